Context: an optimization exercise on an open-source flow, tuned for a short achievable clock period and few clock cycles. The choices shown serve that exercise and are no tape-out recipe. Where RTL was checked, it was by simulation tests only, not by an equivalence proof against the original. Runs are listed by start time; runs that overlapped did not see each other's results, and the first one shown may already differ from the original design. Not every run is shown, and edits may drop behaviour that the tests do not exercise. Only the layout flow was run in runs 2 and 3; the RTL was not checked for function there.

--- config.mk ---
export PLATFORM = sky130hd
export DESIGN_NAME = CPUTop
export DESIGN_NICKNAME = CPUTop
export VERILOG_FILES = /design/flow/design.v
export SDC_FILE = /design/flow/constraint.sdc
export NUM_CORES = 4
export LEC_CHECK = 0
export CAP_MARGIN = 20
export CORE_MARGIN = 2
export CORE_UTILIZATION = 40
export SLEW_MARGIN = 20
--- constraint.sdc ---
create_clock -name core_clock -period 17.5 [get_ports {clock}]
set_input_delay 3.5000 -clock core_clock [delete_from_list [all_inputs] [get_ports {clock}]]
set_output_delay 3.5000 -clock core_clock [all_outputs]
set_load 0.01 [all_outputs]
--- design.v ---
module ControlUnit(
  input  [5:0] io_opcode,
  output       io_output0,
  output       io_output1,
  output       io_output2,
  output       io_output3,
  output       io_output4,
  output       io_output5
);
  assign io_output0 = io_opcode[0];
  assign io_output1 = io_opcode[1];
  assign io_output2 = io_opcode[2];
  assign io_output3 = io_opcode[3];
  assign io_output4 = io_opcode[4];
  assign io_output5 = io_opcode[5];
endmodule
module ALU(
  input  [5:0]  io_sel,
  input  [31:0] io_oper1,
  input  [31:0] io_oper2,
  output reg        io_comparisonResult,
  output reg [31:0] io_result
);
  wire [63:0] product = io_oper1 * io_oper2;
  always @(*) begin
    io_result = 32'h0;
    io_comparisonResult = 1'b0;
    case (io_sel)
      6'b010000: io_result = io_oper1 + io_oper2;           
      6'b010001: io_result = io_oper1 + io_oper2;           
      6'b010010: io_result = io_oper1 - io_oper2;           
      6'b100000: io_result = product[31:0];                 
      6'b000100: io_comparisonResult = 1'b1;                
      6'b000101: io_comparisonResult = io_oper1 == io_oper2;  
      6'b000110: io_comparisonResult = io_oper1 < io_oper2;   
      6'b001000: io_result = io_oper2;                      
      6'b001001: io_result = io_oper1;                      
      6'b001010: io_result = io_oper1;                      
      default: ;
    endcase
  end
endmodule
module RegisterFile(
  input         clock,
  input  [4:0]  io_aSel,
  input  [4:0]  io_bSel,
  input  [31:0] io_writeData,
  input  [4:0]  io_writeSel,
  input         io_writeEnable,
  output [31:0] io_a,
  output [31:0] io_b
);
  reg [31:0] regs [0:31];
  always @(posedge clock) begin
    if (io_writeEnable) begin
      regs[io_writeSel] <= io_writeData;
    end
  end
  assign io_a = regs[io_aSel];
  assign io_b = regs[io_bSel];
endmodule
module ProgramCounter(
  input         clock,
  input         reset,
  input         io_stop,
  input         io_jump,
  input         io_run,
  input  [15:0] io_programCounterJump,
  output [15:0] io_programCounter
);
  reg  [15:0] countReg;
  wire [15:0] adderOutput = countReg + 16'h1;
  wire        stopped = io_stop | ~io_run;
  assign io_programCounter = countReg;
  always @(posedge clock) begin
    if (reset) begin
      countReg <= 16'h0;
    end else if (!stopped) begin
      if (io_jump) begin
        countReg <= io_programCounterJump;
      end else begin
        countReg <= adderOutput;
      end
    end
  end
endmodule
module CPUTop(
  input         clock,
  input         reset,
  input         run,
  output        done,
  output [15:0] imem_addr,
  input  [31:0] imem_rdata,
  output [15:0] dmem_addr,
  input  [31:0] dmem_rdata,
  output        dmem_we,
  output [31:0] dmem_wdata
);
  wire [15:0] pc;
  wire [31:0] instruction = imem_rdata;
  wire [5:0]  opcode = instruction[31:26];
  wire [15:0] data = instruction[15:0];
  wire cu0, cu1, cu2, cu3, cu4, cu5;
  wire [31:0] regA, regB, aluResult;
  wire        cmp;
  wire isSD  = opcode == 6'b001001;
  wire isLD  = opcode == 6'b001010;
  wire isEND = opcode == 6'b111111;
  wire isImm = (opcode == 6'b010000) | (opcode == 6'b001000);
  ControlUnit controlUnit(
    .io_opcode(opcode),
    .io_output0(cu0), .io_output1(cu1), .io_output2(cu2),
    .io_output3(cu3), .io_output4(cu4), .io_output5(cu5)
  );
  wire swapSel = cu2 | isSD;
  wire [4:0] aSel = swapSel ? instruction[25:21] : instruction[20:16];
  wire [4:0] bSel = swapSel ? instruction[20:16] : instruction[15:11];
  wire active = run & ~reset;
  wire regWE = active & (isLD | ((cu5 | cu4 | cu3) & ~isSD & ~isEND));
  wire [31:0] regWD = (isSD | isLD) ? dmem_rdata : aluResult;
  RegisterFile registerFile(
    .clock(clock),
    .io_aSel(aSel), .io_bSel(bSel),
    .io_writeData(regWD), .io_writeSel(instruction[25:21]),
    .io_writeEnable(regWE),
    .io_a(regA), .io_b(regB)
  );
  ALU alu(
    .io_sel(opcode),
    .io_oper1(regA),
    .io_oper2(isImm ? {16'h0, data} : regB),
    .io_comparisonResult(cmp),
    .io_result(aluResult)
  );
  ProgramCounter programCounter(
    .clock(clock), .reset(reset),
    .io_stop(isEND),
    .io_jump(cu2 & cmp),
    .io_run(run),
    .io_programCounterJump(data),
    .io_programCounter(pc)
  );
  assign imem_addr  = pc;
  assign dmem_addr  = isLD ? regA[15:0] : regB[15:0];
  assign dmem_we    = active & isSD;
  assign dmem_wdata = aluResult;
  assign done       = ~run | isEND;
endmodule
--- run.sh ---
#!/bin/bash
# synth_recipe.tcl (not shown) runs the flow's synth.tcl, then flattens the netlist and writes it again
# the make line also repeats each setting of config.mk as NAME=value (left out here)
make -C /OpenROAD-flow-scripts/flow DESIGN_CONFIG=/design/flow/config.mk WORK_HOME=/design/flow/orfs CLKGATE_MAP_FILE= SYNTH_SCRIPT=/design/flow/synth_recipe.tcl finish
==> impl_metrics.tcl, run 1 <==
set metrics [dict create \
    finalCoreUtilization 0.498 \
    drt_first_pass_iters 6 \
    synth_seq_cells 1040 \
    fmax_mhz 58.0 \
    overflow 0 \
    hold_start "programCounter.countReg[0]" \
    postRouteAntennaNets 0 \
    required_ns 14.00 \
    drt_iter0_markers 10608 \
    maxCapViolCount 0 \
    outcome "timing/DRC/antenna clean" \
    multiInputGateArea_um2 37400 \
    wire_per_inst_um 31.9 \
    synth_area_per_cell_um2 9.95 \
    hold_ws_ns 0.517 \
    start_util 0.402 \
    cts_tree "yes" \
    cp_slowest_cell "fa_1" \
    period_share 0.985 \
    hold_viol_final 0 \
    ys.flop_type "edfxtp_1" \
    synth.distinct_cells 103 \
    routed_wl_um 334000 \
    via_per_inst 6.27 \
    fillCellCount 16010 \
    yosysWarnings 3 \
    max_slew_margin 0.165 \
    grtUsageTotal 0.356 \
    die_y_um 427 \
    clock_skew_ns 0.0410 \
    regArea_um2 31100 \
    grt_pass1_vias 62920 \
    numPortBuffers 132 \
    synth_edf_count 1024 \
    layout-drive-gt1-share 0.198 \
    dp_slack_ns -1.24 \
    numClockSinks 1040 \
    crit_fanout 15 \
    cp_common_cell "fa_1" \
    grt_pass1_wl_um 463000 \
    area_delta_synth_final_pct 24.0 \
    root_buffer "clkbuf_16" \
    syn-num-nets 7864 \
    hold_path_class "reg -> reg" \
    gp_congestion 0.994 \
    cts-htree-levels 3 \
    syn_area_um2 71600 \
    setup-tns-final_ns 0 \
    dpl.hpwl_um 234000 \
    numCtsBuffers 109 \
    crit_start "imem_rdata[30]" \
    die_area_um2 182000 \
    criticalPathCategory "in -> out" \
    clk_pin_slew_worst_paths_ns 0.06 \
    antenna_found_initial 14 \
    rows 155 \
    grt_start_max_net_pins 58 \
    fin_crit_ns 17.23 \
    drv_slew 0 \
    arrival_ns 13.73 \
    start_kind "input port" \
    core_area_um2 178000 \
    rr_startpoint "registerFile.regs[17][7]" \
    ctsHoldBuffers 0 \
    yosysSeqAreaShare 0.434 \
    netlist_instances 7199 \
    dieWidth_um 427 \
    clockBufferDepth 3 \
    endpoint_kind "output pin" \
    setup_viol 0 \
    clock_latency_ns 0.76 \
    final_nets 8709 \
    finalWorstSetupSlack_ns 0.267 \
    num_vias 65794 \
    synthArstFlopShare 0 \
    drc 0 \
    critPathMaxStageDelay_ns 0.52 \
    boundaryPins 133 \
    tightest_slew_ns 1.25 \
]
-- per-layer routing --
layer	global-route usage	vias to the layer above	wire length (um)	part of all wire
li1	-	27230	-	-
met1	0.454	32423	122000	0.37
met2	0.545	5005	146000	0.44
met3	0.0811	1124	40000	0.12
met4	0.228	12	26000	0.078
met5	0	-	80	0.00024
-- synthesized netlist by cell type (all sizes together) (60+ instances only) --
| cell type | instances | area [um^2] |
|---|---|---|
| nor2 | 490 | 1840 |
| nand3 | 376 | 1880 |
| buf | 328 | 2000 |
| a21oi | 188 | 978 |
| edfxtp | 1024 | 30700 |
| and3 | 237 | 1480 |
| a311oi | 108 | 946 |
| ha | 188 | 2350 |
| a211oi | 202 | 1550 |
| fa | 410 | 8210 |
| nand2 | 1605 | 6030 |
| a31oi | 157 | 988 |
| o21ai | 114 | 582 |
| clkbuf | 179 | 672 |
| xnor2 | 60 | 526 |
| inv | 518 | 1940 |
| mux2i | 201 | 2030 |
-- path summary, 6_finish.rpt --
| kind | endpoint | slack [ns] | cells after the start |
|---|---|---|---|
| worst max-delay path | dmem_wdata[30] | 0.27 | 45 |
| worst min-delay path | programCounter.countReg[0] | 0.52 | 2 |
| worst max register to register | registerFile.regs[3][30] | 7.60 | 38 |
| worst min register to register | programCounter.countReg[0] | 0.52 | 2 |
-- cell families (layout without fill, tap and decap cells) --
family,Yosys count,count (layout),share of synthesized area
DFF,1040,1040,0.434
other,0,3,0
adders and majority gates,598,598,0.147
and+or+nand+nor,2974,2977,0.181
xor gates and xnor gates,82,82,0.0110
buffers and inverters,1039,1965,0.0651
muxes,245,247,0.0378
AOI/OAI and AO/OA,1221,1221,0.124
-- cells in the final DEF (no fill, tap or decap), types with 38 or more instances in the layout --
cell type,n
nor2_4,41
clkbuf_16,118
nor3_1,43
ha_1,183
o21ai_0,102
buf_12,127
a211oi_1,184
mux2i_1,192
a311oi_1,101
and2_1,38
fa_1,405
inv_1,506
xnor2_1,56
and3_1,233
nand4_1,52
edfxtp_1,1024
a31oi_1,143
clkdlybuf4s50_1,115
a21oi_1,166
nor2_1,414
buf_6,42
nand2_1,1597
nand3_1,375
buf_4,902
-- area by class of cell --
type | count | share of cell area
antenna | 3 | 0.0000845
clock buffer | 138 | 0.0327
clock inverter | 59 | 0.00647
inverter | 532 | 0.0228
multi-input combinational | 5125 | 0.421
sequential | 1040 | 0.350
tap | 2355 | 0.0332
timing repair buffer | 1236 | 0.134
-- flip-flops by register name, summed over array words and instances, names as in the netlist --
| register | count |
|---|---|
| registerFile.regs | 1024 |
| programCounter.countReg | 16 |
-- what timing repair did --
item / CTS / global route
pin swaps: 24 / 75
setup buffers: 29 / 46
resized for setup: 110 / 214
gates cloned: 8 / 8
endpoints found under the setup margin: 11 / 10
-- worst max-delay path: cells and delay by family --
kind | cells | cell delay, ns
AND/OR/NAND/NOR | 8 | 1.80
adder cells (fa/ha/maj) | 9 | 3.93
multiplexers | 1 | 0.34
AO/OA/AOI/OAI | 8 | 1.52
buffers and inverters | 19 | 2.58
-- per-stage QoR --
step	area, um^2	std cells
6_report	88800	10488
3_3_place_gp	82900	10193
3_5_place_dp	82900	10195
5_1_grt	88800	10485
2_1_floorplan	71600	7199
4_1_cts	87300	10429
Testbench counts, summed over its fixed seeds: cycles 201,258.
Power of run 1 is not shown: default switching activity piles up to over one toggle a cycle in this logic, so the estimate is an artifact.
==> run 2: changes to the inputs <==
==> design.v (replaced) <==
module CPUTop(
  input         clock,
  input         reset,
  input         run,
  output        done,
  output [15:0] imem_addr,
  input  [31:0] imem_rdata,
  output [15:0] dmem_addr,
  input  [31:0] dmem_rdata,
  output        dmem_we,
  output [31:0] dmem_wdata
);
  localparam [5:0] OP_JR=6'b000100, OP_JEQ=6'b000101, OP_JLT=6'b000110,
                   OP_LI=6'b001000, OP_SD=6'b001001, OP_LD=6'b001010, OP_ADDI=6'b010000,
                   OP_ADD=6'b010001, OP_SUB=6'b010010, OP_MULT=6'b100000, OP_END=6'b111111;
  reg        e1_end, e1_wen, e1_jr, e1_jeq, e1_jlt, e1_as, e1_sub, e1_mul, e1_li, e1_ld;
  reg [4:0]  e1_a;
  reg [15:0] e1_imm;
  reg [31:0] e1_ra, e1_rb, e1_op2;    
  reg        e2_wen, e2_jr, e2_jeq, e2_jlt, e2_as, e2_sub, e2_mul, e2_li, e2_ld;
  reg        e2_chb, e2_chc;          
  reg [4:0]  e2_a;
  reg [15:0] e2_imm;
  reg [31:0] e2_ra, e2_rb, e2_op2;
  reg        m_sd, m_s2, m_cha, m_chd;
  reg [15:0] m_addr;
  reg [31:0] m_data;
  reg [31:0] mul_x, mul_y;
  reg [15:0] npc, npc1, t1p1, t2p1;
  wire taken1 = e1_jr | (e1_jeq & (e1_ra == e1_rb)) | (e1_jlt & (e1_ra < e1_rb));
  wire taken2 = e2_jr | (e2_jeq & (e2_ra == e2_rb)) | (e2_jlt & (e2_ra < e2_rb));
  assign imem_addr = taken1 ? e1_imm : taken2 ? e2_imm : npc;
  wire [15:0] q    = taken1 ? t1p1   : taken2 ? t2p1   : npc1;
  wire [31:0] sum1 = e1_rb + e1_op2 + {31'h0, e1_sub};
  wire [31:0] b2   = e2_chb ? sum1 : e2_rb;
  wire [31:0] c2   = e2_chc ? (sum1 ^ {32{e2_sub}}) : e2_op2;
  wire [31:0] sum2 = b2 + c2 + {31'h0, e2_sub};
  wire [31:0] prod = mul_x * mul_y;
  reg [31:0] res1, res2;
  always @(*) begin
    res1 = 32'h0;
    if (e1_as)  res1 = sum1;
    if (e1_mul) res1 = prod;
    if (e1_li)  res1 = {16'h0, e1_imm};
    if (e1_ld)  res1 = dmem_rdata;
    res2 = 32'h0;
    if (e2_as)  res2 = sum2;
    if (e2_mul) res2 = prod;
    if (e2_li)  res2 = {16'h0, e2_imm};
    if (e2_ld)  res2 = dmem_rdata;
  end
  assign dmem_addr  = m_cha ? sum1[15:0] : m_addr;
  assign dmem_wdata = m_chd ? sum1 : m_data;
  assign dmem_we    = m_sd & ~(m_s2 & taken1) & run & ~reset;
  assign done       = e1_end;
  wire act = run & ~reset;
  wire adv = act & ~e1_end;
  wire w1  = act & e1_wen;
  wire w2n = e2_wen & ~taken1;
  wire w2  = act & w2n;
  reg [31:0] regs [0:31];
  integer i;
  always @(posedge clock) begin
    for (i = 0; i < 32; i = i + 1) begin
      if (w2 && e2_a == i[4:0]) regs[i] <= res2;
      else if (w1 && e1_a == i[4:0]) regs[i] <= res1;
    end
  end
  function [31:0] rd(input [4:0] f);
    if (w2n && e2_a == f) rd = res2;
    else if (e1_wen && e1_a == f) rd = res1;
    else rd = regs[f];
  endfunction
  reg [63:0] cv;
  reg [9:0]  ct [0:63];
  reg [31:0] cd [0:63];
  wire [15:0] p = imem_addr;
  always @(posedge clock) begin
    if (reset) cv <= 64'h0;
    else if (adv) cv[p[5:0]] <= 1'b1;
  end
  always @(posedge clock) begin
    if (adv) begin
      ct[p[5:0]] <= p[15:6];
      cd[p[5:0]] <= imem_rdata;
    end
  end
  wire [31:0] i1 = imem_rdata;
  wire [31:0] i2 = cd[q[5:0]];
  wire hit = cv[q[5:0]] & (ct[q[5:0]] == q[15:6]);
  wire [5:0] o1 = i1[31:26], o2 = i2[31:26];
  wire [4:0] a1 = i1[25:21], b1f = i1[20:16], c1 = i1[15:11];
  wire [4:0] a2 = i2[25:21], b2f = i2[20:16], c2f = i2[15:11];
  wire i1_sd = o1 == OP_SD, i1_ld = o1 == OP_LD, i1_end = o1 == OP_END, i1_jr = o1 == OP_JR;
  wire i1_mul = o1 == OP_MULT, i1_sub = o1 == OP_SUB;
  wire i1_as = (o1 == OP_ADD) | (o1 == OP_ADDI) | i1_sub;
  wire i1_imm = (o1 == OP_ADDI) | (o1 == OP_LI);
  wire i1_wen = i1_ld | ((o1[5] | o1[4] | o1[3]) & ~i1_sd & ~i1_end);
  wire i2_sd = o2 == OP_SD, i2_ld = o2 == OP_LD, i2_end = o2 == OP_END;
  wire i2_mul = o2 == OP_MULT, i2_sub = o2 == OP_SUB;
  wire i2_as = (o2 == OP_ADD) | (o2 == OP_ADDI) | i2_sub;
  wire i2_imm = (o2 == OP_ADDI) | (o2 == OP_LI);
  wire i2_wen = i2_ld | ((o2[5] | o2[4] | o2[3]) & ~i2_sd & ~i2_end);
  wire i2_br  = (o2 == OP_JEQ) | (o2 == OP_JLT);
  wire i2_rr  = (o2 == OP_ADD) | i2_sub | i2_mul;       
  wire u2_a = i2_br | i2_sd;
  wire u2_b = i2_br | i2_sd | i2_ld | i2_rr | (o2 == OP_ADDI);
  wire u2_c = i2_rr;
  wire d_a = i1_wen & (a1 == a2)  & u2_a;
  wire d_b = i1_wen & (a1 == b2f) & u2_b;
  wire d_c = i1_wen & (a1 == c2f) & u2_c;
  wire ok_a = ~d_a | (i1_as & i2_sd);
  wire ok_b = ~d_b | (i1_as & ~i2_br & ~i2_mul);
  wire ok_c = ~d_c | (i1_as & ~i2_mul);
  wire pair = hit & ~i1_jr & ~i1_end & ~i2_end & ~((i1_sd | i1_ld) & (i2_sd | i2_ld)) &
              ~(i1_mul & i2_mul) & ok_a & ok_b & ok_c;
  wire [31:0] va1 = rd(a1), vb1 = rd(b1f), vc1 = rd(c1);
  wire [31:0] va2 = rd(a2), vb2 = rd(b2f), vc2 = rd(c2f);
  wire [31:0] op2_1 = (i1_imm ? {16'h0, i1[15:0]} : vc1) ^ {32{i1_sub}};
  wire [31:0] op2_2 = (i2_imm ? {16'h0, i2[15:0]} : vc2) ^ {32{i2_sub}};
  always @(posedge clock) begin
    if (reset) begin
      e1_end <= 1'b0; e1_wen <= 1'b0; e1_jr <= 1'b0; e1_jeq <= 1'b0; e1_jlt <= 1'b0;
      e2_wen <= 1'b0; e2_jr <= 1'b0; e2_jeq <= 1'b0; e2_jlt <= 1'b0;
      m_sd <= 1'b0;
      npc <= 16'h0;
      npc1 <= 16'h1;
    end else if (adv) begin
      e1_end <= i1_end;
      e1_wen <= i1_wen;
      e1_jr  <= i1_jr;
      e1_jeq <= o1 == OP_JEQ;
      e1_jlt <= o1 == OP_JLT;
      e2_wen <= pair & i2_wen;
      e2_jr  <= pair & (o2 == OP_JR);
      e2_jeq <= pair & (o2 == OP_JEQ);
      e2_jlt <= pair & (o2 == OP_JLT);
      m_sd   <= i1_sd | (pair & i2_sd);
      npc    <= p + (pair ? 16'h2 : 16'h1);
      npc1   <= p + (pair ? 16'h3 : 16'h2);
    end
  end
  always @(posedge clock) begin
    if (adv) begin
      e1_as  <= i1_as;
      e1_sub <= i1_sub;
      e1_mul <= i1_mul;
      e1_li  <= o1 == OP_LI;
      e1_ld  <= i1_ld;
      e1_a   <= a1;
      e1_imm <= i1[15:0];
      e1_ra  <= va1;
      e1_rb  <= vb1;
      e1_op2 <= op2_1;
      t1p1   <= i1[15:0] + 16'h1;
      e2_as  <= i2_as;
      e2_sub <= i2_sub;
      e2_mul <= i2_mul;
      e2_li  <= o2 == OP_LI;
      e2_ld  <= i2_ld;
      e2_chb <= d_b;
      e2_chc <= d_c;
      e2_a   <= a2;
      e2_imm <= i2[15:0];
      e2_ra  <= va2;
      e2_rb  <= vb2;
      e2_op2 <= op2_2;
      t2p1   <= i2[15:0] + 16'h1;
      m_s2   <= ~(i1_sd | i1_ld);
      m_cha  <= ~(i1_sd | i1_ld) & d_b;
      m_chd  <= ~(i1_sd | i1_ld) & d_a;
      m_addr <= (i1_sd | i1_ld) ? vb1[15:0] : vb2[15:0];
      m_data <= (i1_sd | i1_ld) ? va1 : va2;
      mul_x  <= i1_mul ? vb1 : vb2;
      mul_y  <= i1_mul ? vc1 : vc2;
    end
  end
endmodule
==> flow/run.sh (new file) <==
#!/bin/bash
# The standard layout, with the resizer asked to leave 10 ns of setup slack
# at the design's 17.5 ns clock (the SDC is unchanged).
set -euo pipefail
bash standard.sh SETUP_SLACK_MARGIN=10 finish > standard.log 2>&1
==> standard.sh (new file) <==
#!/bin/bash
# synth_recipe.tcl (not shown) runs the flow's synth.tcl, then flattens the netlist and writes it again
# the make line also repeats each setting of config.mk as NAME=value (left out here)
make -C /OpenROAD-flow-scripts/flow DESIGN_CONFIG=/design/flow/config.mk WORK_HOME=/design/flow/orfs CLKGATE_MAP_FILE= SYNTH_SCRIPT=/design/flow/synth_recipe.tcl "${@:-finish}"
--- a/config.mk
+++ b/config.mk
@@ -7,2 +7,3 @@
 export LEC_CHECK = 0
+export ABC_CLOCK_PERIOD_IN_PS = 6000
 export CAP_MARGIN = 20
@@ -10,2 +11,3 @@
 export CORE_UTILIZATION = 40
+export SETUP_SLACK_MARGIN = 5
 export SLEW_MARGIN = 20
removed: run.sh
==> impl_metrics.tcl, run 2 <==
set metrics [dict create \
    grt_pass1_wl_um 2740000 \
    numCtsBuffers 461 \
    dpl.hpwl_um 1080000 \
    boundaryPins 133 \
    haltStage "global routing" \
    numPortBuffers 132 \
    yosysSeqAreaShare 0.532 \
    synth.most_common_cell "edfxtp_1" \
    netlist_top_cells_count "4105 x edfxtp_1, 2647 x nand2_1, 1593 x nor2_1, 1516 x a21oi_1, 1250 x clkbuf_1" \
    start_util 0.402 \
    yosys.area.top_type "edfxtp_1" \
    synth_area_per_cell_um2 10.8 \
    grt_start_max_net_pins 83 \
    die_y_um 771 \
    grtUsageTotal 0.703 \
    outcome "aborted with a tool error" \
    numClockSinks 4211 \
    root_buffer "clkbuf_16" \
    yosysTopAreaCellShare 0.523 \
    yosysWarnings 2 \
    synth_seq_cells 4211 \
    synth.distinct_cells 126 \
    synthArstFlopShare 0 \
    syn-num-nets 22564 \
    cts-htree-levels 5 \
    error_message "[ERROR GRT-0116] Global routing finished with congestion. Check the congestion regions in the DRC Viewer." \
    netlist_instances 21827 \
    grt_pass1_vias 249586 \
    synth.area.top_cells "edfxtp_1 52%, nand2_1 4.2%, a22oi_1 3.6%" \
    overflow 9 \
    synth_edf_count 4105 \
    dieWidth_um 771 \
    gp_congestion 1.22 \
    clockBufferDepth 4 \
    syn_area_um2 236000 \
    rows 281 \
    ys.flop_type "edfxtp_1" \
]
-- run 2: cell count changes after synthesis, sizes merged, moves of 429 or more --
cell / change
nand2: +1047
nor2: +1112
a221oi: +763
a22oi: +1088
a22o: +786
o21ai: +429
a21oi: +1330
edfxtp: +3081
clkbuf: +1072
-- run 2: worst max-delay path by stage --
| stage | end | slack (ns) | cells past startpoint |
|---|---|---|---|
| global placement | mul_x[23] | 4.88 | 24 |
| detailed placement | m_data[9] | 5.61 | 29 |
| CTS | dmem_wdata[30] | 8.52 | 22 |
| floorplan | cd[57][0] | 9.63 | 7 |
-- run 2: logic make-up after synthesis --
family	share of synthesized area
flip-flops	0.532
AND/OR/NAND/NOR	0.136
multiplexers	0.0195
XOR/XNOR	0.0133
adder cells (fa/ha/maj)	0.0488
buffers and inverters	0.0498
AO/OA/AOI/OAI	0.200
-- run 2: per-stage QoR --
stage	worst slack, ns	hold WS (ns)	cells	utilization	instance area, um^2
3_3_place_gp	4.88	0.448	28853	0.427	250000
2_1_floorplan	9.63	0.419	21827	-	236000
4_1_cts	8.52	0.456	31492	0.517	303000
3_5_place_dp	5.61	0.447	28868	0.428	251000
-- run 2: per-layer routing --
metal,GRT overflow,GRT usage
met1,0,0.728
met2,1,0.805
met3,4,0.609
met4,3,0.623
met5,1,0.476
-- run 2: timing repair --
action / in CTS
pin swaps: 637
setup buffers: 1454
hold buffers: 0
setup endpoints to repair: 2062
cloned: 314
resized for setup: 3716
==> run 3: changes to the inputs <==
--- a/design.v
+++ b/design.v
@@ -1 +1,810 @@
+module mul32lo(
+  input  [31:0] a,
+  input  [31:0] b,
+  output [31:0] p
+);
+  wire s1_0 = b[0] ^ 1'b0;
+  wire s2_0 = (b[1] & ~b[0] & ~1'b0) | (~b[1] & b[0] & 1'b0);
+  wire ng_0 = b[1];
+  wire pp0_0 = ((s1_0 & a[0]) | (s2_0 & 1'b0)) ^ ng_0;
+  wire pp0_1 = ((s1_0 & a[1]) | (s2_0 & a[0])) ^ ng_0;
+  wire pp0_2 = ((s1_0 & a[2]) | (s2_0 & a[1])) ^ ng_0;
+  wire pp0_3 = ((s1_0 & a[3]) | (s2_0 & a[2])) ^ ng_0;
+  wire pp0_4 = ((s1_0 & a[4]) | (s2_0 & a[3])) ^ ng_0;
+  wire pp0_5 = ((s1_0 & a[5]) | (s2_0 & a[4])) ^ ng_0;
+  wire pp0_6 = ((s1_0 & a[6]) | (s2_0 & a[5])) ^ ng_0;
+  wire pp0_7 = ((s1_0 & a[7]) | (s2_0 & a[6])) ^ ng_0;
+  wire pp0_8 = ((s1_0 & a[8]) | (s2_0 & a[7])) ^ ng_0;
+  wire pp0_9 = ((s1_0 & a[9]) | (s2_0 & a[8])) ^ ng_0;
+  wire pp0_10 = ((s1_0 & a[10]) | (s2_0 & a[9])) ^ ng_0;
+  wire pp0_11 = ((s1_0 & a[11]) | (s2_0 & a[10])) ^ ng_0;
+  wire pp0_12 = ((s1_0 & a[12]) | (s2_0 & a[11])) ^ ng_0;
+  wire pp0_13 = ((s1_0 & a[13]) | (s2_0 & a[12])) ^ ng_0;
+  wire pp0_14 = ((s1_0 & a[14]) | (s2_0 & a[13])) ^ ng_0;
+  wire pp0_15 = ((s1_0 & a[15]) | (s2_0 & a[14])) ^ ng_0;
+  wire pp0_16 = ((s1_0 & a[16]) | (s2_0 & a[15])) ^ ng_0;
+  wire pp0_17 = ((s1_0 & a[17]) | (s2_0 & a[16])) ^ ng_0;
+  wire pp0_18 = ((s1_0 & a[18]) | (s2_0 & a[17])) ^ ng_0;
+  wire pp0_19 = ((s1_0 & a[19]) | (s2_0 & a[18])) ^ ng_0;
+  wire pp0_20 = ((s1_0 & a[20]) | (s2_0 & a[19])) ^ ng_0;
+  wire pp0_21 = ((s1_0 & a[21]) | (s2_0 & a[20])) ^ ng_0;
+  wire pp0_22 = ((s1_0 & a[22]) | (s2_0 & a[21])) ^ ng_0;
+  wire pp0_23 = ((s1_0 & a[23]) | (s2_0 & a[22])) ^ ng_0;
+  wire pp0_24 = ((s1_0 & a[24]) | (s2_0 & a[23])) ^ ng_0;
+  wire pp0_25 = ((s1_0 & a[25]) | (s2_0 & a[24])) ^ ng_0;
+  wire pp0_26 = ((s1_0 & a[26]) | (s2_0 & a[25])) ^ ng_0;
+  wire pp0_27 = ((s1_0 & a[27]) | (s2_0 & a[26])) ^ ng_0;
+  wire pp0_28 = ((s1_0 & a[28]) | (s2_0 & a[27])) ^ ng_0;
+  wire pp0_29 = ((s1_0 & a[29]) | (s2_0 & a[28])) ^ ng_0;
+  wire pp0_30 = ((s1_0 & a[30]) | (s2_0 & a[29])) ^ ng_0;
+  wire pp0_31 = ((s1_0 & a[31]) | (s2_0 & a[30])) ^ ng_0;
+  wire s1_1 = b[2] ^ b[1];
+  wire s2_1 = (b[3] & ~b[2] & ~b[1]) | (~b[3] & b[2] & b[1]);
+  wire ng_1 = b[3];
+  wire pp1_0 = ((s1_1 & a[0]) | (s2_1 & 1'b0)) ^ ng_1;
+  wire pp1_1 = ((s1_1 & a[1]) | (s2_1 & a[0])) ^ ng_1;
+  wire pp1_2 = ((s1_1 & a[2]) | (s2_1 & a[1])) ^ ng_1;
+  wire pp1_3 = ((s1_1 & a[3]) | (s2_1 & a[2])) ^ ng_1;
+  wire pp1_4 = ((s1_1 & a[4]) | (s2_1 & a[3])) ^ ng_1;
+  wire pp1_5 = ((s1_1 & a[5]) | (s2_1 & a[4])) ^ ng_1;
+  wire pp1_6 = ((s1_1 & a[6]) | (s2_1 & a[5])) ^ ng_1;
+  wire pp1_7 = ((s1_1 & a[7]) | (s2_1 & a[6])) ^ ng_1;
+  wire pp1_8 = ((s1_1 & a[8]) | (s2_1 & a[7])) ^ ng_1;
+  wire pp1_9 = ((s1_1 & a[9]) | (s2_1 & a[8])) ^ ng_1;
+  wire pp1_10 = ((s1_1 & a[10]) | (s2_1 & a[9])) ^ ng_1;
+  wire pp1_11 = ((s1_1 & a[11]) | (s2_1 & a[10])) ^ ng_1;
+  wire pp1_12 = ((s1_1 & a[12]) | (s2_1 & a[11])) ^ ng_1;
+  wire pp1_13 = ((s1_1 & a[13]) | (s2_1 & a[12])) ^ ng_1;
+  wire pp1_14 = ((s1_1 & a[14]) | (s2_1 & a[13])) ^ ng_1;
+  wire pp1_15 = ((s1_1 & a[15]) | (s2_1 & a[14])) ^ ng_1;
+  wire pp1_16 = ((s1_1 & a[16]) | (s2_1 & a[15])) ^ ng_1;
+  wire pp1_17 = ((s1_1 & a[17]) | (s2_1 & a[16])) ^ ng_1;
+  wire pp1_18 = ((s1_1 & a[18]) | (s2_1 & a[17])) ^ ng_1;
+  wire pp1_19 = ((s1_1 & a[19]) | (s2_1 & a[18])) ^ ng_1;
+  wire pp1_20 = ((s1_1 & a[20]) | (s2_1 & a[19])) ^ ng_1;
+  wire pp1_21 = ((s1_1 & a[21]) | (s2_1 & a[20])) ^ ng_1;
+  wire pp1_22 = ((s1_1 & a[22]) | (s2_1 & a[21])) ^ ng_1;
+  wire pp1_23 = ((s1_1 & a[23]) | (s2_1 & a[22])) ^ ng_1;
+  wire pp1_24 = ((s1_1 & a[24]) | (s2_1 & a[23])) ^ ng_1;
+  wire pp1_25 = ((s1_1 & a[25]) | (s2_1 & a[24])) ^ ng_1;
+  wire pp1_26 = ((s1_1 & a[26]) | (s2_1 & a[25])) ^ ng_1;
+  wire pp1_27 = ((s1_1 & a[27]) | (s2_1 & a[26])) ^ ng_1;
+  wire pp1_28 = ((s1_1 & a[28]) | (s2_1 & a[27])) ^ ng_1;
+  wire pp1_29 = ((s1_1 & a[29]) | (s2_1 & a[28])) ^ ng_1;
+  wire s1_2 = b[4] ^ b[3];
+  wire s2_2 = (b[5] & ~b[4] & ~b[3]) | (~b[5] & b[4] & b[3]);
+  wire ng_2 = b[5];
+  wire pp2_0 = ((s1_2 & a[0]) | (s2_2 & 1'b0)) ^ ng_2;
+  wire pp2_1 = ((s1_2 & a[1]) | (s2_2 & a[0])) ^ ng_2;
+  wire pp2_2 = ((s1_2 & a[2]) | (s2_2 & a[1])) ^ ng_2;
+  wire pp2_3 = ((s1_2 & a[3]) | (s2_2 & a[2])) ^ ng_2;
+  wire pp2_4 = ((s1_2 & a[4]) | (s2_2 & a[3])) ^ ng_2;
+  wire pp2_5 = ((s1_2 & a[5]) | (s2_2 & a[4])) ^ ng_2;
+  wire pp2_6 = ((s1_2 & a[6]) | (s2_2 & a[5])) ^ ng_2;
+  wire pp2_7 = ((s1_2 & a[7]) | (s2_2 & a[6])) ^ ng_2;
+  wire pp2_8 = ((s1_2 & a[8]) | (s2_2 & a[7])) ^ ng_2;
+  wire pp2_9 = ((s1_2 & a[9]) | (s2_2 & a[8])) ^ ng_2;
+  wire pp2_10 = ((s1_2 & a[10]) | (s2_2 & a[9])) ^ ng_2;
+  wire pp2_11 = ((s1_2 & a[11]) | (s2_2 & a[10])) ^ ng_2;
+  wire pp2_12 = ((s1_2 & a[12]) | (s2_2 & a[11])) ^ ng_2;
+  wire pp2_13 = ((s1_2 & a[13]) | (s2_2 & a[12])) ^ ng_2;
+  wire pp2_14 = ((s1_2 & a[14]) | (s2_2 & a[13])) ^ ng_2;
+  wire pp2_15 = ((s1_2 & a[15]) | (s2_2 & a[14])) ^ ng_2;
+  wire pp2_16 = ((s1_2 & a[16]) | (s2_2 & a[15])) ^ ng_2;
+  wire pp2_17 = ((s1_2 & a[17]) | (s2_2 & a[16])) ^ ng_2;
+  wire pp2_18 = ((s1_2 & a[18]) | (s2_2 & a[17])) ^ ng_2;
+  wire pp2_19 = ((s1_2 & a[19]) | (s2_2 & a[18])) ^ ng_2;
+  wire pp2_20 = ((s1_2 & a[20]) | (s2_2 & a[19])) ^ ng_2;
+  wire pp2_21 = ((s1_2 & a[21]) | (s2_2 & a[20])) ^ ng_2;
+  wire pp2_22 = ((s1_2 & a[22]) | (s2_2 & a[21])) ^ ng_2;
+  wire pp2_23 = ((s1_2 & a[23]) | (s2_2 & a[22])) ^ ng_2;
+  wire pp2_24 = ((s1_2 & a[24]) | (s2_2 & a[23])) ^ ng_2;
+  wire pp2_25 = ((s1_2 & a[25]) | (s2_2 & a[24])) ^ ng_2;
+  wire pp2_26 = ((s1_2 & a[26]) | (s2_2 & a[25])) ^ ng_2;
+  wire pp2_27 = ((s1_2 & a[27]) | (s2_2 & a[26])) ^ ng_2;
+  wire s1_3 = b[6] ^ b[5];
+  wire s2_3 = (b[7] & ~b[6] & ~b[5]) | (~b[7] & b[6] & b[5]);
+  wire ng_3 = b[7];
+  wire pp3_0 = ((s1_3 & a[0]) | (s2_3 & 1'b0)) ^ ng_3;
+  wire pp3_1 = ((s1_3 & a[1]) | (s2_3 & a[0])) ^ ng_3;
+  wire pp3_2 = ((s1_3 & a[2]) | (s2_3 & a[1])) ^ ng_3;
+  wire pp3_3 = ((s1_3 & a[3]) | (s2_3 & a[2])) ^ ng_3;
+  wire pp3_4 = ((s1_3 & a[4]) | (s2_3 & a[3])) ^ ng_3;
+  wire pp3_5 = ((s1_3 & a[5]) | (s2_3 & a[4])) ^ ng_3;
+  wire pp3_6 = ((s1_3 & a[6]) | (s2_3 & a[5])) ^ ng_3;
+  wire pp3_7 = ((s1_3 & a[7]) | (s2_3 & a[6])) ^ ng_3;
+  wire pp3_8 = ((s1_3 & a[8]) | (s2_3 & a[7])) ^ ng_3;
+  wire pp3_9 = ((s1_3 & a[9]) | (s2_3 & a[8])) ^ ng_3;
+  wire pp3_10 = ((s1_3 & a[10]) | (s2_3 & a[9])) ^ ng_3;
+  wire pp3_11 = ((s1_3 & a[11]) | (s2_3 & a[10])) ^ ng_3;
+  wire pp3_12 = ((s1_3 & a[12]) | (s2_3 & a[11])) ^ ng_3;
+  wire pp3_13 = ((s1_3 & a[13]) | (s2_3 & a[12])) ^ ng_3;
+  wire pp3_14 = ((s1_3 & a[14]) | (s2_3 & a[13])) ^ ng_3;
+  wire pp3_15 = ((s1_3 & a[15]) | (s2_3 & a[14])) ^ ng_3;
+  wire pp3_16 = ((s1_3 & a[16]) | (s2_3 & a[15])) ^ ng_3;
+  wire pp3_17 = ((s1_3 & a[17]) | (s2_3 & a[16])) ^ ng_3;
+  wire pp3_18 = ((s1_3 & a[18]) | (s2_3 & a[17])) ^ ng_3;
+  wire pp3_19 = ((s1_3 & a[19]) | (s2_3 & a[18])) ^ ng_3;
+  wire pp3_20 = ((s1_3 & a[20]) | (s2_3 & a[19])) ^ ng_3;
+  wire pp3_21 = ((s1_3 & a[21]) | (s2_3 & a[20])) ^ ng_3;
+  wire pp3_22 = ((s1_3 & a[22]) | (s2_3 & a[21])) ^ ng_3;
+  wire pp3_23 = ((s1_3 & a[23]) | (s2_3 & a[22])) ^ ng_3;
+  wire pp3_24 = ((s1_3 & a[24]) | (s2_3 & a[23])) ^ ng_3;
+  wire pp3_25 = ((s1_3 & a[25]) | (s2_3 & a[24])) ^ ng_3;
+  wire s1_4 = b[8] ^ b[7];
+  wire s2_4 = (b[9] & ~b[8] & ~b[7]) | (~b[9] & b[8] & b[7]);
+  wire ng_4 = b[9];
+  wire pp4_0 = ((s1_4 & a[0]) | (s2_4 & 1'b0)) ^ ng_4;
+  wire pp4_1 = ((s1_4 & a[1]) | (s2_4 & a[0])) ^ ng_4;
+  wire pp4_2 = ((s1_4 & a[2]) | (s2_4 & a[1])) ^ ng_4;
+  wire pp4_3 = ((s1_4 & a[3]) | (s2_4 & a[2])) ^ ng_4;
+  wire pp4_4 = ((s1_4 & a[4]) | (s2_4 & a[3])) ^ ng_4;
+  wire pp4_5 = ((s1_4 & a[5]) | (s2_4 & a[4])) ^ ng_4;
+  wire pp4_6 = ((s1_4 & a[6]) | (s2_4 & a[5])) ^ ng_4;
+  wire pp4_7 = ((s1_4 & a[7]) | (s2_4 & a[6])) ^ ng_4;
+  wire pp4_8 = ((s1_4 & a[8]) | (s2_4 & a[7])) ^ ng_4;
+  wire pp4_9 = ((s1_4 & a[9]) | (s2_4 & a[8])) ^ ng_4;
+  wire pp4_10 = ((s1_4 & a[10]) | (s2_4 & a[9])) ^ ng_4;
+  wire pp4_11 = ((s1_4 & a[11]) | (s2_4 & a[10])) ^ ng_4;
+  wire pp4_12 = ((s1_4 & a[12]) | (s2_4 & a[11])) ^ ng_4;
+  wire pp4_13 = ((s1_4 & a[13]) | (s2_4 & a[12])) ^ ng_4;
+  wire pp4_14 = ((s1_4 & a[14]) | (s2_4 & a[13])) ^ ng_4;
+  wire pp4_15 = ((s1_4 & a[15]) | (s2_4 & a[14])) ^ ng_4;
+  wire pp4_16 = ((s1_4 & a[16]) | (s2_4 & a[15])) ^ ng_4;
+  wire pp4_17 = ((s1_4 & a[17]) | (s2_4 & a[16])) ^ ng_4;
+  wire pp4_18 = ((s1_4 & a[18]) | (s2_4 & a[17])) ^ ng_4;
+  wire pp4_19 = ((s1_4 & a[19]) | (s2_4 & a[18])) ^ ng_4;
+  wire pp4_20 = ((s1_4 & a[20]) | (s2_4 & a[19])) ^ ng_4;
+  wire pp4_21 = ((s1_4 & a[21]) | (s2_4 & a[20])) ^ ng_4;
+  wire pp4_22 = ((s1_4 & a[22]) | (s2_4 & a[21])) ^ ng_4;
+  wire pp4_23 = ((s1_4 & a[23]) | (s2_4 & a[22])) ^ ng_4;
+  wire s1_5 = b[10] ^ b[9];
+  wire s2_5 = (b[11] & ~b[10] & ~b[9]) | (~b[11] & b[10] & b[9]);
+  wire ng_5 = b[11];
+  wire pp5_0 = ((s1_5 & a[0]) | (s2_5 & 1'b0)) ^ ng_5;
+  wire pp5_1 = ((s1_5 & a[1]) | (s2_5 & a[0])) ^ ng_5;
+  wire pp5_2 = ((s1_5 & a[2]) | (s2_5 & a[1])) ^ ng_5;
+  wire pp5_3 = ((s1_5 & a[3]) | (s2_5 & a[2])) ^ ng_5;
+  wire pp5_4 = ((s1_5 & a[4]) | (s2_5 & a[3])) ^ ng_5;
+  wire pp5_5 = ((s1_5 & a[5]) | (s2_5 & a[4])) ^ ng_5;
+  wire pp5_6 = ((s1_5 & a[6]) | (s2_5 & a[5])) ^ ng_5;
+  wire pp5_7 = ((s1_5 & a[7]) | (s2_5 & a[6])) ^ ng_5;
+  wire pp5_8 = ((s1_5 & a[8]) | (s2_5 & a[7])) ^ ng_5;
+  wire pp5_9 = ((s1_5 & a[9]) | (s2_5 & a[8])) ^ ng_5;
+  wire pp5_10 = ((s1_5 & a[10]) | (s2_5 & a[9])) ^ ng_5;
+  wire pp5_11 = ((s1_5 & a[11]) | (s2_5 & a[10])) ^ ng_5;
+  wire pp5_12 = ((s1_5 & a[12]) | (s2_5 & a[11])) ^ ng_5;
+  wire pp5_13 = ((s1_5 & a[13]) | (s2_5 & a[12])) ^ ng_5;
+  wire pp5_14 = ((s1_5 & a[14]) | (s2_5 & a[13])) ^ ng_5;
+  wire pp5_15 = ((s1_5 & a[15]) | (s2_5 & a[14])) ^ ng_5;
+  wire pp5_16 = ((s1_5 & a[16]) | (s2_5 & a[15])) ^ ng_5;
+  wire pp5_17 = ((s1_5 & a[17]) | (s2_5 & a[16])) ^ ng_5;
+  wire pp5_18 = ((s1_5 & a[18]) | (s2_5 & a[17])) ^ ng_5;
+  wire pp5_19 = ((s1_5 & a[19]) | (s2_5 & a[18])) ^ ng_5;
+  wire pp5_20 = ((s1_5 & a[20]) | (s2_5 & a[19])) ^ ng_5;
+  wire pp5_21 = ((s1_5 & a[21]) | (s2_5 & a[20])) ^ ng_5;
+  wire s1_6 = b[12] ^ b[11];
+  wire s2_6 = (b[13] & ~b[12] & ~b[11]) | (~b[13] & b[12] & b[11]);
+  wire ng_6 = b[13];
+  wire pp6_0 = ((s1_6 & a[0]) | (s2_6 & 1'b0)) ^ ng_6;
+  wire pp6_1 = ((s1_6 & a[1]) | (s2_6 & a[0])) ^ ng_6;
+  wire pp6_2 = ((s1_6 & a[2]) | (s2_6 & a[1])) ^ ng_6;
+  wire pp6_3 = ((s1_6 & a[3]) | (s2_6 & a[2])) ^ ng_6;
+  wire pp6_4 = ((s1_6 & a[4]) | (s2_6 & a[3])) ^ ng_6;
+  wire pp6_5 = ((s1_6 & a[5]) | (s2_6 & a[4])) ^ ng_6;
+  wire pp6_6 = ((s1_6 & a[6]) | (s2_6 & a[5])) ^ ng_6;
+  wire pp6_7 = ((s1_6 & a[7]) | (s2_6 & a[6])) ^ ng_6;
+  wire pp6_8 = ((s1_6 & a[8]) | (s2_6 & a[7])) ^ ng_6;
+  wire pp6_9 = ((s1_6 & a[9]) | (s2_6 & a[8])) ^ ng_6;
+  wire pp6_10 = ((s1_6 & a[10]) | (s2_6 & a[9])) ^ ng_6;
+  wire pp6_11 = ((s1_6 & a[11]) | (s2_6 & a[10])) ^ ng_6;
+  wire pp6_12 = ((s1_6 & a[12]) | (s2_6 & a[11])) ^ ng_6;
+  wire pp6_13 = ((s1_6 & a[13]) | (s2_6 & a[12])) ^ ng_6;
+  wire pp6_14 = ((s1_6 & a[14]) | (s2_6 & a[13])) ^ ng_6;
+  wire pp6_15 = ((s1_6 & a[15]) | (s2_6 & a[14])) ^ ng_6;
+  wire pp6_16 = ((s1_6 & a[16]) | (s2_6 & a[15])) ^ ng_6;
+  wire pp6_17 = ((s1_6 & a[17]) | (s2_6 & a[16])) ^ ng_6;
+  wire pp6_18 = ((s1_6 & a[18]) | (s2_6 & a[17])) ^ ng_6;
+  wire pp6_19 = ((s1_6 & a[19]) | (s2_6 & a[18])) ^ ng_6;
+  wire s1_7 = b[14] ^ b[13];
+  wire s2_7 = (b[15] & ~b[14] & ~b[13]) | (~b[15] & b[14] & b[13]);
+  wire ng_7 = b[15];
+  wire pp7_0 = ((s1_7 & a[0]) | (s2_7 & 1'b0)) ^ ng_7;
+  wire pp7_1 = ((s1_7 & a[1]) | (s2_7 & a[0])) ^ ng_7;
+  wire pp7_2 = ((s1_7 & a[2]) | (s2_7 & a[1])) ^ ng_7;
+  wire pp7_3 = ((s1_7 & a[3]) | (s2_7 & a[2])) ^ ng_7;
+  wire pp7_4 = ((s1_7 & a[4]) | (s2_7 & a[3])) ^ ng_7;
+  wire pp7_5 = ((s1_7 & a[5]) | (s2_7 & a[4])) ^ ng_7;
+  wire pp7_6 = ((s1_7 & a[6]) | (s2_7 & a[5])) ^ ng_7;
+  wire pp7_7 = ((s1_7 & a[7]) | (s2_7 & a[6])) ^ ng_7;
+  wire pp7_8 = ((s1_7 & a[8]) | (s2_7 & a[7])) ^ ng_7;
+  wire pp7_9 = ((s1_7 & a[9]) | (s2_7 & a[8])) ^ ng_7;
+  wire pp7_10 = ((s1_7 & a[10]) | (s2_7 & a[9])) ^ ng_7;
+  wire pp7_11 = ((s1_7 & a[11]) | (s2_7 & a[10])) ^ ng_7;
+  wire pp7_12 = ((s1_7 & a[12]) | (s2_7 & a[11])) ^ ng_7;
+  wire pp7_13 = ((s1_7 & a[13]) | (s2_7 & a[12])) ^ ng_7;
+  wire pp7_14 = ((s1_7 & a[14]) | (s2_7 & a[13])) ^ ng_7;
+  wire pp7_15 = ((s1_7 & a[15]) | (s2_7 & a[14])) ^ ng_7;
+  wire pp7_16 = ((s1_7 & a[16]) | (s2_7 & a[15])) ^ ng_7;
+  wire pp7_17 = ((s1_7 & a[17]) | (s2_7 & a[16])) ^ ng_7;
+  wire s1_8 = b[16] ^ b[15];
+  wire s2_8 = (b[17] & ~b[16] & ~b[15]) | (~b[17] & b[16] & b[15]);
+  wire ng_8 = b[17];
+  wire pp8_0 = ((s1_8 & a[0]) | (s2_8 & 1'b0)) ^ ng_8;
+  wire pp8_1 = ((s1_8 & a[1]) | (s2_8 & a[0])) ^ ng_8;
+  wire pp8_2 = ((s1_8 & a[2]) | (s2_8 & a[1])) ^ ng_8;
+  wire pp8_3 = ((s1_8 & a[3]) | (s2_8 & a[2])) ^ ng_8;
+  wire pp8_4 = ((s1_8 & a[4]) | (s2_8 & a[3])) ^ ng_8;
+  wire pp8_5 = ((s1_8 & a[5]) | (s2_8 & a[4])) ^ ng_8;
+  wire pp8_6 = ((s1_8 & a[6]) | (s2_8 & a[5])) ^ ng_8;
+  wire pp8_7 = ((s1_8 & a[7]) | (s2_8 & a[6])) ^ ng_8;
+  wire pp8_8 = ((s1_8 & a[8]) | (s2_8 & a[7])) ^ ng_8;
+  wire pp8_9 = ((s1_8 & a[9]) | (s2_8 & a[8])) ^ ng_8;
+  wire pp8_10 = ((s1_8 & a[10]) | (s2_8 & a[9])) ^ ng_8;
+  wire pp8_11 = ((s1_8 & a[11]) | (s2_8 & a[10])) ^ ng_8;
+  wire pp8_12 = ((s1_8 & a[12]) | (s2_8 & a[11])) ^ ng_8;
+  wire pp8_13 = ((s1_8 & a[13]) | (s2_8 & a[12])) ^ ng_8;
+  wire pp8_14 = ((s1_8 & a[14]) | (s2_8 & a[13])) ^ ng_8;
+  wire pp8_15 = ((s1_8 & a[15]) | (s2_8 & a[14])) ^ ng_8;
+  wire s1_9 = b[18] ^ b[17];
+  wire s2_9 = (b[19] & ~b[18] & ~b[17]) | (~b[19] & b[18] & b[17]);
+  wire ng_9 = b[19];
+  wire pp9_0 = ((s1_9 & a[0]) | (s2_9 & 1'b0)) ^ ng_9;
+  wire pp9_1 = ((s1_9 & a[1]) | (s2_9 & a[0])) ^ ng_9;
+  wire pp9_2 = ((s1_9 & a[2]) | (s2_9 & a[1])) ^ ng_9;
+  wire pp9_3 = ((s1_9 & a[3]) | (s2_9 & a[2])) ^ ng_9;
+  wire pp9_4 = ((s1_9 & a[4]) | (s2_9 & a[3])) ^ ng_9;
+  wire pp9_5 = ((s1_9 & a[5]) | (s2_9 & a[4])) ^ ng_9;
+  wire pp9_6 = ((s1_9 & a[6]) | (s2_9 & a[5])) ^ ng_9;
+  wire pp9_7 = ((s1_9 & a[7]) | (s2_9 & a[6])) ^ ng_9;
+  wire pp9_8 = ((s1_9 & a[8]) | (s2_9 & a[7])) ^ ng_9;
+  wire pp9_9 = ((s1_9 & a[9]) | (s2_9 & a[8])) ^ ng_9;
+  wire pp9_10 = ((s1_9 & a[10]) | (s2_9 & a[9])) ^ ng_9;
+  wire pp9_11 = ((s1_9 & a[11]) | (s2_9 & a[10])) ^ ng_9;
+  wire pp9_12 = ((s1_9 & a[12]) | (s2_9 & a[11])) ^ ng_9;
+  wire pp9_13 = ((s1_9 & a[13]) | (s2_9 & a[12])) ^ ng_9;
+  wire s1_10 = b[20] ^ b[19];
+  wire s2_10 = (b[21] & ~b[20] & ~b[19]) | (~b[21] & b[20] & b[19]);
+  wire ng_10 = b[21];
+  wire pp10_0 = ((s1_10 & a[0]) | (s2_10 & 1'b0)) ^ ng_10;
+  wire pp10_1 = ((s1_10 & a[1]) | (s2_10 & a[0])) ^ ng_10;
+  wire pp10_2 = ((s1_10 & a[2]) | (s2_10 & a[1])) ^ ng_10;
+  wire pp10_3 = ((s1_10 & a[3]) | (s2_10 & a[2])) ^ ng_10;
+  wire pp10_4 = ((s1_10 & a[4]) | (s2_10 & a[3])) ^ ng_10;
+  wire pp10_5 = ((s1_10 & a[5]) | (s2_10 & a[4])) ^ ng_10;
+  wire pp10_6 = ((s1_10 & a[6]) | (s2_10 & a[5])) ^ ng_10;
+  wire pp10_7 = ((s1_10 & a[7]) | (s2_10 & a[6])) ^ ng_10;
+  wire pp10_8 = ((s1_10 & a[8]) | (s2_10 & a[7])) ^ ng_10;
+  wire pp10_9 = ((s1_10 & a[9]) | (s2_10 & a[8])) ^ ng_10;
+  wire pp10_10 = ((s1_10 & a[10]) | (s2_10 & a[9])) ^ ng_10;
+  wire pp10_11 = ((s1_10 & a[11]) | (s2_10 & a[10])) ^ ng_10;
+  wire s1_11 = b[22] ^ b[21];
+  wire s2_11 = (b[23] & ~b[22] & ~b[21]) | (~b[23] & b[22] & b[21]);
+  wire ng_11 = b[23];
+  wire pp11_0 = ((s1_11 & a[0]) | (s2_11 & 1'b0)) ^ ng_11;
+  wire pp11_1 = ((s1_11 & a[1]) | (s2_11 & a[0])) ^ ng_11;
+  wire pp11_2 = ((s1_11 & a[2]) | (s2_11 & a[1])) ^ ng_11;
+  wire pp11_3 = ((s1_11 & a[3]) | (s2_11 & a[2])) ^ ng_11;
+  wire pp11_4 = ((s1_11 & a[4]) | (s2_11 & a[3])) ^ ng_11;
+  wire pp11_5 = ((s1_11 & a[5]) | (s2_11 & a[4])) ^ ng_11;
+  wire pp11_6 = ((s1_11 & a[6]) | (s2_11 & a[5])) ^ ng_11;
+  wire pp11_7 = ((s1_11 & a[7]) | (s2_11 & a[6])) ^ ng_11;
+  wire pp11_8 = ((s1_11 & a[8]) | (s2_11 & a[7])) ^ ng_11;
+  wire pp11_9 = ((s1_11 & a[9]) | (s2_11 & a[8])) ^ ng_11;
+  wire s1_12 = b[24] ^ b[23];
+  wire s2_12 = (b[25] & ~b[24] & ~b[23]) | (~b[25] & b[24] & b[23]);
+  wire ng_12 = b[25];
+  wire pp12_0 = ((s1_12 & a[0]) | (s2_12 & 1'b0)) ^ ng_12;
+  wire pp12_1 = ((s1_12 & a[1]) | (s2_12 & a[0])) ^ ng_12;
+  wire pp12_2 = ((s1_12 & a[2]) | (s2_12 & a[1])) ^ ng_12;
+  wire pp12_3 = ((s1_12 & a[3]) | (s2_12 & a[2])) ^ ng_12;
+  wire pp12_4 = ((s1_12 & a[4]) | (s2_12 & a[3])) ^ ng_12;
+  wire pp12_5 = ((s1_12 & a[5]) | (s2_12 & a[4])) ^ ng_12;
+  wire pp12_6 = ((s1_12 & a[6]) | (s2_12 & a[5])) ^ ng_12;
+  wire pp12_7 = ((s1_12 & a[7]) | (s2_12 & a[6])) ^ ng_12;
+  wire s1_13 = b[26] ^ b[25];
+  wire s2_13 = (b[27] & ~b[26] & ~b[25]) | (~b[27] & b[26] & b[25]);
+  wire ng_13 = b[27];
+  wire pp13_0 = ((s1_13 & a[0]) | (s2_13 & 1'b0)) ^ ng_13;
+  wire pp13_1 = ((s1_13 & a[1]) | (s2_13 & a[0])) ^ ng_13;
+  wire pp13_2 = ((s1_13 & a[2]) | (s2_13 & a[1])) ^ ng_13;
+  wire pp13_3 = ((s1_13 & a[3]) | (s2_13 & a[2])) ^ ng_13;
+  wire pp13_4 = ((s1_13 & a[4]) | (s2_13 & a[3])) ^ ng_13;
+  wire pp13_5 = ((s1_13 & a[5]) | (s2_13 & a[4])) ^ ng_13;
+  wire s1_14 = b[28] ^ b[27];
+  wire s2_14 = (b[29] & ~b[28] & ~b[27]) | (~b[29] & b[28] & b[27]);
+  wire ng_14 = b[29];
+  wire pp14_0 = ((s1_14 & a[0]) | (s2_14 & 1'b0)) ^ ng_14;
+  wire pp14_1 = ((s1_14 & a[1]) | (s2_14 & a[0])) ^ ng_14;
+  wire pp14_2 = ((s1_14 & a[2]) | (s2_14 & a[1])) ^ ng_14;
+  wire pp14_3 = ((s1_14 & a[3]) | (s2_14 & a[2])) ^ ng_14;
+  wire s1_15 = b[30] ^ b[29];
+  wire s2_15 = (b[31] & ~b[30] & ~b[29]) | (~b[31] & b[30] & b[29]);
+  wire ng_15 = b[31];
+  wire pp15_0 = ((s1_15 & a[0]) | (s2_15 & 1'b0)) ^ ng_15;
+  wire pp15_1 = ((s1_15 & a[1]) | (s2_15 & a[0])) ^ ng_15;
+  wire hs1 = pp0_24 ^ pp1_22;
+  wire hc2 = pp0_24 & pp1_22;
+  wire hs3 = pp0_25 ^ pp1_23;
+  wire hc4 = pp0_25 & pp1_23;
+  wire fs5 = pp0_26 ^ pp1_24 ^ pp2_22;
+  wire fc6 = (pp0_26 & pp1_24) | (pp0_26 & pp2_22) | (pp1_24 & pp2_22);
+  wire hs7 = pp3_20 ^ pp4_18;
+  wire hc8 = pp3_20 & pp4_18;
+  wire fs9 = pp0_27 ^ pp1_25 ^ pp2_23;
+  wire fc10 = (pp0_27 & pp1_25) | (pp0_27 & pp2_23) | (pp1_25 & pp2_23);
+  wire hs11 = pp3_21 ^ pp4_19;
+  wire hc12 = pp3_21 & pp4_19;
+  wire fs13 = pp0_28 ^ pp1_26 ^ pp2_24;
+  wire fc14 = (pp0_28 & pp1_26) | (pp0_28 & pp2_24) | (pp1_26 & pp2_24);
+  wire fs15 = pp3_22 ^ pp4_20 ^ pp5_18;
+  wire fc16 = (pp3_22 & pp4_20) | (pp3_22 & pp5_18) | (pp4_20 & pp5_18);
+  wire hs17 = pp6_16 ^ pp7_14;
+  wire hc18 = pp6_16 & pp7_14;
+  wire fs19 = pp0_29 ^ pp1_27 ^ pp2_25;
+  wire fc20 = (pp0_29 & pp1_27) | (pp0_29 & pp2_25) | (pp1_27 & pp2_25);
+  wire fs21 = pp3_23 ^ pp4_21 ^ pp5_19;
+  wire fc22 = (pp3_23 & pp4_21) | (pp3_23 & pp5_19) | (pp4_21 & pp5_19);
+  wire hs23 = pp6_17 ^ pp7_15;
+  wire hc24 = pp6_17 & pp7_15;
+  wire fs25 = pp0_30 ^ pp1_28 ^ pp2_26;
+  wire fc26 = (pp0_30 & pp1_28) | (pp0_30 & pp2_26) | (pp1_28 & pp2_26);
+  wire fs27 = pp3_24 ^ pp4_22 ^ pp5_20;
+  wire fc28 = (pp3_24 & pp4_22) | (pp3_24 & pp5_20) | (pp4_22 & pp5_20);
+  wire fs29 = pp6_18 ^ pp7_16 ^ pp8_14;
+  wire fc30 = (pp6_18 & pp7_16) | (pp6_18 & pp8_14) | (pp7_16 & pp8_14);
+  wire hs31 = pp9_12 ^ pp10_10;
+  wire hc32 = pp9_12 & pp10_10;
+  wire fs33 = pp0_31 ^ pp1_29 ^ pp2_27;
+  wire fc34 = (pp0_31 & pp1_29) | (pp0_31 & pp2_27) | (pp1_29 & pp2_27);
+  wire fs35 = pp3_25 ^ pp4_23 ^ pp5_21;
+  wire fc36 = (pp3_25 & pp4_23) | (pp3_25 & pp5_21) | (pp4_23 & pp5_21);
+  wire fs37 = pp6_19 ^ pp7_17 ^ pp8_15;
+  wire fc38 = (pp6_19 & pp7_17) | (pp6_19 & pp8_15) | (pp7_17 & pp8_15);
+  wire hs39 = pp9_13 ^ pp10_11;
+  wire hc40 = pp9_13 & pp10_11;
+  wire hs41 = pp0_16 ^ pp1_14;
+  wire hc42 = pp0_16 & pp1_14;
+  wire hs43 = pp0_17 ^ pp1_15;
+  wire hc44 = pp0_17 & pp1_15;
+  wire fs45 = pp0_18 ^ pp1_16 ^ pp2_14;
+  wire fc46 = (pp0_18 & pp1_16) | (pp0_18 & pp2_14) | (pp1_16 & pp2_14);
+  wire hs47 = pp3_12 ^ pp4_10;
+  wire hc48 = pp3_12 & pp4_10;
+  wire fs49 = pp0_19 ^ pp1_17 ^ pp2_15;
+  wire fc50 = (pp0_19 & pp1_17) | (pp0_19 & pp2_15) | (pp1_17 & pp2_15);
+  wire hs51 = pp3_13 ^ pp4_11;
+  wire hc52 = pp3_13 & pp4_11;
+  wire fs53 = pp0_20 ^ pp1_18 ^ pp2_16;
+  wire fc54 = (pp0_20 & pp1_18) | (pp0_20 & pp2_16) | (pp1_18 & pp2_16);
+  wire fs55 = pp3_14 ^ pp4_12 ^ pp5_10;
+  wire fc56 = (pp3_14 & pp4_12) | (pp3_14 & pp5_10) | (pp4_12 & pp5_10);
+  wire hs57 = pp6_8 ^ pp7_6;
+  wire hc58 = pp6_8 & pp7_6;
+  wire fs59 = pp0_21 ^ pp1_19 ^ pp2_17;
+  wire fc60 = (pp0_21 & pp1_19) | (pp0_21 & pp2_17) | (pp1_19 & pp2_17);
+  wire fs61 = pp3_15 ^ pp4_13 ^ pp5_11;
+  wire fc62 = (pp3_15 & pp4_13) | (pp3_15 & pp5_11) | (pp4_13 & pp5_11);
+  wire hs63 = pp6_9 ^ pp7_7;
+  wire hc64 = pp6_9 & pp7_7;
+  wire fs65 = pp0_22 ^ pp1_20 ^ pp2_18;
+  wire fc66 = (pp0_22 & pp1_20) | (pp0_22 & pp2_18) | (pp1_20 & pp2_18);
+  wire fs67 = pp3_16 ^ pp4_14 ^ pp5_12;
+  wire fc68 = (pp3_16 & pp4_14) | (pp3_16 & pp5_12) | (pp4_14 & pp5_12);
+  wire fs69 = pp6_10 ^ pp7_8 ^ pp8_6;
+  wire fc70 = (pp6_10 & pp7_8) | (pp6_10 & pp8_6) | (pp7_8 & pp8_6);
+  wire hs71 = pp9_4 ^ pp10_2;
+  wire hc72 = pp9_4 & pp10_2;
+  wire fs73 = pp0_23 ^ pp1_21 ^ pp2_19;
+  wire fc74 = (pp0_23 & pp1_21) | (pp0_23 & pp2_19) | (pp1_21 & pp2_19);
+  wire fs75 = pp3_17 ^ pp4_15 ^ pp5_13;
+  wire fc76 = (pp3_17 & pp4_15) | (pp3_17 & pp5_13) | (pp4_15 & pp5_13);
+  wire fs77 = pp6_11 ^ pp7_9 ^ pp8_7;
+  wire fc78 = (pp6_11 & pp7_9) | (pp6_11 & pp8_7) | (pp7_9 & pp8_7);
+  wire hs79 = pp9_5 ^ pp10_3;
+  wire hc80 = pp9_5 & pp10_3;
+  wire fs81 = hs1 ^ pp2_20 ^ pp3_18;
+  wire fc82 = (hs1 & pp2_20) | (hs1 & pp3_18) | (pp2_20 & pp3_18);
+  wire fs83 = pp4_16 ^ pp5_14 ^ pp6_12;
+  wire fc84 = (pp4_16 & pp5_14) | (pp4_16 & pp6_12) | (pp5_14 & pp6_12);
+  wire fs85 = pp7_10 ^ pp8_8 ^ pp9_6;
+  wire fc86 = (pp7_10 & pp8_8) | (pp7_10 & pp9_6) | (pp8_8 & pp9_6);
+  wire fs87 = pp10_4 ^ pp11_2 ^ pp12_0;
+  wire fc88 = (pp10_4 & pp11_2) | (pp10_4 & pp12_0) | (pp11_2 & pp12_0);
+  wire fs89 = hs3 ^ pp2_21 ^ pp3_19;
+  wire fc90 = (hs3 & pp2_21) | (hs3 & pp3_19) | (pp2_21 & pp3_19);
+  wire fs91 = pp4_17 ^ pp5_15 ^ pp6_13;
+  wire fc92 = (pp4_17 & pp5_15) | (pp4_17 & pp6_13) | (pp5_15 & pp6_13);
+  wire fs93 = pp7_11 ^ pp8_9 ^ pp9_7;
+  wire fc94 = (pp7_11 & pp8_9) | (pp7_11 & pp9_7) | (pp8_9 & pp9_7);
+  wire fs95 = pp10_5 ^ pp11_3 ^ pp12_1;
+  wire fc96 = (pp10_5 & pp11_3) | (pp10_5 & pp12_1) | (pp11_3 & pp12_1);
+  wire fs97 = fs5 ^ hs7 ^ pp5_16;
+  wire fc98 = (fs5 & hs7) | (fs5 & pp5_16) | (hs7 & pp5_16);
+  wire fs99 = pp6_14 ^ pp7_12 ^ pp8_10;
+  wire fc100 = (pp6_14 & pp7_12) | (pp6_14 & pp8_10) | (pp7_12 & pp8_10);
+  wire fs101 = pp9_8 ^ pp10_6 ^ pp11_4;
+  wire fc102 = (pp9_8 & pp10_6) | (pp9_8 & pp11_4) | (pp10_6 & pp11_4);
+  wire fs103 = pp12_2 ^ pp13_0 ^ ng_13;
+  wire fc104 = (pp12_2 & pp13_0) | (pp12_2 & ng_13) | (pp13_0 & ng_13);
+  wire fs105 = fs9 ^ hs11 ^ pp5_17;
+  wire fc106 = (fs9 & hs11) | (fs9 & pp5_17) | (hs11 & pp5_17);
+  wire fs107 = pp6_15 ^ pp7_13 ^ pp8_11;
+  wire fc108 = (pp6_15 & pp7_13) | (pp6_15 & pp8_11) | (pp7_13 & pp8_11);
+  wire fs109 = pp9_9 ^ pp10_7 ^ pp11_5;
+  wire fc110 = (pp9_9 & pp10_7) | (pp9_9 & pp11_5) | (pp10_7 & pp11_5);
+  wire fs111 = pp12_3 ^ pp13_1 ^ fc6;
+  wire fc112 = (pp12_3 & pp13_1) | (pp12_3 & fc6) | (pp13_1 & fc6);
+  wire fs113 = fs13 ^ fs15 ^ hs17;
+  wire fc114 = (fs13 & fs15) | (fs13 & hs17) | (fs15 & hs17);
+  wire fs115 = pp8_12 ^ pp9_10 ^ pp10_8;
+  wire fc116 = (pp8_12 & pp9_10) | (pp8_12 & pp10_8) | (pp9_10 & pp10_8);
+  wire fs117 = pp11_6 ^ pp12_4 ^ pp13_2;
+  wire fc118 = (pp11_6 & pp12_4) | (pp11_6 & pp13_2) | (pp12_4 & pp13_2);
+  wire fs119 = pp14_0 ^ ng_14 ^ fc10;
+  wire fc120 = (pp14_0 & ng_14) | (pp14_0 & fc10) | (ng_14 & fc10);
+  wire fs121 = fs19 ^ fs21 ^ hs23;
+  wire fc122 = (fs19 & fs21) | (fs19 & hs23) | (fs21 & hs23);
+  wire fs123 = pp8_13 ^ pp9_11 ^ pp10_9;
+  wire fc124 = (pp8_13 & pp9_11) | (pp8_13 & pp10_9) | (pp9_11 & pp10_9);
+  wire fs125 = pp11_7 ^ pp12_5 ^ pp13_3;
+  wire fc126 = (pp11_7 & pp12_5) | (pp11_7 & pp13_3) | (pp12_5 & pp13_3);
+  wire fs127 = pp14_1 ^ fc14 ^ fc16;
+  wire fc128 = (pp14_1 & fc14) | (pp14_1 & fc16) | (fc14 & fc16);
+  wire fs129 = fs25 ^ fs27 ^ fs29;
+  wire fc130 = (fs25 & fs27) | (fs25 & fs29) | (fs27 & fs29);
+  wire fs131 = hs31 ^ pp11_8 ^ pp12_6;
+  wire fc132 = (hs31 & pp11_8) | (hs31 & pp12_6) | (pp11_8 & pp12_6);
+  wire fs133 = pp13_4 ^ pp14_2 ^ pp15_0;
+  wire fc134 = (pp13_4 & pp14_2) | (pp13_4 & pp15_0) | (pp14_2 & pp15_0);
+  wire fs135 = ng_15 ^ fc20 ^ fc22;
+  wire fc136 = (ng_15 & fc20) | (ng_15 & fc22) | (fc20 & fc22);
+  wire fs137 = fs33 ^ fs35 ^ fs37;
+  wire fc138 = (fs33 & fs35) | (fs33 & fs37) | (fs35 & fs37);
+  wire fs139 = hs39 ^ pp11_9 ^ pp12_7;
+  wire fc140 = (hs39 & pp11_9) | (hs39 & pp12_7) | (pp11_9 & pp12_7);
+  wire fs141 = pp13_5 ^ pp14_3 ^ pp15_1;
+  wire fc142 = (pp13_5 & pp14_3) | (pp13_5 & pp15_1) | (pp14_3 & pp15_1);
+  wire fs143 = fc26 ^ fc28 ^ fc30;
+  wire fc144 = (fc26 & fc28) | (fc26 & fc30) | (fc28 & fc30);
+  wire hs145 = pp0_10 ^ pp1_8;
+  wire hc146 = pp0_10 & pp1_8;
+  wire hs147 = pp0_11 ^ pp1_9;
+  wire hc148 = pp0_11 & pp1_9;
+  wire fs149 = pp0_12 ^ pp1_10 ^ pp2_8;
+  wire fc150 = (pp0_12 & pp1_10) | (pp0_12 & pp2_8) | (pp1_10 & pp2_8);
+  wire hs151 = pp3_6 ^ pp4_4;
+  wire hc152 = pp3_6 & pp4_4;
+  wire fs153 = pp0_13 ^ pp1_11 ^ pp2_9;
+  wire fc154 = (pp0_13 & pp1_11) | (pp0_13 & pp2_9) | (pp1_11 & pp2_9);
+  wire hs155 = pp3_7 ^ pp4_5;
+  wire hc156 = pp3_7 & pp4_5;
+  wire fs157 = pp0_14 ^ pp1_12 ^ pp2_10;
+  wire fc158 = (pp0_14 & pp1_12) | (pp0_14 & pp2_10) | (pp1_12 & pp2_10);
+  wire fs159 = pp3_8 ^ pp4_6 ^ pp5_4;
+  wire fc160 = (pp3_8 & pp4_6) | (pp3_8 & pp5_4) | (pp4_6 & pp5_4);
+  wire hs161 = pp6_2 ^ pp7_0;
+  wire hc162 = pp6_2 & pp7_0;
+  wire fs163 = pp0_15 ^ pp1_13 ^ pp2_11;
+  wire fc164 = (pp0_15 & pp1_13) | (pp0_15 & pp2_11) | (pp1_13 & pp2_11);
+  wire fs165 = pp3_9 ^ pp4_7 ^ pp5_5;
+  wire fc166 = (pp3_9 & pp4_7) | (pp3_9 & pp5_5) | (pp4_7 & pp5_5);
+  wire hs167 = pp6_3 ^ pp7_1;
+  wire hc168 = pp6_3 & pp7_1;
+  wire fs169 = hs41 ^ pp2_12 ^ pp3_10;
+  wire fc170 = (hs41 & pp2_12) | (hs41 & pp3_10) | (pp2_12 & pp3_10);
+  wire fs171 = pp4_8 ^ pp5_6 ^ pp6_4;
+  wire fc172 = (pp4_8 & pp5_6) | (pp4_8 & pp6_4) | (pp5_6 & pp6_4);
+  wire fs173 = pp7_2 ^ pp8_0 ^ ng_8;
+  wire fc174 = (pp7_2 & pp8_0) | (pp7_2 & ng_8) | (pp8_0 & ng_8);
+  wire fs175 = hs43 ^ pp2_13 ^ pp3_11;
+  wire fc176 = (hs43 & pp2_13) | (hs43 & pp3_11) | (pp2_13 & pp3_11);
+  wire fs177 = pp4_9 ^ pp5_7 ^ pp6_5;
+  wire fc178 = (pp4_9 & pp5_7) | (pp4_9 & pp6_5) | (pp5_7 & pp6_5);
+  wire fs179 = pp7_3 ^ pp8_1 ^ hc42;
+  wire fc180 = (pp7_3 & pp8_1) | (pp7_3 & hc42) | (pp8_1 & hc42);
+  wire fs181 = fs45 ^ hs47 ^ pp5_8;
+  wire fc182 = (fs45 & hs47) | (fs45 & pp5_8) | (hs47 & pp5_8);
+  wire fs183 = pp6_6 ^ pp7_4 ^ pp8_2;
+  wire fc184 = (pp6_6 & pp7_4) | (pp6_6 & pp8_2) | (pp7_4 & pp8_2);
+  wire fs185 = pp9_0 ^ ng_9 ^ hc44;
+  wire fc186 = (pp9_0 & ng_9) | (pp9_0 & hc44) | (ng_9 & hc44);
+  wire fs187 = fs49 ^ hs51 ^ pp5_9;
+  wire fc188 = (fs49 & hs51) | (fs49 & pp5_9) | (hs51 & pp5_9);
+  wire fs189 = pp6_7 ^ pp7_5 ^ pp8_3;
+  wire fc190 = (pp6_7 & pp7_5) | (pp6_7 & pp8_3) | (pp7_5 & pp8_3);
+  wire fs191 = pp9_1 ^ fc46 ^ hc48;
+  wire fc192 = (pp9_1 & fc46) | (pp9_1 & hc48) | (fc46 & hc48);
+  wire fs193 = fs53 ^ fs55 ^ hs57;
+  wire fc194 = (fs53 & fs55) | (fs53 & hs57) | (fs55 & hs57);
+  wire fs195 = pp8_4 ^ pp9_2 ^ pp10_0;
+  wire fc196 = (pp8_4 & pp9_2) | (pp8_4 & pp10_0) | (pp9_2 & pp10_0);
+  wire fs197 = ng_10 ^ fc50 ^ hc52;
+  wire fc198 = (ng_10 & fc50) | (ng_10 & hc52) | (fc50 & hc52);
+  wire fs199 = fs59 ^ fs61 ^ hs63;
+  wire fc200 = (fs59 & fs61) | (fs59 & hs63) | (fs61 & hs63);
+  wire fs201 = pp8_5 ^ pp9_3 ^ pp10_1;
+  wire fc202 = (pp8_5 & pp9_3) | (pp8_5 & pp10_1) | (pp9_3 & pp10_1);
+  wire fs203 = fc54 ^ fc56 ^ hc58;
+  wire fc204 = (fc54 & fc56) | (fc54 & hc58) | (fc56 & hc58);
+  wire fs205 = fs65 ^ fs67 ^ fs69;
+  wire fc206 = (fs65 & fs67) | (fs65 & fs69) | (fs67 & fs69);
+  wire fs207 = hs71 ^ pp11_0 ^ ng_11;
+  wire fc208 = (hs71 & pp11_0) | (hs71 & ng_11) | (pp11_0 & ng_11);
+  wire fs209 = fc60 ^ fc62 ^ hc64;
+  wire fc210 = (fc60 & fc62) | (fc60 & hc64) | (fc62 & hc64);
+  wire fs211 = fs73 ^ fs75 ^ fs77;
+  wire fc212 = (fs73 & fs75) | (fs73 & fs77) | (fs75 & fs77);
+  wire fs213 = hs79 ^ pp11_1 ^ fc66;
+  wire fc214 = (hs79 & pp11_1) | (hs79 & fc66) | (pp11_1 & fc66);
+  wire fs215 = fc68 ^ fc70 ^ hc72;
+  wire fc216 = (fc68 & fc70) | (fc68 & hc72) | (fc70 & hc72);
+  wire fs217 = fs81 ^ fs83 ^ fs85;
+  wire fc218 = (fs81 & fs83) | (fs81 & fs85) | (fs83 & fs85);
+  wire fs219 = fs87 ^ ng_12 ^ fc74;
+  wire fc220 = (fs87 & ng_12) | (fs87 & fc74) | (ng_12 & fc74);
+  wire fs221 = fc76 ^ fc78 ^ hc80;
+  wire fc222 = (fc76 & fc78) | (fc76 & hc80) | (fc78 & hc80);
+  wire fs223 = fs89 ^ fs91 ^ fs93;
+  wire fc224 = (fs89 & fs91) | (fs89 & fs93) | (fs91 & fs93);
+  wire fs225 = fs95 ^ hc2 ^ fc82;
+  wire fc226 = (fs95 & hc2) | (fs95 & fc82) | (hc2 & fc82);
+  wire fs227 = fc84 ^ fc86 ^ fc88;
+  wire fc228 = (fc84 & fc86) | (fc84 & fc88) | (fc86 & fc88);
+  wire fs229 = fs97 ^ fs99 ^ fs101;
+  wire fc230 = (fs97 & fs99) | (fs97 & fs101) | (fs99 & fs101);
+  wire fs231 = fs103 ^ hc4 ^ fc90;
+  wire fc232 = (fs103 & hc4) | (fs103 & fc90) | (hc4 & fc90);
+  wire fs233 = fc92 ^ fc94 ^ fc96;
+  wire fc234 = (fc92 & fc94) | (fc92 & fc96) | (fc94 & fc96);
+  wire fs235 = fs105 ^ fs107 ^ fs109;
+  wire fc236 = (fs105 & fs107) | (fs105 & fs109) | (fs107 & fs109);
+  wire fs237 = fs111 ^ hc8 ^ fc98;
+  wire fc238 = (fs111 & hc8) | (fs111 & fc98) | (hc8 & fc98);
+  wire fs239 = fc100 ^ fc102 ^ fc104;
+  wire fc240 = (fc100 & fc102) | (fc100 & fc104) | (fc102 & fc104);
+  wire fs241 = fs113 ^ fs115 ^ fs117;
+  wire fc242 = (fs113 & fs115) | (fs113 & fs117) | (fs115 & fs117);
+  wire fs243 = fs119 ^ hc12 ^ fc106;
+  wire fc244 = (fs119 & hc12) | (fs119 & fc106) | (hc12 & fc106);
+  wire fs245 = fc108 ^ fc110 ^ fc112;
+  wire fc246 = (fc108 & fc110) | (fc108 & fc112) | (fc110 & fc112);
+  wire fs247 = fs121 ^ fs123 ^ fs125;
+  wire fc248 = (fs121 & fs123) | (fs121 & fs125) | (fs123 & fs125);
+  wire fs249 = fs127 ^ hc18 ^ fc114;
+  wire fc250 = (fs127 & hc18) | (fs127 & fc114) | (hc18 & fc114);
+  wire fs251 = fc116 ^ fc118 ^ fc120;
+  wire fc252 = (fc116 & fc118) | (fc116 & fc120) | (fc118 & fc120);
+  wire fs253 = fs129 ^ fs131 ^ fs133;
+  wire fc254 = (fs129 & fs131) | (fs129 & fs133) | (fs131 & fs133);
+  wire fs255 = fs135 ^ hc24 ^ fc122;
+  wire fc256 = (fs135 & hc24) | (fs135 & fc122) | (hc24 & fc122);
+  wire fs257 = fc124 ^ fc126 ^ fc128;
+  wire fc258 = (fc124 & fc126) | (fc124 & fc128) | (fc126 & fc128);
+  wire fs259 = fs137 ^ fs139 ^ fs141;
+  wire fc260 = (fs137 & fs139) | (fs137 & fs141) | (fs139 & fs141);
+  wire fs261 = fs143 ^ hc32 ^ fc130;
+  wire fc262 = (fs143 & hc32) | (fs143 & fc130) | (hc32 & fc130);
+  wire fs263 = fc132 ^ fc134 ^ fc136;
+  wire fc264 = (fc132 & fc134) | (fc132 & fc136) | (fc134 & fc136);
+  wire hs265 = pp0_6 ^ pp1_4;
+  wire hc266 = pp0_6 & pp1_4;
+  wire hs267 = pp0_7 ^ pp1_5;
+  wire hc268 = pp0_7 & pp1_5;
+  wire fs269 = pp0_8 ^ pp1_6 ^ pp2_4;
+  wire fc270 = (pp0_8 & pp1_6) | (pp0_8 & pp2_4) | (pp1_6 & pp2_4);
+  wire hs271 = pp3_2 ^ pp4_0;
+  wire hc272 = pp3_2 & pp4_0;
+  wire fs273 = pp0_9 ^ pp1_7 ^ pp2_5;
+  wire fc274 = (pp0_9 & pp1_7) | (pp0_9 & pp2_5) | (pp1_7 & pp2_5);
+  wire hs275 = pp3_3 ^ pp4_1;
+  wire hc276 = pp3_3 & pp4_1;
+  wire fs277 = hs145 ^ pp2_6 ^ pp3_4;
+  wire fc278 = (hs145 & pp2_6) | (hs145 & pp3_4) | (pp2_6 & pp3_4);
+  wire fs279 = pp4_2 ^ pp5_0 ^ ng_5;
+  wire fc280 = (pp4_2 & pp5_0) | (pp4_2 & ng_5) | (pp5_0 & ng_5);
+  wire fs281 = hs147 ^ pp2_7 ^ pp3_5;
+  wire fc282 = (hs147 & pp2_7) | (hs147 & pp3_5) | (pp2_7 & pp3_5);
+  wire fs283 = pp4_3 ^ pp5_1 ^ hc146;
+  wire fc284 = (pp4_3 & pp5_1) | (pp4_3 & hc146) | (pp5_1 & hc146);
+  wire fs285 = fs149 ^ hs151 ^ pp5_2;
+  wire fc286 = (fs149 & hs151) | (fs149 & pp5_2) | (hs151 & pp5_2);
+  wire fs287 = pp6_0 ^ ng_6 ^ hc148;
+  wire fc288 = (pp6_0 & ng_6) | (pp6_0 & hc148) | (ng_6 & hc148);
+  wire fs289 = fs153 ^ hs155 ^ pp5_3;
+  wire fc290 = (fs153 & hs155) | (fs153 & pp5_3) | (hs155 & pp5_3);
+  wire fs291 = pp6_1 ^ fc150 ^ hc152;
+  wire fc292 = (pp6_1 & fc150) | (pp6_1 & hc152) | (fc150 & hc152);
+  wire fs293 = fs157 ^ fs159 ^ hs161;
+  wire fc294 = (fs157 & fs159) | (fs157 & hs161) | (fs159 & hs161);
+  wire fs295 = ng_7 ^ fc154 ^ hc156;
+  wire fc296 = (ng_7 & fc154) | (ng_7 & hc156) | (fc154 & hc156);
+  wire fs297 = fs163 ^ fs165 ^ hs167;
+  wire fc298 = (fs163 & fs165) | (fs163 & hs167) | (fs165 & hs167);
+  wire fs299 = fc158 ^ fc160 ^ hc162;
+  wire fc300 = (fc158 & fc160) | (fc158 & hc162) | (fc160 & hc162);
+  wire fs301 = fs169 ^ fs171 ^ fs173;
+  wire fc302 = (fs169 & fs171) | (fs169 & fs173) | (fs171 & fs173);
+  wire fs303 = fc164 ^ fc166 ^ hc168;
+  wire fc304 = (fc164 & fc166) | (fc164 & hc168) | (fc166 & hc168);
+  wire fs305 = fs175 ^ fs177 ^ fs179;
+  wire fc306 = (fs175 & fs177) | (fs175 & fs179) | (fs177 & fs179);
+  wire fs307 = fc170 ^ fc172 ^ fc174;
+  wire fc308 = (fc170 & fc172) | (fc170 & fc174) | (fc172 & fc174);
+  wire fs309 = fs181 ^ fs183 ^ fs185;
+  wire fc310 = (fs181 & fs183) | (fs181 & fs185) | (fs183 & fs185);
+  wire fs311 = fc176 ^ fc178 ^ fc180;
+  wire fc312 = (fc176 & fc178) | (fc176 & fc180) | (fc178 & fc180);
+  wire fs313 = fs187 ^ fs189 ^ fs191;
+  wire fc314 = (fs187 & fs189) | (fs187 & fs191) | (fs189 & fs191);
+  wire fs315 = fc182 ^ fc184 ^ fc186;
+  wire fc316 = (fc182 & fc184) | (fc182 & fc186) | (fc184 & fc186);
+  wire fs317 = fs193 ^ fs195 ^ fs197;
+  wire fc318 = (fs193 & fs195) | (fs193 & fs197) | (fs195 & fs197);
+  wire fs319 = fc188 ^ fc190 ^ fc192;
+  wire fc320 = (fc188 & fc190) | (fc188 & fc192) | (fc190 & fc192);
+  wire fs321 = fs199 ^ fs201 ^ fs203;
+  wire fc322 = (fs199 & fs201) | (fs199 & fs203) | (fs201 & fs203);
+  wire fs323 = fc194 ^ fc196 ^ fc198;
+  wire fc324 = (fc194 & fc196) | (fc194 & fc198) | (fc196 & fc198);
+  wire fs325 = fs205 ^ fs207 ^ fs209;
+  wire fc326 = (fs205 & fs207) | (fs205 & fs209) | (fs207 & fs209);
+  wire fs327 = fc200 ^ fc202 ^ fc204;
+  wire fc328 = (fc200 & fc202) | (fc200 & fc204) | (fc202 & fc204);
+  wire fs329 = fs211 ^ fs213 ^ fs215;
+  wire fc330 = (fs211 & fs213) | (fs211 & fs215) | (fs213 & fs215);
+  wire fs331 = fc206 ^ fc208 ^ fc210;
+  wire fc332 = (fc206 & fc208) | (fc206 & fc210) | (fc208 & fc210);
+  wire fs333 = fs217 ^ fs219 ^ fs221;
+  wire fc334 = (fs217 & fs219) | (fs217 & fs221) | (fs219 & fs221);
+  wire fs335 = fc212 ^ fc214 ^ fc216;
+  wire fc336 = (fc212 & fc214) | (fc212 & fc216) | (fc214 & fc216);
+  wire fs337 = fs223 ^ fs225 ^ fs227;
+  wire fc338 = (fs223 & fs225) | (fs223 & fs227) | (fs225 & fs227);
+  wire fs339 = fc218 ^ fc220 ^ fc222;
+  wire fc340 = (fc218 & fc220) | (fc218 & fc222) | (fc220 & fc222);
+  wire fs341 = fs229 ^ fs231 ^ fs233;
+  wire fc342 = (fs229 & fs231) | (fs229 & fs233) | (fs231 & fs233);
+  wire fs343 = fc224 ^ fc226 ^ fc228;
+  wire fc344 = (fc224 & fc226) | (fc224 & fc228) | (fc226 & fc228);
+  wire fs345 = fs235 ^ fs237 ^ fs239;
+  wire fc346 = (fs235 & fs237) | (fs235 & fs239) | (fs237 & fs239);
+  wire fs347 = fc230 ^ fc232 ^ fc234;
+  wire fc348 = (fc230 & fc232) | (fc230 & fc234) | (fc232 & fc234);
+  wire fs349 = fs241 ^ fs243 ^ fs245;
+  wire fc350 = (fs241 & fs243) | (fs241 & fs245) | (fs243 & fs245);
+  wire fs351 = fc236 ^ fc238 ^ fc240;
+  wire fc352 = (fc236 & fc238) | (fc236 & fc240) | (fc238 & fc240);
+  wire fs353 = fs247 ^ fs249 ^ fs251;
+  wire fc354 = (fs247 & fs249) | (fs247 & fs251) | (fs249 & fs251);
+  wire fs355 = fc242 ^ fc244 ^ fc246;
+  wire fc356 = (fc242 & fc244) | (fc242 & fc246) | (fc244 & fc246);
+  wire fs357 = fs253 ^ fs255 ^ fs257;
+  wire fc358 = (fs253 & fs255) | (fs253 & fs257) | (fs255 & fs257);
+  wire fs359 = fc248 ^ fc250 ^ fc252;
+  wire fc360 = (fc248 & fc250) | (fc248 & fc252) | (fc250 & fc252);
+  wire fs361 = fs259 ^ fs261 ^ fs263;
+  wire fc362 = (fs259 & fs261) | (fs259 & fs263) | (fs261 & fs263);
+  wire fs363 = fc254 ^ fc256 ^ fc258;
+  wire fc364 = (fc254 & fc256) | (fc254 & fc258) | (fc256 & fc258);
+  wire hs365 = pp0_4 ^ pp1_2;
+  wire hc366 = pp0_4 & pp1_2;
+  wire hs367 = pp0_5 ^ pp1_3;
+  wire hc368 = pp0_5 & pp1_3;
+  wire fs369 = hs265 ^ pp2_2 ^ pp3_0;
+  wire fc370 = (hs265 & pp2_2) | (hs265 & pp3_0) | (pp2_2 & pp3_0);
+  wire fs371 = hs267 ^ pp2_3 ^ pp3_1;
+  wire fc372 = (hs267 & pp2_3) | (hs267 & pp3_1) | (pp2_3 & pp3_1);
+  wire fs373 = fs269 ^ hs271 ^ ng_4;
+  wire fc374 = (fs269 & hs271) | (fs269 & ng_4) | (hs271 & ng_4);
+  wire fs375 = fs273 ^ hs275 ^ fc270;
+  wire fc376 = (fs273 & hs275) | (fs273 & fc270) | (hs275 & fc270);
+  wire fs377 = fs277 ^ fs279 ^ fc274;
+  wire fc378 = (fs277 & fs279) | (fs277 & fc274) | (fs279 & fc274);
+  wire fs379 = fs281 ^ fs283 ^ fc278;
+  wire fc380 = (fs281 & fs283) | (fs281 & fc278) | (fs283 & fc278);
+  wire fs381 = fs285 ^ fs287 ^ fc282;
+  wire fc382 = (fs285 & fs287) | (fs285 & fc282) | (fs287 & fc282);
+  wire fs383 = fs289 ^ fs291 ^ fc286;
+  wire fc384 = (fs289 & fs291) | (fs289 & fc286) | (fs291 & fc286);
+  wire fs385 = fs293 ^ fs295 ^ fc290;
+  wire fc386 = (fs293 & fs295) | (fs293 & fc290) | (fs295 & fc290);
+  wire fs387 = fs297 ^ fs299 ^ fc294;
+  wire fc388 = (fs297 & fs299) | (fs297 & fc294) | (fs299 & fc294);
+  wire fs389 = fs301 ^ fs303 ^ fc298;
+  wire fc390 = (fs301 & fs303) | (fs301 & fc298) | (fs303 & fc298);
+  wire fs391 = fs305 ^ fs307 ^ fc302;
+  wire fc392 = (fs305 & fs307) | (fs305 & fc302) | (fs307 & fc302);
+  wire fs393 = fs309 ^ fs311 ^ fc306;
+  wire fc394 = (fs309 & fs311) | (fs309 & fc306) | (fs311 & fc306);
+  wire fs395 = fs313 ^ fs315 ^ fc310;
+  wire fc396 = (fs313 & fs315) | (fs313 & fc310) | (fs315 & fc310);
+  wire fs397 = fs317 ^ fs319 ^ fc314;
+  wire fc398 = (fs317 & fs319) | (fs317 & fc314) | (fs319 & fc314);
+  wire fs399 = fs321 ^ fs323 ^ fc318;
+  wire fc400 = (fs321 & fs323) | (fs321 & fc318) | (fs323 & fc318);
+  wire fs401 = fs325 ^ fs327 ^ fc322;
+  wire fc402 = (fs325 & fs327) | (fs325 & fc322) | (fs327 & fc322);
+  wire fs403 = fs329 ^ fs331 ^ fc326;
+  wire fc404 = (fs329 & fs331) | (fs329 & fc326) | (fs331 & fc326);
+  wire fs405 = fs333 ^ fs335 ^ fc330;
+  wire fc406 = (fs333 & fs335) | (fs333 & fc330) | (fs335 & fc330);
+  wire fs407 = fs337 ^ fs339 ^ fc334;
+  wire fc408 = (fs337 & fs339) | (fs337 & fc334) | (fs339 & fc334);
+  wire fs409 = fs341 ^ fs343 ^ fc338;
+  wire fc410 = (fs341 & fs343) | (fs341 & fc338) | (fs343 & fc338);
+  wire fs411 = fs345 ^ fs347 ^ fc342;
+  wire fc412 = (fs345 & fs347) | (fs345 & fc342) | (fs347 & fc342);
+  wire fs413 = fs349 ^ fs351 ^ fc346;
+  wire fc414 = (fs349 & fs351) | (fs349 & fc346) | (fs351 & fc346);
+  wire fs415 = fs353 ^ fs355 ^ fc350;
+  wire fc416 = (fs353 & fs355) | (fs353 & fc350) | (fs355 & fc350);
+  wire fs417 = fs357 ^ fs359 ^ fc354;
+  wire fc418 = (fs357 & fs359) | (fs357 & fc354) | (fs359 & fc354);
+  wire fs419 = fs361 ^ fs363 ^ fc358;
+  wire fc420 = (fs361 & fs363) | (fs361 & fc358) | (fs363 & fc358);
+  wire hs421 = pp0_2 ^ pp1_0;
+  wire hc422 = pp0_2 & pp1_0;
+  wire hs423 = pp0_3 ^ pp1_1;
+  wire hc424 = pp0_3 & pp1_1;
+  wire fs425 = hs365 ^ pp2_0 ^ ng_2;
+  wire fc426 = (hs365 & pp2_0) | (hs365 & ng_2) | (pp2_0 & ng_2);
+  wire fs427 = hs367 ^ pp2_1 ^ hc366;
+  wire fc428 = (hs367 & pp2_1) | (hs367 & hc366) | (pp2_1 & hc366);
+  wire fs429 = fs369 ^ ng_3 ^ hc368;
+  wire fc430 = (fs369 & ng_3) | (fs369 & hc368) | (ng_3 & hc368);
+  wire fs431 = fs371 ^ hc266 ^ fc370;
+  wire fc432 = (fs371 & hc266) | (fs371 & fc370) | (hc266 & fc370);
+  wire fs433 = fs373 ^ hc268 ^ fc372;
+  wire fc434 = (fs373 & hc268) | (fs373 & fc372) | (hc268 & fc372);
+  wire fs435 = fs375 ^ hc272 ^ fc374;
+  wire fc436 = (fs375 & hc272) | (fs375 & fc374) | (hc272 & fc374);
+  wire fs437 = fs377 ^ hc276 ^ fc376;
+  wire fc438 = (fs377 & hc276) | (fs377 & fc376) | (hc276 & fc376);
+  wire fs439 = fs379 ^ fc280 ^ fc378;
+  wire fc440 = (fs379 & fc280) | (fs379 & fc378) | (fc280 & fc378);
+  wire fs441 = fs381 ^ fc284 ^ fc380;
+  wire fc442 = (fs381 & fc284) | (fs381 & fc380) | (fc284 & fc380);
+  wire fs443 = fs383 ^ fc288 ^ fc382;
+  wire fc444 = (fs383 & fc288) | (fs383 & fc382) | (fc288 & fc382);
+  wire fs445 = fs385 ^ fc292 ^ fc384;
+  wire fc446 = (fs385 & fc292) | (fs385 & fc384) | (fc292 & fc384);
+  wire fs447 = fs387 ^ fc296 ^ fc386;
+  wire fc448 = (fs387 & fc296) | (fs387 & fc386) | (fc296 & fc386);
+  wire fs449 = fs389 ^ fc300 ^ fc388;
+  wire fc450 = (fs389 & fc300) | (fs389 & fc388) | (fc300 & fc388);
+  wire fs451 = fs391 ^ fc304 ^ fc390;
+  wire fc452 = (fs391 & fc304) | (fs391 & fc390) | (fc304 & fc390);
+  wire fs453 = fs393 ^ fc308 ^ fc392;
+  wire fc454 = (fs393 & fc308) | (fs393 & fc392) | (fc308 & fc392);
+  wire fs455 = fs395 ^ fc312 ^ fc394;
+  wire fc456 = (fs395 & fc312) | (fs395 & fc394) | (fc312 & fc394);
+  wire fs457 = fs397 ^ fc316 ^ fc396;
+  wire fc458 = (fs397 & fc316) | (fs397 & fc396) | (fc316 & fc396);
+  wire fs459 = fs399 ^ fc320 ^ fc398;
+  wire fc460 = (fs399 & fc320) | (fs399 & fc398) | (fc320 & fc398);
+  wire fs461 = fs401 ^ fc324 ^ fc400;
+  wire fc462 = (fs401 & fc324) | (fs401 & fc400) | (fc324 & fc400);
+  wire fs463 = fs403 ^ fc328 ^ fc402;
+  wire fc464 = (fs403 & fc328) | (fs403 & fc402) | (fc328 & fc402);
+  wire fs465 = fs405 ^ fc332 ^ fc404;
+  wire fc466 = (fs405 & fc332) | (fs405 & fc404) | (fc332 & fc404);
+  wire fs467 = fs407 ^ fc336 ^ fc406;
+  wire fc468 = (fs407 & fc336) | (fs407 & fc406) | (fc336 & fc406);
+  wire fs469 = fs409 ^ fc340 ^ fc408;
+  wire fc470 = (fs409 & fc340) | (fs409 & fc408) | (fc340 & fc408);
+  wire fs471 = fs411 ^ fc344 ^ fc410;
+  wire fc472 = (fs411 & fc344) | (fs411 & fc410) | (fc344 & fc410);
+  wire fs473 = fs413 ^ fc348 ^ fc412;
+  wire fc474 = (fs413 & fc348) | (fs413 & fc412) | (fc348 & fc412);
+  wire fs475 = fs415 ^ fc352 ^ fc414;
+  wire fc476 = (fs415 & fc352) | (fs415 & fc414) | (fc352 & fc414);
+  wire fs477 = fs417 ^ fc356 ^ fc416;
+  wire fc478 = (fs417 & fc356) | (fs417 & fc416) | (fc356 & fc416);
+  wire fs479 = fs419 ^ fc360 ^ fc418;
+  wire fc480 = (fs419 & fc360) | (fs419 & fc418) | (fc360 & fc418);
+  wire [31:0] r0 = {fs479, fs477, fs475, fs473, fs471, fs469, fs467, fs465, fs463, fs461, fs459, fs457, fs455, fs453, fs451, fs449, fs447, fs445, fs443, fs441, fs439, fs437, fs435, fs433, fs431, fs429, fs427, fs425, hs423, hs421, pp0_1, pp0_0};
+  wire [31:0] r1 = {fc478, fc476, fc474, fc472, fc470, fc468, fc466, fc464, fc462, fc460, fc458, fc456, fc454, fc452, fc450, fc448, fc446, fc444, fc442, fc440, fc438, fc436, fc434, fc432, fc430, fc428, fc426, hc424, hc422, ng_1, 1'b0, ng_0};
+  assign p = r0 + r1;
+endmodule
 module CPUTop(
@@ -21,2 +830,4 @@
   reg        e2_chb, e2_chc;          
+  reg        e2_cheq, e2_eqall;       
+  reg [31:0] e2_y;
   reg [4:0]  e2_a;
@@ -29,6 +840,14 @@
   reg [15:0] npc, npc1, t1p1, t2p1;
+  reg        sjr;                     
+  reg [15:0] sjr_t, sjr_t1;           
   wire taken1 = e1_jr | (e1_jeq & (e1_ra == e1_rb)) | (e1_jlt & (e1_ra < e1_rb));
-  wire taken2 = e2_jr | (e2_jeq & (e2_ra == e2_rb)) | (e2_jlt & (e2_ra < e2_rb));
-  assign imem_addr = taken1 ? e1_imm : taken2 ? e2_imm : npc;
-  wire [15:0] q    = taken1 ? t1p1   : taken2 ? t2p1   : npc1;
+  wire [31:0] z  = e1_rb ^ e1_op2 ^ e2_y;
+  wire [31:0] cz = {(e1_rb[30:0] & e1_op2[30:0]) | ((e1_rb[30:0] | e1_op2[30:0]) & z[30:0]), e1_sub};
+  wire ceq = e2_eqall | (z == cz);
+  wire eq2 = e2_cheq ? ceq : (e2_ra == e2_rb);
+  wire taken2 = e2_jr | (e2_jeq & eq2) | (e2_jlt & (e2_ra < e2_rb));
+  wire [15:0] seq  = sjr ? sjr_t : npc;
+  wire [15:0] seq1 = sjr ? sjr_t1 : npc1;
+  assign imem_addr = taken1 ? e1_imm : taken2 ? e2_imm : seq;
+  wire [15:0] q    = taken1 ? t1p1   : taken2 ? t2p1   : seq1;
   wire [31:0] sum1 = e1_rb + e1_op2 + {31'h0, e1_sub};
@@ -37,3 +856,4 @@
   wire [31:0] sum2 = b2 + c2 + {31'h0, e2_sub};
-  wire [31:0] prod = mul_x * mul_y;
+  wire [31:0] prod;
+  mul32lo mul(.a(mul_x), .b(mul_y), .p(prod));
   reg [31:0] res1, res2;
@@ -76,2 +896,4 @@
   reg [31:0] cd [0:63];
+  reg [63:0] cjr;                    
+  reg [15:0] ct1 [0:63];             
   wire [15:0] p = imem_addr;
@@ -85,2 +907,4 @@
       cd[p[5:0]] <= imem_rdata;
+      cjr[p[5:0]] <= imem_rdata[31:26] == OP_JR;
+      ct1[p[5:0]] <= imem_rdata[15:0] + 16'h1;
     end
@@ -111,4 +935,5 @@
   wire d_c = i1_wen & (a1 == c2f) & u2_c;
-  wire ok_a = ~d_a | (i1_as & i2_sd);
-  wire ok_b = ~d_b | (i1_as & ~i2_br & ~i2_mul);
+  wire i2_jeq = o2 == OP_JEQ;
+  wire ok_a = ~d_a | (i1_as & (i2_sd | i2_jeq));
+  wire ok_b = ~d_b | (i1_as & ~(o2 == OP_JLT) & ~i2_mul);
   wire ok_c = ~d_c | (i1_as & ~i2_mul);
@@ -120,2 +945,5 @@
   wire [31:0] op2_2 = (i2_imm ? {16'h0, i2[15:0]} : vc2) ^ {32{i2_sub}};
+  wire [15:0] nseq = p + (pair ? 16'h2 : 16'h1);
+  wire [15:0] q2   = q + 16'h1;
+  wire        njr  = pair & cv[q2[5:0]] & (ct[q2[5:0]] == q2[15:6]) & cjr[q2[5:0]];
   always @(posedge clock) begin
@@ -127,2 +955,3 @@
       npc1 <= 16'h1;
+      sjr <= 1'b0;
     end else if (adv) begin
@@ -138,4 +967,5 @@
       m_sd   <= i1_sd | (pair & i2_sd);
-      npc    <= p + (pair ? 16'h2 : 16'h1);
+      npc    <= nseq;
       npc1   <= p + (pair ? 16'h3 : 16'h2);
+      sjr    <= njr;
     end
@@ -162,2 +992,7 @@
       e2_chc <= d_c;
+      e2_cheq <= d_a | d_b;
+      e2_eqall <= d_a & d_b;
+      e2_y   <= d_a ? vb2 : va2;
+      sjr_t  <= cd[q2[5:0]][15:0];
+      sjr_t1 <= ct1[q2[5:0]];
       e2_a   <= a2;
--- a/config.mk
+++ b/config.mk
@@ -10,3 +10,3 @@
 export CORE_MARGIN = 2
-export CORE_UTILIZATION = 40
+export CORE_UTILIZATION = 30
 export SETUP_SLACK_MARGIN = 5
==> impl_metrics.tcl, run 3 <==
set metrics [dict create \
    outcome "aborted with a tool error" \
    haltStage "global routing" \
    error_message "[ERROR GRT-0232] Routing congestion too high. Check the congestion heatmap in the GUI." \
    rows 367 \
    synth.most_common_cell "edfxtp_1" \
    numCtsBuffers 625 \
    overflow 2 \
    yosys.area.top_type "edfxtp_1" \
    yosysTopAreaCellShare 0.525 \
    synth_area_per_cell_um2 11.2 \
    synth_edf_count 5259 \
    netlist_top_cells_count "5259 x edfxtp_1, 3427 x nand2_1, 2025 x nor2_1, 1778 x a21oi_1, 1584 x clkbuf_1" \
    synth.distinct_cells 119 \
    synthArstFlopShare 0 \
    dieWidth_um 1010 \
    gp_congestion 1.19 \
    ctsHoldBuffers 0 \
    yosysWarnings 2 \
    synth_seq_cells 5366 \
    clockBufferDepth 5 \
    syn_area_um2 301000 \
    numPortBuffers 132 \
    netlist_instances 26756 \
    boundaryPins 133 \
    die_y_um 1010 \
    dpl.hpwl_um 1240000 \
    ys.flop_type "edfxtp_1" \
    root_buffer "clkbuf_16" \
    cts-htree-levels 6 \
    numClockSinks 5366 \
    yosysSeqAreaShare 0.532 \
    syn-num-nets 27272 \
    start_util 0.301 \
    grtUsageTotal 0.444 \
    grt_start_max_net_pins 167 \
    synth.area.top_cells "edfxtp_1 53%, mux4_2 5.2%, nand2_1 4.3%" \
]
run 3: cell types whose count changed after synthesis, sizes merged, moves of 189 or more:
cell	previous run	this run
nand2	2652	3428
nand3	753	1011
fa	413	224
maj3	0	197
mux2i	310	691
edfxtp	4105	5259
a21oi	1518	1782
nor2	1602	2030
clkbuf	1251	1584
and3	571	320
mux4	1	695
inv	737	517
o211ai	48	276
o21ai	543	1011
run 3: timing repair:
| item | CTS |
|---|---|
| gates cloned | 250 |
| setup endpoints to repair | 2794 |
| resized for setup | 3691 |
| pin swaps | 861 |
| buffers inserted | 1456 |
run 3: cells by family after synthesis:
group | after synthesis | synth area share
xor+xnor | 458 | 0.0133
flops | 5366 | 0.532
compound gates | 7671 | 0.180
buf+inv | 3046 | 0.0440
fa+ha+maj | 646 | 0.0308
mux | 1572 | 0.0820
simple gates | 7997 | 0.117
run 3: per-layer routing:
metal	GRT usage	GRT overflow
met2	0.536	0
met1	0.485	0
met3	0.338	0
met4	0.361	2
met5	0.236	0
run 3: worst max-delay path by stage:
stage	slack, ns	end	depth (start not counted)
2_1_floorplan	9.70	mul_y[31]	29
3_3_place_gp	4.59	e2_y[15]	30
3_5_place_dp	4.95	e2_y[19]	27
4_1_cts	8.99	dmem_wdata[30]	22
run 3: per-stage QoR:
stage                     instance area, um^2  worst slack (ns)   util  cells  hold WS (ns)
after floorplan                        301000              9.70      -  26756         0.427
after CTS                              380000              8.99  0.380  41748         0.464
after detailed placement               322000              4.95  0.323  38928         0.453
after global placement                 322000              4.59  0.322  38909         0.439
==> run 4: changes to the inputs <==
==> design.v (replaced) <==
module CPUTop(
  input         clock,
  input         reset,
  input         run,
  output        done,
  output [15:0] imem_addr,
  input  [31:0] imem_rdata,
  output [15:0] dmem_addr,
  input  [31:0] dmem_rdata,
  output        dmem_we,
  output [31:0] dmem_wdata
);
  localparam [5:0] OP_JR=6'b000100, OP_JEQ=6'b000101, OP_JLT=6'b000110,
                   OP_LI=6'b001000, OP_SD=6'b001001, OP_LD=6'b001010, OP_ADDI=6'b010000,
                   OP_ADD=6'b010001, OP_SUB=6'b010010, OP_MULT=6'b100000, OP_END=6'b111111;
  reg [31:0] regs [0:31];
  reg        e_v;       
  reg        e_end;     
  reg        e_sd, e_ld, e_wen, e_jr, e_jeq, e_jlt;
  reg        e_add, e_sub, e_mul, e_li;
  reg [4:0]  e_a;
  reg [15:0] e_imm;
  reg [31:0] e_ra, e_rb, e_op2;
  reg [15:0] npc;       
  wire eq = e_ra == e_rb;
  wire lt = e_ra < e_rb;
  wire taken = e_jr | (e_jeq & eq) | (e_jlt & lt);
  assign imem_addr = taken ? e_imm : npc;
  wire [31:0] sum  = e_rb + e_op2;
  wire [31:0] diff = e_rb - e_op2;
  wire [31:0] prod = e_rb * e_op2;
  reg  [31:0] res;
  always @(*) begin
    res = 32'h0;
    if (e_add) res = sum;
    if (e_sub) res = diff;
    if (e_mul) res = prod;
    if (e_li)  res = {16'h0, e_imm};
    if (e_ld)  res = dmem_rdata;
  end
  assign dmem_addr  = e_rb[15:0];
  assign dmem_wdata = e_ra;
  assign dmem_we    = e_sd & run & ~reset;
  assign done       = e_end;
  wire adv = ~reset & ~e_end & (run | ~e_v);
  wire wr  = e_wen & run & ~reset;
  always @(posedge clock) begin
    if (wr) regs[e_a] <= res;
  end
  wire [31:0] ins = imem_rdata;
  wire [5:0]  op  = ins[31:26];
  wire [4:0]  fa  = ins[25:21];
  wire [4:0]  fb  = ins[20:16];
  wire [4:0]  fc  = ins[15:11];
  wire [15:0] imm = ins[15:0];
  wire fwd_a = e_wen & (e_a == fa);
  wire fwd_b = e_wen & (e_a == fb);
  wire fwd_c = e_wen & (e_a == fc);
  wire [31:0] va = fwd_a ? res : regs[fa];
  wire [31:0] vb = fwd_b ? res : regs[fb];
  wire [31:0] vc = fwd_c ? res : regs[fc];
  wire d_sd  = op == OP_SD;
  wire d_ld  = op == OP_LD;
  wire d_end = op == OP_END;
  wire d_imm = (op == OP_ADDI) | (op == OP_LI);
  wire d_wen = d_ld | ((op[5] | op[4] | op[3]) & ~d_sd & ~d_end);
  always @(posedge clock) begin
    if (reset) begin
      e_v <= 1'b0; e_end <= 1'b0; e_sd <= 1'b0; e_ld <= 1'b0; e_wen <= 1'b0;
      e_jr <= 1'b0; e_jeq <= 1'b0; e_jlt <= 1'b0;
      npc <= 16'h0;
    end else if (adv) begin
      e_v   <= 1'b1;
      e_end <= d_end;
      e_sd  <= d_sd;
      e_ld  <= d_ld;
      e_wen <= d_wen;
      e_jr  <= op == OP_JR;
      e_jeq <= op == OP_JEQ;
      e_jlt <= op == OP_JLT;
      npc   <= imem_addr + 16'h1;
    end
  end
  always @(posedge clock) begin
    if (adv) begin
      e_add <= (op == OP_ADD) | (op == OP_ADDI);
      e_sub <= op == OP_SUB;
      e_mul <= op == OP_MULT;
      e_li  <= op == OP_LI;
      e_a   <= fa;
      e_imm <= imm;
      e_ra  <= va;
      e_rb  <= vb;
      e_op2 <= d_imm ? {16'h0, imm} : vc;
    end
  end
endmodule
==> run.sh (new file) <==
#!/bin/bash
# synth_recipe.tcl (not shown) runs the flow's synth.tcl, then flattens the netlist and writes it again
# the make line also repeats each setting of config.mk as NAME=value (left out here)
make -C /OpenROAD-flow-scripts/flow DESIGN_CONFIG=/design/flow/config.mk WORK_HOME=/design/flow/orfs CLKGATE_MAP_FILE= SYNTH_SCRIPT=/design/flow/synth_recipe.tcl finish
--- a/config.mk
+++ b/config.mk
@@ -10,3 +10,3 @@
 export CORE_MARGIN = 2
-export CORE_UTILIZATION = 30
+export CORE_UTILIZATION = 40
 export SETUP_SLACK_MARGIN = 5
removed: flow/run.sh
removed: standard.sh
==> impl_metrics.tcl, run 4 <==
set metrics [dict create \
    outcome "timing/DRC/antenna clean" \
    clockBufferDepth 3 \
    synth_area_per_cell_um2 14.8 \
    num_vias 52902 \
    maxCapViolCount 0 \
    place_area_um2 85700 \
    synth.area.top_cells "edfxtp_1 42%, mux4_2 27%, fa_1 10%" \
    cts_tree "yes" \
    dp.cells 8034 \
    largest-register "regs" \
    fillCellCount 17611 \
    stdcell_area_um2 89600 \
    netlist_instances 5507 \
    fmax_mhz 101 \
    rsz0062_at_grt "no" \
    start_util 0.403 \
    synth_edf_count 1145 \
    dpl.hpwl_um 186000 \
    required_ns 17.81 \
    largest_register_ffs 1024 \
    endpoint_kind "flop" \
    drc 0 \
    cts_setup_buffers 0 \
    yosysSeqAreaShare 0.428 \
    overflow 0 \
    yosysWarnings 1 \
    drt_iter0_markers 7205 \
    layout-drive-gt1-share 0.255 \
    criticalPathCategory "reg -> reg" \
    dieWidth_um 455 \
    grtUsageTotal 0.272 \
    synth.distinct_cells 96 \
    syn-num-nets 6202 \
    grt_pass1_vias 53833 \
    clk_pin_slew_worst_paths_ns 0.07 \
    core_area_um2 202000 \
    numPortBuffers 132 \
    arrival_ns 10.20 \
    boundaryPins 133 \
    period_share 0.565 \
    synth.most_common_cell "edfxtp_1" \
    grt_pass1_wl_um 398000 \
    clock_skew_ns 0.0320 \
    antenna_found_initial 5 \
    die_y_um 455 \
    grt_start_max_net_pins 119 \
    area_delta_synth_final_pct 10.1 \
    final_nets 6174 \
    yosysTopAreaCellShare 0.422 \
    root_buffer "clkbuf_16" \
    gp_congestion 0.958 \
    ctsResizeCount 0 \
    drt_first_pass_iters 6 \
    wire_per_inst_um 34.1 \
    ys.flop_type "edfxtp_1" \
    netlist_top_cells_count "1145 x edfxtp_1, 960 x mux4_2, 488 x inv_1, 437 x nor2_1, 410 x fa_1" \
    cp_slowest_cell "o41ai_1" \
    routed_wl_um 281000 \
    hold_viol_final 0 \
    synth_seq_cells 1169 \
    setup-tns-final_ns 0 \
    crit_fanout 32 \
    die_area_um2 207000 \
    setup_viol 0 \
    yosys.area.top_type "edfxtp_1" \
    start_kind "flop" \
    tightest_slew_ns 1.19 \
    fin_cells 8253 \
    final_cell_mix "1145 x edfxtp_1, 960 x mux4_2, 487 x inv_1, 410 x fa_1, 405 x nor2_1" \
    rows 165 \
    synthArstFlopShare 0 \
    critPathMaxStageDelay_ns 0.89 \
    hold_path_class "reg -> reg" \
    syn_area_um2 81400 \
    rrSetupSlack_ns 7.61 \
    cp_common_cell "fa_1" \
    cts-htree-levels 3 \
    postRouteAntennaNets 0 \
    fin_crit_ns 9.89 \
    numCtsBuffers 115 \
    drv_slew 0 \
    max_slew_margin 0.196 \
    clock_latency_ns 0.77 \
    ctsHoldBuffers 0 \
    numClockSinks 1169 \
    layout.cells.most_common "edfxtp_1" \
    via_per_inst 6.41 \
]
run 4: cell count changes after synthesis, moves of 408 or more:
cell | before | now
a21oi_1 | 1778 | 193
a221oi_1 | 775 | 10
a22o_1 | 826 | 2
a22oi_1 | 1244 | 10
buf_2 | 458 | 50
clkbuf_1 | 1584 | 257
edfxtp_1 | 5259 | 1145
mux2i_1 | 691 | 50
nand2_1 | 3427 | 358
nand3_1 | 1011 | 23
nor2_1 | 2025 | 437
o21ai_0 | 972 | 121
run 4: worst paths after layout:
path / from / end / cells past startpoint
max: e_op2[5] / regs[14][31] / 25
min: npc[10] / npc[10] / 2
max reg2reg: e_op2[5] / regs[14][31] / 25
min reg2reg: npc[10] / npc[10] / 2
run 4: kinds of logic after synthesis:
group,after synthesis,share of synthesized area
DFF,1169,0.428
xor gates and xnor gates,121,0.0132
and+or+nand+nor,1035,0.0550
adders and majority gates,628,0.134
buffers and inverters,912,0.0438
muxes,1049,0.277
AOI/OAI and AO/OA,593,0.0481
run 4: layout make-up:
type	instances	area (um^2)	share of cell area
clock inverters	84	823	0.00919
inverters	506	1900	0.0213
flip-flops and latches	1169	34900	0.389
multi-input cells	3426	43300	0.483
repair buffers	261	2360	0.0263
diodes	2	5.00	0.0000559
clock buffers	133	3000	0.0335
well taps	2672	3340	0.0373
run 4: per-layer routing:
layer,global-route usage,vias to the layer above,wire length (um)
met5,0,-,34
met4,0.148,4,17600
met2,0.441,3163,135000
met3,0.0549,642,26800
met1,0.344,27935,102000
li1,-,21158,-
run 4: through the flow:
stage / util / setup slack [ns] / hold slack, ns
floorplan: - / 9.74 / 0.438
global placement: 0.424 / 7.75 / 0.450
detailed placement: 0.424 / 7.67 / 0.472
CTS: 0.443 / 7.65 / 0.481
global route: 0.443 / 7.20 / 0.496
finish: 0.443 / 7.61 / 0.486
run 4: worst max-delay path, delay by kind of cell (launching register included):
kind                       cells  cell delay (ns)
DFF                            1             0.53
and+or+nand+nor                1             0.16
adders and majority gates      9             4.37
AOI/OAI and AO/OA              8             2.54
xor gates and xnor gates       1             0.22
buffers and inverters          6             1.57
Testbench counts for the RTL of run 4, summed over its fixed seeds: cycles 201,258.
Power of run 4 is left out for the same reason.
==> run 5: changes to the inputs <==
==> design.v (replaced) <==
module mul32lo(
  input  [31:0] a,
  input  [31:0] b,
  output [31:0] p
);
  wire s1_0 = b[0] ^ 1'b0;
  wire s2_0 = (b[1] & ~b[0] & ~1'b0) | (~b[1] & b[0] & 1'b0);
  wire ng_0 = b[1];
  wire pp0_0 = ((s1_0 & a[0]) | (s2_0 & 1'b0)) ^ ng_0;
  wire pp0_1 = ((s1_0 & a[1]) | (s2_0 & a[0])) ^ ng_0;
  wire pp0_2 = ((s1_0 & a[2]) | (s2_0 & a[1])) ^ ng_0;
  wire pp0_3 = ((s1_0 & a[3]) | (s2_0 & a[2])) ^ ng_0;
  wire pp0_4 = ((s1_0 & a[4]) | (s2_0 & a[3])) ^ ng_0;
  wire pp0_5 = ((s1_0 & a[5]) | (s2_0 & a[4])) ^ ng_0;
  wire pp0_6 = ((s1_0 & a[6]) | (s2_0 & a[5])) ^ ng_0;
  wire pp0_7 = ((s1_0 & a[7]) | (s2_0 & a[6])) ^ ng_0;
  wire pp0_8 = ((s1_0 & a[8]) | (s2_0 & a[7])) ^ ng_0;
  wire pp0_9 = ((s1_0 & a[9]) | (s2_0 & a[8])) ^ ng_0;
  wire pp0_10 = ((s1_0 & a[10]) | (s2_0 & a[9])) ^ ng_0;
  wire pp0_11 = ((s1_0 & a[11]) | (s2_0 & a[10])) ^ ng_0;
  wire pp0_12 = ((s1_0 & a[12]) | (s2_0 & a[11])) ^ ng_0;
  wire pp0_13 = ((s1_0 & a[13]) | (s2_0 & a[12])) ^ ng_0;
  wire pp0_14 = ((s1_0 & a[14]) | (s2_0 & a[13])) ^ ng_0;
  wire pp0_15 = ((s1_0 & a[15]) | (s2_0 & a[14])) ^ ng_0;
  wire pp0_16 = ((s1_0 & a[16]) | (s2_0 & a[15])) ^ ng_0;
  wire pp0_17 = ((s1_0 & a[17]) | (s2_0 & a[16])) ^ ng_0;
  wire pp0_18 = ((s1_0 & a[18]) | (s2_0 & a[17])) ^ ng_0;
  wire pp0_19 = ((s1_0 & a[19]) | (s2_0 & a[18])) ^ ng_0;
  wire pp0_20 = ((s1_0 & a[20]) | (s2_0 & a[19])) ^ ng_0;
  wire pp0_21 = ((s1_0 & a[21]) | (s2_0 & a[20])) ^ ng_0;
  wire pp0_22 = ((s1_0 & a[22]) | (s2_0 & a[21])) ^ ng_0;
  wire pp0_23 = ((s1_0 & a[23]) | (s2_0 & a[22])) ^ ng_0;
  wire pp0_24 = ((s1_0 & a[24]) | (s2_0 & a[23])) ^ ng_0;
  wire pp0_25 = ((s1_0 & a[25]) | (s2_0 & a[24])) ^ ng_0;
  wire pp0_26 = ((s1_0 & a[26]) | (s2_0 & a[25])) ^ ng_0;
  wire pp0_27 = ((s1_0 & a[27]) | (s2_0 & a[26])) ^ ng_0;
  wire pp0_28 = ((s1_0 & a[28]) | (s2_0 & a[27])) ^ ng_0;
  wire pp0_29 = ((s1_0 & a[29]) | (s2_0 & a[28])) ^ ng_0;
  wire pp0_30 = ((s1_0 & a[30]) | (s2_0 & a[29])) ^ ng_0;
  wire pp0_31 = ((s1_0 & a[31]) | (s2_0 & a[30])) ^ ng_0;
  wire s1_1 = b[2] ^ b[1];
  wire s2_1 = (b[3] & ~b[2] & ~b[1]) | (~b[3] & b[2] & b[1]);
  wire ng_1 = b[3];
  wire pp1_0 = ((s1_1 & a[0]) | (s2_1 & 1'b0)) ^ ng_1;
  wire pp1_1 = ((s1_1 & a[1]) | (s2_1 & a[0])) ^ ng_1;
  wire pp1_2 = ((s1_1 & a[2]) | (s2_1 & a[1])) ^ ng_1;
  wire pp1_3 = ((s1_1 & a[3]) | (s2_1 & a[2])) ^ ng_1;
  wire pp1_4 = ((s1_1 & a[4]) | (s2_1 & a[3])) ^ ng_1;
  wire pp1_5 = ((s1_1 & a[5]) | (s2_1 & a[4])) ^ ng_1;
  wire pp1_6 = ((s1_1 & a[6]) | (s2_1 & a[5])) ^ ng_1;
  wire pp1_7 = ((s1_1 & a[7]) | (s2_1 & a[6])) ^ ng_1;
  wire pp1_8 = ((s1_1 & a[8]) | (s2_1 & a[7])) ^ ng_1;
  wire pp1_9 = ((s1_1 & a[9]) | (s2_1 & a[8])) ^ ng_1;
  wire pp1_10 = ((s1_1 & a[10]) | (s2_1 & a[9])) ^ ng_1;
  wire pp1_11 = ((s1_1 & a[11]) | (s2_1 & a[10])) ^ ng_1;
  wire pp1_12 = ((s1_1 & a[12]) | (s2_1 & a[11])) ^ ng_1;
  wire pp1_13 = ((s1_1 & a[13]) | (s2_1 & a[12])) ^ ng_1;
  wire pp1_14 = ((s1_1 & a[14]) | (s2_1 & a[13])) ^ ng_1;
  wire pp1_15 = ((s1_1 & a[15]) | (s2_1 & a[14])) ^ ng_1;
  wire pp1_16 = ((s1_1 & a[16]) | (s2_1 & a[15])) ^ ng_1;
  wire pp1_17 = ((s1_1 & a[17]) | (s2_1 & a[16])) ^ ng_1;
  wire pp1_18 = ((s1_1 & a[18]) | (s2_1 & a[17])) ^ ng_1;
  wire pp1_19 = ((s1_1 & a[19]) | (s2_1 & a[18])) ^ ng_1;
  wire pp1_20 = ((s1_1 & a[20]) | (s2_1 & a[19])) ^ ng_1;
  wire pp1_21 = ((s1_1 & a[21]) | (s2_1 & a[20])) ^ ng_1;
  wire pp1_22 = ((s1_1 & a[22]) | (s2_1 & a[21])) ^ ng_1;
  wire pp1_23 = ((s1_1 & a[23]) | (s2_1 & a[22])) ^ ng_1;
  wire pp1_24 = ((s1_1 & a[24]) | (s2_1 & a[23])) ^ ng_1;
  wire pp1_25 = ((s1_1 & a[25]) | (s2_1 & a[24])) ^ ng_1;
  wire pp1_26 = ((s1_1 & a[26]) | (s2_1 & a[25])) ^ ng_1;
  wire pp1_27 = ((s1_1 & a[27]) | (s2_1 & a[26])) ^ ng_1;
  wire pp1_28 = ((s1_1 & a[28]) | (s2_1 & a[27])) ^ ng_1;
  wire pp1_29 = ((s1_1 & a[29]) | (s2_1 & a[28])) ^ ng_1;
  wire s1_2 = b[4] ^ b[3];
  wire s2_2 = (b[5] & ~b[4] & ~b[3]) | (~b[5] & b[4] & b[3]);
  wire ng_2 = b[5];
  wire pp2_0 = ((s1_2 & a[0]) | (s2_2 & 1'b0)) ^ ng_2;
  wire pp2_1 = ((s1_2 & a[1]) | (s2_2 & a[0])) ^ ng_2;
  wire pp2_2 = ((s1_2 & a[2]) | (s2_2 & a[1])) ^ ng_2;
  wire pp2_3 = ((s1_2 & a[3]) | (s2_2 & a[2])) ^ ng_2;
  wire pp2_4 = ((s1_2 & a[4]) | (s2_2 & a[3])) ^ ng_2;
  wire pp2_5 = ((s1_2 & a[5]) | (s2_2 & a[4])) ^ ng_2;
  wire pp2_6 = ((s1_2 & a[6]) | (s2_2 & a[5])) ^ ng_2;
  wire pp2_7 = ((s1_2 & a[7]) | (s2_2 & a[6])) ^ ng_2;
  wire pp2_8 = ((s1_2 & a[8]) | (s2_2 & a[7])) ^ ng_2;
  wire pp2_9 = ((s1_2 & a[9]) | (s2_2 & a[8])) ^ ng_2;
  wire pp2_10 = ((s1_2 & a[10]) | (s2_2 & a[9])) ^ ng_2;
  wire pp2_11 = ((s1_2 & a[11]) | (s2_2 & a[10])) ^ ng_2;
  wire pp2_12 = ((s1_2 & a[12]) | (s2_2 & a[11])) ^ ng_2;
  wire pp2_13 = ((s1_2 & a[13]) | (s2_2 & a[12])) ^ ng_2;
  wire pp2_14 = ((s1_2 & a[14]) | (s2_2 & a[13])) ^ ng_2;
  wire pp2_15 = ((s1_2 & a[15]) | (s2_2 & a[14])) ^ ng_2;
  wire pp2_16 = ((s1_2 & a[16]) | (s2_2 & a[15])) ^ ng_2;
  wire pp2_17 = ((s1_2 & a[17]) | (s2_2 & a[16])) ^ ng_2;
  wire pp2_18 = ((s1_2 & a[18]) | (s2_2 & a[17])) ^ ng_2;
  wire pp2_19 = ((s1_2 & a[19]) | (s2_2 & a[18])) ^ ng_2;
  wire pp2_20 = ((s1_2 & a[20]) | (s2_2 & a[19])) ^ ng_2;
  wire pp2_21 = ((s1_2 & a[21]) | (s2_2 & a[20])) ^ ng_2;
  wire pp2_22 = ((s1_2 & a[22]) | (s2_2 & a[21])) ^ ng_2;
  wire pp2_23 = ((s1_2 & a[23]) | (s2_2 & a[22])) ^ ng_2;
  wire pp2_24 = ((s1_2 & a[24]) | (s2_2 & a[23])) ^ ng_2;
  wire pp2_25 = ((s1_2 & a[25]) | (s2_2 & a[24])) ^ ng_2;
  wire pp2_26 = ((s1_2 & a[26]) | (s2_2 & a[25])) ^ ng_2;
  wire pp2_27 = ((s1_2 & a[27]) | (s2_2 & a[26])) ^ ng_2;
  wire s1_3 = b[6] ^ b[5];
  wire s2_3 = (b[7] & ~b[6] & ~b[5]) | (~b[7] & b[6] & b[5]);
  wire ng_3 = b[7];
  wire pp3_0 = ((s1_3 & a[0]) | (s2_3 & 1'b0)) ^ ng_3;
  wire pp3_1 = ((s1_3 & a[1]) | (s2_3 & a[0])) ^ ng_3;
  wire pp3_2 = ((s1_3 & a[2]) | (s2_3 & a[1])) ^ ng_3;
  wire pp3_3 = ((s1_3 & a[3]) | (s2_3 & a[2])) ^ ng_3;
  wire pp3_4 = ((s1_3 & a[4]) | (s2_3 & a[3])) ^ ng_3;
  wire pp3_5 = ((s1_3 & a[5]) | (s2_3 & a[4])) ^ ng_3;
  wire pp3_6 = ((s1_3 & a[6]) | (s2_3 & a[5])) ^ ng_3;
  wire pp3_7 = ((s1_3 & a[7]) | (s2_3 & a[6])) ^ ng_3;
  wire pp3_8 = ((s1_3 & a[8]) | (s2_3 & a[7])) ^ ng_3;
  wire pp3_9 = ((s1_3 & a[9]) | (s2_3 & a[8])) ^ ng_3;
  wire pp3_10 = ((s1_3 & a[10]) | (s2_3 & a[9])) ^ ng_3;
  wire pp3_11 = ((s1_3 & a[11]) | (s2_3 & a[10])) ^ ng_3;
  wire pp3_12 = ((s1_3 & a[12]) | (s2_3 & a[11])) ^ ng_3;
  wire pp3_13 = ((s1_3 & a[13]) | (s2_3 & a[12])) ^ ng_3;
  wire pp3_14 = ((s1_3 & a[14]) | (s2_3 & a[13])) ^ ng_3;
  wire pp3_15 = ((s1_3 & a[15]) | (s2_3 & a[14])) ^ ng_3;
  wire pp3_16 = ((s1_3 & a[16]) | (s2_3 & a[15])) ^ ng_3;
  wire pp3_17 = ((s1_3 & a[17]) | (s2_3 & a[16])) ^ ng_3;
  wire pp3_18 = ((s1_3 & a[18]) | (s2_3 & a[17])) ^ ng_3;
  wire pp3_19 = ((s1_3 & a[19]) | (s2_3 & a[18])) ^ ng_3;
  wire pp3_20 = ((s1_3 & a[20]) | (s2_3 & a[19])) ^ ng_3;
  wire pp3_21 = ((s1_3 & a[21]) | (s2_3 & a[20])) ^ ng_3;
  wire pp3_22 = ((s1_3 & a[22]) | (s2_3 & a[21])) ^ ng_3;
  wire pp3_23 = ((s1_3 & a[23]) | (s2_3 & a[22])) ^ ng_3;
  wire pp3_24 = ((s1_3 & a[24]) | (s2_3 & a[23])) ^ ng_3;
  wire pp3_25 = ((s1_3 & a[25]) | (s2_3 & a[24])) ^ ng_3;
  wire s1_4 = b[8] ^ b[7];
  wire s2_4 = (b[9] & ~b[8] & ~b[7]) | (~b[9] & b[8] & b[7]);
  wire ng_4 = b[9];
  wire pp4_0 = ((s1_4 & a[0]) | (s2_4 & 1'b0)) ^ ng_4;
  wire pp4_1 = ((s1_4 & a[1]) | (s2_4 & a[0])) ^ ng_4;
  wire pp4_2 = ((s1_4 & a[2]) | (s2_4 & a[1])) ^ ng_4;
  wire pp4_3 = ((s1_4 & a[3]) | (s2_4 & a[2])) ^ ng_4;
  wire pp4_4 = ((s1_4 & a[4]) | (s2_4 & a[3])) ^ ng_4;
  wire pp4_5 = ((s1_4 & a[5]) | (s2_4 & a[4])) ^ ng_4;
  wire pp4_6 = ((s1_4 & a[6]) | (s2_4 & a[5])) ^ ng_4;
  wire pp4_7 = ((s1_4 & a[7]) | (s2_4 & a[6])) ^ ng_4;
  wire pp4_8 = ((s1_4 & a[8]) | (s2_4 & a[7])) ^ ng_4;
  wire pp4_9 = ((s1_4 & a[9]) | (s2_4 & a[8])) ^ ng_4;
  wire pp4_10 = ((s1_4 & a[10]) | (s2_4 & a[9])) ^ ng_4;
  wire pp4_11 = ((s1_4 & a[11]) | (s2_4 & a[10])) ^ ng_4;
  wire pp4_12 = ((s1_4 & a[12]) | (s2_4 & a[11])) ^ ng_4;
  wire pp4_13 = ((s1_4 & a[13]) | (s2_4 & a[12])) ^ ng_4;
  wire pp4_14 = ((s1_4 & a[14]) | (s2_4 & a[13])) ^ ng_4;
  wire pp4_15 = ((s1_4 & a[15]) | (s2_4 & a[14])) ^ ng_4;
  wire pp4_16 = ((s1_4 & a[16]) | (s2_4 & a[15])) ^ ng_4;
  wire pp4_17 = ((s1_4 & a[17]) | (s2_4 & a[16])) ^ ng_4;
  wire pp4_18 = ((s1_4 & a[18]) | (s2_4 & a[17])) ^ ng_4;
  wire pp4_19 = ((s1_4 & a[19]) | (s2_4 & a[18])) ^ ng_4;
  wire pp4_20 = ((s1_4 & a[20]) | (s2_4 & a[19])) ^ ng_4;
  wire pp4_21 = ((s1_4 & a[21]) | (s2_4 & a[20])) ^ ng_4;
  wire pp4_22 = ((s1_4 & a[22]) | (s2_4 & a[21])) ^ ng_4;
  wire pp4_23 = ((s1_4 & a[23]) | (s2_4 & a[22])) ^ ng_4;
  wire s1_5 = b[10] ^ b[9];
  wire s2_5 = (b[11] & ~b[10] & ~b[9]) | (~b[11] & b[10] & b[9]);
  wire ng_5 = b[11];
  wire pp5_0 = ((s1_5 & a[0]) | (s2_5 & 1'b0)) ^ ng_5;
  wire pp5_1 = ((s1_5 & a[1]) | (s2_5 & a[0])) ^ ng_5;
  wire pp5_2 = ((s1_5 & a[2]) | (s2_5 & a[1])) ^ ng_5;
  wire pp5_3 = ((s1_5 & a[3]) | (s2_5 & a[2])) ^ ng_5;
  wire pp5_4 = ((s1_5 & a[4]) | (s2_5 & a[3])) ^ ng_5;
  wire pp5_5 = ((s1_5 & a[5]) | (s2_5 & a[4])) ^ ng_5;
  wire pp5_6 = ((s1_5 & a[6]) | (s2_5 & a[5])) ^ ng_5;
  wire pp5_7 = ((s1_5 & a[7]) | (s2_5 & a[6])) ^ ng_5;
  wire pp5_8 = ((s1_5 & a[8]) | (s2_5 & a[7])) ^ ng_5;
  wire pp5_9 = ((s1_5 & a[9]) | (s2_5 & a[8])) ^ ng_5;
  wire pp5_10 = ((s1_5 & a[10]) | (s2_5 & a[9])) ^ ng_5;
  wire pp5_11 = ((s1_5 & a[11]) | (s2_5 & a[10])) ^ ng_5;
  wire pp5_12 = ((s1_5 & a[12]) | (s2_5 & a[11])) ^ ng_5;
  wire pp5_13 = ((s1_5 & a[13]) | (s2_5 & a[12])) ^ ng_5;
  wire pp5_14 = ((s1_5 & a[14]) | (s2_5 & a[13])) ^ ng_5;
  wire pp5_15 = ((s1_5 & a[15]) | (s2_5 & a[14])) ^ ng_5;
  wire pp5_16 = ((s1_5 & a[16]) | (s2_5 & a[15])) ^ ng_5;
  wire pp5_17 = ((s1_5 & a[17]) | (s2_5 & a[16])) ^ ng_5;
  wire pp5_18 = ((s1_5 & a[18]) | (s2_5 & a[17])) ^ ng_5;
  wire pp5_19 = ((s1_5 & a[19]) | (s2_5 & a[18])) ^ ng_5;
  wire pp5_20 = ((s1_5 & a[20]) | (s2_5 & a[19])) ^ ng_5;
  wire pp5_21 = ((s1_5 & a[21]) | (s2_5 & a[20])) ^ ng_5;
  wire s1_6 = b[12] ^ b[11];
  wire s2_6 = (b[13] & ~b[12] & ~b[11]) | (~b[13] & b[12] & b[11]);
  wire ng_6 = b[13];
  wire pp6_0 = ((s1_6 & a[0]) | (s2_6 & 1'b0)) ^ ng_6;
  wire pp6_1 = ((s1_6 & a[1]) | (s2_6 & a[0])) ^ ng_6;
  wire pp6_2 = ((s1_6 & a[2]) | (s2_6 & a[1])) ^ ng_6;
  wire pp6_3 = ((s1_6 & a[3]) | (s2_6 & a[2])) ^ ng_6;
  wire pp6_4 = ((s1_6 & a[4]) | (s2_6 & a[3])) ^ ng_6;
  wire pp6_5 = ((s1_6 & a[5]) | (s2_6 & a[4])) ^ ng_6;
  wire pp6_6 = ((s1_6 & a[6]) | (s2_6 & a[5])) ^ ng_6;
  wire pp6_7 = ((s1_6 & a[7]) | (s2_6 & a[6])) ^ ng_6;
  wire pp6_8 = ((s1_6 & a[8]) | (s2_6 & a[7])) ^ ng_6;
  wire pp6_9 = ((s1_6 & a[9]) | (s2_6 & a[8])) ^ ng_6;
  wire pp6_10 = ((s1_6 & a[10]) | (s2_6 & a[9])) ^ ng_6;
  wire pp6_11 = ((s1_6 & a[11]) | (s2_6 & a[10])) ^ ng_6;
  wire pp6_12 = ((s1_6 & a[12]) | (s2_6 & a[11])) ^ ng_6;
  wire pp6_13 = ((s1_6 & a[13]) | (s2_6 & a[12])) ^ ng_6;
  wire pp6_14 = ((s1_6 & a[14]) | (s2_6 & a[13])) ^ ng_6;
  wire pp6_15 = ((s1_6 & a[15]) | (s2_6 & a[14])) ^ ng_6;
  wire pp6_16 = ((s1_6 & a[16]) | (s2_6 & a[15])) ^ ng_6;
  wire pp6_17 = ((s1_6 & a[17]) | (s2_6 & a[16])) ^ ng_6;
  wire pp6_18 = ((s1_6 & a[18]) | (s2_6 & a[17])) ^ ng_6;
  wire pp6_19 = ((s1_6 & a[19]) | (s2_6 & a[18])) ^ ng_6;
  wire s1_7 = b[14] ^ b[13];
  wire s2_7 = (b[15] & ~b[14] & ~b[13]) | (~b[15] & b[14] & b[13]);
  wire ng_7 = b[15];
  wire pp7_0 = ((s1_7 & a[0]) | (s2_7 & 1'b0)) ^ ng_7;
  wire pp7_1 = ((s1_7 & a[1]) | (s2_7 & a[0])) ^ ng_7;
  wire pp7_2 = ((s1_7 & a[2]) | (s2_7 & a[1])) ^ ng_7;
  wire pp7_3 = ((s1_7 & a[3]) | (s2_7 & a[2])) ^ ng_7;
  wire pp7_4 = ((s1_7 & a[4]) | (s2_7 & a[3])) ^ ng_7;
  wire pp7_5 = ((s1_7 & a[5]) | (s2_7 & a[4])) ^ ng_7;
  wire pp7_6 = ((s1_7 & a[6]) | (s2_7 & a[5])) ^ ng_7;
  wire pp7_7 = ((s1_7 & a[7]) | (s2_7 & a[6])) ^ ng_7;
  wire pp7_8 = ((s1_7 & a[8]) | (s2_7 & a[7])) ^ ng_7;
  wire pp7_9 = ((s1_7 & a[9]) | (s2_7 & a[8])) ^ ng_7;
  wire pp7_10 = ((s1_7 & a[10]) | (s2_7 & a[9])) ^ ng_7;
  wire pp7_11 = ((s1_7 & a[11]) | (s2_7 & a[10])) ^ ng_7;
  wire pp7_12 = ((s1_7 & a[12]) | (s2_7 & a[11])) ^ ng_7;
  wire pp7_13 = ((s1_7 & a[13]) | (s2_7 & a[12])) ^ ng_7;
  wire pp7_14 = ((s1_7 & a[14]) | (s2_7 & a[13])) ^ ng_7;
  wire pp7_15 = ((s1_7 & a[15]) | (s2_7 & a[14])) ^ ng_7;
  wire pp7_16 = ((s1_7 & a[16]) | (s2_7 & a[15])) ^ ng_7;
  wire pp7_17 = ((s1_7 & a[17]) | (s2_7 & a[16])) ^ ng_7;
  wire s1_8 = b[16] ^ b[15];
  wire s2_8 = (b[17] & ~b[16] & ~b[15]) | (~b[17] & b[16] & b[15]);
  wire ng_8 = b[17];
  wire pp8_0 = ((s1_8 & a[0]) | (s2_8 & 1'b0)) ^ ng_8;
  wire pp8_1 = ((s1_8 & a[1]) | (s2_8 & a[0])) ^ ng_8;
  wire pp8_2 = ((s1_8 & a[2]) | (s2_8 & a[1])) ^ ng_8;
  wire pp8_3 = ((s1_8 & a[3]) | (s2_8 & a[2])) ^ ng_8;
  wire pp8_4 = ((s1_8 & a[4]) | (s2_8 & a[3])) ^ ng_8;
  wire pp8_5 = ((s1_8 & a[5]) | (s2_8 & a[4])) ^ ng_8;
  wire pp8_6 = ((s1_8 & a[6]) | (s2_8 & a[5])) ^ ng_8;
  wire pp8_7 = ((s1_8 & a[7]) | (s2_8 & a[6])) ^ ng_8;
  wire pp8_8 = ((s1_8 & a[8]) | (s2_8 & a[7])) ^ ng_8;
  wire pp8_9 = ((s1_8 & a[9]) | (s2_8 & a[8])) ^ ng_8;
  wire pp8_10 = ((s1_8 & a[10]) | (s2_8 & a[9])) ^ ng_8;
  wire pp8_11 = ((s1_8 & a[11]) | (s2_8 & a[10])) ^ ng_8;
  wire pp8_12 = ((s1_8 & a[12]) | (s2_8 & a[11])) ^ ng_8;
  wire pp8_13 = ((s1_8 & a[13]) | (s2_8 & a[12])) ^ ng_8;
  wire pp8_14 = ((s1_8 & a[14]) | (s2_8 & a[13])) ^ ng_8;
  wire pp8_15 = ((s1_8 & a[15]) | (s2_8 & a[14])) ^ ng_8;
  wire s1_9 = b[18] ^ b[17];
  wire s2_9 = (b[19] & ~b[18] & ~b[17]) | (~b[19] & b[18] & b[17]);
  wire ng_9 = b[19];
  wire pp9_0 = ((s1_9 & a[0]) | (s2_9 & 1'b0)) ^ ng_9;
  wire pp9_1 = ((s1_9 & a[1]) | (s2_9 & a[0])) ^ ng_9;
  wire pp9_2 = ((s1_9 & a[2]) | (s2_9 & a[1])) ^ ng_9;
  wire pp9_3 = ((s1_9 & a[3]) | (s2_9 & a[2])) ^ ng_9;
  wire pp9_4 = ((s1_9 & a[4]) | (s2_9 & a[3])) ^ ng_9;
  wire pp9_5 = ((s1_9 & a[5]) | (s2_9 & a[4])) ^ ng_9;
  wire pp9_6 = ((s1_9 & a[6]) | (s2_9 & a[5])) ^ ng_9;
  wire pp9_7 = ((s1_9 & a[7]) | (s2_9 & a[6])) ^ ng_9;
  wire pp9_8 = ((s1_9 & a[8]) | (s2_9 & a[7])) ^ ng_9;
  wire pp9_9 = ((s1_9 & a[9]) | (s2_9 & a[8])) ^ ng_9;
  wire pp9_10 = ((s1_9 & a[10]) | (s2_9 & a[9])) ^ ng_9;
  wire pp9_11 = ((s1_9 & a[11]) | (s2_9 & a[10])) ^ ng_9;
  wire pp9_12 = ((s1_9 & a[12]) | (s2_9 & a[11])) ^ ng_9;
  wire pp9_13 = ((s1_9 & a[13]) | (s2_9 & a[12])) ^ ng_9;
  wire s1_10 = b[20] ^ b[19];
  wire s2_10 = (b[21] & ~b[20] & ~b[19]) | (~b[21] & b[20] & b[19]);
  wire ng_10 = b[21];
  wire pp10_0 = ((s1_10 & a[0]) | (s2_10 & 1'b0)) ^ ng_10;
  wire pp10_1 = ((s1_10 & a[1]) | (s2_10 & a[0])) ^ ng_10;
  wire pp10_2 = ((s1_10 & a[2]) | (s2_10 & a[1])) ^ ng_10;
  wire pp10_3 = ((s1_10 & a[3]) | (s2_10 & a[2])) ^ ng_10;
  wire pp10_4 = ((s1_10 & a[4]) | (s2_10 & a[3])) ^ ng_10;
  wire pp10_5 = ((s1_10 & a[5]) | (s2_10 & a[4])) ^ ng_10;
  wire pp10_6 = ((s1_10 & a[6]) | (s2_10 & a[5])) ^ ng_10;
  wire pp10_7 = ((s1_10 & a[7]) | (s2_10 & a[6])) ^ ng_10;
  wire pp10_8 = ((s1_10 & a[8]) | (s2_10 & a[7])) ^ ng_10;
  wire pp10_9 = ((s1_10 & a[9]) | (s2_10 & a[8])) ^ ng_10;
  wire pp10_10 = ((s1_10 & a[10]) | (s2_10 & a[9])) ^ ng_10;
  wire pp10_11 = ((s1_10 & a[11]) | (s2_10 & a[10])) ^ ng_10;
  wire s1_11 = b[22] ^ b[21];
  wire s2_11 = (b[23] & ~b[22] & ~b[21]) | (~b[23] & b[22] & b[21]);
  wire ng_11 = b[23];
  wire pp11_0 = ((s1_11 & a[0]) | (s2_11 & 1'b0)) ^ ng_11;
  wire pp11_1 = ((s1_11 & a[1]) | (s2_11 & a[0])) ^ ng_11;
  wire pp11_2 = ((s1_11 & a[2]) | (s2_11 & a[1])) ^ ng_11;
  wire pp11_3 = ((s1_11 & a[3]) | (s2_11 & a[2])) ^ ng_11;
  wire pp11_4 = ((s1_11 & a[4]) | (s2_11 & a[3])) ^ ng_11;
  wire pp11_5 = ((s1_11 & a[5]) | (s2_11 & a[4])) ^ ng_11;
  wire pp11_6 = ((s1_11 & a[6]) | (s2_11 & a[5])) ^ ng_11;
  wire pp11_7 = ((s1_11 & a[7]) | (s2_11 & a[6])) ^ ng_11;
  wire pp11_8 = ((s1_11 & a[8]) | (s2_11 & a[7])) ^ ng_11;
  wire pp11_9 = ((s1_11 & a[9]) | (s2_11 & a[8])) ^ ng_11;
  wire s1_12 = b[24] ^ b[23];
  wire s2_12 = (b[25] & ~b[24] & ~b[23]) | (~b[25] & b[24] & b[23]);
  wire ng_12 = b[25];
  wire pp12_0 = ((s1_12 & a[0]) | (s2_12 & 1'b0)) ^ ng_12;
  wire pp12_1 = ((s1_12 & a[1]) | (s2_12 & a[0])) ^ ng_12;
  wire pp12_2 = ((s1_12 & a[2]) | (s2_12 & a[1])) ^ ng_12;
  wire pp12_3 = ((s1_12 & a[3]) | (s2_12 & a[2])) ^ ng_12;
  wire pp12_4 = ((s1_12 & a[4]) | (s2_12 & a[3])) ^ ng_12;
  wire pp12_5 = ((s1_12 & a[5]) | (s2_12 & a[4])) ^ ng_12;
  wire pp12_6 = ((s1_12 & a[6]) | (s2_12 & a[5])) ^ ng_12;
  wire pp12_7 = ((s1_12 & a[7]) | (s2_12 & a[6])) ^ ng_12;
  wire s1_13 = b[26] ^ b[25];
  wire s2_13 = (b[27] & ~b[26] & ~b[25]) | (~b[27] & b[26] & b[25]);
  wire ng_13 = b[27];
  wire pp13_0 = ((s1_13 & a[0]) | (s2_13 & 1'b0)) ^ ng_13;
  wire pp13_1 = ((s1_13 & a[1]) | (s2_13 & a[0])) ^ ng_13;
  wire pp13_2 = ((s1_13 & a[2]) | (s2_13 & a[1])) ^ ng_13;
  wire pp13_3 = ((s1_13 & a[3]) | (s2_13 & a[2])) ^ ng_13;
  wire pp13_4 = ((s1_13 & a[4]) | (s2_13 & a[3])) ^ ng_13;
  wire pp13_5 = ((s1_13 & a[5]) | (s2_13 & a[4])) ^ ng_13;
  wire s1_14 = b[28] ^ b[27];
  wire s2_14 = (b[29] & ~b[28] & ~b[27]) | (~b[29] & b[28] & b[27]);
  wire ng_14 = b[29];
  wire pp14_0 = ((s1_14 & a[0]) | (s2_14 & 1'b0)) ^ ng_14;
  wire pp14_1 = ((s1_14 & a[1]) | (s2_14 & a[0])) ^ ng_14;
  wire pp14_2 = ((s1_14 & a[2]) | (s2_14 & a[1])) ^ ng_14;
  wire pp14_3 = ((s1_14 & a[3]) | (s2_14 & a[2])) ^ ng_14;
  wire s1_15 = b[30] ^ b[29];
  wire s2_15 = (b[31] & ~b[30] & ~b[29]) | (~b[31] & b[30] & b[29]);
  wire ng_15 = b[31];
  wire pp15_0 = ((s1_15 & a[0]) | (s2_15 & 1'b0)) ^ ng_15;
  wire pp15_1 = ((s1_15 & a[1]) | (s2_15 & a[0])) ^ ng_15;
  wire hs1 = pp0_24 ^ pp1_22;
  wire hc2 = pp0_24 & pp1_22;
  wire hs3 = pp0_25 ^ pp1_23;
  wire hc4 = pp0_25 & pp1_23;
  wire fs5 = pp0_26 ^ pp1_24 ^ pp2_22;
  wire fc6 = (pp0_26 & pp1_24) | (pp0_26 & pp2_22) | (pp1_24 & pp2_22);
  wire hs7 = pp3_20 ^ pp4_18;
  wire hc8 = pp3_20 & pp4_18;
  wire fs9 = pp0_27 ^ pp1_25 ^ pp2_23;
  wire fc10 = (pp0_27 & pp1_25) | (pp0_27 & pp2_23) | (pp1_25 & pp2_23);
  wire hs11 = pp3_21 ^ pp4_19;
  wire hc12 = pp3_21 & pp4_19;
  wire fs13 = pp0_28 ^ pp1_26 ^ pp2_24;
  wire fc14 = (pp0_28 & pp1_26) | (pp0_28 & pp2_24) | (pp1_26 & pp2_24);
  wire fs15 = pp3_22 ^ pp4_20 ^ pp5_18;
  wire fc16 = (pp3_22 & pp4_20) | (pp3_22 & pp5_18) | (pp4_20 & pp5_18);
  wire hs17 = pp6_16 ^ pp7_14;
  wire hc18 = pp6_16 & pp7_14;
  wire fs19 = pp0_29 ^ pp1_27 ^ pp2_25;
  wire fc20 = (pp0_29 & pp1_27) | (pp0_29 & pp2_25) | (pp1_27 & pp2_25);
  wire fs21 = pp3_23 ^ pp4_21 ^ pp5_19;
  wire fc22 = (pp3_23 & pp4_21) | (pp3_23 & pp5_19) | (pp4_21 & pp5_19);
  wire hs23 = pp6_17 ^ pp7_15;
  wire hc24 = pp6_17 & pp7_15;
  wire fs25 = pp0_30 ^ pp1_28 ^ pp2_26;
  wire fc26 = (pp0_30 & pp1_28) | (pp0_30 & pp2_26) | (pp1_28 & pp2_26);
  wire fs27 = pp3_24 ^ pp4_22 ^ pp5_20;
  wire fc28 = (pp3_24 & pp4_22) | (pp3_24 & pp5_20) | (pp4_22 & pp5_20);
  wire fs29 = pp6_18 ^ pp7_16 ^ pp8_14;
  wire fc30 = (pp6_18 & pp7_16) | (pp6_18 & pp8_14) | (pp7_16 & pp8_14);
  wire hs31 = pp9_12 ^ pp10_10;
  wire hc32 = pp9_12 & pp10_10;
  wire fs33 = pp0_31 ^ pp1_29 ^ pp2_27;
  wire fc34 = (pp0_31 & pp1_29) | (pp0_31 & pp2_27) | (pp1_29 & pp2_27);
  wire fs35 = pp3_25 ^ pp4_23 ^ pp5_21;
  wire fc36 = (pp3_25 & pp4_23) | (pp3_25 & pp5_21) | (pp4_23 & pp5_21);
  wire fs37 = pp6_19 ^ pp7_17 ^ pp8_15;
  wire fc38 = (pp6_19 & pp7_17) | (pp6_19 & pp8_15) | (pp7_17 & pp8_15);
  wire hs39 = pp9_13 ^ pp10_11;
  wire hc40 = pp9_13 & pp10_11;
  wire hs41 = pp0_16 ^ pp1_14;
  wire hc42 = pp0_16 & pp1_14;
  wire hs43 = pp0_17 ^ pp1_15;
  wire hc44 = pp0_17 & pp1_15;
  wire fs45 = pp0_18 ^ pp1_16 ^ pp2_14;
  wire fc46 = (pp0_18 & pp1_16) | (pp0_18 & pp2_14) | (pp1_16 & pp2_14);
  wire hs47 = pp3_12 ^ pp4_10;
  wire hc48 = pp3_12 & pp4_10;
  wire fs49 = pp0_19 ^ pp1_17 ^ pp2_15;
  wire fc50 = (pp0_19 & pp1_17) | (pp0_19 & pp2_15) | (pp1_17 & pp2_15);
  wire hs51 = pp3_13 ^ pp4_11;
  wire hc52 = pp3_13 & pp4_11;
  wire fs53 = pp0_20 ^ pp1_18 ^ pp2_16;
  wire fc54 = (pp0_20 & pp1_18) | (pp0_20 & pp2_16) | (pp1_18 & pp2_16);
  wire fs55 = pp3_14 ^ pp4_12 ^ pp5_10;
  wire fc56 = (pp3_14 & pp4_12) | (pp3_14 & pp5_10) | (pp4_12 & pp5_10);
  wire hs57 = pp6_8 ^ pp7_6;
  wire hc58 = pp6_8 & pp7_6;
  wire fs59 = pp0_21 ^ pp1_19 ^ pp2_17;
  wire fc60 = (pp0_21 & pp1_19) | (pp0_21 & pp2_17) | (pp1_19 & pp2_17);
  wire fs61 = pp3_15 ^ pp4_13 ^ pp5_11;
  wire fc62 = (pp3_15 & pp4_13) | (pp3_15 & pp5_11) | (pp4_13 & pp5_11);
  wire hs63 = pp6_9 ^ pp7_7;
  wire hc64 = pp6_9 & pp7_7;
  wire fs65 = pp0_22 ^ pp1_20 ^ pp2_18;
  wire fc66 = (pp0_22 & pp1_20) | (pp0_22 & pp2_18) | (pp1_20 & pp2_18);
  wire fs67 = pp3_16 ^ pp4_14 ^ pp5_12;
  wire fc68 = (pp3_16 & pp4_14) | (pp3_16 & pp5_12) | (pp4_14 & pp5_12);
  wire fs69 = pp6_10 ^ pp7_8 ^ pp8_6;
  wire fc70 = (pp6_10 & pp7_8) | (pp6_10 & pp8_6) | (pp7_8 & pp8_6);
  wire hs71 = pp9_4 ^ pp10_2;
  wire hc72 = pp9_4 & pp10_2;
  wire fs73 = pp0_23 ^ pp1_21 ^ pp2_19;
  wire fc74 = (pp0_23 & pp1_21) | (pp0_23 & pp2_19) | (pp1_21 & pp2_19);
  wire fs75 = pp3_17 ^ pp4_15 ^ pp5_13;
  wire fc76 = (pp3_17 & pp4_15) | (pp3_17 & pp5_13) | (pp4_15 & pp5_13);
  wire fs77 = pp6_11 ^ pp7_9 ^ pp8_7;
  wire fc78 = (pp6_11 & pp7_9) | (pp6_11 & pp8_7) | (pp7_9 & pp8_7);
  wire hs79 = pp9_5 ^ pp10_3;
  wire hc80 = pp9_5 & pp10_3;
  wire fs81 = hs1 ^ pp2_20 ^ pp3_18;
  wire fc82 = (hs1 & pp2_20) | (hs1 & pp3_18) | (pp2_20 & pp3_18);
  wire fs83 = pp4_16 ^ pp5_14 ^ pp6_12;
  wire fc84 = (pp4_16 & pp5_14) | (pp4_16 & pp6_12) | (pp5_14 & pp6_12);
  wire fs85 = pp7_10 ^ pp8_8 ^ pp9_6;
  wire fc86 = (pp7_10 & pp8_8) | (pp7_10 & pp9_6) | (pp8_8 & pp9_6);
  wire fs87 = pp10_4 ^ pp11_2 ^ pp12_0;
  wire fc88 = (pp10_4 & pp11_2) | (pp10_4 & pp12_0) | (pp11_2 & pp12_0);
  wire fs89 = hs3 ^ pp2_21 ^ pp3_19;
  wire fc90 = (hs3 & pp2_21) | (hs3 & pp3_19) | (pp2_21 & pp3_19);
  wire fs91 = pp4_17 ^ pp5_15 ^ pp6_13;
  wire fc92 = (pp4_17 & pp5_15) | (pp4_17 & pp6_13) | (pp5_15 & pp6_13);
  wire fs93 = pp7_11 ^ pp8_9 ^ pp9_7;
  wire fc94 = (pp7_11 & pp8_9) | (pp7_11 & pp9_7) | (pp8_9 & pp9_7);
  wire fs95 = pp10_5 ^ pp11_3 ^ pp12_1;
  wire fc96 = (pp10_5 & pp11_3) | (pp10_5 & pp12_1) | (pp11_3 & pp12_1);
  wire fs97 = fs5 ^ hs7 ^ pp5_16;
  wire fc98 = (fs5 & hs7) | (fs5 & pp5_16) | (hs7 & pp5_16);
  wire fs99 = pp6_14 ^ pp7_12 ^ pp8_10;
  wire fc100 = (pp6_14 & pp7_12) | (pp6_14 & pp8_10) | (pp7_12 & pp8_10);
  wire fs101 = pp9_8 ^ pp10_6 ^ pp11_4;
  wire fc102 = (pp9_8 & pp10_6) | (pp9_8 & pp11_4) | (pp10_6 & pp11_4);
  wire fs103 = pp12_2 ^ pp13_0 ^ ng_13;
  wire fc104 = (pp12_2 & pp13_0) | (pp12_2 & ng_13) | (pp13_0 & ng_13);
  wire fs105 = fs9 ^ hs11 ^ pp5_17;
  wire fc106 = (fs9 & hs11) | (fs9 & pp5_17) | (hs11 & pp5_17);
  wire fs107 = pp6_15 ^ pp7_13 ^ pp8_11;
  wire fc108 = (pp6_15 & pp7_13) | (pp6_15 & pp8_11) | (pp7_13 & pp8_11);
  wire fs109 = pp9_9 ^ pp10_7 ^ pp11_5;
  wire fc110 = (pp9_9 & pp10_7) | (pp9_9 & pp11_5) | (pp10_7 & pp11_5);
  wire fs111 = pp12_3 ^ pp13_1 ^ fc6;
  wire fc112 = (pp12_3 & pp13_1) | (pp12_3 & fc6) | (pp13_1 & fc6);
  wire fs113 = fs13 ^ fs15 ^ hs17;
  wire fc114 = (fs13 & fs15) | (fs13 & hs17) | (fs15 & hs17);
  wire fs115 = pp8_12 ^ pp9_10 ^ pp10_8;
  wire fc116 = (pp8_12 & pp9_10) | (pp8_12 & pp10_8) | (pp9_10 & pp10_8);
  wire fs117 = pp11_6 ^ pp12_4 ^ pp13_2;
  wire fc118 = (pp11_6 & pp12_4) | (pp11_6 & pp13_2) | (pp12_4 & pp13_2);
  wire fs119 = pp14_0 ^ ng_14 ^ fc10;
  wire fc120 = (pp14_0 & ng_14) | (pp14_0 & fc10) | (ng_14 & fc10);
  wire fs121 = fs19 ^ fs21 ^ hs23;
  wire fc122 = (fs19 & fs21) | (fs19 & hs23) | (fs21 & hs23);
  wire fs123 = pp8_13 ^ pp9_11 ^ pp10_9;
  wire fc124 = (pp8_13 & pp9_11) | (pp8_13 & pp10_9) | (pp9_11 & pp10_9);
  wire fs125 = pp11_7 ^ pp12_5 ^ pp13_3;
  wire fc126 = (pp11_7 & pp12_5) | (pp11_7 & pp13_3) | (pp12_5 & pp13_3);
  wire fs127 = pp14_1 ^ fc14 ^ fc16;
  wire fc128 = (pp14_1 & fc14) | (pp14_1 & fc16) | (fc14 & fc16);
  wire fs129 = fs25 ^ fs27 ^ fs29;
  wire fc130 = (fs25 & fs27) | (fs25 & fs29) | (fs27 & fs29);
  wire fs131 = hs31 ^ pp11_8 ^ pp12_6;
  wire fc132 = (hs31 & pp11_8) | (hs31 & pp12_6) | (pp11_8 & pp12_6);
  wire fs133 = pp13_4 ^ pp14_2 ^ pp15_0;
  wire fc134 = (pp13_4 & pp14_2) | (pp13_4 & pp15_0) | (pp14_2 & pp15_0);
  wire fs135 = ng_15 ^ fc20 ^ fc22;
  wire fc136 = (ng_15 & fc20) | (ng_15 & fc22) | (fc20 & fc22);
  wire fs137 = fs33 ^ fs35 ^ fs37;
  wire fc138 = (fs33 & fs35) | (fs33 & fs37) | (fs35 & fs37);
  wire fs139 = hs39 ^ pp11_9 ^ pp12_7;
  wire fc140 = (hs39 & pp11_9) | (hs39 & pp12_7) | (pp11_9 & pp12_7);
  wire fs141 = pp13_5 ^ pp14_3 ^ pp15_1;
  wire fc142 = (pp13_5 & pp14_3) | (pp13_5 & pp15_1) | (pp14_3 & pp15_1);
  wire fs143 = fc26 ^ fc28 ^ fc30;
  wire fc144 = (fc26 & fc28) | (fc26 & fc30) | (fc28 & fc30);
  wire hs145 = pp0_10 ^ pp1_8;
  wire hc146 = pp0_10 & pp1_8;
  wire hs147 = pp0_11 ^ pp1_9;
  wire hc148 = pp0_11 & pp1_9;
  wire fs149 = pp0_12 ^ pp1_10 ^ pp2_8;
  wire fc150 = (pp0_12 & pp1_10) | (pp0_12 & pp2_8) | (pp1_10 & pp2_8);
  wire hs151 = pp3_6 ^ pp4_4;
  wire hc152 = pp3_6 & pp4_4;
  wire fs153 = pp0_13 ^ pp1_11 ^ pp2_9;
  wire fc154 = (pp0_13 & pp1_11) | (pp0_13 & pp2_9) | (pp1_11 & pp2_9);
  wire hs155 = pp3_7 ^ pp4_5;
  wire hc156 = pp3_7 & pp4_5;
  wire fs157 = pp0_14 ^ pp1_12 ^ pp2_10;
  wire fc158 = (pp0_14 & pp1_12) | (pp0_14 & pp2_10) | (pp1_12 & pp2_10);
  wire fs159 = pp3_8 ^ pp4_6 ^ pp5_4;
  wire fc160 = (pp3_8 & pp4_6) | (pp3_8 & pp5_4) | (pp4_6 & pp5_4);
  wire hs161 = pp6_2 ^ pp7_0;
  wire hc162 = pp6_2 & pp7_0;
  wire fs163 = pp0_15 ^ pp1_13 ^ pp2_11;
  wire fc164 = (pp0_15 & pp1_13) | (pp0_15 & pp2_11) | (pp1_13 & pp2_11);
  wire fs165 = pp3_9 ^ pp4_7 ^ pp5_5;
  wire fc166 = (pp3_9 & pp4_7) | (pp3_9 & pp5_5) | (pp4_7 & pp5_5);
  wire hs167 = pp6_3 ^ pp7_1;
  wire hc168 = pp6_3 & pp7_1;
  wire fs169 = hs41 ^ pp2_12 ^ pp3_10;
  wire fc170 = (hs41 & pp2_12) | (hs41 & pp3_10) | (pp2_12 & pp3_10);
  wire fs171 = pp4_8 ^ pp5_6 ^ pp6_4;
  wire fc172 = (pp4_8 & pp5_6) | (pp4_8 & pp6_4) | (pp5_6 & pp6_4);
  wire fs173 = pp7_2 ^ pp8_0 ^ ng_8;
  wire fc174 = (pp7_2 & pp8_0) | (pp7_2 & ng_8) | (pp8_0 & ng_8);
  wire fs175 = hs43 ^ pp2_13 ^ pp3_11;
  wire fc176 = (hs43 & pp2_13) | (hs43 & pp3_11) | (pp2_13 & pp3_11);
  wire fs177 = pp4_9 ^ pp5_7 ^ pp6_5;
  wire fc178 = (pp4_9 & pp5_7) | (pp4_9 & pp6_5) | (pp5_7 & pp6_5);
  wire fs179 = pp7_3 ^ pp8_1 ^ hc42;
  wire fc180 = (pp7_3 & pp8_1) | (pp7_3 & hc42) | (pp8_1 & hc42);
  wire fs181 = fs45 ^ hs47 ^ pp5_8;
  wire fc182 = (fs45 & hs47) | (fs45 & pp5_8) | (hs47 & pp5_8);
  wire fs183 = pp6_6 ^ pp7_4 ^ pp8_2;
  wire fc184 = (pp6_6 & pp7_4) | (pp6_6 & pp8_2) | (pp7_4 & pp8_2);
  wire fs185 = pp9_0 ^ ng_9 ^ hc44;
  wire fc186 = (pp9_0 & ng_9) | (pp9_0 & hc44) | (ng_9 & hc44);
  wire fs187 = fs49 ^ hs51 ^ pp5_9;
  wire fc188 = (fs49 & hs51) | (fs49 & pp5_9) | (hs51 & pp5_9);
  wire fs189 = pp6_7 ^ pp7_5 ^ pp8_3;
  wire fc190 = (pp6_7 & pp7_5) | (pp6_7 & pp8_3) | (pp7_5 & pp8_3);
  wire fs191 = pp9_1 ^ fc46 ^ hc48;
  wire fc192 = (pp9_1 & fc46) | (pp9_1 & hc48) | (fc46 & hc48);
  wire fs193 = fs53 ^ fs55 ^ hs57;
  wire fc194 = (fs53 & fs55) | (fs53 & hs57) | (fs55 & hs57);
  wire fs195 = pp8_4 ^ pp9_2 ^ pp10_0;
  wire fc196 = (pp8_4 & pp9_2) | (pp8_4 & pp10_0) | (pp9_2 & pp10_0);
  wire fs197 = ng_10 ^ fc50 ^ hc52;
  wire fc198 = (ng_10 & fc50) | (ng_10 & hc52) | (fc50 & hc52);
  wire fs199 = fs59 ^ fs61 ^ hs63;
  wire fc200 = (fs59 & fs61) | (fs59 & hs63) | (fs61 & hs63);
  wire fs201 = pp8_5 ^ pp9_3 ^ pp10_1;
  wire fc202 = (pp8_5 & pp9_3) | (pp8_5 & pp10_1) | (pp9_3 & pp10_1);
  wire fs203 = fc54 ^ fc56 ^ hc58;
  wire fc204 = (fc54 & fc56) | (fc54 & hc58) | (fc56 & hc58);
  wire fs205 = fs65 ^ fs67 ^ fs69;
  wire fc206 = (fs65 & fs67) | (fs65 & fs69) | (fs67 & fs69);
  wire fs207 = hs71 ^ pp11_0 ^ ng_11;
  wire fc208 = (hs71 & pp11_0) | (hs71 & ng_11) | (pp11_0 & ng_11);
  wire fs209 = fc60 ^ fc62 ^ hc64;
  wire fc210 = (fc60 & fc62) | (fc60 & hc64) | (fc62 & hc64);
  wire fs211 = fs73 ^ fs75 ^ fs77;
  wire fc212 = (fs73 & fs75) | (fs73 & fs77) | (fs75 & fs77);
  wire fs213 = hs79 ^ pp11_1 ^ fc66;
  wire fc214 = (hs79 & pp11_1) | (hs79 & fc66) | (pp11_1 & fc66);
  wire fs215 = fc68 ^ fc70 ^ hc72;
  wire fc216 = (fc68 & fc70) | (fc68 & hc72) | (fc70 & hc72);
  wire fs217 = fs81 ^ fs83 ^ fs85;
  wire fc218 = (fs81 & fs83) | (fs81 & fs85) | (fs83 & fs85);
  wire fs219 = fs87 ^ ng_12 ^ fc74;
  wire fc220 = (fs87 & ng_12) | (fs87 & fc74) | (ng_12 & fc74);
  wire fs221 = fc76 ^ fc78 ^ hc80;
  wire fc222 = (fc76 & fc78) | (fc76 & hc80) | (fc78 & hc80);
  wire fs223 = fs89 ^ fs91 ^ fs93;
  wire fc224 = (fs89 & fs91) | (fs89 & fs93) | (fs91 & fs93);
  wire fs225 = fs95 ^ hc2 ^ fc82;
  wire fc226 = (fs95 & hc2) | (fs95 & fc82) | (hc2 & fc82);
  wire fs227 = fc84 ^ fc86 ^ fc88;
  wire fc228 = (fc84 & fc86) | (fc84 & fc88) | (fc86 & fc88);
  wire fs229 = fs97 ^ fs99 ^ fs101;
  wire fc230 = (fs97 & fs99) | (fs97 & fs101) | (fs99 & fs101);
  wire fs231 = fs103 ^ hc4 ^ fc90;
  wire fc232 = (fs103 & hc4) | (fs103 & fc90) | (hc4 & fc90);
  wire fs233 = fc92 ^ fc94 ^ fc96;
  wire fc234 = (fc92 & fc94) | (fc92 & fc96) | (fc94 & fc96);
  wire fs235 = fs105 ^ fs107 ^ fs109;
  wire fc236 = (fs105 & fs107) | (fs105 & fs109) | (fs107 & fs109);
  wire fs237 = fs111 ^ hc8 ^ fc98;
  wire fc238 = (fs111 & hc8) | (fs111 & fc98) | (hc8 & fc98);
  wire fs239 = fc100 ^ fc102 ^ fc104;
  wire fc240 = (fc100 & fc102) | (fc100 & fc104) | (fc102 & fc104);
  wire fs241 = fs113 ^ fs115 ^ fs117;
  wire fc242 = (fs113 & fs115) | (fs113 & fs117) | (fs115 & fs117);
  wire fs243 = fs119 ^ hc12 ^ fc106;
  wire fc244 = (fs119 & hc12) | (fs119 & fc106) | (hc12 & fc106);
  wire fs245 = fc108 ^ fc110 ^ fc112;
  wire fc246 = (fc108 & fc110) | (fc108 & fc112) | (fc110 & fc112);
  wire fs247 = fs121 ^ fs123 ^ fs125;
  wire fc248 = (fs121 & fs123) | (fs121 & fs125) | (fs123 & fs125);
  wire fs249 = fs127 ^ hc18 ^ fc114;
  wire fc250 = (fs127 & hc18) | (fs127 & fc114) | (hc18 & fc114);
  wire fs251 = fc116 ^ fc118 ^ fc120;
  wire fc252 = (fc116 & fc118) | (fc116 & fc120) | (fc118 & fc120);
  wire fs253 = fs129 ^ fs131 ^ fs133;
  wire fc254 = (fs129 & fs131) | (fs129 & fs133) | (fs131 & fs133);
  wire fs255 = fs135 ^ hc24 ^ fc122;
  wire fc256 = (fs135 & hc24) | (fs135 & fc122) | (hc24 & fc122);
  wire fs257 = fc124 ^ fc126 ^ fc128;
  wire fc258 = (fc124 & fc126) | (fc124 & fc128) | (fc126 & fc128);
  wire fs259 = fs137 ^ fs139 ^ fs141;
  wire fc260 = (fs137 & fs139) | (fs137 & fs141) | (fs139 & fs141);
  wire fs261 = fs143 ^ hc32 ^ fc130;
  wire fc262 = (fs143 & hc32) | (fs143 & fc130) | (hc32 & fc130);
  wire fs263 = fc132 ^ fc134 ^ fc136;
  wire fc264 = (fc132 & fc134) | (fc132 & fc136) | (fc134 & fc136);
  wire hs265 = pp0_6 ^ pp1_4;
  wire hc266 = pp0_6 & pp1_4;
  wire hs267 = pp0_7 ^ pp1_5;
  wire hc268 = pp0_7 & pp1_5;
  wire fs269 = pp0_8 ^ pp1_6 ^ pp2_4;
  wire fc270 = (pp0_8 & pp1_6) | (pp0_8 & pp2_4) | (pp1_6 & pp2_4);
  wire hs271 = pp3_2 ^ pp4_0;
  wire hc272 = pp3_2 & pp4_0;
  wire fs273 = pp0_9 ^ pp1_7 ^ pp2_5;
  wire fc274 = (pp0_9 & pp1_7) | (pp0_9 & pp2_5) | (pp1_7 & pp2_5);
  wire hs275 = pp3_3 ^ pp4_1;
  wire hc276 = pp3_3 & pp4_1;
  wire fs277 = hs145 ^ pp2_6 ^ pp3_4;
  wire fc278 = (hs145 & pp2_6) | (hs145 & pp3_4) | (pp2_6 & pp3_4);
  wire fs279 = pp4_2 ^ pp5_0 ^ ng_5;
  wire fc280 = (pp4_2 & pp5_0) | (pp4_2 & ng_5) | (pp5_0 & ng_5);
  wire fs281 = hs147 ^ pp2_7 ^ pp3_5;
  wire fc282 = (hs147 & pp2_7) | (hs147 & pp3_5) | (pp2_7 & pp3_5);
  wire fs283 = pp4_3 ^ pp5_1 ^ hc146;
  wire fc284 = (pp4_3 & pp5_1) | (pp4_3 & hc146) | (pp5_1 & hc146);
  wire fs285 = fs149 ^ hs151 ^ pp5_2;
  wire fc286 = (fs149 & hs151) | (fs149 & pp5_2) | (hs151 & pp5_2);
  wire fs287 = pp6_0 ^ ng_6 ^ hc148;
  wire fc288 = (pp6_0 & ng_6) | (pp6_0 & hc148) | (ng_6 & hc148);
  wire fs289 = fs153 ^ hs155 ^ pp5_3;
  wire fc290 = (fs153 & hs155) | (fs153 & pp5_3) | (hs155 & pp5_3);
  wire fs291 = pp6_1 ^ fc150 ^ hc152;
  wire fc292 = (pp6_1 & fc150) | (pp6_1 & hc152) | (fc150 & hc152);
  wire fs293 = fs157 ^ fs159 ^ hs161;
  wire fc294 = (fs157 & fs159) | (fs157 & hs161) | (fs159 & hs161);
  wire fs295 = ng_7 ^ fc154 ^ hc156;
  wire fc296 = (ng_7 & fc154) | (ng_7 & hc156) | (fc154 & hc156);
  wire fs297 = fs163 ^ fs165 ^ hs167;
  wire fc298 = (fs163 & fs165) | (fs163 & hs167) | (fs165 & hs167);
  wire fs299 = fc158 ^ fc160 ^ hc162;
  wire fc300 = (fc158 & fc160) | (fc158 & hc162) | (fc160 & hc162);
  wire fs301 = fs169 ^ fs171 ^ fs173;
  wire fc302 = (fs169 & fs171) | (fs169 & fs173) | (fs171 & fs173);
  wire fs303 = fc164 ^ fc166 ^ hc168;
  wire fc304 = (fc164 & fc166) | (fc164 & hc168) | (fc166 & hc168);
  wire fs305 = fs175 ^ fs177 ^ fs179;
  wire fc306 = (fs175 & fs177) | (fs175 & fs179) | (fs177 & fs179);
  wire fs307 = fc170 ^ fc172 ^ fc174;
  wire fc308 = (fc170 & fc172) | (fc170 & fc174) | (fc172 & fc174);
  wire fs309 = fs181 ^ fs183 ^ fs185;
  wire fc310 = (fs181 & fs183) | (fs181 & fs185) | (fs183 & fs185);
  wire fs311 = fc176 ^ fc178 ^ fc180;
  wire fc312 = (fc176 & fc178) | (fc176 & fc180) | (fc178 & fc180);
  wire fs313 = fs187 ^ fs189 ^ fs191;
  wire fc314 = (fs187 & fs189) | (fs187 & fs191) | (fs189 & fs191);
  wire fs315 = fc182 ^ fc184 ^ fc186;
  wire fc316 = (fc182 & fc184) | (fc182 & fc186) | (fc184 & fc186);
  wire fs317 = fs193 ^ fs195 ^ fs197;
  wire fc318 = (fs193 & fs195) | (fs193 & fs197) | (fs195 & fs197);
  wire fs319 = fc188 ^ fc190 ^ fc192;
  wire fc320 = (fc188 & fc190) | (fc188 & fc192) | (fc190 & fc192);
  wire fs321 = fs199 ^ fs201 ^ fs203;
  wire fc322 = (fs199 & fs201) | (fs199 & fs203) | (fs201 & fs203);
  wire fs323 = fc194 ^ fc196 ^ fc198;
  wire fc324 = (fc194 & fc196) | (fc194 & fc198) | (fc196 & fc198);
  wire fs325 = fs205 ^ fs207 ^ fs209;
  wire fc326 = (fs205 & fs207) | (fs205 & fs209) | (fs207 & fs209);
  wire fs327 = fc200 ^ fc202 ^ fc204;
  wire fc328 = (fc200 & fc202) | (fc200 & fc204) | (fc202 & fc204);
  wire fs329 = fs211 ^ fs213 ^ fs215;
  wire fc330 = (fs211 & fs213) | (fs211 & fs215) | (fs213 & fs215);
  wire fs331 = fc206 ^ fc208 ^ fc210;
  wire fc332 = (fc206 & fc208) | (fc206 & fc210) | (fc208 & fc210);
  wire fs333 = fs217 ^ fs219 ^ fs221;
  wire fc334 = (fs217 & fs219) | (fs217 & fs221) | (fs219 & fs221);
  wire fs335 = fc212 ^ fc214 ^ fc216;
  wire fc336 = (fc212 & fc214) | (fc212 & fc216) | (fc214 & fc216);
  wire fs337 = fs223 ^ fs225 ^ fs227;
  wire fc338 = (fs223 & fs225) | (fs223 & fs227) | (fs225 & fs227);
  wire fs339 = fc218 ^ fc220 ^ fc222;
  wire fc340 = (fc218 & fc220) | (fc218 & fc222) | (fc220 & fc222);
  wire fs341 = fs229 ^ fs231 ^ fs233;
  wire fc342 = (fs229 & fs231) | (fs229 & fs233) | (fs231 & fs233);
  wire fs343 = fc224 ^ fc226 ^ fc228;
  wire fc344 = (fc224 & fc226) | (fc224 & fc228) | (fc226 & fc228);
  wire fs345 = fs235 ^ fs237 ^ fs239;
  wire fc346 = (fs235 & fs237) | (fs235 & fs239) | (fs237 & fs239);
  wire fs347 = fc230 ^ fc232 ^ fc234;
  wire fc348 = (fc230 & fc232) | (fc230 & fc234) | (fc232 & fc234);
  wire fs349 = fs241 ^ fs243 ^ fs245;
  wire fc350 = (fs241 & fs243) | (fs241 & fs245) | (fs243 & fs245);
  wire fs351 = fc236 ^ fc238 ^ fc240;
  wire fc352 = (fc236 & fc238) | (fc236 & fc240) | (fc238 & fc240);
  wire fs353 = fs247 ^ fs249 ^ fs251;
  wire fc354 = (fs247 & fs249) | (fs247 & fs251) | (fs249 & fs251);
  wire fs355 = fc242 ^ fc244 ^ fc246;
  wire fc356 = (fc242 & fc244) | (fc242 & fc246) | (fc244 & fc246);
  wire fs357 = fs253 ^ fs255 ^ fs257;
  wire fc358 = (fs253 & fs255) | (fs253 & fs257) | (fs255 & fs257);
  wire fs359 = fc248 ^ fc250 ^ fc252;
  wire fc360 = (fc248 & fc250) | (fc248 & fc252) | (fc250 & fc252);
  wire fs361 = fs259 ^ fs261 ^ fs263;
  wire fc362 = (fs259 & fs261) | (fs259 & fs263) | (fs261 & fs263);
  wire fs363 = fc254 ^ fc256 ^ fc258;
  wire fc364 = (fc254 & fc256) | (fc254 & fc258) | (fc256 & fc258);
  wire hs365 = pp0_4 ^ pp1_2;
  wire hc366 = pp0_4 & pp1_2;
  wire hs367 = pp0_5 ^ pp1_3;
  wire hc368 = pp0_5 & pp1_3;
  wire fs369 = hs265 ^ pp2_2 ^ pp3_0;
  wire fc370 = (hs265 & pp2_2) | (hs265 & pp3_0) | (pp2_2 & pp3_0);
  wire fs371 = hs267 ^ pp2_3 ^ pp3_1;
  wire fc372 = (hs267 & pp2_3) | (hs267 & pp3_1) | (pp2_3 & pp3_1);
  wire fs373 = fs269 ^ hs271 ^ ng_4;
  wire fc374 = (fs269 & hs271) | (fs269 & ng_4) | (hs271 & ng_4);
  wire fs375 = fs273 ^ hs275 ^ fc270;
  wire fc376 = (fs273 & hs275) | (fs273 & fc270) | (hs275 & fc270);
  wire fs377 = fs277 ^ fs279 ^ fc274;
  wire fc378 = (fs277 & fs279) | (fs277 & fc274) | (fs279 & fc274);
  wire fs379 = fs281 ^ fs283 ^ fc278;
  wire fc380 = (fs281 & fs283) | (fs281 & fc278) | (fs283 & fc278);
  wire fs381 = fs285 ^ fs287 ^ fc282;
  wire fc382 = (fs285 & fs287) | (fs285 & fc282) | (fs287 & fc282);
  wire fs383 = fs289 ^ fs291 ^ fc286;
  wire fc384 = (fs289 & fs291) | (fs289 & fc286) | (fs291 & fc286);
  wire fs385 = fs293 ^ fs295 ^ fc290;
  wire fc386 = (fs293 & fs295) | (fs293 & fc290) | (fs295 & fc290);
  wire fs387 = fs297 ^ fs299 ^ fc294;
  wire fc388 = (fs297 & fs299) | (fs297 & fc294) | (fs299 & fc294);
  wire fs389 = fs301 ^ fs303 ^ fc298;
  wire fc390 = (fs301 & fs303) | (fs301 & fc298) | (fs303 & fc298);
  wire fs391 = fs305 ^ fs307 ^ fc302;
  wire fc392 = (fs305 & fs307) | (fs305 & fc302) | (fs307 & fc302);
  wire fs393 = fs309 ^ fs311 ^ fc306;
  wire fc394 = (fs309 & fs311) | (fs309 & fc306) | (fs311 & fc306);
  wire fs395 = fs313 ^ fs315 ^ fc310;
  wire fc396 = (fs313 & fs315) | (fs313 & fc310) | (fs315 & fc310);
  wire fs397 = fs317 ^ fs319 ^ fc314;
  wire fc398 = (fs317 & fs319) | (fs317 & fc314) | (fs319 & fc314);
  wire fs399 = fs321 ^ fs323 ^ fc318;
  wire fc400 = (fs321 & fs323) | (fs321 & fc318) | (fs323 & fc318);
  wire fs401 = fs325 ^ fs327 ^ fc322;
  wire fc402 = (fs325 & fs327) | (fs325 & fc322) | (fs327 & fc322);
  wire fs403 = fs329 ^ fs331 ^ fc326;
  wire fc404 = (fs329 & fs331) | (fs329 & fc326) | (fs331 & fc326);
  wire fs405 = fs333 ^ fs335 ^ fc330;
  wire fc406 = (fs333 & fs335) | (fs333 & fc330) | (fs335 & fc330);
  wire fs407 = fs337 ^ fs339 ^ fc334;
  wire fc408 = (fs337 & fs339) | (fs337 & fc334) | (fs339 & fc334);
  wire fs409 = fs341 ^ fs343 ^ fc338;
  wire fc410 = (fs341 & fs343) | (fs341 & fc338) | (fs343 & fc338);
  wire fs411 = fs345 ^ fs347 ^ fc342;
  wire fc412 = (fs345 & fs347) | (fs345 & fc342) | (fs347 & fc342);
  wire fs413 = fs349 ^ fs351 ^ fc346;
  wire fc414 = (fs349 & fs351) | (fs349 & fc346) | (fs351 & fc346);
  wire fs415 = fs353 ^ fs355 ^ fc350;
  wire fc416 = (fs353 & fs355) | (fs353 & fc350) | (fs355 & fc350);
  wire fs417 = fs357 ^ fs359 ^ fc354;
  wire fc418 = (fs357 & fs359) | (fs357 & fc354) | (fs359 & fc354);
  wire fs419 = fs361 ^ fs363 ^ fc358;
  wire fc420 = (fs361 & fs363) | (fs361 & fc358) | (fs363 & fc358);
  wire hs421 = pp0_2 ^ pp1_0;
  wire hc422 = pp0_2 & pp1_0;
  wire hs423 = pp0_3 ^ pp1_1;
  wire hc424 = pp0_3 & pp1_1;
  wire fs425 = hs365 ^ pp2_0 ^ ng_2;
  wire fc426 = (hs365 & pp2_0) | (hs365 & ng_2) | (pp2_0 & ng_2);
  wire fs427 = hs367 ^ pp2_1 ^ hc366;
  wire fc428 = (hs367 & pp2_1) | (hs367 & hc366) | (pp2_1 & hc366);
  wire fs429 = fs369 ^ ng_3 ^ hc368;
  wire fc430 = (fs369 & ng_3) | (fs369 & hc368) | (ng_3 & hc368);
  wire fs431 = fs371 ^ hc266 ^ fc370;
  wire fc432 = (fs371 & hc266) | (fs371 & fc370) | (hc266 & fc370);
  wire fs433 = fs373 ^ hc268 ^ fc372;
  wire fc434 = (fs373 & hc268) | (fs373 & fc372) | (hc268 & fc372);
  wire fs435 = fs375 ^ hc272 ^ fc374;
  wire fc436 = (fs375 & hc272) | (fs375 & fc374) | (hc272 & fc374);
  wire fs437 = fs377 ^ hc276 ^ fc376;
  wire fc438 = (fs377 & hc276) | (fs377 & fc376) | (hc276 & fc376);
  wire fs439 = fs379 ^ fc280 ^ fc378;
  wire fc440 = (fs379 & fc280) | (fs379 & fc378) | (fc280 & fc378);
  wire fs441 = fs381 ^ fc284 ^ fc380;
  wire fc442 = (fs381 & fc284) | (fs381 & fc380) | (fc284 & fc380);
  wire fs443 = fs383 ^ fc288 ^ fc382;
  wire fc444 = (fs383 & fc288) | (fs383 & fc382) | (fc288 & fc382);
  wire fs445 = fs385 ^ fc292 ^ fc384;
  wire fc446 = (fs385 & fc292) | (fs385 & fc384) | (fc292 & fc384);
  wire fs447 = fs387 ^ fc296 ^ fc386;
  wire fc448 = (fs387 & fc296) | (fs387 & fc386) | (fc296 & fc386);
  wire fs449 = fs389 ^ fc300 ^ fc388;
  wire fc450 = (fs389 & fc300) | (fs389 & fc388) | (fc300 & fc388);
  wire fs451 = fs391 ^ fc304 ^ fc390;
  wire fc452 = (fs391 & fc304) | (fs391 & fc390) | (fc304 & fc390);
  wire fs453 = fs393 ^ fc308 ^ fc392;
  wire fc454 = (fs393 & fc308) | (fs393 & fc392) | (fc308 & fc392);
  wire fs455 = fs395 ^ fc312 ^ fc394;
  wire fc456 = (fs395 & fc312) | (fs395 & fc394) | (fc312 & fc394);
  wire fs457 = fs397 ^ fc316 ^ fc396;
  wire fc458 = (fs397 & fc316) | (fs397 & fc396) | (fc316 & fc396);
  wire fs459 = fs399 ^ fc320 ^ fc398;
  wire fc460 = (fs399 & fc320) | (fs399 & fc398) | (fc320 & fc398);
  wire fs461 = fs401 ^ fc324 ^ fc400;
  wire fc462 = (fs401 & fc324) | (fs401 & fc400) | (fc324 & fc400);
  wire fs463 = fs403 ^ fc328 ^ fc402;
  wire fc464 = (fs403 & fc328) | (fs403 & fc402) | (fc328 & fc402);
  wire fs465 = fs405 ^ fc332 ^ fc404;
  wire fc466 = (fs405 & fc332) | (fs405 & fc404) | (fc332 & fc404);
  wire fs467 = fs407 ^ fc336 ^ fc406;
  wire fc468 = (fs407 & fc336) | (fs407 & fc406) | (fc336 & fc406);
  wire fs469 = fs409 ^ fc340 ^ fc408;
  wire fc470 = (fs409 & fc340) | (fs409 & fc408) | (fc340 & fc408);
  wire fs471 = fs411 ^ fc344 ^ fc410;
  wire fc472 = (fs411 & fc344) | (fs411 & fc410) | (fc344 & fc410);
  wire fs473 = fs413 ^ fc348 ^ fc412;
  wire fc474 = (fs413 & fc348) | (fs413 & fc412) | (fc348 & fc412);
  wire fs475 = fs415 ^ fc352 ^ fc414;
  wire fc476 = (fs415 & fc352) | (fs415 & fc414) | (fc352 & fc414);
  wire fs477 = fs417 ^ fc356 ^ fc416;
  wire fc478 = (fs417 & fc356) | (fs417 & fc416) | (fc356 & fc416);
  wire fs479 = fs419 ^ fc360 ^ fc418;
  wire fc480 = (fs419 & fc360) | (fs419 & fc418) | (fc360 & fc418);
  wire [31:0] r0 = {fs479, fs477, fs475, fs473, fs471, fs469, fs467, fs465, fs463, fs461, fs459, fs457, fs455, fs453, fs451, fs449, fs447, fs445, fs443, fs441, fs439, fs437, fs435, fs433, fs431, fs429, fs427, fs425, hs423, hs421, pp0_1, pp0_0};
  wire [31:0] r1 = {fc478, fc476, fc474, fc472, fc470, fc468, fc466, fc464, fc462, fc460, fc458, fc456, fc454, fc452, fc450, fc448, fc446, fc444, fc442, fc440, fc438, fc436, fc434, fc432, fc430, fc428, fc426, hc424, hc422, ng_1, 1'b0, ng_0};
  assign p = r0 + r1;
endmodule
module CPUTop(
  input         clock,
  input         reset,
  input         run,
  output        done,
  output [15:0] imem_addr,
  input  [31:0] imem_rdata,
  output [15:0] dmem_addr,
  input  [31:0] dmem_rdata,
  output        dmem_we,
  output [31:0] dmem_wdata
);
  localparam [5:0] OP_JR=6'b000100, OP_JEQ=6'b000101, OP_JLT=6'b000110,
                   OP_LI=6'b001000, OP_SD=6'b001001, OP_LD=6'b001010, OP_ADDI=6'b010000,
                   OP_ADD=6'b010001, OP_SUB=6'b010010, OP_MULT=6'b100000, OP_END=6'b111111;
  reg        e1_end, e1_wen, e1_jr, e1_jeq, e1_jlt, e1_as, e1_sub, e1_mul, e1_li, e1_ld;
  reg [4:0]  e1_a;
  reg [15:0] e1_imm;
  reg [31:0] e1_ra, e1_rb, e1_op2;
  reg [31:0] e1_x1;                   
  reg        e2_wen, e2_jr, e2_jeq, e2_jlt, e2_as, e2_sub, e2_mul, e2_li, e2_ld;
  reg        e2_chb, e2_chc;          
  reg        e2_cheq, e2_eqall;       
  reg [31:0] e2_y;
  reg [4:0]  e2_a;
  reg [15:0] e2_imm;
  reg [31:0] e2_ra, e2_rb, e2_op2;
  reg        m_sd, m_s2, m_cha;
  reg [15:0] m_addr;
  reg [31:0] m_data;
  reg [31:0] mul_x, mul_y;
  reg [15:0] seq;                     
  reg [15:0] t1p1, t2p1;              
  wire taken1 = e1_jr | (e1_jeq & (e1_ra == e1_rb)) | (e1_jlt & (e1_ra < e1_rb));
  wire [31:0] x1 = e1_x1;
  wire [31:0] z  = e1_rb ^ x1 ^ e2_y;
  wire [31:0] cz = {(e1_rb[30:0] & x1[30:0]) | ((e1_rb[30:0] | x1[30:0]) & z[30:0]), e1_sub};
  wire ceq = e2_eqall | (z == cz);
  wire eq2 = e2_cheq ? ceq : (e2_ra == e2_rb);
  wire taken2 = e2_jr | (e2_jeq & eq2) | (e2_jlt & (e2_ra < e2_rb));
  wire [15:0] seq1 = seq + 16'h1;
  wire [15:0] seq2 = seq + 16'h2;
  assign imem_addr = taken1 ? e1_imm : taken2 ? e2_imm : seq;
  wire [31:0] sum1 = e1_rb + (e1_op2 ^ {32{e1_sub}}) + {31'h0, e1_sub};
  wire [15:0] adr1 = e1_rb[15:0] + x1[15:0] + {15'h0, e1_sub};
  wire [31:0] b2   = e2_chb ? sum1 : e2_rb;
  wire [31:0] c2   = (e2_chc ? sum1 : e2_op2) ^ {32{e2_sub}};
  wire [31:0] sum2 = b2 + c2 + {31'h0, e2_sub};
  wire [31:0] prod;
  mul32lo mul(.a(mul_x), .b(mul_y), .p(prod));
  reg [31:0] r1n, r2n;
  always @(*) begin
    r1n = 32'h0;
    if (e1_as)  r1n = sum1;
    if (e1_li)  r1n = {16'h0, e1_imm};
    if (e1_ld)  r1n = dmem_rdata;
    r2n = 32'h0;
    if (e2_as)  r2n = sum2;
    if (e2_li)  r2n = {16'h0, e2_imm};
    if (e2_ld)  r2n = dmem_rdata;
  end
  wire [31:0] res1 = e1_mul ? prod : r1n;
  wire [31:0] res2 = e2_mul ? prod : r2n;
  assign dmem_addr  = m_cha ? adr1 : m_addr;
  assign dmem_wdata = m_data;
  assign dmem_we    = m_sd & run & ~reset;
  assign done       = e1_end;
  wire act = run & ~reset;
  wire adv = act & ~e1_end;
  wire w1  = act & e1_wen;
  wire w2n = e2_wen & ~taken1;
  wire w2  = act & w2n;
  reg [31:0] regs [0:31];
  integer i;
  always @(posedge clock) begin
    for (i = 0; i < 32; i = i + 1) begin
      if (w2 && e2_a == i[4:0]) regs[i] <= res2;
      else if (w1 && e1_a == i[4:0]) regs[i] <= res1;
    end
  end
  function up(input [4:0] f);
    if (w2n && e2_a == f) up = e2_mul;
    else up = e1_wen && e1_a == f && e1_mul;
  endfunction
  function [31:0] rdo(input [4:0] f);
    if (w2n && e2_a == f) rdo = r2n;
    else if (e1_wen && e1_a == f) rdo = r1n;
    else rdo = regs[f];
  endfunction
  reg [63:0] cv;
  reg [9:0]  ct [0:63];
  reg [31:0] cd [0:63];
  reg [63:0] cjr;                    
  wire [15:0] p = imem_addr;
  reg        fv;
  reg [15:0] fa;
  reg [31:0] fd;
  always @(posedge clock) begin
    if (reset) fv <= 1'b0;
    else fv <= adv;
    if (adv) begin
      fa <= p;
      fd <= imem_rdata;
    end
  end
  always @(posedge clock) begin
    if (reset) cv <= 64'h0;
    else if (fv) cv[fa[5:0]] <= 1'b1;
  end
  always @(posedge clock) begin
    if (fv) begin
      ct[fa[5:0]] <= fa[15:6];
      cd[fa[5:0]] <= fd;
      cjr[fa[5:0]] <= fd[31:26] == OP_JR;
    end
  end
  wire [31:0] i1 = imem_rdata;
  wire hit_t1 = cv[t1p1[5:0]] & (ct[t1p1[5:0]] == t1p1[15:6]);
  wire hit_t2 = cv[t2p1[5:0]] & (ct[t2p1[5:0]] == t2p1[15:6]);
  wire hit_s  = cv[seq1[5:0]] & (ct[seq1[5:0]] == seq1[15:6]);
  wire [31:0] i2 = taken1 ? cd[t1p1[5:0]] : taken2 ? cd[t2p1[5:0]] : cd[seq1[5:0]];
  wire hit = taken1 ? hit_t1 : taken2 ? hit_t2 : hit_s;
  wire [5:0] o1 = i1[31:26], o2 = i2[31:26];
  wire [4:0] a1 = i1[25:21], b1f = i1[20:16], c1 = i1[15:11];
  wire [4:0] a2 = i2[25:21], b2f = i2[20:16], c2f = i2[15:11];
  wire i1_sd = o1 == OP_SD, i1_ld = o1 == OP_LD, i1_end = o1 == OP_END, i1_jr = o1 == OP_JR;
  wire i1_mul = o1 == OP_MULT, i1_sub = o1 == OP_SUB;
  wire i1_as = (o1 == OP_ADD) | (o1 == OP_ADDI) | i1_sub;
  wire i1_imm = (o1 == OP_ADDI) | (o1 == OP_LI);
  wire i1_wen = i1_ld | ((o1[5] | o1[4] | o1[3]) & ~i1_sd & ~i1_end);
  wire i2_sd = o2 == OP_SD, i2_ld = o2 == OP_LD, i2_end = o2 == OP_END;
  wire i2_mul = o2 == OP_MULT, i2_sub = o2 == OP_SUB;
  wire i2_as = (o2 == OP_ADD) | (o2 == OP_ADDI) | i2_sub;
  wire i2_imm = (o2 == OP_ADDI) | (o2 == OP_LI);
  wire i2_wen = i2_ld | ((o2[5] | o2[4] | o2[3]) & ~i2_sd & ~i2_end);
  wire i2_br  = (o2 == OP_JEQ) | (o2 == OP_JLT);
  wire i2_rr  = (o2 == OP_ADD) | i2_sub | i2_mul;       
  wire u2_a = i2_br | i2_sd;
  wire u2_b = i2_br | i2_sd | i2_ld | i2_rr | (o2 == OP_ADDI);
  wire u2_c = i2_rr;
  wire d_a = i1_wen & (a1 == a2)  & u2_a;
  wire d_b = i1_wen & (a1 == b2f) & u2_b;
  wire d_c = i1_wen & (a1 == c2f) & u2_c;
  wire i2_jeq = o2 == OP_JEQ;
  wire ok_a = ~d_a | (i1_as & i2_jeq);
  wire ok_b = ~d_b | (i1_as & ~(o2 == OP_JLT) & ~i2_mul);
  wire ok_c = ~d_c | (i1_as & ~i2_mul);
  wire i1_br = (o1 == OP_JEQ) | (o1 == OP_JLT);
  wire pair = hit & ~i1_jr & ~i1_end & ~i2_end & ~((i1_sd | i1_ld) & (i2_sd | i2_ld)) & ~(i1_br & i2_sd) &
              ~(i1_mul & i2_mul) & ok_a & ok_b & ok_c;
  wire pa1 = up(a1), pb1 = up(b1f), pc1 = up(c1), pa2 = up(a2), pb2 = up(b2f), pc2 = up(c2f);
  wire [31:0] oa1 = rdo(a1), ob1 = rdo(b1f), oc1 = rdo(c1);
  wire [31:0] oa2 = rdo(a2), ob2 = rdo(b2f), oc2 = rdo(c2f);
  wire m1 = i1_sd | i1_ld;
  wire [15:0] pp1  = p + 16'h1;
  wire [15:0] pp2  = p + 16'h2;
  wire [15:0] nseq = pair ? pp2 : pp1;
  wire        njr  = pair & ~taken1 & ~taken2 &
                     cv[seq2[5:0]] & (ct[seq2[5:0]] == seq2[15:6]) & cjr[seq2[5:0]];
  always @(posedge clock) begin
    if (reset) begin
      e1_end <= 1'b0; e1_wen <= 1'b0; e1_jr <= 1'b0; e1_jeq <= 1'b0; e1_jlt <= 1'b0;
      e2_wen <= 1'b0; e2_jr <= 1'b0; e2_jeq <= 1'b0; e2_jlt <= 1'b0;
      m_sd <= 1'b0;
      seq <= 16'h0;
    end else if (adv) begin
      e1_end <= i1_end;
      e1_wen <= i1_wen;
      e1_jr  <= i1_jr;
      e1_jeq <= o1 == OP_JEQ;
      e1_jlt <= o1 == OP_JLT;
      e2_wen <= pair & i2_wen;
      e2_jr  <= pair & (o2 == OP_JR);
      e2_jeq <= pair & (o2 == OP_JEQ);
      e2_jlt <= pair & (o2 == OP_JLT);
      m_sd   <= i1_sd | (pair & i2_sd);
      seq    <= njr ? cd[seq2[5:0]][15:0] : nseq;
    end
  end
  always @(posedge clock) begin
    if (adv) begin
      e1_as  <= i1_as;
      e1_sub <= i1_sub;
      e1_mul <= i1_mul;
      e1_li  <= o1 == OP_LI;
      e1_ld  <= i1_ld;
      e1_a   <= a1;
      e1_imm <= i1[15:0];
      e1_ra  <= pa1 ? prod : oa1;
      e1_rb  <= pb1 ? prod : ob1;
      e1_op2 <= (pc1 & ~i1_imm) ? prod : i1_imm ? {16'h0, i1[15:0]} : oc1;
      e1_x1  <= ((pc1 & ~i1_imm) ? prod : i1_imm ? {16'h0, i1[15:0]} : oc1) ^ {32{i1_sub}};
      t1p1   <= i1[15:0] + 16'h1;
      e2_as  <= i2_as;
      e2_sub <= i2_sub;
      e2_mul <= i2_mul;
      e2_li  <= o2 == OP_LI;
      e2_ld  <= i2_ld;
      e2_chb <= d_b;
      e2_chc <= d_c;
      e2_cheq <= d_a | d_b;
      e2_eqall <= d_a & d_b;
      e2_y   <= (d_a ? pb2 : pa2) ? prod : d_a ? ob2 : oa2;
      e2_a   <= a2;
      e2_imm <= i2[15:0];
      e2_ra  <= pa2 ? prod : oa2;
      e2_rb  <= pb2 ? prod : ob2;
      e2_op2 <= (pc2 & ~i2_imm) ? prod : i2_imm ? {16'h0, i2[15:0]} : oc2;
      t2p1   <= i2[15:0] + 16'h1;
      m_s2   <= ~m1;
      m_cha  <= ~m1 & d_b;
      m_addr <= (m1 ? pb1 : pb2) ? prod[15:0] : m1 ? ob1[15:0] : ob2[15:0];
      m_data <= (m1 ? pa1 : pa2) ? prod : m1 ? oa1 : oa2;
      mul_x  <= (i1_mul ? pb1 : pb2) ? prod : i1_mul ? ob1 : ob2;
      mul_y  <= (i1_mul ? pc1 : pc2) ? prod : i1_mul ? oc1 : oc2;
    end
  end
endmodule
==> flow/run.sh (new file) <==
#!/bin/bash
# The standard layout, with the resizer asked to leave 10 ns of setup slack
# at the design's 17.5 ns clock (the SDC is unchanged), the pins of the
# run/reset -> dmem_we path placed side by side, and more global-routing
# iterations against congestion.
set -euo pipefail
bash standard.sh SETUP_SLACK_MARGIN=10 PRE_IO_PLACEMENT_TCL=$PWD/flow/io.tcl \
  "GLOBAL_ROUTE_ARGS=-congestion_iterations 100 -congestion_report_iter_step 5 -verbose" \
  finish > standard.log 2>&1
==> flow/io.tcl (new file) <==
# Keep the pins of the one path from inputs straight to an output together:
# dmem_we depends on run and reset in the same cycle.
set_io_pin_constraint -group -order -pin_names {reset run dmem_we}
==> standard.sh (new file) <==
#!/bin/bash
# synth_recipe.tcl (not shown) runs the flow's synth.tcl, then flattens the netlist and writes it again
# the make line also repeats each setting of config.mk as NAME=value (left out here)
make -C /OpenROAD-flow-scripts/flow DESIGN_CONFIG=/design/flow/config.mk WORK_HOME=/design/flow/orfs CLKGATE_MAP_FILE= SYNTH_SCRIPT=/design/flow/synth_recipe.tcl "${@:-finish}"
--- a/config.mk
+++ b/config.mk
@@ -7,6 +7,8 @@
 export LEC_CHECK = 0
-export ABC_CLOCK_PERIOD_IN_PS = 6000
+export ABC_CLOCK_PERIOD_IN_PS = 4000
 export CAP_MARGIN = 20
 export CORE_MARGIN = 2
-export CORE_UTILIZATION = 40
+export CORE_UTILIZATION = 30
+export MIN_ROUTING_LAYER = met2
+export PLACE_DENSITY = 0.5
 export SETUP_SLACK_MARGIN = 5
removed: run.sh
==> impl_metrics.tcl, run 5 <==
set metrics [dict create \
    outcome "aborted with a tool error" \
    haltStage "global routing" \
    error_message "[ERROR GRT-0116] Global routing finished with congestion. Check the congestion regions in the DRC Viewer." \
    cts-htree-levels 6 \
    synth_top_family_by_area "multiplexers" \
    synth.most_common_cell "edfxtp_1" \
    synth_compound_area_frac 0.158 \
    grt_pass1_wl_um 3890000 \
    numCtsBuffers 572 \
    ys.flop_type "edfxtp_1" \
    ctsHoldBuffers 0 \
    yosysTopAreaCellShare 0.429 \
    boundaryPins 133 \
    yosys.area.top_type "edfxtp_1" \
    grtUsageTotal 0.862 \
    synth_edf_count 4260 \
    synthSimpleGateAreaFrac 0.0780 \
    numPortBuffers 132 \
    netlist_top_cells_count "4260 x edfxtp_1, 2987 x mux4_2, 1930 x nand2_1, 1584 x clkbuf_1, 1404 x o21ai_0" \
    gp_congestion 1.32 \
    yosysSeqAreaShare 0.436 \
    dpl.hpwl_um 1660000 \
    synth_seq_cells 4363 \
    syn_area_um2 298000 \
    dieWidth_um 1000 \
    synth_mux_area_frac 0.245 \
    netlist_instances 23621 \
    overflow 10704 \
    yosysWarnings 2 \
    syn-num-nets 24134 \
    root_buffer "clkbuf_16" \
    die_y_um 1000 \
    synth_area_per_cell_um2 12.6 \
    grt_start_max_net_pins 128 \
    clockBufferDepth 5 \
    synth_fa_ha_area_frac 0.0268 \
    synthXorXnorAreaFrac 0.0143 \
    synth.distinct_cells 105 \
    synthArstFlopShare 0 \
    synth.area.top_cells "edfxtp_1 43%, mux4_2 23%, a22oi_1 3.4%" \
    start_util 0.301 \
    grt_pass1_vias 435241 \
    rows 366 \
    numClockSinks 4363 \
]
==> run 5: cell count changes after synthesis, moves of 1283 or more <==
cell / before / now
clkbuf_1: 257 / 1584
edfxtp_1: 1145 / 4260
mux4_2: 960 / 2987
nand2_1: 358 / 1930
o21ai_0: 121 / 1404
a22oi_1: 10 / 1355
==> run 5: routing by layer <==
layer,global-route usage,overflow
met5,0.769,911
met4,0.744,1363
met3,0.920,6186
met2,0.883,2244
met1,-,-
==> run 5: logic make-up after synthesis <==
family,after synthesis
compound gates,6753
xor+xnor,484
flops,4363
mux,3544
fa+ha+maj,518
simple gates,5077
buf+inv,2882
==> run 5: worst max-delay path by stage <==
stage	end	slack, ns	depth (start not counted)
after floorplan	dmem_we	9.99	3
after global placement	e2_y[20]	6.22	22
after detailed placement	e2_ra[26]	6.70	21
after CTS	imem_addr[7]	8.56	16
==> run 5: what timing repair did <==
action,4_1_cts
gates resized for setup,1596
setup buffers,527
pin swaps,228
gates cloned,55
endpoints found under the setup margin,1192
endpoints found under the hold margin,0
==> run 5: per-stage QoR <==
stage	hold slack [ns]	util	instance area, um^2	setup slack, ns	std cells
after CTS	0.473	0.355	352000	8.56	37618
after detailed placement	0.465	0.324	321000	6.70	36020
after global placement	0.465	0.323	321000	6.22	36000
after floorplan	0.441	-	298000	9.99	23621
Testbench counts for the RTL of run 5, summed over its fixed seeds: cycles 101,777.
==> run 6: changes to the inputs <==
--- a/design.v
+++ b/design.v
@@ -824,164 +824,69 @@
                    OP_ADD=6'b010001, OP_SUB=6'b010010, OP_MULT=6'b100000, OP_END=6'b111111;
-  reg        e1_end, e1_wen, e1_jr, e1_jeq, e1_jlt, e1_as, e1_sub, e1_mul, e1_li, e1_ld;
-  reg [4:0]  e1_a;
-  reg [15:0] e1_imm;
-  reg [31:0] e1_ra, e1_rb, e1_op2;
-  reg [31:0] e1_x1;                   
-  reg        e2_wen, e2_jr, e2_jeq, e2_jlt, e2_as, e2_sub, e2_mul, e2_li, e2_ld;
-  reg        e2_chb, e2_chc;          
-  reg        e2_cheq, e2_eqall;       
-  reg [31:0] e2_y;
-  reg [4:0]  e2_a;
-  reg [15:0] e2_imm;
-  reg [31:0] e2_ra, e2_rb, e2_op2;
-  reg        m_sd, m_s2, m_cha;
-  reg [15:0] m_addr;
-  reg [31:0] m_data;
-  reg [31:0] mul_x, mul_y;
-  reg [15:0] seq;                     
-  reg [15:0] t1p1, t2p1;              
-  wire taken1 = e1_jr | (e1_jeq & (e1_ra == e1_rb)) | (e1_jlt & (e1_ra < e1_rb));
-  wire [31:0] x1 = e1_x1;
-  wire [31:0] z  = e1_rb ^ x1 ^ e2_y;
-  wire [31:0] cz = {(e1_rb[30:0] & x1[30:0]) | ((e1_rb[30:0] | x1[30:0]) & z[30:0]), e1_sub};
-  wire ceq = e2_eqall | (z == cz);
-  wire eq2 = e2_cheq ? ceq : (e2_ra == e2_rb);
-  wire taken2 = e2_jr | (e2_jeq & eq2) | (e2_jlt & (e2_ra < e2_rb));
-  wire [15:0] seq1 = seq + 16'h1;
-  wire [15:0] seq2 = seq + 16'h2;
-  assign imem_addr = taken1 ? e1_imm : taken2 ? e2_imm : seq;
-  wire [31:0] sum1 = e1_rb + (e1_op2 ^ {32{e1_sub}}) + {31'h0, e1_sub};
-  wire [15:0] adr1 = e1_rb[15:0] + x1[15:0] + {15'h0, e1_sub};
-  wire [31:0] b2   = e2_chb ? sum1 : e2_rb;
-  wire [31:0] c2   = (e2_chc ? sum1 : e2_op2) ^ {32{e2_sub}};
-  wire [31:0] sum2 = b2 + c2 + {31'h0, e2_sub};
+  reg [31:0] regs [0:31];
+  reg        e_v;       
+  reg        e_end;     
+  reg        e_sd, e_ld, e_wen, e_jr, e_jeq, e_jlt;
+  reg        e_add, e_sub, e_mul, e_li;
+  reg [4:0]  e_a;
+  reg [15:0] e_imm;
+  reg [31:0] e_ra, e_rb, e_op2;
+  reg [15:0] npc;       
+  wire eq = e_ra == e_rb;
+  wire lt = e_ra < e_rb;
+  wire taken = e_jr | (e_jeq & eq) | (e_jlt & lt);
+  assign imem_addr = taken ? e_imm : npc;
+  wire [31:0] sum  = e_rb + e_op2;
+  wire [31:0] diff = e_rb - e_op2;
   wire [31:0] prod;
-  mul32lo mul(.a(mul_x), .b(mul_y), .p(prod));
-  reg [31:0] r1n, r2n;
+  mul32lo mul(.a(e_rb), .b(e_op2), .p(prod));
+  reg  [31:0] res;
   always @(*) begin
-    r1n = 32'h0;
-    if (e1_as)  r1n = sum1;
-    if (e1_li)  r1n = {16'h0, e1_imm};
-    if (e1_ld)  r1n = dmem_rdata;
-    r2n = 32'h0;
-    if (e2_as)  r2n = sum2;
-    if (e2_li)  r2n = {16'h0, e2_imm};
-    if (e2_ld)  r2n = dmem_rdata;
-  end
-  wire [31:0] res1 = e1_mul ? prod : r1n;
-  wire [31:0] res2 = e2_mul ? prod : r2n;
-  assign dmem_addr  = m_cha ? adr1 : m_addr;
-  assign dmem_wdata = m_data;
-  assign dmem_we    = m_sd & run & ~reset;
-  assign done       = e1_end;
-  wire act = run & ~reset;
-  wire adv = act & ~e1_end;
-  wire w1  = act & e1_wen;
-  wire w2n = e2_wen & ~taken1;
-  wire w2  = act & w2n;
-  reg [31:0] regs [0:31];
-  integer i;
-  always @(posedge clock) begin
-    for (i = 0; i < 32; i = i + 1) begin
-      if (w2 && e2_a == i[4:0]) regs[i] <= res2;
-      else if (w1 && e1_a == i[4:0]) regs[i] <= res1;
-    end
-  end
-  function up(input [4:0] f);
-    if (w2n && e2_a == f) up = e2_mul;
-    else up = e1_wen && e1_a == f && e1_mul;
-  endfunction
-  function [31:0] rdo(input [4:0] f);
-    if (w2n && e2_a == f) rdo = r2n;
-    else if (e1_wen && e1_a == f) rdo = r1n;
-    else rdo = regs[f];
-  endfunction
-  reg [63:0] cv;
-  reg [9:0]  ct [0:63];
-  reg [31:0] cd [0:63];
-  reg [63:0] cjr;                    
-  wire [15:0] p = imem_addr;
-  reg        fv;
-  reg [15:0] fa;
-  reg [31:0] fd;
-  always @(posedge clock) begin
-    if (reset) fv <= 1'b0;
-    else fv <= adv;
-    if (adv) begin
-      fa <= p;
-      fd <= imem_rdata;
-    end
-  end
-  always @(posedge clock) begin
-    if (reset) cv <= 64'h0;
-    else if (fv) cv[fa[5:0]] <= 1'b1;
-  end
-  always @(posedge clock) begin
-    if (fv) begin
-      ct[fa[5:0]] <= fa[15:6];
-      cd[fa[5:0]] <= fd;
-      cjr[fa[5:0]] <= fd[31:26] == OP_JR;
-    end
-  end
-  wire [31:0] i1 = imem_rdata;
-  wire hit_t1 = cv[t1p1[5:0]] & (ct[t1p1[5:0]] == t1p1[15:6]);
-  wire hit_t2 = cv[t2p1[5:0]] & (ct[t2p1[5:0]] == t2p1[15:6]);
-  wire hit_s  = cv[seq1[5:0]] & (ct[seq1[5:0]] == seq1[15:6]);
-  wire [31:0] i2 = taken1 ? cd[t1p1[5:0]] : taken2 ? cd[t2p1[5:0]] : cd[seq1[5:0]];
-  wire hit = taken1 ? hit_t1 : taken2 ? hit_t2 : hit_s;
-  wire [5:0] o1 = i1[31:26], o2 = i2[31:26];
-  wire [4:0] a1 = i1[25:21], b1f = i1[20:16], c1 = i1[15:11];
-  wire [4:0] a2 = i2[25:21], b2f = i2[20:16], c2f = i2[15:11];
-  wire i1_sd = o1 == OP_SD, i1_ld = o1 == OP_LD, i1_end = o1 == OP_END, i1_jr = o1 == OP_JR;
-  wire i1_mul = o1 == OP_MULT, i1_sub = o1 == OP_SUB;
-  wire i1_as = (o1 == OP_ADD) | (o1 == OP_ADDI) | i1_sub;
-  wire i1_imm = (o1 == OP_ADDI) | (o1 == OP_LI);
-  wire i1_wen = i1_ld | ((o1[5] | o1[4] | o1[3]) & ~i1_sd & ~i1_end);
-  wire i2_sd = o2 == OP_SD, i2_ld = o2 == OP_LD, i2_end = o2 == OP_END;
-  wire i2_mul = o2 == OP_MULT, i2_sub = o2 == OP_SUB;
-  wire i2_as = (o2 == OP_ADD) | (o2 == OP_ADDI) | i2_sub;
-  wire i2_imm = (o2 == OP_ADDI) | (o2 == OP_LI);
-  wire i2_wen = i2_ld | ((o2[5] | o2[4] | o2[3]) & ~i2_sd & ~i2_end);
-  wire i2_br  = (o2 == OP_JEQ) | (o2 == OP_JLT);
-  wire i2_rr  = (o2 == OP_ADD) | i2_sub | i2_mul;       
-  wire u2_a = i2_br | i2_sd;
-  wire u2_b = i2_br | i2_sd | i2_ld | i2_rr | (o2 == OP_ADDI);
-  wire u2_c = i2_rr;
-  wire d_a = i1_wen & (a1 == a2)  & u2_a;
-  wire d_b = i1_wen & (a1 == b2f) & u2_b;
-  wire d_c = i1_wen & (a1 == c2f) & u2_c;
-  wire i2_jeq = o2 == OP_JEQ;
-  wire ok_a = ~d_a | (i1_as & i2_jeq);
-  wire ok_b = ~d_b | (i1_as & ~(o2 == OP_JLT) & ~i2_mul);
-  wire ok_c = ~d_c | (i1_as & ~i2_mul);
-  wire i1_br = (o1 == OP_JEQ) | (o1 == OP_JLT);
-  wire pair = hit & ~i1_jr & ~i1_end & ~i2_end & ~((i1_sd | i1_ld) & (i2_sd | i2_ld)) & ~(i1_br & i2_sd) &
-              ~(i1_mul & i2_mul) & ok_a & ok_b & ok_c;
-  wire pa1 = up(a1), pb1 = up(b1f), pc1 = up(c1), pa2 = up(a2), pb2 = up(b2f), pc2 = up(c2f);
-  wire [31:0] oa1 = rdo(a1), ob1 = rdo(b1f), oc1 = rdo(c1);
-  wire [31:0] oa2 = rdo(a2), ob2 = rdo(b2f), oc2 = rdo(c2f);
-  wire m1 = i1_sd | i1_ld;
-  wire [15:0] pp1  = p + 16'h1;
-  wire [15:0] pp2  = p + 16'h2;
-  wire [15:0] nseq = pair ? pp2 : pp1;
-  wire        njr  = pair & ~taken1 & ~taken2 &
-                     cv[seq2[5:0]] & (ct[seq2[5:0]] == seq2[15:6]) & cjr[seq2[5:0]];
+    res = 32'h0;
+    if (e_add) res = sum;
+    if (e_sub) res = diff;
+    if (e_mul) res = prod;
+    if (e_li)  res = {16'h0, e_imm};
+    if (e_ld)  res = dmem_rdata;
+  end
+  assign dmem_addr  = e_rb[15:0];
+  assign dmem_wdata = e_ra;
+  assign dmem_we    = e_sd & run & ~reset;
+  assign done       = e_end;
+  wire adv = ~reset & ~e_end & (run | ~e_v);
+  wire wr  = e_wen & run & ~reset;
+  always @(posedge clock) begin
+    if (wr) regs[e_a] <= res;
+  end
+  wire [31:0] ins = imem_rdata;
+  wire [5:0]  op  = ins[31:26];
+  wire [4:0]  fa  = ins[25:21];
+  wire [4:0]  fb  = ins[20:16];
+  wire [4:0]  fc  = ins[15:11];
+  wire [15:0] imm = ins[15:0];
+  wire fwd_a = e_wen & (e_a == fa);
+  wire fwd_b = e_wen & (e_a == fb);
+  wire fwd_c = e_wen & (e_a == fc);
+  wire [31:0] va = fwd_a ? res : regs[fa];
+  wire [31:0] vb = fwd_b ? res : regs[fb];
+  wire [31:0] vc = fwd_c ? res : regs[fc];
+  wire d_sd  = op == OP_SD;
+  wire d_ld  = op == OP_LD;
+  wire d_end = op == OP_END;
+  wire d_imm = (op == OP_ADDI) | (op == OP_LI);
+  wire d_wen = d_ld | ((op[5] | op[4] | op[3]) & ~d_sd & ~d_end);
   always @(posedge clock) begin
     if (reset) begin
-      e1_end <= 1'b0; e1_wen <= 1'b0; e1_jr <= 1'b0; e1_jeq <= 1'b0; e1_jlt <= 1'b0;
-      e2_wen <= 1'b0; e2_jr <= 1'b0; e2_jeq <= 1'b0; e2_jlt <= 1'b0;
-      m_sd <= 1'b0;
-      seq <= 16'h0;
+      e_v <= 1'b0; e_end <= 1'b0; e_sd <= 1'b0; e_ld <= 1'b0; e_wen <= 1'b0;
+      e_jr <= 1'b0; e_jeq <= 1'b0; e_jlt <= 1'b0;
+      npc <= 16'h0;
     end else if (adv) begin
-      e1_end <= i1_end;
-      e1_wen <= i1_wen;
-      e1_jr  <= i1_jr;
-      e1_jeq <= o1 == OP_JEQ;
-      e1_jlt <= o1 == OP_JLT;
-      e2_wen <= pair & i2_wen;
-      e2_jr  <= pair & (o2 == OP_JR);
-      e2_jeq <= pair & (o2 == OP_JEQ);
-      e2_jlt <= pair & (o2 == OP_JLT);
-      m_sd   <= i1_sd | (pair & i2_sd);
-      seq    <= njr ? cd[seq2[5:0]][15:0] : nseq;
+      e_v   <= 1'b1;
+      e_end <= d_end;
+      e_sd  <= d_sd;
+      e_ld  <= d_ld;
+      e_wen <= d_wen;
+      e_jr  <= op == OP_JR;
+      e_jeq <= op == OP_JEQ;
+      e_jlt <= op == OP_JLT;
+      npc   <= imem_addr + 16'h1;
     end
@@ -990,36 +895,11 @@
     if (adv) begin
-      e1_as  <= i1_as;
-      e1_sub <= i1_sub;
-      e1_mul <= i1_mul;
-      e1_li  <= o1 == OP_LI;
-      e1_ld  <= i1_ld;
-      e1_a   <= a1;
-      e1_imm <= i1[15:0];
-      e1_ra  <= pa1 ? prod : oa1;
-      e1_rb  <= pb1 ? prod : ob1;
-      e1_op2 <= (pc1 & ~i1_imm) ? prod : i1_imm ? {16'h0, i1[15:0]} : oc1;
-      e1_x1  <= ((pc1 & ~i1_imm) ? prod : i1_imm ? {16'h0, i1[15:0]} : oc1) ^ {32{i1_sub}};
-      t1p1   <= i1[15:0] + 16'h1;
-      e2_as  <= i2_as;
-      e2_sub <= i2_sub;
-      e2_mul <= i2_mul;
-      e2_li  <= o2 == OP_LI;
-      e2_ld  <= i2_ld;
-      e2_chb <= d_b;
-      e2_chc <= d_c;
-      e2_cheq <= d_a | d_b;
-      e2_eqall <= d_a & d_b;
-      e2_y   <= (d_a ? pb2 : pa2) ? prod : d_a ? ob2 : oa2;
-      e2_a   <= a2;
-      e2_imm <= i2[15:0];
-      e2_ra  <= pa2 ? prod : oa2;
-      e2_rb  <= pb2 ? prod : ob2;
-      e2_op2 <= (pc2 & ~i2_imm) ? prod : i2_imm ? {16'h0, i2[15:0]} : oc2;
-      t2p1   <= i2[15:0] + 16'h1;
-      m_s2   <= ~m1;
-      m_cha  <= ~m1 & d_b;
-      m_addr <= (m1 ? pb1 : pb2) ? prod[15:0] : m1 ? ob1[15:0] : ob2[15:0];
-      m_data <= (m1 ? pa1 : pa2) ? prod : m1 ? oa1 : oa2;
-      mul_x  <= (i1_mul ? pb1 : pb2) ? prod : i1_mul ? ob1 : ob2;
-      mul_y  <= (i1_mul ? pc1 : pc2) ? prod : i1_mul ? oc1 : oc2;
+      e_add <= (op == OP_ADD) | (op == OP_ADDI);
+      e_sub <= op == OP_SUB;
+      e_mul <= op == OP_MULT;
+      e_li  <= op == OP_LI;
+      e_a   <= fa;
+      e_imm <= imm;
+      e_ra  <= va;
+      e_rb  <= vb;
+      e_op2 <= d_imm ? {16'h0, imm} : vc;
     end
--- a/config.mk
+++ b/config.mk
@@ -10,5 +10,3 @@
 export CORE_MARGIN = 2
-export CORE_UTILIZATION = 30
-export MIN_ROUTING_LAYER = met2
-export PLACE_DENSITY = 0.5
+export CORE_UTILIZATION = 40
 export SETUP_SLACK_MARGIN = 5
==> impl_metrics.tcl, run 6 <==
set metrics [dict create \
    outcome "timing/DRC/antenna clean" \
    critPathCapture "dmem_we" \
    fin_crit_ns 7.48 \
    hold_viol_final 0 \
    busiest_layer "met2" \
    rr_endpoint "regs[22][30]" \
    fmax_mhz 134 \
    period_share 0.427 \
    grt_start_max_net_pins 118 \
    die_y_um 458 \
    synth.area.top_cells "edfxtp_1 42%, mux4_2 26%, fa_1 4.6%" \
    largest-register "regs" \
    routed_wl_um 319000 \
    rr_startpoint "e_op2[17]" \
    overflow 0 \
    cts-htree-levels 3 \
    synth_edf_count 1145 \
    setup_viol 0 \
    core_area_um2 205000 \
    numCtsBuffers 112 \
    crit_start "reset" \
    criticalPathCategory "in -> out" \
    r2r_cells 23 \
    yosys.area.top_type "edfxtp_1" \
    synth.distinct_cells 93 \
    layout-drive-gt1-share 0.277 \
    synth_area_per_cell_um2 13.4 \
    layout.cells.most_common "edfxtp_1" \
    wire_per_inst_um 35.8 \
    dpl.hpwl_um 192000 \
    largest_register_ffs 1024 \
    dieWidth_um 458 \
    clock_latency_ns 0.79 \
    crit_fanout 24 \
    grt_pass1_vias 59270 \
    drt_first_pass_iters 7 \
    yosysWarnings 1 \
    synth_compound_area_frac 0.119 \
    drv_slew 0 \
    clockBufferDepth 3 \
    hold_path_class "reg -> reg" \
    netlist_instances 6149 \
    start_kind "input port" \
    gp_congestion 0.958 \
    grtUsageTotal 0.291 \
    drc 0 \
    start_util 0.403 \
    arrival_ns 3.98 \
    num_vias 61931 \
    synthSimpleGateAreaFrac 0.0524 \
    postRouteAntennaNets 0 \
    met1_usage 0.382 \
    endpoint_kind "output pin" \
    clock_skew_ns 0.0740 \
    yosysSeqAreaShare 0.423 \
    tightest_slew_ns 1.10 \
    yosysTopAreaCellShare 0.417 \
    syn_area_um2 82400 \
    use_met2 0.451 \
    antenna_found_initial 7 \
    synth_seq_cells 1169 \
    via_per_inst 6.96 \
    dp_slack_ns 7.85 \
    required_ns 14.00 \
    rows 166 \
    setup-tns-final_ns 0 \
    drt_iter0_markers 9398 \
    boundaryPins 133 \
    numPortBuffers 132 \
    rsz0062_at_grt "yes" \
    synth_top_family_by_area "multiplexers" \
    syn-num-nets 6560 \
    ys.flop_type "edfxtp_1" \
    synthArstFlopShare 0 \
    netlist_top_cells_count "1145 x edfxtp_1, 960 x mux4_2, 489 x a21oi_1, 455 x clkbuf_1, 393 x nor2_1" \
    finalWorstSetupSlack_ns 10.02 \
    ctsHoldBuffers 0 \
    synth_mux_area_frac 0.273 \
    clk_pin_slew_worst_paths_ns 0.07 \
    area_delta_synth_final_pct 13.2 \
    grt_pass1_wl_um 439000 \
    numClockSinks 1169 \
    rrSetupSlack_ns 10.11 \
    maxCapViolCount 0 \
    root_buffer "clkbuf_16" \
    cts_tree "yes" \
    fillCellCount 17993 \
    die_area_um2 210000 \
    synth.most_common_cell "edfxtp_1" \
    final_nets 6522 \
    final_cell_mix "1145 x edfxtp_1, 960 x mux4_2, 487 x a21oi_1, 350 x nor2_1, 271 x inv_1" \
    synth_fa_ha_area_frac 0.0701 \
    max_slew_margin 0.265 \
    use_met3 0.0648 \
    synthXorXnorAreaFrac 0.0175 \
]
==> run 6: layer usage <==
layer	wire [um]	share of wire	vias to the layer above
li1	-	-	24627
met1	114000	0.36	31784
met2	146000	0.46	4560
met3	38000	0.12	952
met4	21300	0.067	8
met5	52	0.00016	-
==> run 6: worst min path at each step <==
stage	start	to	slack (ns)	cells after the start
after global placement	npc[4]	npc[4]	0.45	2
after floorplan	e_jeq	e_jeq	0.44	1
final	e_v	e_v	0.48	2
after CTS	npc[15]	npc[15]	0.48	2
after global routing	npc[15]	npc[15]	0.51	2
after detailed placement	npc[4]	npc[4]	0.46	2
==> run 6: repair_timing <==
item | in CTS | in global routing
setup endpoints to repair | 649 | 553
resized for setup | 211 | 141
pin swaps | 10 | 14
setup buffers | 77 | 42
gates cloned | 21 | 25
==> run 6: cell type report <==
cell class / instances / area (um^2) / share of cell area
clock buffer: 131 / 2900 / 0.0310
sequential: 1169 / 34900 / 0.374
timing repair inverter: 14 / 105 / 0.00113
timing repair buffer: 470 / 5210 / 0.0558
multi-input combinational: 4024 / 44600 / 0.478
antenna: 6 / 15.0 / 0.000161
clock inverter: 78 / 856 / 0.00917
tap: 2688 / 3360 / 0.0360
inverter: 320 / 1370 / 0.0146
==> run 6: through the flow <==
step                utilization  hold slack [ns]  std cells  instance area (um^2)
detailed placement        0.422            0.461       8520                 86400
floorplan                     -            0.442       6149                 82500
CTS                       0.449            0.477       8827                 92000
finish                    0.456            0.475       8900                 93300
global placement          0.422            0.454       8518                 86400
global route              0.456            0.512       8894                 93300
==> run 6: worst max-delay path, cell delays in order <==
cell and delay (ns):
buf_8 0.15, nor2_4 0.09, and2_4 0.14, buf_6 0.09
==> run 6: cells by family (layout without fill, tap and decap cells) <==
logic type	count (synthesis)	count (layout)
other	0	6
buffers and inverters	956	1013
AOI/OAI and AO/OA	1519	1519
DFF	1169	1169
and+or+nand+nor	957	957
xor gates and xnor gates	153	153
adders and majority gates	349	349
muxes	1046	1046
Testbench counts for the RTL of run 6, summed over its fixed seeds: cycles 201,258.
Power of run 6 is not shown: the default activity estimate is doubtful for this run.
==> run 7: changes to the inputs <==
==> design.v: back to that of run 5 <==
==> flow/run.sh (replaced) <==
#!/bin/bash
# The standard layout, with the resizer asked to leave 10 ns of setup slack
# at the design's 17.5 ns clock (the SDC is unchanged), the pins of the
# run/reset -> dmem_we path placed side by side, global routing steered off
# met1/met2, and more global-routing iterations against congestion.
set -euo pipefail
bash standard.sh SETUP_SLACK_MARGIN=10 PRE_IO_PLACEMENT_TCL=$PWD/flow/io.tcl \
  FASTROUTE_TCL=$PWD/flow/fastroute.tcl \
  "GLOBAL_ROUTE_ARGS=-congestion_iterations 100 -congestion_report_iter_step 5 -verbose" \
  finish > standard.log 2>&1
==> flow/fastroute.tcl (new file) <==
# Global routing resources: keep most of met1 (pin access) and some of met2
# free, so that the global router moves wires up to met3-met5.
set_global_routing_layer_adjustment met1 0.6
set_global_routing_layer_adjustment met2 0.35
set_global_routing_layer_adjustment met3-met5 0.15
set_routing_layers -clock met3-met5
set_routing_layers -signal met1-met5
--- a/config.mk
+++ b/config.mk
@@ -9,4 +9,7 @@
 export CAP_MARGIN = 20
+export CELL_PAD_IN_SITES_DETAIL_PLACEMENT = 1
+export CELL_PAD_IN_SITES_GLOBAL_PLACEMENT = 1
 export CORE_MARGIN = 2
-export CORE_UTILIZATION = 40
+export CORE_UTILIZATION = 25
+export PLACE_DENSITY = 0.45
 export SETUP_SLACK_MARGIN = 5
==> impl_metrics.tcl, run 7 <==
set metrics [dict create \
    synth_seq_cells 4363 \
    rows 401 \
    dpl.hpwl_um 1570000 \
    overflow 4 \
    ctsHoldBuffers 0 \
    boundaryPins 133 \
    grt_start_max_net_pins 130 \
    synth_area_per_cell_um2 12.6 \
    die_y_um 1100 \
    yosys.area.top_type "edfxtp_1" \
    numClockSinks 4363 \
    netlist_instances 23621 \
    yosysWarnings 2 \
    synthArstFlopShare 0 \
    cts-htree-levels 6 \
    grtUsageTotal 0.535 \
    outcome "aborted with a tool error" \
    netlist_top_cells_count "4260 x edfxtp_1, 2987 x mux4_2, 1930 x nand2_1, 1584 x clkbuf_1, 1404 x o21ai_0" \
    syn-num-nets 24134 \
    synth.distinct_cells 105 \
    haltStage "global routing" \
    clockBufferDepth 5 \
    dieWidth_um 1100 \
    synth.area.top_cells "edfxtp_1 43%, mux4_2 23%, a22oi_1 3.4%" \
    root_buffer "clkbuf_16" \
    numCtsBuffers 576 \
    start_util 0.250 \
    numPortBuffers 132 \
    error_message "[ERROR GRT-0232] Routing congestion too high. Check the congestion heatmap in the GUI." \
    syn_area_um2 298000 \
    synth.most_common_cell "edfxtp_1" \
    gp_congestion 1.16 \
    synth_edf_count 4260 \
    yosysTopAreaCellShare 0.429 \
    yosysSeqAreaShare 0.436 \
    ys.flop_type "edfxtp_1" \
]
==> run 7: through the flow <==
step	hold WS, ns	area (um^2)	worst slack (ns)	util	instances
after CTS	0.486	362000	8.20	0.304	40555
after global placement	0.469	324000	5.51	0.272	38646
after detailed placement	0.467	325000	5.76	0.273	38671
after floorplan	0.441	298000	9.99	-	23621
==> run 7: how the worst min path moves through the flow <==
stage	to
after floorplan	e2_wen
after global placement	e2_jr
after detailed placement	e2_jr
after CTS	e2_jr
==> run 7: cells by family after synthesis <==
| logic type | synth area share |
|---|---|
| multiplexers | 0.245 |
| flip-flops | 0.436 |
| AND/OR/NAND/NOR | 0.0780 |
| buffers and inverters | 0.0419 |
| AO/OA/AOI/OAI | 0.158 |
| adder cells (fa/ha/maj) | 0.0268 |
| XOR/XNOR | 0.0143 |
==> run 7: routing by layer <==
layer,GRT overflow,track usage
met2,3,0.624
met3,0,0.484
met1,1,0.612
met5,0,0.275
met4,0,0.438
==> run 7: what timing repair did <==
action | CTS
gates resized for setup | 2388
gates cloned | 82
setup buffers | 775
pin swaps | 423
setup endpoints to repair | 1419
Testbench counts for the RTL of run 7, summed over its fixed seeds: cycles 101,777.
==> run 8: changes to the inputs <==
--- a/design.v
+++ b/design.v
@@ -824,164 +824,85 @@
                    OP_ADD=6'b010001, OP_SUB=6'b010010, OP_MULT=6'b100000, OP_END=6'b111111;
-  reg        e1_end, e1_wen, e1_jr, e1_jeq, e1_jlt, e1_as, e1_sub, e1_mul, e1_li, e1_ld;
-  reg [4:0]  e1_a;
-  reg [15:0] e1_imm;
-  reg [31:0] e1_ra, e1_rb, e1_op2;
-  reg [31:0] e1_x1;                   
-  reg        e2_wen, e2_jr, e2_jeq, e2_jlt, e2_as, e2_sub, e2_mul, e2_li, e2_ld;
-  reg        e2_chb, e2_chc;          
-  reg        e2_cheq, e2_eqall;       
-  reg [31:0] e2_y;
-  reg [4:0]  e2_a;
-  reg [15:0] e2_imm;
-  reg [31:0] e2_ra, e2_rb, e2_op2;
-  reg        m_sd, m_s2, m_cha;
-  reg [15:0] m_addr;
-  reg [31:0] m_data;
-  reg [31:0] mul_x, mul_y;
-  reg [15:0] seq;                     
-  reg [15:0] t1p1, t2p1;              
-  wire taken1 = e1_jr | (e1_jeq & (e1_ra == e1_rb)) | (e1_jlt & (e1_ra < e1_rb));
-  wire [31:0] x1 = e1_x1;
-  wire [31:0] z  = e1_rb ^ x1 ^ e2_y;
-  wire [31:0] cz = {(e1_rb[30:0] & x1[30:0]) | ((e1_rb[30:0] | x1[30:0]) & z[30:0]), e1_sub};
-  wire ceq = e2_eqall | (z == cz);
-  wire eq2 = e2_cheq ? ceq : (e2_ra == e2_rb);
-  wire taken2 = e2_jr | (e2_jeq & eq2) | (e2_jlt & (e2_ra < e2_rb));
-  wire [15:0] seq1 = seq + 16'h1;
-  wire [15:0] seq2 = seq + 16'h2;
-  assign imem_addr = taken1 ? e1_imm : taken2 ? e2_imm : seq;
-  wire [31:0] sum1 = e1_rb + (e1_op2 ^ {32{e1_sub}}) + {31'h0, e1_sub};
-  wire [15:0] adr1 = e1_rb[15:0] + x1[15:0] + {15'h0, e1_sub};
-  wire [31:0] b2   = e2_chb ? sum1 : e2_rb;
-  wire [31:0] c2   = (e2_chc ? sum1 : e2_op2) ^ {32{e2_sub}};
-  wire [31:0] sum2 = b2 + c2 + {31'h0, e2_sub};
+  reg [31:0] regs [0:31];
+  reg        e_v;       
+  reg        e_end;     
+  reg        e_sd, e_ld, e_wen, e_jr, e_jeq, e_jlt;
+  reg        e_add, e_sub, e_mul, e_li;
+  reg [4:0]  e_a;
+  reg [15:0] e_imm;
+  reg [31:0] e_ra, e_rb, e_op2;
+  reg [15:0] npc;       
+  wire eq = e_ra == e_rb;
+  wire lt = e_ra < e_rb;
+  wire taken = e_jr | (e_jeq & eq) | (e_jlt & lt);
+  assign imem_addr = taken ? e_imm : npc;
+  wire [31:0] sum  = e_rb + e_op2;
+  wire [31:0] diff = e_rb - e_op2;
   wire [31:0] prod;
-  mul32lo mul(.a(mul_x), .b(mul_y), .p(prod));
-  reg [31:0] r1n, r2n;
+  mul32lo mul(.a(e_rb), .b(e_op2), .p(prod));
+  reg  [31:0] res;
   always @(*) begin
-    r1n = 32'h0;
-    if (e1_as)  r1n = sum1;
-    if (e1_li)  r1n = {16'h0, e1_imm};
-    if (e1_ld)  r1n = dmem_rdata;
-    r2n = 32'h0;
-    if (e2_as)  r2n = sum2;
-    if (e2_li)  r2n = {16'h0, e2_imm};
-    if (e2_ld)  r2n = dmem_rdata;
-  end
-  wire [31:0] res1 = e1_mul ? prod : r1n;
-  wire [31:0] res2 = e2_mul ? prod : r2n;
-  assign dmem_addr  = m_cha ? adr1 : m_addr;
-  assign dmem_wdata = m_data;
-  assign dmem_we    = m_sd & run & ~reset;
-  assign done       = e1_end;
-  wire act = run & ~reset;
-  wire adv = act & ~e1_end;
-  wire w1  = act & e1_wen;
-  wire w2n = e2_wen & ~taken1;
-  wire w2  = act & w2n;
-  reg [31:0] regs [0:31];
-  integer i;
-  always @(posedge clock) begin
-    for (i = 0; i < 32; i = i + 1) begin
-      if (w2 && e2_a == i[4:0]) regs[i] <= res2;
-      else if (w1 && e1_a == i[4:0]) regs[i] <= res1;
-    end
-  end
-  function up(input [4:0] f);
-    if (w2n && e2_a == f) up = e2_mul;
-    else up = e1_wen && e1_a == f && e1_mul;
-  endfunction
-  function [31:0] rdo(input [4:0] f);
-    if (w2n && e2_a == f) rdo = r2n;
-    else if (e1_wen && e1_a == f) rdo = r1n;
-    else rdo = regs[f];
-  endfunction
-  reg [63:0] cv;
-  reg [9:0]  ct [0:63];
-  reg [31:0] cd [0:63];
-  reg [63:0] cjr;                    
-  wire [15:0] p = imem_addr;
-  reg        fv;
-  reg [15:0] fa;
-  reg [31:0] fd;
-  always @(posedge clock) begin
-    if (reset) fv <= 1'b0;
-    else fv <= adv;
-    if (adv) begin
-      fa <= p;
-      fd <= imem_rdata;
-    end
-  end
-  always @(posedge clock) begin
-    if (reset) cv <= 64'h0;
-    else if (fv) cv[fa[5:0]] <= 1'b1;
-  end
-  always @(posedge clock) begin
-    if (fv) begin
-      ct[fa[5:0]] <= fa[15:6];
-      cd[fa[5:0]] <= fd;
-      cjr[fa[5:0]] <= fd[31:26] == OP_JR;
+    res = 32'h0;
+    if (e_add) res = sum;
+    if (e_sub) res = diff;
+    if (e_mul) res = prod;
+    if (e_li)  res = {16'h0, e_imm};
+    if (e_ld)  res = dmem_rdata;
+  end
+  assign dmem_addr  = e_rb[15:0];
+  assign dmem_wdata = e_ra;
+  assign dmem_we    = e_sd & run & ~reset;
+  assign done       = e_end;
+  wire adv = ~reset & ~e_end & (run | ~e_v);
+  wire wr  = e_wen & run & ~reset;
+  always @(posedge clock) begin
+    if (wr) regs[e_a] <= res;
+  end
+  reg [7:0]  jv;
+  reg [15:0] ja [0:7];
+  reg [15:0] jt [0:7];
+  wire [15:0] pn = imem_addr + 16'h1;
+  wire jhit = jv[pn[2:0]] & (ja[pn[2:0]] == pn);
+  wire d_jr = imem_rdata[31:26] == OP_JR;
+  always @(posedge clock) begin
+    if (reset) jv <= 8'h0;
+    else if (adv & d_jr) jv[imem_addr[2:0]] <= 1'b1;
+  end
+  always @(posedge clock) begin
+    if (adv & d_jr) begin
+      ja[imem_addr[2:0]] <= imem_addr;
+      jt[imem_addr[2:0]] <= imem_rdata[15:0];
     end
   end
-  wire [31:0] i1 = imem_rdata;
-  wire hit_t1 = cv[t1p1[5:0]] & (ct[t1p1[5:0]] == t1p1[15:6]);
-  wire hit_t2 = cv[t2p1[5:0]] & (ct[t2p1[5:0]] == t2p1[15:6]);
-  wire hit_s  = cv[seq1[5:0]] & (ct[seq1[5:0]] == seq1[15:6]);
-  wire [31:0] i2 = taken1 ? cd[t1p1[5:0]] : taken2 ? cd[t2p1[5:0]] : cd[seq1[5:0]];
-  wire hit = taken1 ? hit_t1 : taken2 ? hit_t2 : hit_s;
-  wire [5:0] o1 = i1[31:26], o2 = i2[31:26];
-  wire [4:0] a1 = i1[25:21], b1f = i1[20:16], c1 = i1[15:11];
-  wire [4:0] a2 = i2[25:21], b2f = i2[20:16], c2f = i2[15:11];
-  wire i1_sd = o1 == OP_SD, i1_ld = o1 == OP_LD, i1_end = o1 == OP_END, i1_jr = o1 == OP_JR;
-  wire i1_mul = o1 == OP_MULT, i1_sub = o1 == OP_SUB;
-  wire i1_as = (o1 == OP_ADD) | (o1 == OP_ADDI) | i1_sub;
-  wire i1_imm = (o1 == OP_ADDI) | (o1 == OP_LI);
-  wire i1_wen = i1_ld | ((o1[5] | o1[4] | o1[3]) & ~i1_sd & ~i1_end);
-  wire i2_sd = o2 == OP_SD, i2_ld = o2 == OP_LD, i2_end = o2 == OP_END;
-  wire i2_mul = o2 == OP_MULT, i2_sub = o2 == OP_SUB;
-  wire i2_as = (o2 == OP_ADD) | (o2 == OP_ADDI) | i2_sub;
-  wire i2_imm = (o2 == OP_ADDI) | (o2 == OP_LI);
-  wire i2_wen = i2_ld | ((o2[5] | o2[4] | o2[3]) & ~i2_sd & ~i2_end);
-  wire i2_br  = (o2 == OP_JEQ) | (o2 == OP_JLT);
-  wire i2_rr  = (o2 == OP_ADD) | i2_sub | i2_mul;       
-  wire u2_a = i2_br | i2_sd;
-  wire u2_b = i2_br | i2_sd | i2_ld | i2_rr | (o2 == OP_ADDI);
-  wire u2_c = i2_rr;
-  wire d_a = i1_wen & (a1 == a2)  & u2_a;
-  wire d_b = i1_wen & (a1 == b2f) & u2_b;
-  wire d_c = i1_wen & (a1 == c2f) & u2_c;
-  wire i2_jeq = o2 == OP_JEQ;
-  wire ok_a = ~d_a | (i1_as & i2_jeq);
-  wire ok_b = ~d_b | (i1_as & ~(o2 == OP_JLT) & ~i2_mul);
-  wire ok_c = ~d_c | (i1_as & ~i2_mul);
-  wire i1_br = (o1 == OP_JEQ) | (o1 == OP_JLT);
-  wire pair = hit & ~i1_jr & ~i1_end & ~i2_end & ~((i1_sd | i1_ld) & (i2_sd | i2_ld)) & ~(i1_br & i2_sd) &
-              ~(i1_mul & i2_mul) & ok_a & ok_b & ok_c;
-  wire pa1 = up(a1), pb1 = up(b1f), pc1 = up(c1), pa2 = up(a2), pb2 = up(b2f), pc2 = up(c2f);
-  wire [31:0] oa1 = rdo(a1), ob1 = rdo(b1f), oc1 = rdo(c1);
-  wire [31:0] oa2 = rdo(a2), ob2 = rdo(b2f), oc2 = rdo(c2f);
-  wire m1 = i1_sd | i1_ld;
-  wire [15:0] pp1  = p + 16'h1;
-  wire [15:0] pp2  = p + 16'h2;
-  wire [15:0] nseq = pair ? pp2 : pp1;
-  wire        njr  = pair & ~taken1 & ~taken2 &
-                     cv[seq2[5:0]] & (ct[seq2[5:0]] == seq2[15:6]) & cjr[seq2[5:0]];
+  wire [31:0] ins = imem_rdata;
+  wire [5:0]  op  = ins[31:26];
+  wire [4:0]  fa  = ins[25:21];
+  wire [4:0]  fb  = ins[20:16];
+  wire [4:0]  fc  = ins[15:11];
+  wire [15:0] imm = ins[15:0];
+  wire fwd_a = e_wen & (e_a == fa);
+  wire fwd_b = e_wen & (e_a == fb);
+  wire fwd_c = e_wen & (e_a == fc);
+  wire [31:0] va = fwd_a ? res : regs[fa];
+  wire [31:0] vb = fwd_b ? res : regs[fb];
+  wire [31:0] vc = fwd_c ? res : regs[fc];
+  wire d_sd  = op == OP_SD;
+  wire d_ld  = op == OP_LD;
+  wire d_end = op == OP_END;
+  wire d_imm = (op == OP_ADDI) | (op == OP_LI);
+  wire d_wen = d_ld | ((op[5] | op[4] | op[3]) & ~d_sd & ~d_end);
   always @(posedge clock) begin
     if (reset) begin
-      e1_end <= 1'b0; e1_wen <= 1'b0; e1_jr <= 1'b0; e1_jeq <= 1'b0; e1_jlt <= 1'b0;
-      e2_wen <= 1'b0; e2_jr <= 1'b0; e2_jeq <= 1'b0; e2_jlt <= 1'b0;
-      m_sd <= 1'b0;
-      seq <= 16'h0;
+      e_v <= 1'b0; e_end <= 1'b0; e_sd <= 1'b0; e_ld <= 1'b0; e_wen <= 1'b0;
+      e_jr <= 1'b0; e_jeq <= 1'b0; e_jlt <= 1'b0;
+      npc <= 16'h0;
     end else if (adv) begin
-      e1_end <= i1_end;
-      e1_wen <= i1_wen;
-      e1_jr  <= i1_jr;
-      e1_jeq <= o1 == OP_JEQ;
-      e1_jlt <= o1 == OP_JLT;
-      e2_wen <= pair & i2_wen;
-      e2_jr  <= pair & (o2 == OP_JR);
-      e2_jeq <= pair & (o2 == OP_JEQ);
-      e2_jlt <= pair & (o2 == OP_JLT);
-      m_sd   <= i1_sd | (pair & i2_sd);
-      seq    <= njr ? cd[seq2[5:0]][15:0] : nseq;
+      e_v   <= 1'b1;
+      e_end <= d_end;
+      e_sd  <= d_sd;
+      e_ld  <= d_ld;
+      e_wen <= d_wen;
+      e_jr  <= op == OP_JR;
+      e_jeq <= op == OP_JEQ;
+      e_jlt <= op == OP_JLT;
+      npc   <= jhit ? jt[pn[2:0]] : pn;
     end
@@ -990,36 +911,11 @@
     if (adv) begin
-      e1_as  <= i1_as;
-      e1_sub <= i1_sub;
-      e1_mul <= i1_mul;
-      e1_li  <= o1 == OP_LI;
-      e1_ld  <= i1_ld;
-      e1_a   <= a1;
-      e1_imm <= i1[15:0];
-      e1_ra  <= pa1 ? prod : oa1;
-      e1_rb  <= pb1 ? prod : ob1;
-      e1_op2 <= (pc1 & ~i1_imm) ? prod : i1_imm ? {16'h0, i1[15:0]} : oc1;
-      e1_x1  <= ((pc1 & ~i1_imm) ? prod : i1_imm ? {16'h0, i1[15:0]} : oc1) ^ {32{i1_sub}};
-      t1p1   <= i1[15:0] + 16'h1;
-      e2_as  <= i2_as;
-      e2_sub <= i2_sub;
-      e2_mul <= i2_mul;
-      e2_li  <= o2 == OP_LI;
-      e2_ld  <= i2_ld;
-      e2_chb <= d_b;
-      e2_chc <= d_c;
-      e2_cheq <= d_a | d_b;
-      e2_eqall <= d_a & d_b;
-      e2_y   <= (d_a ? pb2 : pa2) ? prod : d_a ? ob2 : oa2;
-      e2_a   <= a2;
-      e2_imm <= i2[15:0];
-      e2_ra  <= pa2 ? prod : oa2;
-      e2_rb  <= pb2 ? prod : ob2;
-      e2_op2 <= (pc2 & ~i2_imm) ? prod : i2_imm ? {16'h0, i2[15:0]} : oc2;
-      t2p1   <= i2[15:0] + 16'h1;
-      m_s2   <= ~m1;
-      m_cha  <= ~m1 & d_b;
-      m_addr <= (m1 ? pb1 : pb2) ? prod[15:0] : m1 ? ob1[15:0] : ob2[15:0];
-      m_data <= (m1 ? pa1 : pa2) ? prod : m1 ? oa1 : oa2;
-      mul_x  <= (i1_mul ? pb1 : pb2) ? prod : i1_mul ? ob1 : ob2;
-      mul_y  <= (i1_mul ? pc1 : pc2) ? prod : i1_mul ? oc1 : oc2;
+      e_add <= (op == OP_ADD) | (op == OP_ADDI);
+      e_sub <= op == OP_SUB;
+      e_mul <= op == OP_MULT;
+      e_li  <= op == OP_LI;
+      e_a   <= fa;
+      e_imm <= imm;
+      e_ra  <= va;
+      e_rb  <= vb;
+      e_op2 <= d_imm ? {16'h0, imm} : vc;
     end
==> flow/run.sh (replaced) <==
#!/bin/bash
# The standard layout, with the resizer asked to leave 10 ns of setup slack
# at the design's 17.5 ns clock (the SDC is unchanged), the pins of the
# run/reset -> dmem_we path placed side by side, and more global-routing
# iterations against congestion.
set -euo pipefail
bash standard.sh SETUP_SLACK_MARGIN=10 PRE_IO_PLACEMENT_TCL=$PWD/flow/io.tcl \
  "GLOBAL_ROUTE_ARGS=-congestion_iterations 100 -congestion_report_iter_step 5 -verbose" \
  finish > standard.log 2>&1
--- a/config.mk
+++ b/config.mk
@@ -9,7 +9,4 @@
 export CAP_MARGIN = 20
-export CELL_PAD_IN_SITES_DETAIL_PLACEMENT = 1
-export CELL_PAD_IN_SITES_GLOBAL_PLACEMENT = 1
 export CORE_MARGIN = 2
-export CORE_UTILIZATION = 25
-export PLACE_DENSITY = 0.45
+export CORE_UTILIZATION = 40
 export SETUP_SLACK_MARGIN = 5
removed: flow/fastroute.tcl
==> impl_metrics.tcl, run 8 <==
set metrics [dict create \
    crit_fanout 2 \
    setup_viol 0 \
    wire_per_inst_um 36.2 \
    netlist_instances 6797 \
    tightest_slew_ns 1.24 \
    final_nets 7349 \
    via_per_inst 6.86 \
    synthArstFlopShare 0 \
    cts_tree "yes" \
    clock_latency_ns 0.87 \
    hold_ws_ns 0.468 \
    root_buffer "clkbuf_16" \
    overflow 0 \
    synth.most_common_cell "edfxtp_1" \
    num_vias 69454 \
    layout-drive-gt1-share 0.295 \
    drc 0 \
    yosys.area.top_type "edfxtp_1" \
    drt_iter0_markers 10929 \
    dpl.hpwl_um 225000 \
    required_ns 14.00 \
    drt_first_pass_iters 9 \
    synth_edf_count 1401 \
    grt_pass1_wl_um 508000 \
    routed_wl_um 366000 \
    hold_path_class "reg -> reg" \
    yosysSeqAreaShare 0.459 \
    fmax_mhz 131 \
    clockBufferDepth 3 \
    numCtsBuffers 160 \
    layout.cells.most_common "edfxtp_1" \
    drv_slew 0 \
    cts-htree-levels 4 \
    synth_area_per_cell_um2 13.7 \
    largest-register "regs" \
    worst-path-buf-inv 4 \
    yosysTopAreaCellShare 0.452 \
    yosysWarnings 1 \
    clk_pin_slew_worst_paths_ns 0.06 \
    fillCellCount 20149 \
    rows 177 \
    postRouteAntennaNets 0 \
    grtUsageTotal 0.301 \
    start_kind "input port" \
    cp_top_family "buffers and inverters" \
    largest_register_ffs 1024 \
    gp_congestion 0.990 \
    synth.distinct_cells 85 \
    numClockSinks 1433 \
    grt_pass1_vias 66923 \
    rsz0062_at_grt "yes" \
    criticalPathCategory "in -> out" \
    dieWidth_um 486 \
    clock_skew_ns 0.0580 \
    syn_area_um2 93100 \
    maxCapViolCount 0 \
    die_y_um 486 \
    area_delta_synth_final_pct 16.4 \
    outcome "timing/DRC/antenna clean" \
    boundaryPins 133 \
    cp_slowest_cell "and2_4" \
    period_share 0.436 \
    arrival_ns 4.13 \
    endpoint_kind "output pin" \
    setup-tns-final_ns 0 \
    ys.flop_type "edfxtp_1" \
    critPathMaxStageDelay_ns 0.12 \
    fin_crit_ns 7.63 \
    final_cell_mix "1401 x edfxtp_1, 992 x mux4_2, 491 x a21oi_1, 361 x nor2_1, 357 x buf_4" \
    hold_viol_final 0 \
    grt_start_max_net_pins 88 \
    die_area_um2 237000 \
    synth_seq_cells 1433 \
    start_util 0.401 \
    crit_chain "buf_12 > buf_12 > nor2b_4 > buf_6 > and2_4 > buf_6" \
    numPortBuffers 132 \
    netlist_top_cells_count "1401 x edfxtp_1, 992 x mux4_2, 502 x a21oi_1, 501 x clkbuf_1, 419 x nor2_1" \
    synth.area.top_cells "edfxtp_1 45%, mux4_2 24%, fa_1 4.1%" \
    ctsHoldBuffers 0 \
    core_area_um2 232000 \
    max_slew_margin 0.171 \
    antenna_found_initial 14 \
    syn-num-nets 7209 \
]
run 8: cell types whose count changed after synthesis, sizes merged, moves of 1083 or more:
cell / delta
a22oi: -1256
o21ai: -1192
edfxtp: -2859
clkbuf: -1083
nand2: -1554
mux4: -1995
run 8: routing by layer:
layer | vias to the layer above | track usage | part of all wire
li1 | 27538 | - | -
met1 | 35398 | 0.384 | 0.35
met2 | 5261 | 0.468 | 0.45
met3 | 1241 | 0.0779 | 0.12
met4 | 16 | 0.171 | 0.073
met5 | - | 0 | 0.00028
run 8: final timing paths:
path / startpoint / slack [ns] / end / cells after the start
max: reset / 9.87 / dmem_we / 6
min: e_v / 0.47 / e_v / 2
max reg2reg: e_op2[5] / 10.02 / regs[9][30] / 29
min reg2reg: e_v / 0.47 / e_v / 2
run 8: worst reg2reg max path, delay by kind of cell, from the launching register on:
kind / cells / cell delay [ns]
DFF: 1 / 0.43
xor gates and xnor gates: 1 / 0.12
adders and majority gates: 6 / 2.80
AOI/OAI and AO/OA: 12 / 2.21
and+or+nand+nor: 2 / 0.34
buffers and inverters: 8 / 1.29
run 8: logic make-up (layout without fill, tap and decap cells):
kind of cell,after synthesis,count (layout),share of synthesized area
xor gates and xnor gates,233,233,0.0219
and+or+nand+nor,1122,1123,0.0536
muxes,1106,1106,0.253
AOI/OAI and AO/OA,1571,1571,0.110
adders and majority gates,346,346,0.0618
DFF,1433,1433,0.459
other,0,7,0
buffers and inverters,986,1256,0.0407
run 8: final cells by class:
type	instances	area (um^2)	share of cell area
clock inverter	110	1220	0.0113
multi-input combinational	4379	48100	0.444
antenna	7	17.5	0.000162
timing repair buffer	628	6940	0.0641
clock buffer	183	4110	0.0379
sequential	1433	42700	0.394
tap	3043	3810	0.0351
inverter	322	1400	0.0129
timing repair inverter	13	95.1	0.000877
run 8: repair_timing:
action                                  in CTS  in global routing
endpoints found under the setup margin     668                439
cloned                                      33                 17
pin swaps                                   35                 37
gates resized for setup                    394                166
buffers inserted                           150                 78
run 8: through the flow:
stage | instances | utilization | worst slack, ns | cell area (um^2)
final | 10118 | 0.467 | 9.87 | 108000
after global routing | 10112 | 0.467 | 9.85 | 108000
after CTS | 10015 | 0.459 | 9.88 | 107000
after detailed placement | 9539 | 0.422 | 8.07 | 97800
after global placement | 9539 | 0.422 | 8.30 | 97800
after floorplan | 6797 | - | 9.70 | 93100
Testbench counts for the RTL of run 8, summed over its fixed seeds: cycles 175,476.
Power of run 8 is not shown: the default activity estimate is doubtful for this run.

-- separate check: timing with driven ports --
The results above use ideal ports. As a check the final layouts listed here were re-extracted and re-timed, cells and wires unchanged. Step 1 (the two cells are an assumption about what drives the block):
set clk [get_ports {clock}]
set_driving_cell -lib_cell sky130_fd_sc_hd__clkbuf_16 $clk
set_driving_cell -lib_cell sky130_fd_sc_hd__buf_2 [delete_from_list [all_inputs] $clk]
Step 2, shift: input delay + t, output delay - t, t = (earliest + latest rising clock arrival at the registers) / 2. This alone moves slack from input paths to output paths. Three values: ideal, step 1, step 2; two values: the first two.
| run | t (ns) | setup slack, ns | hold slack, ns | worst setup path at the end | latest minus earliest clock arrival (ns) |
|---|---|---|---|---|---|
| run 1 | 0.824 | 0.267 / 0.238 / 0.238 | 0.517 / 0.517 / 0.517 | input to output | 0.041 / 0.041 |
| run 4 | 0.841 | 7.614 / 7.614 / 7.614 | 0.486 / 0.486 / 0.486 | register to register | 0.033 / 0.033 |
| run 6 | 0.826 | 10.022 / 9.973 / 9.531 | 0.475 / 0.475 / 0.475 | input to register | 0.075 / 0.074 |
| run 8 | 0.929 | 9.872 / 9.824 / 9.270 | 0.468 / 0.468 / 0.468 | input to register | 0.058 / 0.058 |
After both steps setup and hold are still met in every run listed. For run 8, which loses most, drivers alone change the setup slack by -0.048 ns; drivers and shift together by -0.602 ns.
